This is an optimization exercise on Yosys and OpenROAD, whose aim is small area, not a production implementation.
Only simulation tests tie the RTL to the original design; equivalence was not proved.
The runs stand in the order in which they began. Some may have run side by side, so a run need not build on the results above it, and the first need not be the original design.
Not every run is shown, and edits may drop behaviour that the tests do not exercise.

File: design/flow/config.mk
export PLATFORM = sky130hd
export DESIGN_NAME = oc8051_top
export DESIGN_NICKNAME = oc8051_top
export VERILOG_FILES = /design/flow/design.v
export SDC_FILE = /design/flow/constraint.sdc
export NUM_CORES = 4
export LEC_CHECK = 0
export CAP_MARGIN = 20
export CORE_MARGIN = 2
export CORE_UTILIZATION = 40
export SLEW_MARGIN = 20
File: design/flow/constraint.sdc
create_clock -name core_clock -period 16.0 [get_ports {wb_clk_i}]
set_input_delay 3.2000 -clock core_clock [delete_from_list [all_inputs] [get_ports {wb_clk_i}]]
set_output_delay 3.2000 -clock core_clock [all_outputs]
set_load 0.01 [all_outputs]
File: design/flow/design.v
module generic_dpram_8_8(
	input           rclk,   
	input           rrst,   
	input           rce,    
	input           oe,	    
	input  [aw-1:0] raddr,  
	output reg [dw-1:0] dout,     
	input          wclk,   
	input          wrst,   
	input          wce,    
	input          we,     
	input [aw-1:0] waddr,  
	input [dw-1:0] di     
);
localparam aw = 8;   
localparam dw = 8;  
reg [dw-1 :0] mem [(1<<aw) -1:0];  
always @(posedge rclk)
begin
    dout <= mem[raddr];
end
always @(posedge wclk)
begin
    if (we && wce)
    begin
        mem[waddr] <= di;
    end
end
endmodule
module oc8051_ram_256x8_two_bist (
input         clk, 
input         wr, 
input         rst,
input         rd_en,
input         wr_en,
input  [7:0]  wr_data,
input  [7:0]  rd_addr,
input  [7:0]  wr_addr,
output [7:0]  rd_data
);
generic_dpram_8_8 oc8051_ram1(
    .rclk  ( clk            ),
    .rrst  ( rst            ),
    .rce   ( rd_en          ),
    .oe    ( 1'b1           ),
    .raddr ( rd_addr        ),
    .dout    ( rd_data        ),
    .wclk  ( clk            ),
    .wrst  ( rst            ),
    .wce   ( wr_en          ),
    .we    ( wr             ),
    .waddr ( wr_addr        ),
    .di    ( wr_data        )
);
endmodule
module oc8051_ram_top (
  input clk, input wr, input bit_addr, input bit_data_in, input rst,
  input [7:0] wr_data,
  input [7:0] rd_addr, input [7:0] wr_addr,
  output bit_data_out,
  output [7:0] rd_data
);
localparam ram_aw = 8;  
reg [7:0] wr_data_m;
reg [7:0] rd_addr_m, wr_addr_m;
wire       rd_en;
reg        bit_addr_r;
reg        rd_en_r;
reg  [7:0] wr_data_r;
wire [7:0] rd_data_m;
reg  [2:0] bit_select;
assign bit_data_out = rd_data[bit_select];
assign rd_data = rd_en_r ? wr_data_r: rd_data_m;
assign rd_en   = (rd_addr_m == wr_addr_m) & wr;
oc8051_ram_256x8_two_bist oc8051_idata(
                           .clk     ( clk        ),
                           .rst     ( rst        ),
                           .rd_addr ( rd_addr_m  ),
                           .rd_data ( rd_data_m  ),
                           .rd_en   ( !rd_en     ),
                           .wr_addr ( wr_addr_m  ),
                           .wr_data ( wr_data_m  ),
                           .wr_en   ( 1'b1       ),
                           .wr      ( wr         )
                           );
always @(posedge clk or posedge rst)
begin
  if (rst) begin
    bit_addr_r <= 1'b0;
    bit_select <= 3'b0;
  end else begin
    bit_addr_r <= bit_addr;
    bit_select <= rd_addr[2:0];
  end
end
always @(posedge clk or posedge rst)
begin
  if (rst) begin
    rd_en_r    <= 1'b0;
    wr_data_r  <= 8'h0;
  end else begin
    rd_en_r    <= rd_en;
    wr_data_r  <= wr_data_m;
  end
end
always @*
begin
  casex ( {bit_addr, rd_addr[7]} )  
      2'b0?: begin rd_addr_m = rd_addr; end
      2'b10: begin rd_addr_m = {4'b0010, rd_addr[6:3]}; end
      2'b11: begin rd_addr_m = {1'b1, rd_addr[6:3], 3'b000}; end
  endcase
end
always @*
begin
  casex ( {bit_addr_r, wr_addr[7]} )  
      2'b0?: begin wr_addr_m = wr_addr; end
      2'b10: begin wr_addr_m = {8'h00, 4'b0010, wr_addr[6:3]}; end
      2'b11: begin wr_addr_m = {8'h00, 1'b1, wr_addr[6:3], 3'b000}; end
  endcase
end
always @*
begin
  casex ( {bit_addr_r, bit_select} )  
      4'b0_???: begin wr_data_m = wr_data; end
      4'b1_000: begin wr_data_m = {rd_data[7:1], bit_data_in}; end
      4'b1_001: begin wr_data_m = {rd_data[7:2], bit_data_in, rd_data[0]}; end
      4'b1_010: begin wr_data_m = {rd_data[7:3], bit_data_in, rd_data[1:0]}; end
      4'b1_011: begin wr_data_m = {rd_data[7:4], bit_data_in, rd_data[2:0]}; end
      4'b1_100: begin wr_data_m = {rd_data[7:5], bit_data_in, rd_data[3:0]}; end
      4'b1_101: begin wr_data_m = {rd_data[7:6], bit_data_in, rd_data[4:0]}; end
      4'b1_110: begin wr_data_m = {rd_data[7], bit_data_in, rd_data[5:0]}; end
      4'b1_111: begin wr_data_m = {bit_data_in, rd_data[6:0]}; end
  endcase
end
endmodule
module oc8051_multiply (
  input clk, input rst, input enable,
  input [7:0] src1, input [7:0] src2,
  output desOv,
  output [7:0] des1, output [7:0] des2
);
wire [15:0] mul_result1, mul_result, shifted;
reg [1:0] cycle;
reg [15:0] tmp_mul;
assign mul_result1 = src1 * (cycle == 2'h0 ? src2[7:6] 
                           : cycle == 2'h1 ? src2[5:4]
                           : cycle == 2'h2 ? src2[3:2]
                           : src2[1:0]);
assign shifted = (cycle == 2'h0 ? 16'h0 : {tmp_mul[13:0], 2'b00});
assign mul_result = mul_result1 + shifted;
assign des1 = mul_result[15:8];
assign des2 = mul_result[7:0];
assign desOv = | des1;
always @(posedge clk or posedge rst)
begin
  if (rst) begin
    cycle <= 2'b0;
    tmp_mul <= 16'b0;
  end else begin
    if (enable) begin cycle <= cycle + 2'b1; end
    tmp_mul <= mul_result;
  end
end
endmodule
module oc8051_divide (
  input clk, input rst, input enable,
  input [7:0] src1, input [7:0] src2,
  output wire desOv,
  output wire [7:0] des1, output wire [7:0] des2);
wire div0, div1;
wire [7:0] rem0, rem1, rem2;
wire [8:0] sub0, sub1;
wire [15:0] cmp0, cmp1;
wire [7:0] div_out, rem_out;
reg [1:0] cycle;
reg [5:0] tmp_div;
reg [7:0] tmp_rem;
assign cmp1 = src2 << ({2'h3 - cycle, 1'b0} + 3'h1);
assign cmp0 = src2 << ({2'h3 - cycle, 1'b0} + 3'h0);
assign rem2 = cycle != 0 ? tmp_rem : src1;
assign sub1 = {1'b0, rem2} - {1'b0, cmp1[7:0]};
assign div1 = |cmp1[15:8] ? 1'b0 : !sub1[8];
assign rem1 = div1 ? sub1[7:0] : rem2[7:0];
assign sub0 = {1'b0, rem1} - {1'b0, cmp0[7:0]};
assign div0 = |cmp0[15:8] ? 1'b0 : !sub0[8];
assign rem0 = div0 ? sub0[7:0] : rem1[7:0];
assign div_out = {tmp_div, div1, div0};
assign rem_out = rem0;
assign desOv = src2 == 8'h0;
always @(posedge clk or posedge rst)
begin
  if (rst) begin
    cycle <= 2'b0;
    tmp_div <= 6'h0;
    tmp_rem <= 8'h0;
  end else begin
    if (enable) begin cycle <= cycle + 2'b1; end
    tmp_div <= div_out[5:0];
    tmp_rem <= rem_out;
  end
end
assign des1 = rem_out;
assign des2 = div_out;
endmodule
module oc8051_alu (
input        clk, input rst, input srcCy, input srcAc, input bit_in,
input  [3:0] op_code,
input [7:0] src1, input [7:0] src2, input [7:0] src3,
output reg       desCy, output reg desAc, output reg desOv,
output reg [7:0] des1, output reg [7:0] des2, output reg [7:0] des_acc,
output wire [7:0] sub_result);
wire [4:0] add1, add2, add3, add4;
wire [3:0] add5, add6, add7, add8;
wire [1:0] add9, adda, addb, addc;
wire [4:0] sub1, sub2, sub3, sub4;
wire [3:0] sub5, sub6, sub7, sub8;
wire [1:0] sub9, suba, subb, subc;
  wire [7:0] mulsrc1, mulsrc2;
  wire mulOv;
  reg enable_mul;
wire [7:0] divsrc1,divsrc2;
wire divOv;
reg enable_div;
reg da_tmp, da_tmp1;
wire [15:0] inc, dec;
oc8051_multiply oc8051_mul1(.clk(clk), .rst(rst), .enable(enable_mul), .src1(src1), .src2(src2), .des1(mulsrc1), .des2(mulsrc2), .desOv(mulOv));
oc8051_divide oc8051_div1(.clk(clk), .rst(rst), .enable(enable_div), .src1(src1), .src2(src2), .des1(divsrc1), .des2(divsrc2), .desOv(divOv));
assign add1 = {1'b0,src1[3:0]};
assign add2 = {1'b0,src2[3:0]};
assign add3 = {3'b000,srcCy};
assign add4 = add1+add2+add3;
assign add5 = {1'b0,src1[6:4]};
assign add6 = {1'b0,src2[6:4]};
assign add7 = {1'b0,1'b0,1'b0,add4[4]};
assign add8 = add5+add6+add7;
assign add9 = {1'b0,src1[7]};
assign adda = {1'b0,src2[7]};
assign addb = {1'b0,add8[3]};
assign addc = add9+adda+addb;
assign sub1 = {1'b1,src1[3:0]};
assign sub2 = {1'b0,src2[3:0]};
assign sub3 = {1'b0,1'b0,1'b0,srcCy};
assign sub4 = sub1-sub2-sub3;
assign sub5 = {1'b1,src1[6:4]};
assign sub6 = {1'b0,src2[6:4]};
assign sub7 = {1'b0,1'b0,1'b0, !sub4[4]};
assign sub8 = sub5-sub6-sub7;
assign sub9 = {1'b1,src1[7]};
assign suba = {1'b0,src2[7]};
assign subb = {1'b0,!sub8[3]};
assign subc = sub9-suba-subb;
assign sub_result = {subc[0],sub8[2:0],sub4[3:0]};
assign inc = {src2, src1} + {15'h0, 1'b1};
assign dec = {src2, src1} - {15'h0, 1'b1};
always @*
begin
  da_tmp = 1'b0;
  da_tmp1 = 1'b0;
  case (op_code)  
    4'b0001: begin
      des_acc = {addc[0],add8[2:0],add4[3:0]};
      des1 = src1;
      des2 = src3+ {7'b0, addc[1]};
      desCy = addc[1];
      desAc = add4[4];
      desOv = addc[1] ^ add8[3];
      enable_mul = 1'b0;
      enable_div = 1'b0;
    end
    4'b0010: begin
      des_acc = sub_result;
      des1 = 8'h00;
      des2 = 8'h00;
      desCy = !subc[1];
      desAc = !sub4[4];
      desOv = !subc[1] ^ !sub8[3];
      enable_mul = 1'b0;
      enable_div = 1'b0;
    end
    4'b0011: begin
      des_acc = mulsrc1;
      des1 = src1;
      des2 = mulsrc2;
      desOv = mulOv;
      desCy = 1'b0;
      desAc = 1'b0;
      enable_mul = 1'b1;
      enable_div = 1'b0;
    end
    4'b0100: begin
      des_acc = divsrc1;
      des1 = src1;
      des2 = divsrc2;
      desOv = divOv;
      desAc = 1'b0;
      desCy = 1'b0;
      enable_mul = 1'b0;
      enable_div = 1'b1;
    end
    4'b0101: begin
      if (srcAc==1'b1 | src1[3:0]>4'b1001) begin {da_tmp, des_acc[3:0]} = {1'b0, src1[3:0]}+ 5'b00110; end
      else begin {da_tmp, des_acc[3:0]} = {1'b0, src1[3:0]}; end
      if (srcCy | da_tmp | src1[7:4]>4'b1001) begin
        {da_tmp1, des_acc[7:4]} = {srcCy, src1[7:4]}+ 5'b00110 + {4'b0, da_tmp}; end
      else begin {da_tmp1, des_acc[7:4]} = {srcCy, src1[7:4]} + {4'b0, da_tmp}; end
      desCy = da_tmp | da_tmp1;
      des1 = src1;
      des2 = 8'h00;
      desAc = 1'b0;
      desOv = 1'b0;
      enable_mul = 1'b0;
      enable_div = 1'b0;
    end
    4'b0110: begin
      des_acc = ~src1;
      des1 = ~src1;
      des2 = 8'h00;
      desCy = !srcCy;
      desAc = 1'b0;
      desOv = 1'b0;
      enable_mul = 1'b0;
      enable_div = 1'b0;
    end
    4'b0111: begin
      des_acc = src1 & src2;
      des1 = src1 & src2;
      des2 = 8'h00;
      desCy = srcCy & bit_in;
      desAc = 1'b0;
      desOv = 1'b0;
      enable_mul = 1'b0;
      enable_div = 1'b0;
    end
    4'b1000: begin
      des_acc = src1 ^ src2;
      des1 = src1 ^ src2;
      des2 = 8'h00;
      desCy = srcCy ^ bit_in;
      desAc = 1'b0;
      desOv = 1'b0;
      enable_mul = 1'b0;
      enable_div = 1'b0;
    end
    4'b1001: begin
      des_acc = src1 | src2;
      des1 = src1 | src2;
      des2 = 8'h00;
      desCy = srcCy | bit_in;
      desAc = 1'b0;
      desOv = 1'b0;
      enable_mul = 1'b0;
      enable_div = 1'b0;
    end
    4'b1010: begin
      des_acc = {src1[6:0], src1[7]};
      des1 = src1 ;
      des2 = 8'h00;
      desCy = srcCy | !bit_in;
      desAc = 1'b0;
      desOv = 1'b0;
      enable_mul = 1'b0;
      enable_div = 1'b0;
    end
    4'b1011: begin
      des_acc = {src1[6:0], srcCy};
      des1 = src1 ;
      des2 = {src1[3:0], src1[7:4]};
      desCy = src1[7];
      desAc = 1'b0;
      desOv = 1'b0;
      enable_mul = 1'b0;
      enable_div = 1'b0;
    end
    4'b1100: begin
      des_acc = {src1[0], src1[7:1]};
      des1 = src1 ;
      des2 = 8'h00;
      desCy = srcCy & !bit_in;
      desAc = 1'b0;
      desOv = 1'b0;
      enable_mul = 1'b0;
      enable_div = 1'b0;
    end
    4'b1101: begin
      des_acc = {srcCy, src1[7:1]};
      des1 = src1 ;
      des2 = 8'h00;
      desCy = src1[0];
      desAc = 1'b0;
      desOv = 1'b0;
      enable_mul = 1'b0;
      enable_div = 1'b0;
    end
    4'b1110: begin
      if (srcCy) begin
        des_acc = dec[7:0];
        des1 = dec[7:0];
        des2 = dec[15:8];
      end else begin
        des_acc = inc[7:0];
        des1 = inc[7:0];
        des2 = inc[15:8];
      end
      desCy = 1'b0;
      desAc = 1'b0;
      desOv = 1'b0;
      enable_mul = 1'b0;
      enable_div = 1'b0;
    end
    4'b1111: begin
      if (srcCy)
      begin
        des_acc = src2;
        des1 = src2;
        des2 = src1;
      end else begin
        des_acc = {src1[7:4],src2[3:0]};
        des1 = {src1[7:4],src2[3:0]};
        des2 = {src2[7:4],src1[3:0]};
      end
      desCy = 1'b0;
      desAc = 1'b0;
      desOv = 1'b0;
      enable_mul = 1'b0;
      enable_div = 1'b0;
    end
    4'b0000: begin
      des_acc = src1;
      des1 = src1;
      des2 = src2;
      desCy = srcCy;
      desAc = srcAc;
      desOv = 1'b0;
      enable_mul = 1'b0;
      enable_div = 1'b0;
    end
  endcase
end
endmodule
module oc8051_alu_src_sel (input clk, input rst, input rd, input [2:0] sel1, input [1:0] sel2, input sel3,
                     input [7:0] acc, input [7:0] ram, input [15:0] pc, input [15:0] dptr,
                     input [7:0] op1, input [7:0] op2, input [7:0] op3,
                     output reg [7:0] src1, output reg [7:0] src2, output reg [7:0] src3);
reg [7:0] op1_r;
reg [7:0] op2_r;
reg [7:0] op3_r;
always @*
begin
  case (sel1)  
    3'b000: src1 = ram;
    3'b011: src1 = acc;
    3'b111: src1 = op1_r;
    3'b001: src1 = op2_r;
    3'b010: src1 = op3_r;
    3'b100: src1 = pc[15:8];
    3'b101: src1 = pc[7:0];
    default: src1 = 8'h00;
  endcase
end
always @*
begin
  case (sel2)  
    2'b01: src2= acc;
    2'b10: src2= 8'h00;
    2'b00: src2= ram;
    2'b11: src2= op2_r;
  endcase
end
always @*
begin
  case (sel3)  
    1'b0:   src3= dptr[15:8];
    1'b1:   src3= pc[15:8];
  endcase
end
always @(posedge clk or posedge rst)
begin
  if (rst)
  begin
    op1_r <= 8'h00;
    op2_r <= 8'h00;
    op3_r <= 8'h00;
  end else begin
    op1_r <= op1;
    op2_r <= op2;
    op3_r <= op3;
  end
end
endmodule
module oc8051_comp (
input [1:0] sel,
input b_in, input cy,
input [7:0] acc, input [7:0] des,
output eq
);
reg eq_r;
assign eq = eq_r; 
always @*
begin
  case (sel)  
    2'b00  : eq_r = (acc == 8'h00);
    2'b01 : eq_r = (des == 8'h00);
    2'b10  : eq_r = cy;
    2'b11 : eq_r = b_in;
  endcase
end
endmodule
module oc8051_cy_select (
input [1:0] cy_sel,
input cy_in, input data_in,
output reg data_out
);
always @*
begin
  case (cy_sel)  
    2'b00: data_out = 1'b0;
    2'b01: data_out = cy_in;
    2'b10: data_out = data_in;
    2'b11: data_out = 1'b1;
  endcase
end
endmodule
module oc8051_indi_addr (
input        clk,         
input          rst,         
input   wr,         
input       sel,         
input  wr_bit,         
input  [1:0] bank,         
input  [7:0] data_in,         
input  [7:0] wr_addr,         
output reg [7:0] ri_out);
reg wr_bit_r;
reg [7:0] buff [0:7];
always @(posedge clk or posedge rst)
begin
  if (rst) begin
    buff[3'b000] <= 8'h00;
    buff[3'b001] <= 8'h00;
    buff[3'b010] <= 8'h00;
    buff[3'b011] <= 8'h00;
    buff[3'b100] <= 8'h00;
    buff[3'b101] <= 8'h00;
    buff[3'b110] <= 8'h00;
    buff[3'b111] <= 8'h00;
  end else begin
    if ((wr) & !(wr_bit_r)) begin
      case (wr_addr)  
        8'h00: begin buff[3'b000] <= data_in; end
        8'h01: begin buff[3'b001] <= data_in; end
        8'h08: begin buff[3'b010] <= data_in; end
        8'h09: begin buff[3'b011] <= data_in; end
        8'h10: begin buff[3'b100] <= data_in; end
        8'h11: begin buff[3'b101] <= data_in; end
        8'h18: begin buff[3'b110] <= data_in; end
        8'h19: begin buff[3'b111] <= data_in; end
      endcase
    end
  end
end
always @*
begin
  ri_out = (({3'b000, bank, 2'b00, sel}==wr_addr) & (wr) & !wr_bit_r) ?
                 data_in : buff[{bank, sel}];
end
always @(posedge clk or posedge rst)
begin
  if (rst) begin
    wr_bit_r <= 1'b0;
  end else begin
    wr_bit_r <= wr_bit;
  end
end
endmodule
module oc8051_decoder (
  input clk, input rst, input eq, input mem_wait, input wait_data,
input [7:0] op_in,
output wr_o, output reg bit_addr, output reg pc_wr, output reg rmw, output istb, output reg src_sel3,
output reg [1:0] psw_set, output reg [1:0] cy_sel, output [1:0] wr_sfr_o,
output reg [1:0] src_sel2, output reg [1:0] comp_sel,
output reg [2:0] mem_act, output reg [2:0] src_sel1, output [2:0] ram_rd_sel_o,
output [2:0] ram_wr_sel_o, output reg [2:0] pc_sel, output [2:0] op1_c,
output [3:0] alu_op_o,
output rd);
reg wr;
reg [3:0] alu_op;
reg [1:0] wr_sfr;
reg [2:0] ram_wr_sel, ram_rd_sel;
reg  [1:0] state;
wire [1:0] state_dec;
reg  [7:0] op;
wire [7:0] op_cur;
reg  [2:0] ram_rd_sel_r;
reg stb_i;
assign rd = !state[0] && !state[1] && !wait_data; 
assign istb = (!state[1]) && stb_i;
assign state_dec = wait_data ? 2'b00 : state;
assign op_cur = mem_wait ? 8'h00
                : (state[0] || state[1] || mem_wait || wait_data) ? op : op_in;
assign op1_c = op_cur[2:0];
assign alu_op_o     = wait_data ? 4'b0000 : alu_op;
assign wr_sfr_o     = wait_data ? 2'b00   : wr_sfr;
assign ram_rd_sel_o = wait_data ? ram_rd_sel_r    : ram_rd_sel;
assign ram_wr_sel_o = wait_data ? 3'b000  : ram_wr_sel;
assign wr_o         = wait_data ? 1'b0            : wr;
always @*
begin
    case (state_dec)  
      2'b01: begin
        casex (op_cur)  
          8'b1000_0100 : begin
              ram_rd_sel = 3'b100;
            end
          8'b1010_0100 : begin
              ram_rd_sel = 3'b100;
            end
          default begin
              ram_rd_sel = 3'b000;
          end
        endcase
        stb_i = 1'b1;
        bit_addr = 1'b0;
        pc_wr = 1'b0;
        pc_sel = 3'b000;
        comp_sel =  2'b01;
        rmw = 1'b0;
      end
      2'b10: begin
        casex (op_cur)  
          8'b1000_0000 : begin
              ram_rd_sel = 3'b000;
              pc_wr = 1'b1;
              pc_sel = 3'b010;
              comp_sel =  2'b01;
              bit_addr = 1'b0;
            end
          8'b0100_0000 : begin
              ram_rd_sel = 3'b110;
              pc_wr = eq;
              pc_sel = 3'b010;
              comp_sel =  2'b10;
              bit_addr = 1'b0;
            end
          8'b0101_0000 : begin
              ram_rd_sel = 3'b110;
              pc_wr = !eq;
              pc_sel = 3'b010;
              comp_sel =  2'b10;
              bit_addr = 1'b0;
            end
          8'b0111_0000 : begin
              ram_rd_sel = 3'b111;
              pc_wr = !eq;
              pc_sel = 3'b010;
              comp_sel =  2'b00;
              bit_addr = 1'b0;
            end
          8'b0110_0000 : begin
              ram_rd_sel = 3'b111;
              pc_wr = eq;
              pc_sel = 3'b010;
              comp_sel =  2'b00;
              bit_addr = 1'b0;
            end
          8'b0010_0010 : begin
              ram_rd_sel = 3'b000;
              pc_wr = 1'b1;
              pc_sel = 3'b000;
              comp_sel =  2'b01;
              bit_addr = 1'b0;
            end
          8'b0011_0010 : begin
              ram_rd_sel = 3'b000;
              pc_wr = 1'b1;
              pc_sel = 3'b000;
              comp_sel =  2'b01;
              bit_addr = 1'b0;
            end
          8'b1011_1xxx : begin
              ram_rd_sel = 3'b000;
              pc_wr = !eq;
              pc_sel = 3'b011;
              comp_sel =  2'b01;
              bit_addr = 1'b0;
            end
          8'b1011_011x : begin
              ram_rd_sel = 3'b000;
              pc_wr = !eq;
              pc_sel = 3'b011;
              comp_sel =  2'b01;
              bit_addr = 1'b0;
            end
          8'b1011_0101 : begin
              ram_rd_sel = 3'b000;
              pc_wr = !eq;
              pc_sel = 3'b011;
              comp_sel =  2'b01;
              bit_addr = 1'b0;
            end
          8'b1011_0100 : begin
              ram_rd_sel = 3'b000;
              pc_wr = !eq;
              pc_sel = 3'b011;
              comp_sel =  2'b01;
              bit_addr = 1'b0;
            end
          8'b1101_1xxx : begin
              ram_rd_sel = 3'b000;
              pc_wr = !eq;
              pc_sel = 3'b010;
              comp_sel =  2'b01;
              bit_addr = 1'b0;
            end
          8'b1101_0101 : begin
              ram_rd_sel = 3'b000;
              pc_wr = !eq;
              pc_sel = 3'b011;
              comp_sel =  2'b01;
              bit_addr = 1'b0;
            end
          8'b0010_0000 : begin
              ram_rd_sel = 3'b000;
              pc_wr = eq;
              pc_sel = 3'b011;
              comp_sel =  2'b11;
              bit_addr = 1'b0;
            end
          8'b0001_0000 : begin
              ram_rd_sel = 3'b000;
              pc_wr = eq;
              pc_sel = 3'b011;
              comp_sel =  2'b11;
              bit_addr = 1'b1;
            end
          8'b0111_0011 : begin
              ram_rd_sel = 3'b000;
              pc_wr = 1'b1;
              pc_sel = 3'b110;
              comp_sel =  2'b01;
              bit_addr = 1'b0;
            end
          8'b0011_0000 : begin
              ram_rd_sel = 3'b000;
              pc_wr = !eq;
              pc_sel = 3'b011;
              comp_sel =  2'b11;
              bit_addr = 1'b1;
            end
          8'b1000_0100 : begin
              ram_rd_sel = 3'b100;
              pc_wr = 1'b0;
              pc_sel = 3'b000;
              comp_sel =  2'b01;
              bit_addr = 1'b0;
            end
          8'b1010_0100 : begin
              ram_rd_sel = 3'b100;
              pc_wr = 1'b0;
              pc_sel = 3'b000;
              comp_sel =  2'b01;
              bit_addr = 1'b0;
            end
          default begin
              ram_rd_sel = 3'b000;
              pc_wr = 1'b0;
              pc_sel = 3'b000;
              comp_sel =  2'b01;
              bit_addr = 1'b0;
          end
        endcase
        rmw = 1'b0;
        stb_i = 1'b1;
      end
      2'b11: begin
        casex (op_cur)  
          8'b1011_1xxx : begin
              ram_rd_sel = 3'b000;
              pc_wr = 1'b0;
              pc_sel = 3'b000;
            end
          8'b1011_011x : begin
              ram_rd_sel = 3'b000;
              pc_wr = 1'b0;
              pc_sel = 3'b000;
            end
          8'b1011_0101 : begin
              ram_rd_sel = 3'b000;
              pc_wr = 1'b0;
              pc_sel = 3'b000;
            end
          8'b1011_0100 : begin
              ram_rd_sel = 3'b000;
              pc_wr = 1'b0;
              pc_sel = 3'b000;
            end
          8'b1101_1xxx : begin
              ram_rd_sel = 3'b000;
              pc_wr = 1'b0;
              pc_sel = 3'b000;
            end
          8'b1101_0101 : begin
              ram_rd_sel = 3'b000;
              pc_wr = 1'b0;
              pc_sel = 3'b000;
            end
          8'b0010_0010 : begin
              ram_rd_sel = 3'b011;
              pc_wr = 1'b1;
              pc_sel = 3'b001;
            end
          8'b0011_0010 : begin
              ram_rd_sel = 3'b011;
              pc_wr = 1'b1;
              pc_sel = 3'b001;
            end
          8'b1000_0100 : begin
              ram_rd_sel = 3'b100;
              pc_wr = 1'b0;
              pc_sel = 3'b000;
            end
          8'b1010_0100 : begin
              ram_rd_sel = 3'b100;
              pc_wr = 1'b0;
              pc_sel = 3'b000;
            end
         default begin
              ram_rd_sel = 3'b000;
              pc_wr = 1'b0;
              pc_sel = 3'b000;
          end
        endcase
        comp_sel =  2'b01;
        rmw = 1'b0;
        stb_i = 1'b1;
        bit_addr = 1'b0;
      end
      2'b00: begin
        casex (op_cur)  
          8'bxxx1_0001 :begin
              ram_rd_sel = 3'b000;
              pc_wr = 1'b1;
              pc_sel = 3'b100;
              comp_sel =  2'b01;
              rmw = 1'b0;
              stb_i = 1'b0;
              bit_addr = 1'b0;
            end
          8'bxxx0_0001 : begin
              ram_rd_sel = 3'b000;
              pc_wr = 1'b1;
              pc_sel = 3'b100;
              comp_sel =  2'b01;
              rmw = 1'b0;
              stb_i = 1'b0;
              bit_addr = 1'b0;
            end
          8'b0010_1xxx : begin
              ram_rd_sel = 3'b000;
              pc_wr = 1'b0;
              pc_sel = 3'b000;
              comp_sel =  2'b01;
              rmw = 1'b0;
              stb_i = 1'b1;
              bit_addr = 1'b0;
            end
          8'b0011_1xxx : begin
             ram_rd_sel = 3'b000;
              pc_wr = 1'b0;
              pc_sel = 3'b000;
              comp_sel =  2'b01;
              rmw = 1'b0;
              stb_i = 1'b1;
              bit_addr = 1'b0;
            end
          8'b0101_1xxx : begin
              ram_rd_sel = 3'b000;
              pc_wr = 1'b0;
              pc_sel = 3'b000;
              comp_sel =  2'b01;
              rmw = 1'b1;
              stb_i = 1'b1;
              bit_addr = 1'b0;
            end
          8'b1011_1xxx : begin
              ram_rd_sel = 3'b000;
              pc_wr = 1'b0;
              pc_sel = 3'b000;
              comp_sel =  2'b01;
              rmw = 1'b0;
              stb_i = 1'b0;
              bit_addr = 1'b0;
            end
          8'b0001_1xxx : begin
              ram_rd_sel = 3'b000;
              pc_wr = 1'b0;
              pc_sel = 3'b000;
              comp_sel =  2'b01;
              rmw = 1'b1;
              stb_i = 1'b1;
              bit_addr = 1'b0;
            end
          8'b1101_1xxx : begin
              ram_rd_sel = 3'b000;
              pc_wr = 1'b0;
              pc_sel = 3'b000;
              comp_sel =  2'b01;
              rmw = 1'b1;
              stb_i = 1'b0;
              bit_addr = 1'b0;
            end
          8'b0000_1xxx : begin
              ram_rd_sel = 3'b000;
              pc_wr = 1'b0;
              pc_sel = 3'b000;
              comp_sel =  2'b01;
              rmw = 1'b1;
              stb_i = 1'b1;
              bit_addr = 1'b0;
            end
          8'b1110_1xxx : begin
              ram_rd_sel = 3'b000;
              pc_wr = 1'b0;
              pc_sel = 3'b000;
              comp_sel =  2'b01;
              rmw = 1'b0;
              stb_i = 1'b1;
              bit_addr = 1'b0;
            end
          8'b1010_1xxx : begin
              ram_rd_sel = 3'b010;
              pc_wr = 1'b0;
              pc_sel = 3'b000;
              comp_sel =  2'b01;
              rmw = 1'b0;
              stb_i = 1'b1;
              bit_addr = 1'b0;
            end
          8'b1000_1xxx : begin
              ram_rd_sel = 3'b000;
              pc_wr = 1'b0;
              pc_sel = 3'b000;
              comp_sel =  2'b01;
              rmw = 1'b0;
              stb_i = 1'b1;
              bit_addr = 1'b0;
            end
          8'b0100_1xxx : begin
              ram_rd_sel = 3'b000;
              pc_wr = 1'b0;
              pc_sel = 3'b000;
              comp_sel =  2'b01;
              rmw = 1'b1;
              stb_i = 1'b1;
              bit_addr = 1'b0;
            end
          8'b1001_1xxx : begin
              ram_rd_sel = 3'b000;
              pc_wr = 1'b0;
              pc_sel = 3'b000;
              comp_sel =  2'b01;
              rmw = 1'b0;
              stb_i = 1'b1;
              bit_addr = 1'b0;
            end
          8'b1100_1xxx : begin
              ram_rd_sel = 3'b000;
              pc_wr = 1'b0;
              pc_sel = 3'b000;
              comp_sel =  2'b01;
              rmw = 1'b0;
              stb_i = 1'b1;
              bit_addr = 1'b0;
            end
          8'b0110_1xxx : begin
              ram_rd_sel = 3'b000;
              pc_wr = 1'b0;
              pc_sel = 3'b000;
              comp_sel =  2'b01;
              rmw = 1'b1;
              stb_i = 1'b1;
              bit_addr = 1'b0;
            end
          8'b0010_011x : begin
              ram_rd_sel = 3'b001;
              pc_wr = 1'b0;
              pc_sel = 3'b000;
              comp_sel =  2'b01;
              rmw = 1'b0;
              stb_i = 1'b1;
              bit_addr = 1'b0;
            end
          8'b0011_011x : begin
              ram_rd_sel = 3'b001;
              pc_wr = 1'b0;
              pc_sel = 3'b000;
              comp_sel =  2'b01;
              rmw = 1'b0;
              stb_i = 1'b1;
              bit_addr = 1'b0;
            end
          8'b0101_011x : begin
              ram_rd_sel = 3'b001;
              pc_wr = 1'b0;
              pc_sel = 3'b000;
              comp_sel =  2'b01;
              rmw = 1'b1;
              stb_i = 1'b1;
              bit_addr = 1'b0;
            end
          8'b1011_011x : begin
              ram_rd_sel = 3'b001;
              pc_wr = 1'b0;
              pc_sel = 3'b000;
              comp_sel =  2'b01;
              rmw = 1'b0;
              stb_i = 1'b0;
              bit_addr = 1'b0;
            end
          8'b0001_011x : begin
              ram_rd_sel = 3'b001;
              pc_wr = 1'b0;
              pc_sel = 3'b000;
              comp_sel =  2'b01;
              rmw = 1'b1;
              stb_i = 1'b1;
              bit_addr = 1'b0;
            end
          8'b0000_011x : begin
              ram_rd_sel = 3'b001;
              pc_wr = 1'b0;
              pc_sel = 3'b000;
              comp_sel =  2'b01;
              rmw = 1'b1;
              stb_i = 1'b1;
              bit_addr = 1'b0;
            end
          8'b1110_011x : begin
              ram_rd_sel = 3'b001;
              pc_wr = 1'b0;
              pc_sel = 3'b000;
              comp_sel =  2'b01;
              rmw = 1'b0;
              stb_i = 1'b1;
              bit_addr = 1'b0;
            end
          8'b1000_011x : begin
              ram_rd_sel = 3'b001;
              pc_wr = 1'b0;
              pc_sel = 3'b000;
              comp_sel =  2'b01;
              rmw = 1'b0;
              stb_i = 1'b1;
              bit_addr = 1'b0;
            end
          8'b1010_011x : begin
              ram_rd_sel = 3'b010;
              pc_wr = 1'b0;
              pc_sel = 3'b000;
              comp_sel =  2'b01;
              rmw = 1'b0;
              stb_i = 1'b1;
              bit_addr = 1'b0;
            end
          8'b1110_001x : begin
              ram_rd_sel = 3'b000;
              pc_wr = 1'b0;
              pc_sel = 3'b000;
              comp_sel =  2'b01;
              rmw = 1'b0;
              stb_i = 1'b0;
              bit_addr = 1'b0;
            end
          8'b1111_001x :begin
              ram_rd_sel = 3'b000;
              pc_wr = 1'b0;
              pc_sel = 3'b000;
              comp_sel =  2'b01;
              rmw = 1'b0;
              stb_i = 1'b0;
              bit_addr = 1'b0;
            end
          8'b0100_011x : begin
              ram_rd_sel = 3'b001;
              pc_wr = 1'b0;
              pc_sel = 3'b000;
              comp_sel =  2'b01;
              rmw = 1'b1;
              stb_i = 1'b1;
              bit_addr = 1'b0;
            end
          8'b1001_011x : begin
              ram_rd_sel = 3'b001;
              pc_wr = 1'b0;
              pc_sel = 3'b000;
              comp_sel =  2'b01;
              rmw = 1'b0;
              stb_i = 1'b1;
              bit_addr = 1'b0;
            end
          8'b1100_011x : begin
              ram_rd_sel = 3'b001;
              pc_wr = 1'b0;
              pc_sel = 3'b000;
              comp_sel =  2'b01;
              rmw = 1'b0;
              stb_i = 1'b1;
              bit_addr = 1'b0;
            end
          8'b1101_011x :begin
              ram_rd_sel = 3'b001;
              pc_wr = 1'b0;
              pc_sel = 3'b000;
              comp_sel =  2'b01;
              rmw = 1'b0;
              stb_i = 1'b1;
              bit_addr = 1'b0;
            end
          8'b0110_011x : begin
              ram_rd_sel = 3'b001;
              pc_wr = 1'b0;
              pc_sel = 3'b000;
              comp_sel =  2'b01;
              rmw = 1'b1;
              stb_i = 1'b1;
              bit_addr = 1'b0;
            end
          8'b0010_0101 : begin
              ram_rd_sel = 3'b010;
              pc_wr = 1'b0;
              pc_sel = 3'b000;
              comp_sel =  2'b01;
              rmw = 1'b0;
              stb_i = 1'b1;
              bit_addr = 1'b0;
            end
          8'b0011_0101 : begin
              ram_rd_sel = 3'b010;
              pc_wr = 1'b0;
              pc_sel = 3'b000;
              comp_sel =  2'b01;
              rmw = 1'b0;
              stb_i = 1'b1;
              bit_addr = 1'b0;
            end
          8'b0101_0101 : begin
              ram_rd_sel = 3'b010;
              pc_wr = 1'b0;
              pc_sel = 3'b000;
              comp_sel =  2'b01;
              rmw = 1'b1;
              stb_i = 1'b1;
              bit_addr = 1'b0;
            end
          8'b0101_0100 : begin
              ram_rd_sel = 3'b000;
              pc_wr = 1'b0;
              pc_sel = 3'b000;
              comp_sel =  2'b01;
              rmw = 1'b1;
              stb_i = 1'b1;
              bit_addr = 1'b0;
            end
          8'b0101_0010 : begin
              ram_rd_sel = 3'b010;
              pc_wr = 1'b0;
              pc_sel = 3'b000;
              comp_sel =  2'b01;
              rmw = 1'b1;
              stb_i = 1'b1;
              bit_addr = 1'b0;
            end
          8'b0101_0011 : begin
              ram_rd_sel = 3'b010;
              pc_wr = 1'b0;
              pc_sel = 3'b000;
              comp_sel =  2'b01;
              rmw = 1'b1;
              stb_i = 1'b1;
              bit_addr = 1'b0;
            end
          8'b1000_0010 : begin
              ram_rd_sel = 3'b010;
              pc_wr = 1'b0;
              pc_sel = 3'b000;
              comp_sel =  2'b01;
              rmw = 1'b1;
              stb_i = 1'b1;
              bit_addr = 1'b1;
            end
          8'b1011_0000 : begin
              ram_rd_sel = 3'b010;
              pc_wr = 1'b0;
              pc_sel = 3'b000;
              comp_sel =  2'b01;
              rmw = 1'b1;
              stb_i = 1'b1;
              bit_addr = 1'b1;
            end
          8'b1011_0101 : begin
              ram_rd_sel = 3'b010;
              pc_wr = 1'b0;
              pc_sel = 3'b000;
              comp_sel =  2'b01;
              rmw = 1'b0;
              stb_i = 1'b0;
              bit_addr = 1'b0;
            end
          8'b1011_0100 : begin
              ram_rd_sel = 3'b000;
              pc_wr = 1'b0;
              pc_sel = 3'b000;
              comp_sel =  2'b01;
              rmw = 1'b0;
              stb_i = 1'b0;
              bit_addr = 1'b0;
            end
          8'b1100_0010 : begin
              ram_rd_sel = 3'b010;
              pc_wr = 1'b0;
              pc_sel = 3'b000;
              comp_sel =  2'b01;
              rmw = 1'b1;
              stb_i = 1'b1;
              bit_addr = 1'b1;
            end
          8'b1011_0010 : begin
              ram_rd_sel = 3'b010;
              pc_wr = 1'b0;
              pc_sel = 3'b000;
              comp_sel =  2'b01;
              rmw = 1'b1;
              stb_i = 1'b1;
              bit_addr = 1'b1;
            end
          8'b0001_0101 : begin
              ram_rd_sel = 3'b010;
              pc_wr = 1'b0;
              pc_sel = 3'b000;
              comp_sel =  2'b01;
              rmw = 1'b1;
              stb_i = 1'b1;
              bit_addr = 1'b0;
            end
          8'b1000_0100 : begin
              ram_rd_sel = 3'b100;
              pc_wr = 1'b0;
              pc_sel = 3'b000;
              comp_sel =  2'b01;
              rmw = 1'b0;
              stb_i = 1'b0;
              bit_addr = 1'b0;
            end
          8'b1101_0101 : begin
              ram_rd_sel = 3'b010;
              pc_wr = 1'b0;
              pc_sel = 3'b000;
              comp_sel =  2'b01;
              rmw = 1'b1;
              stb_i = 1'b0;
              bit_addr = 1'b0;
            end
          8'b0000_0101 : begin
              ram_rd_sel = 3'b010;
              pc_wr = 1'b0;
              pc_sel = 3'b000;
              comp_sel =  2'b01;
              rmw = 1'b1;
              stb_i = 1'b1;
              bit_addr = 1'b0;
            end
          8'b1010_0011 : begin
              ram_rd_sel = 3'b101;
              pc_wr = 1'b0;
              pc_sel = 3'b000;
              comp_sel =  2'b01;
              rmw = 1'b0;
              stb_i = 1'b1;
              bit_addr = 1'b0;
            end
          8'b0010_0000 : begin
              ram_rd_sel = 3'b010;
              pc_wr = 1'b0;
              pc_sel = 3'b011;
              comp_sel =  2'b11;
              rmw = 1'b0;
              stb_i = 1'b0;
              bit_addr = 1'b1;
            end
          8'b0001_0000 : begin
              ram_rd_sel = 3'b010;
              pc_wr = 1'b0;
              pc_sel = 3'b000;
              comp_sel =  2'b11;
              rmw = 1'b0;
              stb_i = 1'b0;
              bit_addr = 1'b1;
            end
          8'b0111_0011 : begin
              ram_rd_sel = 3'b101;
              pc_wr = 1'b0;
              pc_sel = 3'b000;
              comp_sel =  2'b01;
              rmw = 1'b0;
              stb_i = 1'b0;
              bit_addr = 1'b0;
            end
          8'b0011_0000 : begin
              ram_rd_sel = 3'b010;
              pc_wr = 1'b0;
              pc_sel = 3'b011;
              comp_sel =  2'b11;
              rmw = 1'b0;
              stb_i = 1'b0;
              bit_addr = 1'b1;
            end
          8'b0001_0010 :begin
              ram_rd_sel = 3'b000;
              pc_wr = 1'b1;
              pc_sel = 3'b101;
              comp_sel =  2'b01;
              rmw = 1'b0;
              stb_i = 1'b0;
              bit_addr = 1'b0;
            end
          8'b0000_0010 : begin
              ram_rd_sel = 3'b000;
              pc_wr = 1'b1;
              pc_sel = 3'b101;
              comp_sel =  2'b01;
              rmw = 1'b0;
              stb_i = 1'b0;
              bit_addr = 1'b0;
            end
          8'b1110_0101 : begin
              ram_rd_sel = 3'b010;
              pc_wr = 1'b0;
              pc_sel = 3'b000;
              comp_sel =  2'b01;
              rmw = 1'b0;
              stb_i = 1'b1;
              bit_addr = 1'b0;
            end
          8'b1000_0101 : begin
              ram_rd_sel = 3'b010;
              pc_wr = 1'b0;
              pc_sel = 3'b000;
              comp_sel =  2'b01;
              rmw = 1'b0;
              stb_i = 1'b1;
              bit_addr = 1'b0;
            end
          8'b1010_0010 : begin
              ram_rd_sel = 3'b010;
              pc_wr = 1'b0;
              pc_sel = 3'b000;
              comp_sel =  2'b01;
              rmw = 1'b0;
              stb_i = 1'b1;
              bit_addr = 1'b1;
            end
          8'b1001_0010 : begin
              ram_rd_sel = 3'b010;
              pc_wr = 1'b0;
              pc_sel = 3'b000;
              comp_sel =  2'b01;
              rmw = 1'b0;
              stb_i = 1'b1;
              bit_addr = 1'b1;
            end
          8'b1001_0011 :begin
              ram_rd_sel = 3'b101;
              pc_wr = 1'b0;
              pc_sel = 3'b000;
              comp_sel =  2'b01;
              rmw = 1'b0;
              stb_i = 1'b0;
              bit_addr = 1'b0;
            end
          8'b1000_0011 : begin
              ram_rd_sel = 3'b000;
              pc_wr = 1'b0;
              pc_sel = 3'b000;
              comp_sel =  2'b01;
              rmw = 1'b0;
              stb_i = 1'b0;
              bit_addr = 1'b0;
            end
          8'b1110_0000 : begin
              ram_rd_sel = 3'b000;
              pc_wr = 1'b0;
              pc_sel = 3'b000;
              comp_sel =  2'b01;
              rmw = 1'b0;
              stb_i = 1'b0;
              bit_addr = 1'b0;
            end
          8'b1111_0000 : begin
              ram_rd_sel = 3'b000;
              pc_wr = 1'b0;
              pc_sel = 3'b000;
              comp_sel =  2'b01;
              rmw = 1'b0;
              stb_i = 1'b0;
              bit_addr = 1'b0;
            end
          8'b1010_0100 : begin
              ram_rd_sel = 3'b100;
              pc_wr = 1'b0;
              pc_sel = 3'b000;
              comp_sel =  2'b01;
              rmw = 1'b0;
              stb_i = 1'b0;
              bit_addr = 1'b0;
            end
          8'b0100_0101 : begin
              ram_rd_sel = 3'b010;
              pc_wr = 1'b0;
              pc_sel = 3'b000;
              comp_sel =  2'b01;
              rmw = 1'b1;
              stb_i = 1'b1;
              bit_addr = 1'b0;
            end
          8'b0100_0010 : begin
              ram_rd_sel = 3'b010;
              pc_wr = 1'b0;
              pc_sel = 3'b000;
              comp_sel =  2'b01;
              rmw = 1'b1;
              stb_i = 1'b1;
              bit_addr = 1'b0;
            end
          8'b0100_0011 : begin
              ram_rd_sel = 3'b010;
              pc_wr = 1'b0;
              pc_sel = 3'b000;
              comp_sel =  2'b01;
              rmw = 1'b1;
              stb_i = 1'b1;
              bit_addr = 1'b0;
            end
          8'b0111_0010 : begin
              ram_rd_sel = 3'b010;
              pc_wr = 1'b0;
              pc_sel = 3'b000;
              comp_sel =  2'b01;
              rmw = 1'b1;
              stb_i = 1'b1;
              bit_addr = 1'b1;
            end
          8'b1010_0000 : begin
              ram_rd_sel = 3'b010;
              pc_wr = 1'b0;
              pc_sel = 3'b000;
              comp_sel =  2'b01;
              rmw = 1'b1;
              stb_i = 1'b1;
              bit_addr = 1'b1;
            end
          8'b1101_0000 : begin
              ram_rd_sel = 3'b011;
              pc_wr = 1'b0;
              pc_sel = 3'b000;
              comp_sel =  2'b01;
              rmw = 1'b0;
              stb_i = 1'b1;
              bit_addr = 1'b0;
            end
          8'b1100_0000 : begin
              ram_rd_sel = 3'b010;
              pc_wr = 1'b0;
              pc_sel = 3'b000;
              comp_sel =  2'b01;
              rmw = 1'b0;
              stb_i = 1'b1;
              bit_addr = 1'b0;
            end
          8'b0010_0010 : begin
              ram_rd_sel = 3'b011;
              pc_wr = 1'b0;
              pc_sel = 3'b000;
              comp_sel =  2'b01;
              rmw = 1'b0;
              stb_i = 1'b0;
              bit_addr = 1'b0;
            end
          8'b0011_0010 : begin
              ram_rd_sel = 3'b011;
              pc_wr = 1'b0;
              pc_sel = 3'b000;
              comp_sel =  2'b01;
              rmw = 1'b0;
              stb_i = 1'b0;
              bit_addr = 1'b0;
            end
          8'b1101_0010 : begin
              ram_rd_sel = 3'b010;
              pc_wr = 1'b0;
              pc_sel = 3'b000;
              comp_sel =  2'b01;
              rmw = 1'b1;
              stb_i = 1'b1;
              bit_addr = 1'b1;
            end
          8'b1001_0101 : begin
              ram_rd_sel = 3'b010;
              pc_wr = 1'b0;
              pc_sel = 3'b000;
              comp_sel =  2'b01;
              rmw = 1'b0;
              stb_i = 1'b1;
              bit_addr = 1'b0;
            end
          8'b1100_0101 : begin
              ram_rd_sel = 3'b010;
              pc_wr = 1'b0;
              pc_sel = 3'b000;
              comp_sel =  2'b01;
              rmw = 1'b0;
              stb_i = 1'b1;
              bit_addr = 1'b0;
            end
          8'b0110_0101 : begin
              ram_rd_sel = 3'b010;
              pc_wr = 1'b0;
              pc_sel = 3'b000;
              comp_sel =  2'b01;
              rmw = 1'b1;
              stb_i = 1'b1;
              bit_addr = 1'b0;
            end
          8'b0110_0010 : begin
              ram_rd_sel = 3'b010;
              pc_wr = 1'b0;
              pc_sel = 3'b000;
              comp_sel =  2'b01;
              rmw = 1'b1;
              stb_i = 1'b1;
              bit_addr = 1'b0;
            end
          8'b0110_0011 : begin
              ram_rd_sel = 3'b010;
              pc_wr = 1'b0;
              pc_sel = 3'b000;
              comp_sel =  2'b01;
              rmw = 1'b1;
              stb_i = 1'b1;
              bit_addr = 1'b0;
            end
          default: begin
              ram_rd_sel = 3'b000;
              pc_wr = 1'b0;
              pc_sel = 3'b000;
              comp_sel =  2'b01;
              rmw = 1'b0;
              stb_i = 1'b1;
              bit_addr = 1'b0;
           end
        endcase
      end
    endcase
end
always @(posedge clk or posedge rst)
begin
  if (rst) begin
    ram_wr_sel <= 3'b000;
    src_sel1 <= 3'b000;
    src_sel2 <= 2'b00;
    alu_op <= 4'b0000;
    wr <= 1'b0;
    psw_set <= 2'b00;
    cy_sel <= 2'b00;
    src_sel3 <= 1'b0;
    wr_sfr <= 2'b00;
  end else if (!wait_data) begin
    case (state_dec)  
      2'b01: begin
        casex (op_cur)  
          8'b1001_0011 :begin
              ram_wr_sel <= 3'b000;
              src_sel1 <= 3'b111;
              src_sel2 <= 2'b00;
              alu_op <= 4'b0000;
              wr <= 1'b0;
              psw_set <= 2'b00;
              wr_sfr <= 2'b01;
            end
          8'b1000_0011 :begin
              ram_wr_sel <= 3'b000;
              src_sel1 <= 3'b111;
              src_sel2 <= 2'b00;
              alu_op <= 4'b0000;
              wr <= 1'b0;
              psw_set <= 2'b00;
              wr_sfr <= 2'b01;
            end
          8'b1110_0000 : begin
              ram_wr_sel <= 3'b000;
              src_sel1 <= 3'b111;
              src_sel2 <= 2'b00;
              alu_op <= 4'b0000;
              wr <= 1'b0;
              psw_set <= 2'b00;
              wr_sfr <= 2'b01;
            end
          8'b1110_001x : begin
              ram_wr_sel <= 3'b000;
              src_sel1 <= 3'b111;
              src_sel2 <= 2'b00;
              alu_op <= 4'b0000;
              wr <= 1'b0;
              psw_set <= 2'b00;
              wr_sfr <= 2'b01;
            end
          8'b1000_0100 : begin
              ram_wr_sel <= 3'b111;
              src_sel1 <= 3'b011;
              src_sel2 <= 2'b00;
              alu_op <= 4'b0100;
              wr <= 1'b1;
              psw_set <= 2'b10;
              wr_sfr <= 2'b10;
            end
          8'b1010_0100 : begin
              ram_wr_sel <= 3'b111;
              src_sel1 <= 3'b011;
              src_sel2 <= 2'b00;
              alu_op <= 4'b0011;
              wr <= 1'b1;
              psw_set <= 2'b10;
              wr_sfr <= 2'b10;
            end
          default begin
              ram_wr_sel <= 3'b000;
              src_sel1 <= 3'b000;
              src_sel2 <= 2'b00;
              alu_op <= 4'b0000;
              wr <= 1'b0;
              psw_set <= 2'b00;
              wr_sfr <= 2'b00;
          end
        endcase
        cy_sel <= 2'b00;
        src_sel3 <= 1'b0;
      end
      2'b10: begin
        casex (op_cur)  
          8'bxxx1_0001 :begin
              ram_wr_sel <= 3'b011;
              src_sel1 <= 3'b100;
              src_sel2 <= 2'b00;
              alu_op <= 4'b0000;
              wr <= 1'b1;
              psw_set <= 2'b00;
            end
          8'b0001_0010 :begin
              ram_wr_sel <= 3'b011;
              src_sel1 <= 3'b100;
              src_sel2 <= 2'b00;
              alu_op <= 4'b0000;
              wr <= 1'b1;
              psw_set <= 2'b00;
            end
          8'b0001_0000 : begin
              ram_wr_sel <= 3'b001;
              src_sel1 <= 3'b000;
              src_sel2 <= 2'b00;
              alu_op <= 4'b0000;
              wr <= 1'b1;
              psw_set <= 2'b00;
            end
          8'b1000_0100 : begin
              ram_wr_sel <= 3'b000;
              src_sel1 <= 3'b011;
              src_sel2 <= 2'b00;
              alu_op <= 4'b0100;
              wr <= 1'b0;
              psw_set <= 2'b10;
            end
          8'b1010_0100 : begin
              ram_wr_sel <= 3'b000;
              src_sel1 <= 3'b011;
              src_sel2 <= 2'b00;
              alu_op <= 4'b0011;
              wr <= 1'b0;
              psw_set <= 2'b10;
            end
          default begin
              ram_wr_sel <= 3'b000;
              src_sel1 <= 3'b000;
              src_sel2 <= 2'b00;
              alu_op <= 4'b0000;
              wr <= 1'b0;
              psw_set <= 2'b00;
          end
        endcase
        cy_sel <= 2'b00;
        src_sel3 <= 1'b0;
        wr_sfr <= 2'b00;
      end
      2'b11: begin
        casex (op_cur)  
          8'b0010_0010 : begin
              src_sel1 <= 3'b000;
              src_sel2 <= 2'b00;
              alu_op <= 4'b0000;
              psw_set <= 2'b00;
            end
          8'b0011_0010 : begin
              src_sel1 <= 3'b000;
              src_sel2 <= 2'b00;
              alu_op <= 4'b0000;
              psw_set <= 2'b00;
            end
          8'b1000_0100 : begin
              src_sel1 <= 3'b011;
              src_sel2 <= 2'b00;
              alu_op <= 4'b0100;
              psw_set <= 2'b10;
            end
          8'b1010_0100 : begin
              src_sel1 <= 3'b011;
              src_sel2 <= 2'b00;
              alu_op <= 4'b0011;
              psw_set <= 2'b10;
            end
         default begin
              src_sel1 <= 3'b000;
              src_sel2 <= 2'b00;
              alu_op <= 4'b0000;
              psw_set <= 2'b00;
          end
        endcase
        ram_wr_sel <= 3'b000;
        wr <= 1'b0;
        cy_sel <= 2'b00;
        src_sel3 <= 1'b0;
        wr_sfr <= 2'b00;
      end
      default: begin
        casex (op_cur)  
          8'bxxx1_0001 :begin
              ram_wr_sel <= 3'b011;
              src_sel1 <= 3'b101;
              src_sel2 <= 2'b00;
              alu_op <= 4'b0000;
              wr <= 1'b1;
              psw_set <= 2'b00;
              cy_sel <= 2'b00;
              src_sel3 <= 1'b0;
              wr_sfr <= 2'b00;
            end
          8'bxxx0_0001 : begin
              ram_wr_sel <= 3'b000;
              src_sel1 <= 3'b000;
              src_sel2 <= 2'b00;
              alu_op <= 4'b0000;
              wr <= 1'b0;
              psw_set <= 2'b00;
              cy_sel <= 2'b00;
              src_sel3 <= 1'b0;
              wr_sfr <= 2'b00;
            end
          8'b0010_1xxx : begin
              ram_wr_sel <= 3'b000;
              src_sel1 <= 3'b011;
              src_sel2 <= 2'b00;
              alu_op <= 4'b0001;
              wr <= 1'b0;
              psw_set <= 2'b11;
              cy_sel <= 2'b00;
              src_sel3 <= 1'b0;
              wr_sfr <= 2'b01;
            end
          8'b0011_1xxx : begin
              ram_wr_sel <= 3'b000;
              src_sel1 <= 3'b011;
              src_sel2 <= 2'b00;
              alu_op <= 4'b0001;
              wr <= 1'b0;
              psw_set <= 2'b11;
              cy_sel <= 2'b01;
              src_sel3 <= 1'b0;
              wr_sfr <= 2'b01;
            end
          8'b0101_1xxx : begin
              ram_wr_sel <= 3'b000;
              src_sel1 <= 3'b011;
              src_sel2 <= 2'b00;
              alu_op <= 4'b0111;
              wr <= 1'b0;
              psw_set <= 2'b00;
              cy_sel <= 2'b00;
              src_sel3 <= 1'b0;
              wr_sfr <= 2'b01;
            end
          8'b1011_1xxx : begin
              ram_wr_sel <= 3'b000;
              src_sel1 <= 3'b000;
              src_sel2 <= 2'b11;
              alu_op <= 4'b0010;
              wr <= 1'b0;
              psw_set <= 2'b01;
              cy_sel <= 2'b00;
              src_sel3 <= 1'b0;
              wr_sfr <= 2'b00;
            end
          8'b0001_1xxx : begin
              ram_wr_sel <= 3'b000;
              src_sel1 <= 3'b000;
              src_sel2 <= 2'b10;
              alu_op <= 4'b1110;
              wr <= 1'b1;
              psw_set <= 2'b00;
              cy_sel <= 2'b11;
              src_sel3 <= 1'b0;
              wr_sfr <= 2'b00;
            end
          8'b1101_1xxx : begin
              ram_wr_sel <= 3'b000;
              src_sel1 <= 3'b000;
              src_sel2 <= 2'b10;
              alu_op <= 4'b1110;
              wr <= 1'b1;
              psw_set <= 2'b00;
              cy_sel <= 2'b11;
              src_sel3 <= 1'b0;
              wr_sfr <= 2'b00;
            end
          8'b0000_1xxx : begin
              ram_wr_sel <= 3'b000;
              src_sel1 <= 3'b000;
              src_sel2 <= 2'b10;
              alu_op <= 4'b1110;
              wr <= 1'b1;
              psw_set <= 2'b00;
              cy_sel <= 2'b00;
              src_sel3 <= 1'b0;
              wr_sfr <= 2'b00;
            end
          8'b1110_1xxx : begin
              ram_wr_sel <= 3'b000;
              src_sel1 <= 3'b000;
              src_sel2 <= 2'b00;
              alu_op <= 4'b0000;
              wr <= 1'b0;
              psw_set <= 2'b00;
              cy_sel <= 2'b00;
              src_sel3 <= 1'b0;
              wr_sfr <= 2'b01;
            end
          8'b1111_1xxx : begin
              ram_wr_sel <= 3'b000;
              src_sel1 <= 3'b011;
              src_sel2 <= 2'b00;
              alu_op <= 4'b0000;
              wr <= 1'b1;
              psw_set <= 2'b00;
              cy_sel <= 2'b00;
              src_sel3 <= 1'b0;
              wr_sfr <= 2'b00;
            end
          8'b1010_1xxx : begin
              ram_wr_sel <= 3'b000;
              src_sel1 <= 3'b000;
              src_sel2 <= 2'b00;
              alu_op <= 4'b0000;
              wr <= 1'b1;
              psw_set <= 2'b00;
              cy_sel <= 2'b00;
              src_sel3 <= 1'b0;
              wr_sfr <= 2'b00;
            end
          8'b0111_1xxx : begin
              ram_wr_sel <= 3'b000;
              src_sel1 <= 3'b001;
              src_sel2 <= 2'b00;
              alu_op <= 4'b0000;
              wr <= 1'b1;
              psw_set <= 2'b00;
              cy_sel <= 2'b00;
              src_sel3 <= 1'b0;
              wr_sfr <= 2'b00;
            end
          8'b1000_1xxx : begin
              ram_wr_sel <= 3'b001;
              src_sel1 <= 3'b000;
              src_sel2 <= 2'b00;
              alu_op <= 4'b0000;
              wr <= 1'b1;
              psw_set <= 2'b00;
              cy_sel <= 2'b00;
              src_sel3 <= 1'b0;
              wr_sfr <= 2'b00;
            end
          8'b0100_1xxx : begin
              ram_wr_sel <= 3'b000;
              src_sel1 <= 3'b000;
              src_sel2 <= 2'b01;
              alu_op <= 4'b1001;
              wr <= 1'b0;
              psw_set <= 2'b00;
              cy_sel <= 2'b00;
              src_sel3 <= 1'b0;
              wr_sfr <= 2'b01;
            end
          8'b1001_1xxx : begin
              ram_wr_sel <= 3'b000;
              src_sel1 <= 3'b011;
              src_sel2 <= 2'b00;
              alu_op <= 4'b0010;
              wr <= 1'b0;
              psw_set <= 2'b11;
              cy_sel <= 2'b01;
              src_sel3 <= 1'b0;
              wr_sfr <= 2'b01;
            end
          8'b1100_1xxx : begin
              ram_wr_sel <= 3'b000;
              src_sel1 <= 3'b000;
              src_sel2 <= 2'b01;
              alu_op <= 4'b1111;
              wr <= 1'b1;
              psw_set <= 2'b00;
              cy_sel <= 2'b11;
              src_sel3 <= 1'b0;
              wr_sfr <= 2'b10;
            end
          8'b0110_1xxx : begin
              ram_wr_sel <= 3'b000;
              src_sel1 <= 3'b000;
              src_sel2 <= 2'b01;
              alu_op <= 4'b1000;
              wr <= 1'b0;
              psw_set <= 2'b00;
              cy_sel <= 2'b00;
              src_sel3 <= 1'b0;
              wr_sfr <= 2'b01;
            end
          8'b0010_011x : begin
              ram_wr_sel <= 3'b000;
              src_sel1 <= 3'b011;
              src_sel2 <= 2'b00;
              alu_op <= 4'b0001;
              wr <= 1'b0;
              psw_set <= 2'b11;
              cy_sel <= 2'b00;
              src_sel3 <= 1'b0;
              wr_sfr <= 2'b01;
            end
          8'b0011_011x : begin
              ram_wr_sel <= 3'b000;
              src_sel1 <= 3'b011;
              src_sel2 <= 2'b00;
              alu_op <= 4'b0001;
              wr <= 1'b0;
              psw_set <= 2'b11;
              cy_sel <= 2'b01;
              src_sel3 <= 1'b0;
              wr_sfr <= 2'b01;
            end
          8'b0101_011x : begin
              ram_wr_sel <= 3'b000;
              src_sel1 <= 3'b011;
              src_sel2 <= 2'b00;
              alu_op <= 4'b0111;
              wr <= 1'b0;
              psw_set <= 2'b00;
              cy_sel <= 2'b00;
              src_sel3 <= 1'b0;
              wr_sfr <= 2'b01;
            end
          8'b1011_011x : begin
              ram_wr_sel <= 3'b000;
              src_sel1 <= 3'b000;
              src_sel2 <= 2'b11;
              alu_op <= 4'b0010;
              wr <= 1'b0;
              psw_set <= 2'b01;
              cy_sel <= 2'b00;
              src_sel3 <= 1'b0;
              wr_sfr <= 2'b00;
            end
          8'b0001_011x : begin
              ram_wr_sel <= 3'b010;
              src_sel1 <= 3'b000;
              src_sel2 <= 2'b10;
              alu_op <= 4'b1110;
              wr <= 1'b1;
              psw_set <= 2'b00;
              cy_sel <= 2'b11;
              src_sel3 <= 1'b0;
              wr_sfr <= 2'b00;
            end
          8'b0000_011x : begin
              ram_wr_sel <= 3'b010;
              src_sel1 <= 3'b000;
              src_sel2 <= 2'b10;
              alu_op <= 4'b1110;
              wr <= 1'b1;
              psw_set <= 2'b00;
              cy_sel <= 2'b00;
              src_sel3 <= 1'b0;
              wr_sfr <= 2'b00;
            end
          8'b1110_011x : begin
              ram_wr_sel <= 3'b000;
              src_sel1 <= 3'b000;
              src_sel2 <= 2'b00;
              alu_op <= 4'b0000;
              wr <= 1'b0;
              psw_set <= 2'b00;
              cy_sel <= 2'b00;
              src_sel3 <= 1'b0;
              wr_sfr <= 2'b01;
            end
          8'b1000_011x : begin
              ram_wr_sel <= 3'b001;
              src_sel1 <= 3'b000;
              src_sel2 <= 2'b00;
              alu_op <= 4'b0000;
              wr <= 1'b1;
              psw_set <= 2'b00;
              cy_sel <= 2'b00;
              src_sel3 <= 1'b0;
              wr_sfr <= 2'b00;
            end
          8'b1111_011x : begin
              ram_wr_sel <= 3'b010;
              src_sel1 <= 3'b011;
              src_sel2 <= 2'b00;
              alu_op <= 4'b0000;
              wr <= 1'b1;
              psw_set <= 2'b00;
              cy_sel <= 2'b00;
              src_sel3 <= 1'b0;
              wr_sfr <= 2'b00;
            end
          8'b1010_011x : begin
              ram_wr_sel <= 3'b010;
              src_sel1 <= 3'b000;
              src_sel2 <= 2'b00;
              alu_op <= 4'b0000;
              wr <= 1'b1;
              psw_set <= 2'b00;
              cy_sel <= 2'b00;
              src_sel3 <= 1'b0;
              wr_sfr <= 2'b00;
            end
          8'b0111_011x : begin
              ram_wr_sel <= 3'b010;
              src_sel1 <= 3'b001;
              src_sel2 <= 2'b00;
              alu_op <= 4'b0000;
              wr <= 1'b1;
              psw_set <= 2'b00;
              cy_sel <= 2'b00;
              src_sel3 <= 1'b0;
              wr_sfr <= 2'b00;
            end
          8'b1110_001x : begin
              ram_wr_sel <= 3'b000;
              src_sel1 <= 3'b000;
              src_sel2 <= 2'b00;
              alu_op <= 4'b0000;
              wr <= 1'b0;
              psw_set <= 2'b00;
              cy_sel <= 2'b00;
              src_sel3 <= 1'b0;
              wr_sfr <= 2'b00;
            end
          8'b1111_001x :begin
              ram_wr_sel <= 3'b000;
              src_sel1 <= 3'b000;
              src_sel2 <= 2'b00;
              alu_op <= 4'b0000;
              wr <= 1'b0;
              psw_set <= 2'b00;
              cy_sel <= 2'b00;
              src_sel3 <= 1'b0;
              wr_sfr <= 2'b00;
            end
          8'b0100_011x : begin
              ram_wr_sel <= 3'b000;
              src_sel1 <= 3'b000;
              src_sel2 <= 2'b01;
              alu_op <= 4'b1001;
              wr <= 1'b0;
              psw_set <= 2'b00;
              cy_sel <= 2'b00;
              src_sel3 <= 1'b0;
              wr_sfr <= 2'b01;
            end
          8'b1001_011x : begin
              ram_wr_sel <= 3'b000;
              src_sel1 <= 3'b011;
              src_sel2 <= 2'b00;
              alu_op <= 4'b0010;
              wr <= 1'b0;
              psw_set <= 2'b11;
              cy_sel <= 2'b01;
              src_sel3 <= 1'b0;
              wr_sfr <= 2'b01;
            end
          8'b1100_011x : begin
              ram_wr_sel <= 3'b010;
              src_sel1 <= 3'b000;
              src_sel2 <= 2'b01;
              alu_op <= 4'b1111;
              wr <= 1'b1;
              psw_set <= 2'b00;
              cy_sel <= 2'b11;
              src_sel3 <= 1'b0;
              wr_sfr <= 2'b10;
            end
          8'b1101_011x :begin
              ram_wr_sel <= 3'b010;
              src_sel1 <= 3'b000;
              src_sel2 <= 2'b01;
              alu_op <= 4'b1111;
              wr <= 1'b1;
              psw_set <= 2'b00;
              cy_sel <= 2'b00;
              src_sel3 <= 1'b0;
              wr_sfr <= 2'b10;
            end
          8'b0110_011x : begin
              ram_wr_sel <= 3'b000;
              src_sel1 <= 3'b000;
              src_sel2 <= 2'b01;
              alu_op <= 4'b1000;
              wr <= 1'b0;
              psw_set <= 2'b00;
              cy_sel <= 2'b00;
              src_sel3 <= 1'b0;
              wr_sfr <= 2'b01;
            end
          8'b0010_0101 : begin
              ram_wr_sel <= 3'b000;
              src_sel1 <= 3'b011;
              src_sel2 <= 2'b00;
              alu_op <= 4'b0001;
              wr <= 1'b0;
              psw_set <= 2'b11;
              cy_sel <= 2'b00;
              src_sel3 <= 1'b0;
              wr_sfr <= 2'b01;
            end
          8'b0010_0100 : begin
              ram_wr_sel <= 3'b000;
              src_sel1 <= 3'b001;
              src_sel2 <= 2'b01;
              alu_op <= 4'b0001;
              wr <= 1'b0;
              psw_set <= 2'b11;
              cy_sel <= 2'b00;
              src_sel3 <= 1'b0;
              wr_sfr <= 2'b01;
            end
          8'b0011_0101 : begin
              ram_wr_sel <= 3'b000;
              src_sel1 <= 3'b011;
              src_sel2 <= 2'b00;
              alu_op <= 4'b0001;
              wr <= 1'b0;
              psw_set <= 2'b11;
              cy_sel <= 2'b01;
              src_sel3 <= 1'b0;
              wr_sfr <= 2'b01;
            end
          8'b0011_0100 : begin
              ram_wr_sel <= 3'b000;
              src_sel1 <= 3'b001;
              src_sel2 <= 2'b01;
              alu_op <= 4'b0001;
              wr <= 1'b0;
              psw_set <= 2'b11;
              cy_sel <= 2'b01;
              src_sel3 <= 1'b0;
              wr_sfr <= 2'b01;
            end
          8'b0101_0101 : begin
              ram_wr_sel <= 3'b000;
              src_sel1 <= 3'b011;
              src_sel2 <= 2'b00;
              alu_op <= 4'b0111;
              wr <= 1'b0;
              psw_set <= 2'b00;
              cy_sel <= 2'b00;
              src_sel3 <= 1'b0;
              wr_sfr <= 2'b01;
            end
          8'b0101_0100 : begin
              ram_wr_sel <= 3'b000;
              src_sel1 <= 3'b001;
              src_sel2 <= 2'b01;
              alu_op <= 4'b0111;
              wr <= 1'b0;
              psw_set <= 2'b00;
              cy_sel <= 2'b00;
              src_sel3 <= 1'b0;
              wr_sfr <= 2'b01;
            end
          8'b0101_0010 : begin
              ram_wr_sel <= 3'b001;
              src_sel1 <= 3'b011;
              src_sel2 <= 2'b00;
              alu_op <= 4'b0111;
              wr <= 1'b1;
              psw_set <= 2'b00;
              cy_sel <= 2'b00;
              src_sel3 <= 1'b0;
              wr_sfr <= 2'b00;
            end
          8'b0101_0011 : begin
              ram_wr_sel <= 3'b001;
              src_sel1 <= 3'b010;
              src_sel2 <= 2'b00;
              alu_op <= 4'b0111;
              wr <= 1'b1;
              psw_set <= 2'b00;
              cy_sel <= 2'b00;
              src_sel3 <= 1'b0;
              wr_sfr <= 2'b00;
            end
          8'b1000_0010 : begin
              ram_wr_sel <= 3'b000;
              src_sel1 <= 3'b000;
              src_sel2 <= 2'b00;
              alu_op <= 4'b0111;
              wr <= 1'b0;
              psw_set <= 2'b01;
              cy_sel <= 2'b01;
              src_sel3 <= 1'b0;
              wr_sfr <= 2'b00;
            end
          8'b1011_0000 : begin
              ram_wr_sel <= 3'b000;
              src_sel1 <= 3'b000;
              src_sel2 <= 2'b00;
              alu_op <= 4'b1100;
              wr <= 1'b0;
              psw_set <= 2'b01;
              cy_sel <= 2'b01;
              src_sel3 <= 1'b0;
              wr_sfr <= 2'b00;
            end
          8'b1011_0101 : begin
              ram_wr_sel <= 3'b000;
              src_sel1 <= 3'b011;
              src_sel2 <= 2'b00;
              alu_op <= 4'b0010;
              wr <= 1'b0;
              psw_set <= 2'b01;
              cy_sel <= 2'b00;
              src_sel3 <= 1'b0;
              wr_sfr <= 2'b00;
            end
          8'b1011_0100 : begin
              ram_wr_sel <= 3'b000;
              src_sel1 <= 3'b011;
              src_sel2 <= 2'b11;
              alu_op <= 4'b0010;
              wr <= 1'b0;
              psw_set <= 2'b01;
              cy_sel <= 2'b00;
              src_sel3 <= 1'b0;
              wr_sfr <= 2'b00;
            end
          8'b1110_0100 : begin
              ram_wr_sel <= 3'b000;
              src_sel1 <= 3'b011;
              src_sel2 <= 2'b01;
              alu_op <= 4'b0010;
              wr <= 1'b0;
              psw_set <= 2'b00;
              cy_sel <= 2'b00;
              src_sel3 <= 1'b1;
              wr_sfr <= 2'b01;
            end
          8'b1100_0011 : begin
              ram_wr_sel <= 3'b000;
              src_sel1 <= 3'b000;
              src_sel2 <= 2'b00;
              alu_op <= 4'b0000;
              wr <= 1'b0;
              psw_set <= 2'b01;
              cy_sel <= 2'b00;
              src_sel3 <= 1'b1;
              wr_sfr <= 2'b00;
            end
          8'b1100_0010 : begin
              ram_wr_sel <= 3'b001;
              src_sel1 <= 3'b000;
              src_sel2 <= 2'b00;
              alu_op <= 4'b0000;
              wr <= 1'b1;
              psw_set <= 2'b00;
              cy_sel <= 2'b00;
              src_sel3 <= 1'b1;
              wr_sfr <= 2'b00;
            end
          8'b1111_0100 : begin
              ram_wr_sel <= 3'b000;
              src_sel1 <= 3'b011;
              src_sel2 <= 2'b00;
              alu_op <= 4'b0110;
              wr <= 1'b0;
              psw_set <= 2'b00;
              cy_sel <= 2'b00;
              src_sel3 <= 1'b0;
              wr_sfr <= 2'b01;
            end
          8'b1011_0011 : begin
              ram_wr_sel <= 3'b000;
              src_sel1 <= 3'b000;
              src_sel2 <= 2'b00;
              alu_op <= 4'b0110;
              wr <= 1'b0;
              psw_set <= 2'b01;
              cy_sel <= 2'b01;
              src_sel3 <= 1'b0;
              wr_sfr <= 2'b00;
            end
          8'b1011_0010 : begin
              ram_wr_sel <= 3'b001;
              src_sel1 <= 3'b000;
              src_sel2 <= 2'b00;
              alu_op <= 4'b0110;
              wr <= 1'b1;
              psw_set <= 2'b00;
              cy_sel <= 2'b10;
              src_sel3 <= 1'b0;
              wr_sfr <= 2'b00;
            end
          8'b1101_0100 : begin
              ram_wr_sel <= 3'b000;
              src_sel1 <= 3'b011;
              src_sel2 <= 2'b00;
              alu_op <= 4'b0101;
              wr <= 1'b0;
              psw_set <= 2'b01;
              cy_sel <= 2'b01;
              src_sel3 <= 1'b0;
              wr_sfr <= 2'b01;
            end
          8'b0001_0100 : begin
              ram_wr_sel <= 3'b000;
              src_sel1 <= 3'b011;
              src_sel2 <= 2'b10;
              alu_op <= 4'b1110;
              wr <= 1'b0;
              psw_set <= 2'b00;
              cy_sel <= 2'b11;
              src_sel3 <= 1'b0;
              wr_sfr <= 2'b01;
            end
          8'b0001_0101 : begin
              ram_wr_sel <= 3'b001;
              src_sel1 <= 3'b000;
              src_sel2 <= 2'b10;
              alu_op <= 4'b1110;
              wr <= 1'b1;
              psw_set <= 2'b00;
              cy_sel <= 2'b11;
              src_sel3 <= 1'b0;
              wr_sfr <= 2'b00;
            end
          8'b1000_0100 : begin
              ram_wr_sel <= 3'b000;
              src_sel1 <= 3'b011;
              src_sel2 <= 2'b00;
              alu_op <= 4'b0100;
              wr <= 1'b0;
              psw_set <= 2'b10;
              cy_sel <= 2'b00;
              src_sel3 <= 1'b0;
              wr_sfr <= 2'b00;
            end
          8'b1101_0101 : begin
              ram_wr_sel <= 3'b001;
              src_sel1 <= 3'b000;
              src_sel2 <= 2'b10;
              alu_op <= 4'b1110;
              wr <= 1'b1;
              psw_set <= 2'b00;
              cy_sel <= 2'b11;
              src_sel3 <= 1'b0;
              wr_sfr <= 2'b00;
            end
          8'b0000_0100 : begin
              ram_wr_sel <= 3'b000;
              src_sel1 <= 3'b011;
              src_sel2 <= 2'b10;
              alu_op <= 4'b1110;
              wr <= 1'b0;
              psw_set <= 2'b00;
              cy_sel <= 2'b00;
              src_sel3 <= 1'b0;
              wr_sfr <= 2'b01;
            end
          8'b0000_0101 : begin
              ram_wr_sel <= 3'b001;
              src_sel1 <= 3'b000;
              src_sel2 <= 2'b10;
              alu_op <= 4'b1110;
              wr <= 1'b1;
              psw_set <= 2'b00;
              cy_sel <= 2'b00;
              src_sel3 <= 1'b0;
              wr_sfr <= 2'b00;
            end
          8'b1010_0011 : begin
              ram_wr_sel <= 3'b000;
              src_sel1 <= 3'b000;
              src_sel2 <= 2'b10;
              alu_op <= 4'b0001;
              wr <= 1'b0;
              psw_set <= 2'b00;
              cy_sel <= 2'b11;
              src_sel3 <= 1'b0;
              wr_sfr <= 2'b11;
            end
          8'b0010_0000 : begin
              ram_wr_sel <= 3'b000;
              src_sel1 <= 3'b000;
              src_sel2 <= 2'b00;
              alu_op <= 4'b0000;
              wr <= 1'b0;
              psw_set <= 2'b00;
              cy_sel <= 2'b00;
              src_sel3 <= 1'b1;
              wr_sfr <= 2'b00;
            end
          8'b0001_0000 :begin
              ram_wr_sel <= 3'b000;
              src_sel1 <= 3'b000;
              src_sel2 <= 2'b00;
              alu_op <= 4'b0000;
              wr <= 1'b0;
              psw_set <= 2'b00;
              cy_sel <= 2'b00;
              src_sel3 <= 1'b1;
              wr_sfr <= 2'b00;
            end
          8'b0100_0000 : begin
              ram_wr_sel <= 3'b000;
              src_sel1 <= 3'b000;
              src_sel2 <= 2'b00;
              alu_op <= 4'b0000;
              wr <= 1'b0;
              psw_set <= 2'b00;
              cy_sel <= 2'b00;
              src_sel3 <= 1'b1;
              wr_sfr <= 2'b00;
            end
          8'b0111_0011 : begin
              ram_wr_sel <= 3'b000;
              src_sel1 <= 3'b011;
              src_sel2 <= 2'b00;
              alu_op <= 4'b0001;
              wr <= 1'b0;
              psw_set <= 2'b00;
              cy_sel <= 2'b00;
              src_sel3 <= 1'b0;
              wr_sfr <= 2'b00;
            end
          8'b0011_0000 : begin
              ram_wr_sel <= 3'b000;
              src_sel1 <= 3'b000;
              src_sel2 <= 2'b00;
              alu_op <= 4'b0000;
              wr <= 1'b0;
              psw_set <= 2'b00;
              cy_sel <= 2'b00;
              src_sel3 <= 1'b1;
              wr_sfr <= 2'b00;
            end
          8'b0101_0000 : begin
              ram_wr_sel <= 3'b000;
              src_sel1 <= 3'b000;
              src_sel2 <= 2'b00;
              alu_op <= 4'b0000;
              wr <= 1'b0;
              psw_set <= 2'b00;
              cy_sel <= 2'b00;
              src_sel3 <= 1'b1;
              wr_sfr <= 2'b00;
            end
          8'b0111_0000 :begin
              ram_wr_sel <= 3'b000;
              src_sel1 <= 3'b000;
              src_sel2 <= 2'b00;
              alu_op <= 4'b0000;
              wr <= 1'b0;
              psw_set <= 2'b00;
              cy_sel <= 2'b00;
              src_sel3 <= 1'b1;
              wr_sfr <= 2'b00;
            end
          8'b0110_0000 : begin
              ram_wr_sel <= 3'b000;
              src_sel1 <= 3'b000;
              src_sel2 <= 2'b00;
              alu_op <= 4'b0000;
              wr <= 1'b0;
              psw_set <= 2'b00;
              cy_sel <= 2'b00;
              src_sel3 <= 1'b1;
              wr_sfr <= 2'b00;
            end
          8'b0001_0010 :begin
              ram_wr_sel <= 3'b011;
              src_sel1 <= 3'b101;
              src_sel2 <= 2'b00;
              alu_op <= 4'b0000;
              wr <= 1'b1;
              psw_set <= 2'b00;
              cy_sel <= 2'b00;
              src_sel3 <= 1'b0;
              wr_sfr <= 2'b00;
            end
          8'b0000_0010 : begin
              ram_wr_sel <= 3'b000;
              src_sel1 <= 3'b000;
              src_sel2 <= 2'b00;
              alu_op <= 4'b0000;
              wr <= 1'b0;
              psw_set <= 2'b00;
              cy_sel <= 2'b00;
              src_sel3 <= 1'b0;
              wr_sfr <= 2'b00;
            end
          8'b1110_0101 : begin
              ram_wr_sel <= 3'b000;
              src_sel1 <= 3'b000;
              src_sel2 <= 2'b00;
              alu_op <= 4'b0000;
              wr <= 1'b0;
              psw_set <= 2'b00;
              cy_sel <= 2'b00;
              src_sel3 <= 1'b0;
              wr_sfr <= 2'b01;
            end
          8'b0111_0100 : begin
              ram_wr_sel <= 3'b000;
              src_sel1 <= 3'b001;
              src_sel2 <= 2'b00;
              alu_op <= 4'b0000;
              wr <= 1'b0;
              psw_set <= 2'b00;
              cy_sel <= 2'b00;
              src_sel3 <= 1'b0;
              wr_sfr <= 2'b01;
            end
          8'b1111_0101 : begin
              ram_wr_sel <= 3'b001;
              src_sel1 <= 3'b011;
              src_sel2 <= 2'b00;
              alu_op <= 4'b0000;
              wr <= 1'b1;
              psw_set <= 2'b00;
              cy_sel <= 2'b00;
              src_sel3 <= 1'b0;
              wr_sfr <= 2'b00;
            end
          8'b1000_0101 : begin
              ram_wr_sel <= 3'b101;
              src_sel1 <= 3'b000;
              src_sel2 <= 2'b00;
              alu_op <= 4'b0000;
              wr <= 1'b1;
              psw_set <= 2'b00;
              cy_sel <= 2'b00;
              src_sel3 <= 1'b0;
              wr_sfr <= 2'b00;
            end
          8'b0111_0101 : begin
              ram_wr_sel <= 3'b001;
              src_sel1 <= 3'b010;
              src_sel2 <= 2'b00;
              alu_op <= 4'b0000;
              wr <= 1'b1;
              psw_set <= 2'b00;
              cy_sel <= 2'b00;
              src_sel3 <= 1'b0;
              wr_sfr <= 2'b00;
            end
          8'b1010_0010 : begin
              ram_wr_sel <= 3'b000;
              src_sel1 <= 3'b000;
              src_sel2 <= 2'b00;
              alu_op <= 4'b0000;
              wr <= 1'b0;
              psw_set <= 2'b01;
              cy_sel <= 2'b10;
              src_sel3 <= 1'b0;
              wr_sfr <= 2'b00;
            end
          8'b1001_0010 : begin
              ram_wr_sel <= 3'b001;
              src_sel1 <= 3'b000;
              src_sel2 <= 2'b00;
              alu_op <= 4'b0000;
              wr <= 1'b1;
              psw_set <= 2'b00;
              cy_sel <= 2'b01;
              src_sel3 <= 1'b0;
              wr_sfr <= 2'b00;
            end
          8'b1001_0000 : begin
              ram_wr_sel <= 3'b000;
              src_sel1 <= 3'b010;
              src_sel2 <= 2'b11;
              alu_op <= 4'b0000;
              wr <= 1'b0;
              psw_set <= 2'b00;
              cy_sel <= 2'b00;
              src_sel3 <= 1'b0;
              wr_sfr <= 2'b11;
            end
          8'b1001_0011 :begin
              ram_wr_sel <= 3'b000;
              src_sel1 <= 3'b011;
              src_sel2 <= 2'b00;
              alu_op <= 4'b0001;
              wr <= 1'b0;
              psw_set <= 2'b00;
              cy_sel <= 2'b00;
              src_sel3 <= 1'b0;
              wr_sfr <= 2'b00;
            end
          8'b1000_0011 : begin
              ram_wr_sel <= 3'b000;
              src_sel1 <= 3'b101;
              src_sel2 <= 2'b01;
              alu_op <= 4'b0001;
              wr <= 1'b0;
              psw_set <= 2'b00;
              cy_sel <= 2'b00;
              src_sel3 <= 1'b1;
              wr_sfr <= 2'b00;
            end
          8'b1110_0000 : begin
              ram_wr_sel <= 3'b000;
              src_sel1 <= 3'b000;
              src_sel2 <= 2'b00;
              alu_op <= 4'b0000;
              wr <= 1'b0;
              psw_set <= 2'b00;
              cy_sel <= 2'b00;
              src_sel3 <= 1'b0;
              wr_sfr <= 2'b00;
            end
          8'b1111_0000 : begin
              ram_wr_sel <= 3'b000;
              src_sel1 <= 3'b000;
              src_sel2 <= 2'b00;
              alu_op <= 4'b0000;
              wr <= 1'b0;
              psw_set <= 2'b00;
              cy_sel <= 2'b00;
              src_sel3 <= 1'b0;
              wr_sfr <= 2'b00;
            end
          8'b1010_0100 : begin
              ram_wr_sel <= 3'b000;
              src_sel1 <= 3'b011;
              src_sel2 <= 2'b00;
              alu_op <= 4'b0011;
              wr <= 1'b0;
              psw_set <= 2'b10;
              cy_sel <= 2'b00;
              src_sel3 <= 1'b0;
              wr_sfr <= 2'b00;
            end
          8'b0100_0101 : begin
              ram_wr_sel <= 3'b000;
              src_sel1 <= 3'b000;
              src_sel2 <= 2'b01;
              alu_op <= 4'b1001;
              wr <= 1'b0;
              psw_set <= 2'b00;
              cy_sel <= 2'b00;
              src_sel3 <= 1'b0;
              wr_sfr <= 2'b01;
            end
          8'b0100_0100 : begin
              ram_wr_sel <= 3'b000;
              src_sel1 <= 3'b001;
              src_sel2 <= 2'b01;
              alu_op <= 4'b1001;
              wr <= 1'b0;
              psw_set <= 2'b00;
              cy_sel <= 2'b00;
              src_sel3 <= 1'b0;
              wr_sfr <= 2'b01;
            end
          8'b0100_0010 : begin
              ram_wr_sel <= 3'b001;
              src_sel1 <= 3'b000;
              src_sel2 <= 2'b01;
              alu_op <= 4'b1001;
              wr <= 1'b1;
              psw_set <= 2'b00;
              cy_sel <= 2'b00;
              src_sel3 <= 1'b0;
              wr_sfr <= 2'b00;
            end
          8'b0100_0011 : begin
              ram_wr_sel <= 3'b001;
              src_sel1 <= 3'b010;
              src_sel2 <= 2'b00;
              alu_op <= 4'b1001;
              wr <= 1'b1;
              psw_set <= 2'b00;
              cy_sel <= 2'b00;
              src_sel3 <= 1'b0;
              wr_sfr <= 2'b00;
            end
          8'b0111_0010 : begin
              ram_wr_sel <= 3'b000;
              src_sel1 <= 3'b000;
              src_sel2 <= 2'b00;
              alu_op <= 4'b1001;
              wr <= 1'b0;
              psw_set <= 2'b01;
              cy_sel <= 2'b01;
              src_sel3 <= 1'b0;
              wr_sfr <= 2'b00;
            end
          8'b1010_0000 : begin
              ram_wr_sel <= 3'b000;
              src_sel1 <= 3'b000;
              src_sel2 <= 2'b00;
              alu_op <= 4'b1010;
              wr <= 1'b0;
              psw_set <= 2'b01;
              cy_sel <= 2'b01;
              src_sel3 <= 1'b0;
              wr_sfr <= 2'b00;
            end
          8'b1101_0000 : begin
              ram_wr_sel <= 3'b001;
              src_sel1 <= 3'b000;
              src_sel2 <= 2'b00;
              alu_op <= 4'b0000;
              wr <= 1'b1;
              psw_set <= 2'b00;
              cy_sel <= 2'b00;
              src_sel3 <= 1'b0;
              wr_sfr <= 2'b00;
            end
          8'b1100_0000 : begin
              ram_wr_sel <= 3'b011;
              src_sel1 <= 3'b000;
              src_sel2 <= 2'b00;
              alu_op <= 4'b0000;
              wr <= 1'b1;
              psw_set <= 2'b00;
              cy_sel <= 2'b00;
              src_sel3 <= 1'b0;
              wr_sfr <= 2'b00;
            end
          8'b0010_0010 : begin
              ram_wr_sel <= 3'b000;
              src_sel1 <= 3'b000;
              src_sel2 <= 2'b00;
              alu_op <= 4'b0000;
              wr <= 1'b0;
              psw_set <= 2'b00;
              cy_sel <= 2'b00;
              src_sel3 <= 1'b0;
              wr_sfr <= 2'b00;
            end
          8'b0011_0010 : begin
              ram_wr_sel <= 3'b000;
              src_sel1 <= 3'b000;
              src_sel2 <= 2'b00;
              alu_op <= 4'b0000;
              wr <= 1'b0;
              psw_set <= 2'b00;
              cy_sel <= 2'b00;
              src_sel3 <= 1'b0;
              wr_sfr <= 2'b00;
            end
          8'b0010_0011 : begin
              ram_wr_sel <= 3'b000;
              src_sel1 <= 3'b011;
              src_sel2 <= 2'b00;
              alu_op <= 4'b1010;
              wr <= 1'b0;
              psw_set <= 2'b00;
              cy_sel <= 2'b00;
              src_sel3 <= 1'b0;
              wr_sfr <= 2'b01;
            end
          8'b0011_0011 : begin
              ram_wr_sel <= 3'b000;
              src_sel1 <= 3'b011;
              src_sel2 <= 2'b00;
              alu_op <= 4'b1011;
              wr <= 1'b0;
              psw_set <= 2'b01;
              cy_sel <= 2'b01;
              src_sel3 <= 1'b0;
              wr_sfr <= 2'b01;
            end
          8'b0000_0011 : begin
              ram_wr_sel <= 3'b000;
              src_sel1 <= 3'b011;
              src_sel2 <= 2'b00;
              alu_op <= 4'b1100;
              wr <= 1'b0;
              psw_set <= 2'b00;
              cy_sel <= 2'b00;
              src_sel3 <= 1'b0;
              wr_sfr <= 2'b01;
            end
          8'b0001_0011 : begin
              ram_wr_sel <= 3'b000;
              src_sel1 <= 3'b011;
              src_sel2 <= 2'b00;
              alu_op <= 4'b1101;
              wr <= 1'b0;
              psw_set <= 2'b01;
              cy_sel <= 2'b01;
              src_sel3 <= 1'b0;
              wr_sfr <= 2'b01;
            end
          8'b1101_0011 : begin
              ram_wr_sel <= 3'b000;
              src_sel1 <= 3'b000;
              src_sel2 <= 2'b00;
              alu_op <= 4'b0000;
              wr <= 1'b0;
              psw_set <= 2'b01;
              cy_sel <= 2'b11;
              src_sel3 <= 1'b1;
              wr_sfr <= 2'b00;
            end
          8'b1101_0010 : begin
              ram_wr_sel <= 3'b001;
              src_sel1 <= 3'b000;
              src_sel2 <= 2'b00;
              alu_op <= 4'b0000;
              wr <= 1'b1;
              psw_set <= 2'b00;
              cy_sel <= 2'b11;
              src_sel3 <= 1'b1;
              wr_sfr <= 2'b00;
            end
          8'b1000_0000 : begin
              ram_wr_sel <= 3'b000;
              src_sel1 <= 3'b000;
              src_sel2 <= 2'b00;
              alu_op <= 4'b0000;
              wr <= 1'b0;
              psw_set <= 2'b00;
              cy_sel <= 2'b00;
              src_sel3 <= 1'b1;
              wr_sfr <= 2'b00;
            end
          8'b1001_0101 : begin
              ram_wr_sel <= 3'b000;
              src_sel1 <= 3'b011;
              src_sel2 <= 2'b00;
              alu_op <= 4'b0010;
              wr <= 1'b0;
              psw_set <= 2'b11;
              cy_sel <= 2'b01;
              src_sel3 <= 1'b0;
              wr_sfr <= 2'b01;
            end
          8'b1001_0100 : begin
              ram_wr_sel <= 3'b000;
              src_sel1 <= 3'b011;
              src_sel2 <= 2'b11;
              alu_op <= 4'b0010;
              wr <= 1'b0;
              psw_set <= 2'b11;
              cy_sel <= 2'b01;
              src_sel3 <= 1'b0;
              wr_sfr <= 2'b01;
            end
          8'b1100_0100 : begin
              ram_wr_sel <= 3'b000;
              src_sel1 <= 3'b011;
              src_sel2 <= 2'b00;
              alu_op <= 4'b1011;
              wr <= 1'b0;
              psw_set <= 2'b00;
              cy_sel <= 2'b00;
              src_sel3 <= 1'b0;
              wr_sfr <= 2'b10;
            end
          8'b1100_0101 : begin
              ram_wr_sel <= 3'b001;
              src_sel1 <= 3'b000;
              src_sel2 <= 2'b01;
              alu_op <= 4'b1111;
              wr <= 1'b1;
              psw_set <= 2'b00;
              cy_sel <= 2'b11;
              src_sel3 <= 1'b0;
              wr_sfr <= 2'b10;
            end
          8'b0110_0101 : begin
              ram_wr_sel <= 3'b000;
              src_sel1 <= 3'b000;
              src_sel2 <= 2'b01;
              alu_op <= 4'b1000;
              wr <= 1'b0;
              psw_set <= 2'b00;
              cy_sel <= 2'b00;
              src_sel3 <= 1'b0;
              wr_sfr <= 2'b01;
            end
          8'b0110_0100 : begin
              ram_wr_sel <= 3'b000;
              src_sel1 <= 3'b001;
              src_sel2 <= 2'b01;
              alu_op <= 4'b1000;
              wr <= 1'b0;
              psw_set <= 2'b00;
              cy_sel <= 2'b00;
              src_sel3 <= 1'b0;
              wr_sfr <= 2'b01;
            end
          8'b0110_0010 : begin
              ram_wr_sel <= 3'b001;
              src_sel1 <= 3'b000;
              src_sel2 <= 2'b01;
              alu_op <= 4'b1000;
              wr <= 1'b1;
              psw_set <= 2'b00;
              cy_sel <= 2'b00;
              src_sel3 <= 1'b0;
              wr_sfr <= 2'b00;
            end
          8'b0110_0011 : begin
              ram_wr_sel <= 3'b001;
              src_sel1 <= 3'b010;
              src_sel2 <= 2'b00;
              alu_op <= 4'b1000;
              wr <= 1'b1;
              psw_set <= 2'b00;
              cy_sel <= 2'b00;
              src_sel3 <= 1'b0;
              wr_sfr <= 2'b00;
            end
          default: begin
              ram_wr_sel <= 3'b000;
              src_sel1 <= 3'b000;
              src_sel2 <= 2'b00;
              alu_op <= 4'b0000;
              wr <= 1'b0;
              psw_set <= 2'b00;
              cy_sel <= 2'b00;
              src_sel3 <= 1'b0;
              wr_sfr <= 2'b00;
           end
        endcase
      end
      endcase
  end
end
always @(posedge clk or posedge rst)
begin
  if (rst) begin op <= 8'b00; end
  else if (state==2'b00) begin op <= op_in; end
end
always @(posedge clk or posedge rst)
begin
  if (rst) begin
    state <= 2'b11; end
  else if  (!mem_wait & !wait_data) begin
    case (state)  
      2'b10: begin  state <= 2'b01; end
      2'b11: begin  state <= 2'b10; end
      2'b00:
          casex (op_in)  
            8'bxxx1_0001   : begin  state <= 2'b10; end
            8'bxxx0_0001    : begin  state <= 2'b10; end
            8'b1011_1xxx  : begin  state <= 2'b10; end
            8'b1011_011x  : begin  state <= 2'b10; end
            8'b1011_0101  : begin  state <= 2'b10; end
            8'b1011_0100  : begin  state <= 2'b10; end
            8'b0000_0010    : begin  state <= 2'b10; end
            8'b1101_1xxx  : begin  state <= 2'b10; end
            8'b1101_0101  : begin  state <= 2'b10; end
            8'b0001_0010   : begin  state <= 2'b10; end
            8'b1001_0011 : begin  state <= 2'b11; end
            8'b1000_0011 : begin  state <= 2'b11; end
            8'b1110_001x : begin  state <= 2'b10; end
            8'b1111_001x : begin  state <= 2'b10; end
            8'b1110_0000 : begin  state <= 2'b10; end
            8'b1111_0000 : begin  state <= 2'b10; end
            8'b0010_0010     : begin  state <= 2'b11; end
            8'b0011_0010    : begin  state <= 2'b11; end
            8'b1000_0000    : begin  state <= 2'b10; end
            8'b0010_0000      : begin  state <= 2'b10; end
            8'b0001_0000     : begin  state <= 2'b10; end
            8'b0100_0000      : begin  state <= 2'b10; end
            8'b0111_0011   : begin  state <= 2'b10; end
            8'b0101_0000     : begin  state <= 2'b10; end
            8'b0011_0000     : begin  state <= 2'b10; end
            8'b0111_0000     : begin  state <= 2'b10; end
            8'b0110_0000      : begin  state <= 2'b10; end
            8'b1000_0100     : begin  state <= 2'b11; end
            8'b1010_0100     : begin  state <= 2'b11; end
          endcase
      default: begin  state <= 2'b00; end
    endcase
  end
end
always @(posedge clk or posedge rst)
begin
  if (rst) begin
    mem_act <= 3'b111;
  end else if (!rd) begin
    mem_act <= 3'b111;
  end else begin
    casex (op_cur)  
      8'b1111_001x : begin mem_act <= 3'b011; end
      8'b1111_0000 : begin mem_act <= 3'b001; end
      8'b1110_001x : begin mem_act <= 3'b010; end
      8'b1110_0000 : begin mem_act <= 3'b000; end
      8'b1001_0011 : begin mem_act <= 3'b100; end
      8'b1000_0011 : begin mem_act <= 3'b100; end
      default : begin mem_act <= 3'b111; end
    endcase
  end
end
always @(posedge clk or posedge rst)
begin
  if (rst) begin
    ram_rd_sel_r <= 3'h0;
  end else begin
    ram_rd_sel_r <= ram_rd_sel;
  end
end
endmodule
module oc8051_memory_interface (
input         clk,
input         rst,
input         wr_i,
input         wr_bit_i,
input         bit_in,
input         sfr_bit,
input         dack_i,
input [2:0]   mem_act,
input [7:0]   in_ram,
input [7:0]   sfr,
input [7:0]   acc,
input [7:0]   sp_w,
input [31:0]  idat_i,
output reg    bit_out,
output        mem_wait,
output reg    reti,
output reg [7:0]  iram_out,
output [7:0]  wr_dat,
output        wr_o,
output        wr_bit_o,
input         iack_i,
input [7:0]   des_acc,
input [7:0]   des1,
input [7:0]   des2,
output [15:0] iadr_o,
input [7:0]   ri,
input [7:0]   ddat_i,
input [15:0]  dptr,
output reg    dstb_o,
output reg    dwe_o,
output reg [7:0]  ddat_o,
output [15:0] dadr_o,
input [2:0]   rd_sel,
input [2:0]   wr_sel,
input [4:0]   rn,
input [7:0]   sp,
output reg    rd_ind,
output reg    wr_ind,
output reg [7:0]  wr_addr,
output reg [7:0]  rd_addr,
input         intr,
input         rd,
input         ea, 
input         ea_int, 
input         istb,
input  [7:0]  int_v,
input  [31:0] idat_onchip,
output reg    int_ack,
output        istb_o,
output reg [7:0] op1_out,
output [7:0] op3_out,
output [7:0] op2_out,
input [2:0]   pc_wr_sel,
input         pc_wr,
output reg [15:0] pc
);
reg [7:0]        sp_r;
reg           rd_addr_r;
reg           dack_ir;
reg [7:0]     ddat_ir;
reg [23:0]    idat_ir;
wire          ea_rom_sel;
reg [4:0]     rn_r;
reg [7:0]     ri_r;
reg [7:0]     imm_r;
reg [7:0]     imm2_r;
reg [7:0]     op1_r;
wire [7:0]    imm;
wire [7:0]    imm2;
reg           int_ack_t;
reg           int_ack_buff;
reg [7:0]     int_vec_buff;
reg [7:0]     op2_buff;
reg [7:0]     op3_buff;
reg [7:0]     op1_o;
reg [7:0]     op2_o;
reg [7:0]     op3_o;
reg [7:0]     op1_xt;
reg [7:0]     op2_xt;
reg [7:0]     op3_xt;
reg [7:0]     op1;
reg [7:0]     op2;
reg [7:0]     op3;
wire [7:0]    op2_direct;
reg [15:0]    pc_buf;
wire [15:0]   alu;
reg           int_buff;
reg           int_buff1;  
reg           istb_t;
reg           imem_wait;
reg [15:0]    iadr_t;
reg [15:0]    dadr_ot;
reg           dmem_wait;
wire          pc_wait;
wire [1:0]    bank;
wire [7:0]    isr_call;
reg [1:0]     op_length;
reg [2:0]     op_pos;
wire          inc_pc;
reg           pc_wr_r;
wire [15:0]   pc_out;
reg [31:0]    idat_cur;
reg [31:0]    idat_old;
reg           inc_pc_r;
reg           pc_wr_r2;
reg [7:0]     cdata;
reg           cdone;
assign bank       = rn[4:3];
assign imm        = op2_out;
assign imm2       = op3_out;
assign alu        = {des2, des_acc};
assign ea_rom_sel = ea && ea_int;
assign wr_o       = wr_i;
assign wr_bit_o   = wr_bit_i;
assign mem_wait   = dmem_wait || imem_wait || pc_wr_r2;
assign istb_o     = (istb || (istb_t & !iack_i)) && !dstb_o && !ea_rom_sel;
assign pc_wait    = rd && (ea_rom_sel || (!istb_t && iack_i));
assign wr_dat     = des1;
always @*
begin
  if (rd_addr_r && !rd_ind) begin
    iram_out = sfr;
    bit_out = sfr_bit;
  end else begin
    iram_out = in_ram;
    bit_out = bit_in;
  end
end
always @*
begin
  case (rd_sel)  
    3'b000   : begin rd_addr = {3'h0, rn}; end
    3'b001    : begin rd_addr = ri; end
    3'b010    : begin rd_addr = imm; end
    3'b011   : begin rd_addr = sp; end
    3'b100    : begin rd_addr = 8'hf0; end
    3'b101 : begin rd_addr = 8'h82; end
    3'b110  : begin rd_addr = 8'hd0; end
    3'b111  : begin rd_addr = 8'he0; end
  endcase
end
always @*
begin
  case (wr_sel)  
    3'b000 : begin wr_addr = {3'h0, rn_r}; end
    3'b010  : begin wr_addr = ri_r; end
    3'b001  : begin wr_addr = imm_r; end
    3'b011 : begin wr_addr = sp_w; end
    3'b101 : begin wr_addr = imm2_r; end
    3'b111  : begin wr_addr = 8'hf0; end
    default : begin wr_addr = 8'h00; end
  endcase
end
always @(posedge clk or posedge rst)
begin
  if (rst) begin
    rd_ind <= 1'b0; end
  else if ((rd_sel==3'b001) || (rd_sel==3'b011)) begin
    rd_ind <= 1'b1;
  end else begin
    rd_ind <= 1'b0;
  end
end
always @*
begin
  if ((wr_sel==3'b010) || (wr_sel==3'b011)) begin
    wr_ind = 1'b1;
  end else begin
    wr_ind = 1'b0;
  end
end
assign iadr_o = (istb_t) ? iadr_t : pc_out;
always @(posedge clk or posedge rst)
begin
  if (rst) begin
    iadr_t <= 23'h0;
    istb_t <= 1'b0;
    imem_wait <= 1'b0;
    idat_ir <= 24'h0;
  end else if (mem_act==3'b100) begin
    iadr_t <= alu;
    istb_t <= 1'b1;
    imem_wait <= 1'b1;
  end else if (ea_rom_sel && imem_wait) begin
    imem_wait <= 1'b0;
  end else if (!imem_wait && istb_t) begin
    istb_t <= 1'b0;
  end else if (iack_i) begin
    imem_wait <= 1'b0;
    idat_ir <= idat_i [23:0];
  end
end
assign dadr_o = dadr_ot;
always @(posedge clk or posedge rst)
begin
  if (rst) begin
    dwe_o <= 1'b0;
    dmem_wait <= 1'b0;
    dstb_o <= 1'b0;
    ddat_o <= 8'h00;
    dadr_ot <= 23'h0;
  end else if (dack_i) begin
    dwe_o <= 1'b0;
    dstb_o <= 1'b0;
    dmem_wait <= 1'b0;
  end else begin
    case (mem_act)  
      3'b000: begin   
        dwe_o <= 1'b0;
        dstb_o <= 1'b1;
        ddat_o <= 8'h00;
        dadr_ot <= {7'h0, dptr};
        dmem_wait <= 1'b1;
      end
      3'b001: begin   
        dwe_o <= 1'b1;
        dstb_o <= 1'b1;
        ddat_o <= acc;
        dadr_ot <= {7'h0, dptr};
        dmem_wait <= 1'b1;
      end
      3'b010:   begin   
        dwe_o <= 1'b0;
        dstb_o <= 1'b1;
        ddat_o <= 8'h00;
        dadr_ot <= {15'h0, ri};
        dmem_wait <= 1'b1;
      end
      3'b011: begin     
        dwe_o <= 1'b1;
        dstb_o <= 1'b1;
        ddat_o <= acc;
        dadr_ot <= {15'h0, ri};
        dmem_wait <= 1'b1;
      end
    endcase
  end
end
always @(posedge clk or posedge rst)
begin
  if (rst) begin
    idat_cur <= 32'h0;
    idat_old <= 32'h0;
  end else if ((iack_i | ea_rom_sel) & (inc_pc | pc_wr_r2)) begin
    idat_cur <= ea_rom_sel ? idat_onchip : idat_i;
    idat_old <= idat_cur;
  end
end
always @(posedge clk or posedge rst)
begin
  if (rst) begin
    cdata <= 8'h00;
    cdone <= 1'b0;
  end else if (istb_t) begin
    cdata <= ea_rom_sel ? idat_onchip[7:0] : idat_i[7:0];
    cdone <= 1'b1;
  end else begin
    cdone <= 1'b0;
  end
end
always @*
begin
  case (op_pos)   
    3'b000: begin
       op1 = idat_old[7:0]  ;
       op2 = idat_old[15:8] ;
       op3 = idat_old[23:16];
      end
    3'b001: begin
       op1 = idat_old[15:8] ;
       op2 = idat_old[23:16];
       op3 = idat_old[31:24];
      end
    3'b010: begin
       op1 = idat_old[23:16];
       op2 = idat_old[31:24];
       op3 = idat_cur[7:0]  ;
      end
    3'b011: begin
       op1 = idat_old[31:24];
       op2 = idat_cur[7:0]  ;
       op3 = idat_cur[15:8] ;
      end
    3'b100: begin
       op1 = idat_cur[7:0]  ;
       op2 = idat_cur[15:8] ;
       op3 = idat_cur[23:16];
      end
    default: begin
       op1 = idat_cur[15:8] ;
       op2 = idat_cur[23:16];
       op3 = idat_cur[31:24];
      end
  endcase
end
always @*
begin
  if (dack_ir) begin
    op1_out = ddat_ir;
  end else if (cdone) begin
    op1_out = cdata;
  end else begin
    op1_out = op1_o;
  end
end
assign op3_out = (rd) ? op3_o : op3_buff;
assign op2_out = (rd) ? op2_o : op2_buff;
always @*
begin
  if (iack_i) begin
    op1_xt = idat_i[7:0];
    op2_xt = idat_i[15:8];
    op3_xt = idat_i[23:16];
  end else if (!rd) begin
    op1_xt = idat_ir[7:0];
    op2_xt = idat_ir[15:8];
    op3_xt = idat_ir[23:16];
  end else begin
    op1_xt = 8'h00;
    op2_xt = 8'h00;
    op3_xt = 8'h00;
  end
end
always @*
begin
  if (int_ack_t && (iack_i || ea_rom_sel)) begin
    op1_o = 8'b0001_0010;
    op2_o = 8'h00;
    op3_o = int_vec_buff;
  end else begin
    op1_o = op1;
    op2_o = op2;
    op3_o = op3;
  end
end
always @(posedge clk or posedge rst)
begin
  if (rst) begin reti <= 1'b0; end
  else if ((op1_o==8'b0011_0010) & rd & !mem_wait) begin reti <= 1'b1; end
  else begin reti <= 1'b0; end
end
always @(posedge clk or posedge rst)
begin
  if (rst) begin
    op2_buff <= 8'h0;
    op3_buff <= 8'h0;
  end else if (rd) begin
    op2_buff <= op2_o;
    op3_buff <= op3_o;
  end
end
always @*
begin
  casex (op1_out)  
    8'bxxx1_0001 : begin  op_length = 2'h2; end
    8'bxxx0_0001 : begin   op_length = 2'h2; end
    8'b1011_1xxx : begin op_length = 2'h3; end
    8'b1101_1xxx : begin op_length = 2'h2; end
    8'b1010_1xxx : begin op_length = 2'h2; end
    8'b0111_1xxx : begin op_length = 2'h2; end
    8'b1000_1xxx : begin op_length = 2'h2; end
    8'b1011_011x : begin op_length = 2'h3; end
    8'b1000_011x : begin op_length = 2'h2; end
    8'b1010_011x : begin op_length = 2'h2; end
    8'b0111_011x : begin op_length = 2'h2; end
    8'b0010_0101 : begin  op_length = 2'h2; end
    8'b0010_0100 : begin  op_length = 2'h2; end
    8'b0011_0101 : begin op_length = 2'h2; end
    8'b0011_0100 : begin op_length = 2'h2; end
    8'b0101_0101 : begin  op_length = 2'h2; end
    8'b0101_0100 : begin  op_length = 2'h2; end
    8'b0101_0010 : begin op_length = 2'h2; end
    8'b0101_0011 : begin op_length = 2'h3; end
    8'b1000_0010 : begin  op_length = 2'h2; end
    8'b1011_0000 : begin op_length = 2'h2; end
    8'b1011_0101 : begin op_length = 2'h3; end
    8'b1011_0100 : begin op_length = 2'h3; end
    8'b1100_0010 : begin  op_length = 2'h2; end
    8'b1011_0010 : begin  op_length = 2'h2; end
    8'b0001_0101 : begin  op_length = 2'h2; end
    8'b1101_0101 : begin op_length = 2'h3; end
    8'b0000_0101 : begin  op_length = 2'h2; end
    8'b0010_0000 : begin     op_length = 2'h3; end
    8'b0001_0000 : begin    op_length = 2'h3; end
    8'b0100_0000 : begin     op_length = 2'h2; end
    8'b0011_0000 : begin    op_length = 2'h3; end
    8'b0101_0000 : begin    op_length = 2'h2; end
    8'b0111_0000 : begin    op_length = 2'h2; end
    8'b0110_0000 : begin     op_length = 2'h2; end
    8'b0001_0010 : begin  op_length = 2'h3; end
    8'b0000_0010 : begin   op_length = 2'h3; end
    8'b1110_0101 : begin  op_length = 2'h2; end
    8'b0111_0100 : begin  op_length = 2'h2; end
    8'b1111_0101 : begin op_length = 2'h2; end
    8'b1000_0101 : begin op_length = 2'h3; end
    8'b0111_0101 : begin op_length = 2'h3; end
    8'b1010_0010 : begin op_length = 2'h2; end
    8'b1001_0010 : begin op_length = 2'h2; end
    8'b1001_0000 : begin op_length = 2'h3; end
    8'b0100_0101 : begin  op_length = 2'h2; end
    8'b0100_0100 : begin  op_length = 2'h2; end
    8'b0100_0010 : begin op_length = 2'h2; end
    8'b0100_0011 : begin op_length = 2'h3; end
    8'b0111_0010 : begin  op_length = 2'h2; end
    8'b1010_0000 : begin op_length = 2'h2; end
    8'b1101_0000 : begin    op_length = 2'h2; end
    8'b1100_0000 : begin   op_length = 2'h2; end
    8'b1101_0010 : begin op_length = 2'h2; end
    8'b1000_0000 : begin   op_length = 2'h2; end
    8'b1001_0101 : begin op_length = 2'h2; end
    8'b1001_0100 : begin op_length = 2'h2; end
    8'b1100_0101 : begin  op_length = 2'h2; end
    8'b0110_0101 : begin  op_length = 2'h2; end
    8'b0110_0100 : begin  op_length = 2'h2; end
    8'b0110_0010 : begin op_length = 2'h2; end
    8'b0110_0011 : begin op_length = 2'h3; end
    default:       begin  op_length = 2'h1; end
  endcase
end
assign inc_pc = ((op_pos[2] | (&op_pos[1:0])) & rd) | pc_wr_r2;
always @(posedge rst or posedge clk)
begin
  if (rst) begin
    op_pos <= 3'h0;
  end else if (pc_wr_r2) begin
    op_pos <= 3'h4; 
  end else if (inc_pc & rd) begin
    op_pos[2]   <= op_pos[2] & !op_pos[1] & op_pos[0] & (&op_length);
    op_pos[1:0] <= op_pos[1:0] + op_length;
  end else if (rd) begin
    op_pos <= op_pos + {1'b0, op_length};
  end
end
always @(posedge clk or posedge rst)
begin
 if (rst) begin
   int_ack_t <= 1'b0;
   int_vec_buff <= 8'h00;
 end else if (intr) begin
   int_ack_t <= 1'b1;
   int_vec_buff <= int_v;
 end else if (rd && (ea_rom_sel || iack_i) && !pc_wr_r2) begin int_ack_t <= 1'b0; end
end
always @(posedge clk or posedge rst)
begin
  if (rst) begin int_ack_buff <= 1'b0; end
  else begin int_ack_buff <= int_ack_t; end
end
always @(posedge clk or posedge rst)
begin
  if (rst) int_ack <= 1'b0;
  else begin
    if ((int_ack_buff) & !(int_ack_t))
    begin
      int_ack <= 1'b1;
    end else begin int_ack <= 1'b0; end
  end
end
always @(posedge clk or posedge rst)
begin
  if (rst) begin
    int_buff1 <= 1'b0;
  end else begin
    int_buff1 <= int_buff;
  end
end
always @(posedge clk or posedge rst)
begin
  if (rst) begin
    int_buff <= 1'b0;
  end else if (intr) begin
    int_buff <= 1'b1;
  end else if (pc_wait) begin
    int_buff <= 1'b0;
  end
end
wire [7:0]  pcs_source;
reg  [15:0] pcs_result;
reg         pcs_cy;
assign pcs_source = pc_wr_sel[0] ? op3_out : op2_out;
always @*
begin
  pcs_cy = 1'b0;
  if (pcs_source[7]) begin
    {pcs_cy, pcs_result[7:0]} = {1'b0, pc[7:0]} + {1'b0, pcs_source};
    pcs_result[15:8] = pc[15:8] - {7'h0, !pcs_cy};
  end else begin
    pcs_result = pc + {8'h00, pcs_source};
  end
end
always @(posedge clk or posedge rst)
begin
  if (rst) begin
    pc <= 16'h0;
  end else if (pc_wr_r2) begin
    pc <= pc_buf;
  end else if (rd & !int_ack_t) begin
    pc <= pc_buf - 16'h8 + {13'h0, op_pos} + {14'h0, op_length};
  end
end
always @(posedge clk or posedge rst)
begin
  if (rst) begin
    pc_buf <= 23'h0;
  end else if (pc_wr) begin
      case (pc_wr_sel)  
        3'b110: begin pc_buf        <= alu; end
        3'b000: begin  pc_buf[7:0]   <= alu[7:0]; end
        3'b001: begin  pc_buf[15:8]  <= alu[7:0]; end
        3'b100: begin pc_buf[10:0]  <= {op1_out[7:5], op2_out}; end
        3'b101: begin pc_buf        <= {op2_out, op3_out}; end
        3'b010: begin pc_buf        <= pcs_result; end
        3'b011: begin pc_buf        <= pcs_result; end
      endcase
  end else begin
      pc_buf <= pc_out;
  end
end
assign pc_out = inc_pc ? pc_buf + 16'h4
                       : pc_buf ;
always @(posedge clk or posedge rst)
begin
  if (rst) begin
    ddat_ir <= 8'h00;
  end else if (dack_i) begin
    ddat_ir <= ddat_i;
  end
end
always @(posedge clk or posedge rst)
begin
  if (rst) begin
    rn_r      <= 5'd0;
    ri_r      <= 8'h00;
    imm_r     <= 8'h00;
    imm2_r    <= 8'h00;
    rd_addr_r <= 1'b0;
    op1_r     <= 8'h0;
    dack_ir   <= 1'b0;
    sp_r      <= 1'b0;
    pc_wr_r   <= 1'b0;
    pc_wr_r2  <= 1'b0;
  end else begin
    rn_r      <= rn;
    ri_r      <= ri;
    imm_r     <= imm;
    imm2_r    <= imm2;
    rd_addr_r <= rd_addr[7];
    op1_r     <= op1_out;
    dack_ir   <= dack_i;
    sp_r      <= sp;
    pc_wr_r   <= pc_wr && (pc_wr_sel != 3'b001);
    pc_wr_r2  <= pc_wr_r;
  end
end
always @(posedge clk or posedge rst)
begin
  if (rst) begin
    inc_pc_r  <= 1'b1;
  end else if (istb) begin
    inc_pc_r  <= inc_pc;
  end
end
endmodule
module oc8051_acc (input clk, input rst, 
                 input bit_in, input [7:0] data_in, input [7:0] data2_in, 
                 output reg [7:0] data_out,
                 input wr, input wr_bit, input [7:0] wr_addr,
                 output wire p, input [1:0] wr_sfr);
reg [7:0] acc;
wire wr_acc, wr2_acc, wr_bit_acc;
assign p = ^acc;
assign wr_acc     = (wr_sfr==2'b01) | (wr & !wr_bit & (wr_addr==8'he0));
assign wr2_acc    = (wr_sfr==2'b10);
assign wr_bit_acc = (wr & wr_bit & (wr_addr[7:3]==5'b11100));
always @*
begin
  if (wr2_acc) begin
    acc = data2_in;
  end else if (wr_acc) begin
    acc = data_in;
  end else if (wr_bit_acc) begin
    case (wr_addr[2:0])  
      3'b000: acc = {data_out[7:1], bit_in};
      3'b001: acc = {data_out[7:2], bit_in, data_out[0]};
      3'b010: acc = {data_out[7:3], bit_in, data_out[1:0]};
      3'b011: acc = {data_out[7:4], bit_in, data_out[2:0]};
      3'b100: acc = {data_out[7:5], bit_in, data_out[3:0]};
      3'b101: acc = {data_out[7:6], bit_in, data_out[4:0]};
      3'b110: acc = {data_out[7],   bit_in, data_out[5:0]};
      3'b111: acc = {bit_in, data_out[6:0]};
    endcase
  end else begin
    acc = data_out;
  end
end
always @(posedge clk or posedge rst)
begin
  if (rst)
  begin
    data_out <= 8'h00;
  end else begin
    data_out <= acc;
  end
end
endmodule
module oc8051_b_register ( 
input clk, input rst, input bit_in,
input [7:0] data_in, input wr, input wr_bit,
input [7:0] wr_addr, output reg [7:0] data_out);
always @(posedge clk or posedge rst)
begin
  if (rst) begin
    data_out <= 8'h00;
  end else if (wr) begin
    if (!wr_bit) begin
      if (wr_addr==8'hf0) begin
        data_out <= data_in; end
    end else begin
      if (wr_addr[7:3]==5'b11110) begin
        data_out[wr_addr[2:0]] <= bit_in; end
    end
  end
end
endmodule
module oc8051_sp (
  input clk, input rst, input wr, input wr_bit,
  input [2:0] ram_rd_sel, input [2:0] ram_wr_sel,
  input [7:0] data_in, input [7:0] wr_addr,
  output reg [7:0] sp_out, output reg [7:0] sp_w
);
reg pop;
wire write;
wire [7:0] sp_t;
reg [7:0] sp;
assign write = ((wr_addr==8'h81) & (wr) & !(wr_bit));
assign sp_t= write ? data_in : sp;
always @(posedge clk or posedge rst)
begin
  if (rst) begin
    sp <= 8'b0000_0111;
  end else if (write) begin
    sp <= data_in;
  end else begin
    sp <= sp_out;
  end
end
always @*
begin
  if (ram_wr_sel==3'b011) begin sp_w = sp + 8'h01; end
  else begin sp_w = sp; end
end
always @*
begin
  if (write) begin sp_out = sp_t; end
  else if (ram_wr_sel==3'b011) begin sp_out = sp_t + 8'h01; end
  else begin sp_out = sp_t - {7'b0, pop}; end
end
always @(posedge clk or posedge rst)
begin
  if (rst) begin
    pop <= 1'b0;
  end else if (ram_rd_sel==3'b011) begin
    pop <= 1'b1;
  end else begin
    pop <= 1'b0;
  end
end
endmodule
module oc8051_dptr(
input clk, input rst, input wr, input wr_bit,
input [1:0] wr_sfr,
input [7:0] addr, input [7:0] data_in, input [7:0] data2_in,
output reg [7:0] data_hi, output reg [7:0] data_lo
);
always @(posedge clk or posedge rst)
begin
  if (rst) begin
    data_hi <= 8'h00;
    data_lo <= 8'h00;
  end else if (wr_sfr==2'b11) begin
    data_hi <= data2_in;
    data_lo <= data_in;
  end else if ((addr==8'h83) & (wr) & !(wr_bit)) begin
    data_hi <= data_in;
  end else if ((addr==8'h82) & (wr) & !(wr_bit)) begin
    data_lo <= data_in;
  end
end
endmodule
module oc8051_psw (
input clk, 
input rst, 
input wr, 
input p, 
input cy_in, 
input ac_in, 
input ov_in, 
input wr_bit,
input [1:0] set,
input [7:0] wr_addr, input [7:0] data_in,
output [1:0] bank_sel,
output [7:0] data_out
);
reg [7:1] data;
wire wr_psw;
assign wr_psw = (wr & (wr_addr==8'hd0) && !wr_bit);
assign bank_sel = wr_psw ? data_in[4:3]:data[4:3];
assign data_out = {data[7:1], p};
always @(posedge clk or posedge rst)
begin
  if (rst)
  begin
    data <= 8'h00;
  end else begin
    if (wr & (wr_bit==1'b0) & (wr_addr==8'hd0)) begin
      data[7:1] <= data_in[7:1];
    end else if (wr & wr_bit & (wr_addr[7:3]==5'b11010)) begin
      data[wr_addr[2:0]] <= cy_in;
    end else begin
      case (set)  
        2'b01: begin
          data[7] <= cy_in;
        end
        2'b10: begin
          data[7] <= cy_in;
          data[2] <= ov_in;
        end
        2'b11:begin
          data[7] <= cy_in;
          data[6] <= ac_in;
          data[2] <= ov_in;
        end
      endcase
    end
  end
end
endmodule
module oc8051_ports (
  input        clk,         
  input        rst,         
  input        wr,         
  input        wr_bit,         
  input        bit_in,         
  input        rmw,         
  input [7:0]  wr_addr,         
  input [7:0]  data_in,          
  output reg [7:0]    p0_out,
  input  [7:0]        p0_in,
  output [7:0]        p0_data,
  output reg [7:0]    p1_out,
  input  [7:0]        p1_in,
  output [7:0]        p1_data,
  output reg [7:0]    p2_out,
  input  [7:0]        p2_in,
  output [7:0]        p2_data,
  output reg [7:0]    p3_out,
  input  [7:0]        p3_in,
  output [7:0]        p3_data
);
assign p0_data = rmw ? p0_out : p0_in;
assign p1_data = rmw ? p1_out : p1_in;
assign p2_data = rmw ? p2_out : p2_in;
assign p3_data = rmw ? p3_out : p3_in;
always @(posedge clk or posedge rst)
begin
  if (rst) begin
    p0_out <= 8'b1111_1111;
    p1_out <= 8'b1111_1111;
    p2_out <= 8'b1111_1111;
    p3_out <= 8'b1111_1111;
  end else if (wr) begin
    if (!wr_bit) begin
      case (wr_addr)  
        8'h80: begin p0_out <= data_in; end
        8'h90: begin p1_out <= data_in; end
        8'ha0: begin p2_out <= data_in; end
        8'hb0: begin p3_out <= data_in; end
      endcase
    end else begin
      case (wr_addr[7:3])  
        5'b10000: begin p0_out[wr_addr[2:0]] <= bit_in; end
        5'b10010: begin p1_out[wr_addr[2:0]] <= bit_in; end
        5'b10100: begin p2_out[wr_addr[2:0]] <= bit_in; end
        5'b10110: begin p3_out[wr_addr[2:0]] <= bit_in; end
      endcase
    end
  end
end
endmodule
module oc8051_uart (
input clk,
input rst,
input bit_in,
input wr,
input rxd,
input wr_bit,
input t1_ow,
input brate2,
input pres_ow,
input rclk,
input tclk,
input [7:0] data_in,
input [7:0] wr_addr,
output reg txd,
output intr,
output reg [7:0] scon,
output reg [7:0] pcon,
output [7:0] sbuf
);
reg t1_ow_buf;
reg trans;
reg receive;
reg tx_done;
reg rx_done;
reg rxd_r;
reg shift_tr;
reg shift_re;
reg [1:0]  rx_sam;
reg [3:0]  tr_count;
reg [3:0]  re_count;
reg [7:0]  sbuf_rxd;
reg [11:0] sbuf_rxd_tmp;
reg [10:0] sbuf_txd;
assign sbuf = sbuf_rxd;
assign intr = scon[1] | scon [0];
wire ren;
wire tb8;
wire rb8;
wire ri;
assign ren = scon[4];
assign tb8 = scon[3];
assign rb8 = scon[2];
assign ri  = scon[0];
always @(posedge clk or posedge rst)
begin
  if (rst) begin
    scon <= 8'b0000_0000;
  end else if ((wr) & !(wr_bit) & (wr_addr==8'h98)) begin
    scon <= data_in;
  end else if ((wr) & (wr_bit) & (wr_addr[7:3]==5'b10011)) begin
    scon[wr_addr[2:0]] <= bit_in;
  end else if (tx_done) begin
    scon[1] <= 1'b1;
  end else if (!rx_done) begin
    if (scon[7:6]==2'b00) begin
      scon[0] <= 1'b1;
    end else if ((sbuf_rxd_tmp[11]) | !(scon[5])) begin
      scon[0] <= 1'b1;
      scon[2] <= sbuf_rxd_tmp[11];
    end else begin
      scon[2] <= sbuf_rxd_tmp[11];
    end
  end
end
wire smod;
assign smod = pcon[7];
always @(posedge clk or posedge rst)
begin
  if (rst)
  begin
    pcon <= 8'b0000_0000;
  end else if ((wr_addr==8'h87) & (wr) & !(wr_bit)) begin
    pcon <= data_in;
  end
end
wire wr_sbuf;
assign wr_sbuf = (wr_addr==8'h99) & (wr) & !(wr_bit);
always @(posedge clk or posedge rst)
begin
  if (rst) begin
    txd      <= 1'b1;
    tr_count <= 4'd0;
    trans    <= 1'b0;
    sbuf_txd <= 11'h00;
    tx_done  <= 1'b0;
  end else if (wr_sbuf) begin
    case (scon[7:6])  
      2'b00: begin   
        sbuf_txd <= {3'b001, data_in};
      end
      2'b01: begin  
        sbuf_txd <= {2'b01, data_in, 1'b0};
      end
      default: begin   
        sbuf_txd <= {1'b1, tb8, data_in, 1'b0};
      end
    endcase
    trans    <= 1'b1;
    tr_count <= 4'd0;
    tx_done  <= 1'b0;
  end else if (trans & (scon[7:6] == 2'b00) & pres_ow)  
  begin
    if (~|sbuf_txd[10:1]) begin
      trans   <= 1'b0;
      tx_done <= 1'b1;
    end else begin
      {sbuf_txd, txd} <= {1'b0, sbuf_txd};
      tx_done         <= 1'b0;
    end
  end else if (trans & (scon[7:6] != 2'b00) & shift_tr) begin  
    tr_count <= tr_count + 4'd1;
    if (~|tr_count) begin
      if (~|sbuf_txd[10:0]) begin
        trans   <= 1'b0;
        tx_done <= 1'b1;
        txd <= 1'b1;
      end else begin
        {sbuf_txd, txd} <= {1'b0, sbuf_txd};
        tx_done         <= 1'b0;
      end
    end
  end else if (!trans) begin
    txd     <= 1'b1;
    tx_done <= 1'b0;
  end
end
reg sc_clk_tr;
reg smod_clk_tr;
always @*
begin
  if (scon[7:6]==8'b10) begin  
    sc_clk_tr = 1'b1;
  end else if (tclk) begin 
    sc_clk_tr = brate2;
  end else begin 
    sc_clk_tr = !t1_ow_buf & t1_ow;
  end
end
always @(posedge clk or posedge rst)
begin
  if (rst) begin
    smod_clk_tr <= 1'b0;
    shift_tr    <= 1'b0;
  end else if (sc_clk_tr) begin
    if (smod) begin
      shift_tr <= 1'b1;
    end else begin
      shift_tr    <=  smod_clk_tr;
      smod_clk_tr <= !smod_clk_tr;
    end
  end else begin
    shift_tr <= 1'b0;
  end
end
always @(posedge clk or posedge rst)
begin
  if (rst) begin
    re_count     <= 4'd0;
    receive      <= 1'b0;
    sbuf_rxd     <= 8'h00;
    sbuf_rxd_tmp <= 12'd0;
    rx_done      <= 1'b1;
    rxd_r        <= 1'b1;
    rx_sam       <= 2'b00;
  end else if (!rx_done) begin
    receive <= 1'b0;
    rx_done <= 1'b1;
    sbuf_rxd <= sbuf_rxd_tmp[10:3];
  end else if (receive & (scon[7:6]==2'b00) & pres_ow) begin  
    {sbuf_rxd_tmp, rx_done} <= {rxd, sbuf_rxd_tmp};
  end else if (receive & (scon[7:6]!=2'b00) & shift_re) begin  
    re_count <= re_count + 4'd1;
    case (re_count)  
      4'h7: begin rx_sam[0] <= rxd; end
      4'h8: begin rx_sam[1] <= rxd; end
      4'h9: begin
        {sbuf_rxd_tmp, rx_done} <= {(rxd==rx_sam[0] ? rxd : rx_sam[1]), sbuf_rxd_tmp};
      end
    endcase
  end else if (scon[7:6]==2'b00) begin  
    rx_done <= 1'b1;
    if (ren && !ri && !receive) begin
      receive      <= 1'b1;
      sbuf_rxd_tmp <= 10'h0ff;
    end
  end else if (ren & shift_re) begin
    rxd_r <= rxd;
    rx_done <= 1'b1;
    re_count <= 4'h0;
    receive <= (rxd_r & !rxd);
    sbuf_rxd_tmp <= 10'h1ff;
  end else if (!ren) begin
    rxd_r <= rxd;
  end else begin
    rx_done <= 1'b1;
  end
end
reg sc_clk_re, smod_clk_re;
always @*
begin
  if (scon[7:6]==8'b10) begin  
    sc_clk_re = 1'b1;
  end else if (rclk) begin 
    sc_clk_re = brate2;
  end else begin 
    sc_clk_re = !t1_ow_buf & t1_ow;
  end
end
always @(posedge clk or posedge rst)
begin
  if (rst) begin
    smod_clk_re <= 1'b0;
    shift_re    <= 1'b0;
  end else if (sc_clk_re) begin
    if (smod) begin
      shift_re <= 1'b1;
    end else begin
      shift_re    <=  smod_clk_re;
      smod_clk_re <= !smod_clk_re;
    end
  end else begin
    shift_re <= 1'b0;
  end
end
always @(posedge clk or posedge rst)
begin
  if (rst) begin
    t1_ow_buf <= 1'b0;
  end else begin
    t1_ow_buf <= t1_ow;
  end
end
endmodule
module oc8051_int (
  input clk, input rst,
  input [7:0] wr_addr, input [7:0] data_in,
  input wr, input tf0, input tf1, input t2_int, input ie0, input ie1,
  input reti, input wr_bit, input bit_in, input ack, input uart_int,
  output tr0, output tr1, output intr,
  output reg [7:0] int_vec,
  output reg [7:0] ie,
  output wire [7:0] tcon,
  output reg [7:0] ip
);
reg [3:0] tcon_s;
reg tcon_tf1, tcon_tf0, tcon_ie1, tcon_ie0;
reg [2:0] isrc_cur;
reg [2:0] isrc [1:0];
reg [1:0] int_dept;
reg [1:0] int_dept_1;
reg int_proc;
reg [1:0] int_lev [1:0];
reg cur_lev;
always @*
begin
  isrc_cur = int_proc ? isrc[int_dept_1] : 2'h0;
  int_dept_1 = int_dept - 2'b01;
  cur_lev = int_lev[int_dept_1];
end
wire [5:0] int_l0, int_l1;
wire [5:0] ip_l0, ip_l1;
wire [5:0] int_src;
wire il0, il1;
reg tf0_buff, tf1_buff, ie0_buff, ie1_buff;
assign ip_l0 = ~ip[5:0];
assign ip_l1 = ip[5:0];
assign int_src = {t2_int, uart_int, tcon_tf1, tcon_ie1, tcon_tf0, tcon_ie0};
assign int_l0 = ip_l0 & {ie[5:0]} & int_src;
assign int_l1 = ip_l1 & {ie[5:0]} & int_src;
assign il0 = |int_l0;
assign il1 = |int_l1;
assign tcon = {tcon_tf1, tcon_s[3], tcon_tf0, tcon_s[2], tcon_ie1, tcon_s[1], tcon_ie0, tcon_s[0]};
assign tr0 = tcon_s[2];
assign tr1 = tcon_s[3];
assign intr = |int_vec;
always @(posedge clk or posedge rst)
begin
 if (rst) begin
   ip <=8'b0000_0000;
 end else if ((wr) & !(wr_bit) & (wr_addr==8'hb7)) begin
   ip <= data_in;
 end else if ((wr) & (wr_bit) & (wr_addr[7:3]==5'b10111)) begin
   ip[wr_addr[2:0]] <= bit_in;
  end
end
always @(posedge clk or posedge rst)
begin
 if (rst) begin
   ie <=8'b0000_0000;
 end else if ((wr) & !(wr_bit) & (wr_addr==8'ha8)) begin
   ie <= data_in;
 end else if ((wr) & (wr_bit) & (wr_addr[7:3]==5'b10101)) begin
   ie[wr_addr[2:0]] <= bit_in;
 end
end
always @(posedge clk or posedge rst)
begin
 if (rst) begin
   tcon_s <=4'b0000;
 end else if ((wr) & !(wr_bit) & (wr_addr==8'h88)) begin
   tcon_s <= {data_in[6], data_in[4], data_in[2], data_in[0]};
 end else if ((wr) & (wr_bit) & (wr_addr[7:3]==5'b10001)) begin
   case (wr_addr[2:0])  
     3'b000: begin tcon_s[0] <= bit_in; end
     3'b010: begin tcon_s[1] <= bit_in; end
     3'b100: begin tcon_s[2] <= bit_in; end
     3'b110: begin tcon_s[3] <= bit_in; end
   endcase
 end
end
always @(posedge clk or posedge rst)
begin
 if (rst) begin
   tcon_tf1 <=1'b0;
 end else if ((wr) & !(wr_bit) & (wr_addr==8'h88)) begin
   tcon_tf1 <= data_in[7];
 end else if ((wr) & (wr_bit) & (wr_addr=={5'b10001, 3'b111})) begin
   tcon_tf1 <= bit_in;
 end else if (!(tf1_buff) & (tf1)) begin
   tcon_tf1 <= 1'b1;
 end else if (ack & (isrc_cur==3'b100)) begin
   tcon_tf1 <= 1'b0;
 end
end
always @(posedge clk or posedge rst)
begin
 if (rst) begin
   tcon_tf0 <=1'b0;
 end else if ((wr) & !(wr_bit) & (wr_addr==8'h88)) begin
   tcon_tf0 <= data_in[5];
 end else if ((wr) & (wr_bit) & (wr_addr=={5'b10001, 3'b101})) begin
   tcon_tf0 <= bit_in;
 end else if (!(tf0_buff) & (tf0)) begin
   tcon_tf0 <= 1'b1;
 end else if (ack & (isrc_cur==3'b010)) begin
   tcon_tf0 <= 1'b0;
 end
end
always @(posedge clk or posedge rst)
begin
 if (rst) begin
   tcon_ie0 <=1'b0;
 end else if ((wr) & !(wr_bit) & (wr_addr==8'h88)) begin
   tcon_ie0 <= data_in[1];
 end else if ((wr) & (wr_bit) & (wr_addr=={5'b10001, 3'b001})) begin
   tcon_ie0 <= bit_in;
 end else if (((tcon_s[0]) & (ie0_buff) & !(ie0)) | (!(tcon_s[0]) & !(ie0))) begin
   tcon_ie0 <= 1'b1;
 end else if (ack & (isrc_cur==3'b001) & (tcon_s[0])) begin
   tcon_ie0 <= 1'b0;
 end else if (!(tcon_s[0]) & (ie0)) begin
   tcon_ie0 <= 1'b0;
 end
end
always @(posedge clk or posedge rst)
begin
 if (rst) begin
   tcon_ie1 <=1'b0;
 end else if ((wr) & !(wr_bit) & (wr_addr==8'h88)) begin
   tcon_ie1 <= data_in[3];
 end else if ((wr) & (wr_bit) & (wr_addr=={5'b10001, 3'b011})) begin
   tcon_ie1 <= bit_in;
 end else if (((tcon_s[1]) & (ie1_buff) & !(ie1)) | (!(tcon_s[1]) & !(ie1))) begin
   tcon_ie1 <= 1'b1;
 end else if (ack & (isrc_cur==3'b011) & (tcon_s[1])) begin
   tcon_ie1 <= 1'b0;
 end else if (!(tcon_s[1]) & (ie1)) begin
   tcon_ie1 <= 1'b0;
 end
end
always @(posedge clk or posedge rst)
begin
  if (rst) begin
    int_vec <= 8'h00;
    int_dept <= 2'b0;
    isrc[0] <= 3'h0;
    isrc[1] <= 3'h0;
    int_proc <= 1'b0;
    int_lev[0] <= 1'b0;
    int_lev[1] <= 1'b0;
  end else if (reti & int_proc) begin   
   if (int_dept==2'b01)
     int_proc <= 1'b0;
   int_dept <= int_dept - 2'b01;
  end else if (((ie[7]) & (!cur_lev) || !int_proc) & il1) begin   
   int_proc <= 1'b1;
   int_lev[int_dept] <= 1'b1;
   int_dept <= int_dept + 2'b01;
   if (int_l1[0]) begin
     int_vec <= 8'h03;
     isrc[int_dept] <= 3'b001;
   end else if (int_l1[1]) begin
     int_vec <= 8'h0b;
     isrc[int_dept] <= 3'b010;
   end else if (int_l1[2]) begin
     int_vec <= 8'h13;
     isrc[int_dept] <= 3'b011;
   end else if (int_l1[3]) begin
     int_vec <= 8'h1b;
     isrc[int_dept] <= 3'b100;
   end else if (int_l1[4]) begin
     int_vec <= 8'h23;
     isrc[int_dept] <= 3'b101;
   end else if (int_l1[5]) begin
     int_vec <= 8'h2b;
     isrc[int_dept] <= 3'b110;
   end
 end else if ((ie[7]) & !int_proc & il0) begin   
   int_proc <= 1'b1;
   int_lev[int_dept] <= 1'b0;
   int_dept <= 2'b01;
   if (int_l0[0]) begin
     int_vec <= 8'h03;
     isrc[int_dept] <= 3'b001;
   end else if (int_l0[1]) begin
     int_vec <= 8'h0b;
     isrc[int_dept] <= 3'b010;
   end else if (int_l0[2]) begin
     int_vec <= 8'h13;
     isrc[int_dept] <= 3'b011;
   end else if (int_l0[3]) begin
     int_vec <= 8'h1b;
     isrc[int_dept] <= 3'b100;
   end else if (int_l0[4]) begin
     int_vec <= 8'h23;
     isrc[int_dept] <= 3'b101;
   end else if (int_l0[5]) begin
     int_vec <= 8'h2b;
     isrc[int_dept] <= 3'b110;
   end
 end else begin
   int_vec <= 8'h00;
 end
end
always @(posedge clk or posedge rst)
begin
  if (rst) begin
    tf0_buff <= 1'b0;
    tf1_buff <= 1'b0;
    ie0_buff <= 1'b0;
    ie1_buff <= 1'b0;
  end else begin
    tf0_buff <= tf0;
    tf1_buff <= tf1;
    ie0_buff <= ie0;
    ie1_buff <= ie1;
  end
end
endmodule
module oc8051_tc (
input clk,
input rst,
input [7:0]  wr_addr,
input [7:0]  data_in,
input wr,
input wr_bit,
input ie0,
input ie1,
input tr0,
input tr1,
input t0,
input t1,
input pres_ow,
output reg [7:0] tmod,
output reg [7:0] tl0,
output reg [7:0] th0,
output reg [7:0] tl1,
output reg [7:0] th1,
output reg tf0,
output tf1
);
reg tf1_0, tf1_1, t0_buff, t1_buff;
wire tc0_add, tc1_add;
assign tc0_add = (tr0 & (!tmod[3] | !ie0) & ((!tmod[2] & pres_ow) | (tmod[2] & !t0 & t0_buff)));
assign tc1_add = (tr1 & (!tmod[7] | !ie1) & ((!tmod[6] & pres_ow) | (tmod[6] & !t1 & t1_buff)));
assign tf1= tf1_0 | tf1_1;
always @(posedge clk or posedge rst)
begin
 if (rst) begin
   tmod <=8'b0000_0000;
 end else if ((wr) & !(wr_bit) & (wr_addr==8'h89)) begin
    tmod <= data_in;
  end
end
always @(posedge clk or posedge rst)
begin
 if (rst) begin
   tl0 <=8'b0000_0000;
   th0 <=8'b0000_0000;
   tf0 <= 1'b0;
   tf1_0 <= 1'b0;
 end else if ((wr) & !(wr_bit) & (wr_addr==8'h8a)) begin
   tl0 <= data_in;
   tf0 <= 1'b0;
   tf1_0 <= 1'b0;
 end else if ((wr) & !(wr_bit) & (wr_addr==8'h8c)) begin
   th0 <= data_in;
   tf0 <= 1'b0;
   tf1_0 <= 1'b0;
 end else begin
     case (tmod[1:0])  
      2'b00: begin                        
        tf1_0 <= 1'b0;
        if (tc0_add)
          {tf0, th0,tl0[4:0]} <= {1'b0, th0, tl0[4:0]}+ 1'b1;
      end
      2'b01: begin                        
        tf1_0 <= 1'b0;
        if (tc0_add)
          {tf0, th0,tl0} <= {1'b0, th0, tl0}+ 1'b1;
      end
      2'b10: begin                        
        tf1_0 <= 1'b0;
        if (tc0_add) begin
          if (tl0 == 8'b1111_1111) begin
            tf0 <=1'b1;
            tl0 <=th0;
           end
          else begin
            tl0 <=tl0 + 8'h1;
            tf0 <= 1'b0;
          end
        end
      end
      2'b11: begin                        
         if (tc0_add)
           {tf0, tl0} <= {1'b0, tl0} +1'b1;
         if (tr1 & pres_ow)
           {tf1_0, th0} <= {1'b0, th0} +1'b1;
      end
    endcase
 end
end
always @(posedge clk or posedge rst)
begin
 if (rst) begin
   tl1 <=8'b0000_0000;
   th1 <=8'b0000_0000;
   tf1_1 <= 1'b0;
 end else if ((wr) & !(wr_bit) & (wr_addr==8'h8b)) begin
   tl1 <= data_in;
   tf1_1 <= 1'b0;
 end else if ((wr) & !(wr_bit) & (wr_addr==8'h8d)) begin
   th1 <= data_in;
   tf1_1 <= 1'b0;
 end else begin
     case (tmod[5:4])  
      2'b00: begin                        
        if (tc1_add)
          {tf1_1, th1,tl1[4:0]} <= {1'b0, th1, tl1[4:0]}+ 1'b1;
      end
      2'b01: begin                        
        if (tc1_add)
          {tf1_1, th1,tl1} <= {1'b0, th1, tl1}+ 1'b1;
      end
      2'b10: begin                        
        if (tc1_add) begin
          if (tl1 == 8'b1111_1111) begin
            tf1_1 <=1'b1;
            tl1 <=th1;
           end
          else begin
            tl1 <=tl1 + 8'h1;
            tf1_1 <= 1'b0;
          end
        end
      end
    endcase
 end
end
always @(posedge clk or posedge rst)
begin
  if (rst) begin
    t0_buff <= 1'b0;
    t1_buff <= 1'b0;
  end else begin
    t0_buff <= t0;
    t1_buff <= t1;
  end
end
endmodule
module oc8051_tc2 (
input clk,
input rst,
input [7:0] wr_addr,
input [7:0] data_in,
input wr,
input wr_bit,
input t2,
input t2ex,
input bit_in,
input pres_ow,         
output reg [7:0] t2con,
output reg [7:0] tl2,
output reg [7:0] th2,
output reg [7:0] rcap2l,
output reg [7:0] rcap2h,
output tc2_int,
output rclk,
output tclk,
output reg brate2
);
reg neg_trans, t2ex_r, t2_r, tc2_event, tf2_set;
wire run;
wire tf2, exf2, exen2, tr2, ct2, cprl2;
assign tc2_int = tf2 | exf2;
assign tf2   = t2con[7];
assign exf2  = t2con[6];
assign rclk  = t2con[5];
assign tclk  = t2con[4];
assign exen2 = t2con[3];
assign tr2   = t2con[2];
assign ct2   = t2con[1];
assign cprl2 = t2con[0];
always @(posedge clk or posedge rst)
begin
  if (rst) begin
    t2con <= 8'h00;
  end else if ((wr) & !(wr_bit) & (wr_addr==8'hc8)) begin
    t2con <= data_in;
  end else if ((wr) & (wr_bit) & (wr_addr[7:3]==5'b11001)) begin
    t2con[wr_addr[2:0]] <= bit_in;
  end else if (tf2_set) begin
    t2con[7] <= 1'b1;
  end else if (exen2 & neg_trans) begin
    t2con[6] <= 1'b1;
  end
end
assign run = tr2 & ((!ct2 & pres_ow) | (ct2 & tc2_event));
always @(posedge clk or posedge rst)
begin
  if (rst) begin
    tl2 <= 8'h00;
    th2 <= 8'h00;
    brate2 <= 1'b0;
    tf2_set <= 1'b0;
  end else if ((wr) & !(wr_bit) & (wr_addr==8'hcd)) begin
    th2 <= data_in;
  end else if ((wr) & !(wr_bit) & (wr_addr==8'hcc)) begin
    tl2 <= data_in;
  end else if (!(rclk | tclk) & !cprl2 & exen2 & neg_trans) begin
    th2 <= rcap2h;
    tl2 <= rcap2l;
    tf2_set <= 1'b0;
  end else if (run) begin
    if (rclk | tclk) begin
      if (&{th2, tl2}) begin
        th2 <= rcap2h;
        tl2 <= rcap2l;
        brate2 <= 1'b1;
      end else begin
        {brate2, th2, tl2}  <= {1'b0, th2, tl2} + 17'h1;
      end
      tf2_set <= 1'b0;
    end else if (cprl2) begin
      {tf2_set, th2, tl2}  <= {1'b0, th2, tl2} + 17'h1;
    end else begin
      if (&{th2, tl2}) begin
        th2 <= rcap2h;
        tl2 <= rcap2l;
        tf2_set <= 1'b1;
      end else begin
        {tf2_set, th2, tl2} <= {1'b0, th2, tl2} + 17'h1;
      end
    end
  end else begin tf2_set <= 1'b0; end
end
always @(posedge clk or posedge rst)
begin
  if (rst) begin
    rcap2l <= 8'h00;
    rcap2h <= 8'h00;
  end else if ((wr) & !(wr_bit) & (wr_addr==8'hcb)) begin
    rcap2h <= data_in;
  end else if ((wr) & !(wr_bit) & (wr_addr==8'hca)) begin
    rcap2l <= data_in;
  end else if (!(rclk | tclk) & exen2 & cprl2 & neg_trans) begin
    rcap2l <= tl2;
    rcap2h <= th2;
  end
end
always @(posedge clk or posedge rst)
begin
  if (rst) begin
    neg_trans <= 1'b0;
    t2ex_r <= 1'b0;
  end else if (t2ex) begin
    neg_trans <= 1'b0;
    t2ex_r <= 1'b1;
  end else if (t2ex_r) begin
    neg_trans <= 1'b1;
    t2ex_r <= 1'b0;
  end else begin
    neg_trans <= 1'b0;
    t2ex_r <= t2ex_r;
  end
end
always @(posedge clk or posedge rst)
begin
  if (rst) begin
    tc2_event <= 1'b0;
    t2_r <= 1'b0;
  end else if (t2) begin
    tc2_event <= 1'b0;
    t2_r <= 1'b1;
  end else if (!t2 & t2_r) begin
    tc2_event <= 1'b1;
    t2_r <= 1'b0;
  end else begin
    tc2_event <= 1'b0;
  end
end
endmodule
module oc8051_sfr (
input  clk,         
input  rst,         
input  we,      
input  bit_in,
input  desAc,
input  desOv,
input  rmw,
input  int_ack,
input  int0,
input  int1,
input  reti,
input  wr_bit,
input [1:0] psw_set,
input [1:0] wr_sfr,
input [1:0] comp_sel,
input [2:0] ram_rd_sel,
input [2:0] ram_wr_sel,
input [7:0] adr0,          
input [7:0] adr1,          
input [7:0] des_acc,
input [7:0] dat1,         
input [7:0] dat2,         
output reg bit_out,
output intr,
output srcAc,
output cy,
output reg wait_data,
output comp_wait,
output [1:0] bank_sel,
output reg [7:0] dat0,         
output [7:0] int_src,
output [7:0] dptr_hi,
output [7:0] dptr_lo,
output [7:0] acc,
output [7:0] sp,
output [7:0] sp_w,
input  [7:0] p0_in,
output [7:0] p0_out,
input  [7:0] p1_in,
output [7:0] p1_out,
input  [7:0] p2_in,
output [7:0] p2_out,
input  [7:0] p3_in,
output [7:0] p3_out,
input        rxd,
output       txd,
input             t0, input t1,
input             t2, input t2ex
);
reg [7:0]  adr0_r;
reg        wr_bit_r;
reg [2:0]  ram_wr_sel_r;
wire   [7:0] p0_data;
wire   [7:0] p1_data;
wire   [7:0] p2_data;
wire   [7:0] p3_data;
wire       p;
wire uart_int;
wire tf0;
wire tf1;
wire tr0;
wire tr1;
wire rclk;
wire tclk;
wire brate2;
wire tc2_int;
wire [7:0] b_reg;
wire [7:0] psw;
wire [7:0] t2con;
wire [7:0] tl2;
wire [7:0] th2;
wire [7:0] rcap2l;
wire [7:0] rcap2h;
wire [7:0] tmod;
wire [7:0] tl0;
wire [7:0] th0;
wire [7:0] tl1;
wire [7:0] th1;
wire [7:0] scon;
wire [7:0] pcon;
wire [7:0] sbuf;
wire [7:0] ie;
wire [7:0] tcon;
wire [7:0] ip;
reg        pres_ow;
reg [3:0]  prescaler;
assign cy = psw[7];
assign srcAc = psw [6];
oc8051_acc oc8051_acc1(.clk(clk), 
                       .rst(rst), 
                       .bit_in(bit_in), 
                       .data_in(des_acc),
                       .data2_in(dat2),
                       .wr(we),
                       .wr_bit(wr_bit_r),
                       .wr_sfr(wr_sfr),
                       .wr_addr(adr1),
                       .data_out(acc),
                       .p(p));
oc8051_b_register oc8051_b_register (.clk(clk),
                                     .rst(rst),
                                     .bit_in(bit_in),
                                     .data_in(des_acc),
                                     .wr(we), 
                                     .wr_bit(wr_bit_r), 
                                     .wr_addr(adr1),
                                     .data_out(b_reg));
oc8051_sp oc8051_sp1(.clk(clk), 
                     .rst(rst), 
                     .ram_rd_sel(ram_rd_sel), 
                     .ram_wr_sel(ram_wr_sel), 
                     .wr_addr(adr1), 
                     .wr(we), 
                     .wr_bit(wr_bit_r), 
                     .data_in(dat1), 
                     .sp_out(sp), 
                     .sp_w(sp_w));
oc8051_dptr oc8051_dptr1(.clk(clk), 
                         .rst(rst), 
                         .addr(adr1), 
                         .data_in(des_acc),
                         .data2_in(dat2), 
                         .wr(we), 
                         .wr_bit(wr_bit_r),
                         .data_hi(dptr_hi),
                         .data_lo(dptr_lo), 
                         .wr_sfr(wr_sfr));
oc8051_psw oc8051_psw1 (.clk(clk), 
                        .rst(rst), 
                        .wr_addr(adr1), 
                        .data_in(dat1),
                        .wr(we), 
                        .wr_bit(wr_bit_r), 
                        .data_out(psw), 
                        .p(p), 
                        .cy_in(bit_in),
                        .ac_in(desAc), 
                        .ov_in(desOv), 
                        .set(psw_set), 
                        .bank_sel(bank_sel));
  oc8051_ports oc8051_ports1(.clk(clk),
                           .rst(rst),
                           .bit_in(bit_in),
                           .data_in(dat1),
                           .wr(we),
                           .wr_bit(wr_bit_r),
                           .wr_addr(adr1),
                           .p0_out(p0_out),
                           .p0_in(p0_in),
                           .p0_data(p0_data),
                           .p1_out(p1_out),
                           .p1_in(p1_in),
                           .p1_data(p1_data),
                           .p2_out(p2_out),
                           .p2_in(p2_in),
                           .p2_data(p2_data),
                           .p3_out(p3_out),
                           .p3_in(p3_in),
                           .p3_data(p3_data),
                           .rmw(rmw));
  oc8051_uart oc8051_uatr1 (.clk(clk), 
                            .rst(rst), 
                            .bit_in(bit_in),
                            .data_in(dat1), 
                            .wr(we), 
                            .wr_bit(wr_bit_r), 
                            .wr_addr(adr1),
                            .rxd(rxd), 
                            .txd(txd), 
                            .intr(uart_int),
                            .brate2(brate2),
                            .t1_ow(tf1),
                            .pres_ow(pres_ow),
                            .rclk(rclk),
                            .tclk(tclk),
                            .scon(scon),
                            .pcon(pcon),
                            .sbuf(sbuf));
oc8051_int oc8051_int1 (.clk(clk), 
                        .rst(rst), 
                        .wr_addr(adr1), 
                        .bit_in(bit_in),
                        .ack(int_ack), 
                        .data_in(dat1),
                        .wr(we), 
                        .wr_bit(wr_bit_r),
                        .tf0(tf0), 
                        .tf1(tf1), 
                        .t2_int(tc2_int), 
                        .tr0(tr0), 
                        .tr1(tr1),
                        .ie0(int0), 
                        .ie1(int1),
                        .uart_int(uart_int),
                        .reti(reti),
                        .intr(intr),
                        .int_vec(int_src),
                        .ie(ie),
                        .tcon(tcon), 
                        .ip(ip));
  oc8051_tc oc8051_tc1(.clk(clk), 
                       .rst(rst), 
                       .wr_addr(adr1),
                       .data_in(dat1), 
                       .wr(we), 
                       .wr_bit(wr_bit_r), 
                       .ie0(int0), 
                       .ie1(int1), 
                       .tr0(tr0),
                       .tr1(tr1), 
                       .t0(t0), 
                       .t1(t1), 
                       .tf0(tf0), 
                       .tf1(tf1), 
                       .pres_ow(pres_ow),
                       .tmod(tmod), 
                       .tl0(tl0), 
                       .th0(th0), 
                       .tl1(tl1), 
                       .th1(th1));
  oc8051_tc2 oc8051_tc21(.clk(clk), 
                         .rst(rst), 
                         .wr_addr(adr1),
                         .data_in(dat1), 
                         .wr(we),
                         .wr_bit(wr_bit_r), 
                         .bit_in(bit_in), 
                         .t2(t2), 
                         .t2ex(t2ex),
                         .rclk(rclk), 
                         .tclk(tclk), 
                         .brate2(brate2), 
                         .tc2_int(tc2_int), 
                         .pres_ow(pres_ow),
                         .t2con(t2con), 
                         .tl2(tl2), 
                         .th2(th2), 
                         .rcap2l(rcap2l), 
                         .rcap2h(rcap2h));
always @(posedge clk or posedge rst)
begin
  if (rst) begin
    adr0_r <= 8'h00;
    ram_wr_sel_r <= 3'b000;
    wr_bit_r <= 1'b0;
  end else begin
    adr0_r <= adr0;
    ram_wr_sel_r <= ram_wr_sel;
    wr_bit_r <= wr_bit;
  end
end
assign comp_wait = !(
                    ((comp_sel==2'b00) &
                       ((wr_sfr==2'b01) |
                        (wr_sfr==2'b10) |
                        ((adr1==8'he0) & we & !wr_bit_r) |
                        ((adr1[7:3]==5'b11100) & we & wr_bit_r))) |
                    ((comp_sel==2'b10) &
                       ((|psw_set) |
                        ((adr1==8'hd0) & we & !wr_bit_r) |
                        ((adr1[7:3]==5'b11010) & we & wr_bit_r))) |
                    ((comp_sel==2'b11) &
                       ((adr1[7:3]==adr0[7:3]) & (~&adr1[2:0]) &  we & !wr_bit_r) |
                       ((adr1==adr0) & adr1[7] & we & !wr_bit_r)));
always @(posedge clk or posedge rst)
begin
  if (rst) begin
    dat0 <= 8'h00;
    wait_data <= 1'b0;
  end else if ((wr_sfr==2'b11) & (adr0==8'h82)) begin                                 
    dat0 <= des_acc;
    wait_data <= 1'b0;
  end else if (
      (
        ((wr_sfr==2'b01) & (adr0==8'he0)) |          
        (adr1[7] & (adr1==adr0) & we & !wr_bit_r) |                         
        (adr1[7] & (adr1[7:3]==adr0[7:3]) & (~&adr0[2:0]) &  we & wr_bit_r)  
      ) & !wait_data) begin
    wait_data <= 1'b1;
  end else if ((
      ((|psw_set) & (adr0==8'hd0)) |
      ((wr_sfr==2'b10) & (adr0==8'he0)) |          
      ((wr_sfr==2'b11) & (adr0==8'h83))         
      ) & !wait_data) begin
    wait_data <= 1'b1;
  end else begin
    case (adr0)  
      8'he0:   begin      dat0 <= acc; end
      8'hd0:   begin      dat0 <= psw; end
      8'h80:   begin      dat0 <= p0_data; end
      8'h90:   begin      dat0 <= p1_data; end
      8'ha0:   begin      dat0 <= p2_data; end
      8'hb0:   begin      dat0 <= p3_data; end
      8'h81:   begin      dat0 <= sp; end
      8'hf0:   begin      dat0 <= b_reg; end
      8'h83:   begin      dat0 <= dptr_hi; end
      8'h82:   begin      dat0 <= dptr_lo; end
      8'h98:   begin      dat0 <= scon; end
      8'h99:   begin      dat0 <= sbuf; end
      8'h87:   begin      dat0 <= pcon; end
      8'h8c:   begin      dat0 <= th0; end
      8'h8d:   begin      dat0 <= th1; end
      8'h8a:   begin      dat0 <= tl0; end
      8'h8b:   begin      dat0 <= tl1; end
      8'h89:   begin      dat0 <= tmod; end
      8'hb7:   begin      dat0 <= ip; end
      8'ha8:   begin      dat0 <= ie; end
      8'h88:   begin      dat0 <= tcon; end
      8'hcb:   begin      dat0 <= rcap2h; end
      8'hca:   begin      dat0 <= rcap2l; end
      8'hcd:   begin      dat0 <= th2; end
      8'hcc:   begin      dat0 <= tl2; end
      8'hc8:   begin      dat0 <= t2con; end
    endcase
    wait_data <= 1'b0;
  end
end
always @(posedge clk or posedge rst)
begin
  if (rst) begin
    bit_out <= 1'h0;
  end else if (
          ((adr1[7:3]==adr0[7:3]) & (~&adr1[2:0]) &  we & !wr_bit_r) |
          ((wr_sfr==2'b01) & (adr0[7:3]==5'b11100))          
  ) begin
    bit_out <= dat1[adr0[2:0]];
  end else if ((adr1==adr0) & we & wr_bit_r) begin
    bit_out <= bit_in;
  end else begin
    case (adr0[7:3])  
      5'b11100: begin bit_out <= acc[adr0[2:0]]; end
      5'b11010: begin bit_out <= psw[adr0[2:0]]; end
      5'b10000: begin bit_out <= p0_data[adr0[2:0]]; end
      5'b10010: begin bit_out <= p1_data[adr0[2:0]]; end
      5'b10100: begin bit_out <= p2_data[adr0[2:0]]; end
      5'b10110: begin bit_out <= p3_data[adr0[2:0]]; end
      5'b11110: begin  bit_out <= b_reg[adr0[2:0]]; end
      5'b10111: begin bit_out <= ip[adr0[2:0]]; end
      5'b10101: begin bit_out <= ie[adr0[2:0]]; end
      5'b10001: begin bit_out <= tcon[adr0[2:0]]; end
      5'b10011: begin bit_out <= scon[adr0[2:0]]; end
      5'b11001: begin bit_out <= t2con[adr0[2:0]]; end
    endcase
  end
end
always @(posedge clk or posedge rst)
begin
  if (rst) begin
    prescaler <= 4'h0;
    pres_ow <= 1'b0;
  end else if (prescaler==4'b1011) begin
    prescaler <= 4'h0;
    pres_ow <= 1'b1;
  end else begin
    prescaler <= prescaler + 4'h1;
    pres_ow <= 1'b0;
  end
end
endmodule
module oc8051_top (
input wb_clk_i,   
input wb_rst_i,   
input int0_i,   
input int1_i,   
input ea_in,    
input wbd_ack_i,    
input wbi_ack_i,    
input wbd_err_i,    
input wbi_err_i,    
input [7:0]   wbd_dat_i,    
input [31:0]  wbi_dat_i,    
output wbd_we_o,   
output wbd_stb_o,    
output wbd_cyc_o,    
output wbi_stb_o,    
output wbi_cyc_o,    
output [7:0]  wbd_dat_o,    
output [15:0] wbd_adr_o,    
output [15:0] wbi_adr_o,    
input  [7:0]  p0_i,   
output [7:0]  p0_o,   
input  [7:0]  p1_i,   
output [7:0]  p1_o,   
input  [7:0]  p2_i,   
output [7:0]  p2_o,   
input  [7:0]  p3_i,   
output [7:0]  p3_o,   
input rxd_i,    
output txd_o,    
input t0_i,   
input t1_i,   
input t2_i,   
input t2ex_i  
);
wire [7:0] dptr_hi;
wire [7:0] dptr_lo; 
wire [7:0] ri; 
wire [7:0] data_out;
wire [7:0] op1;
wire [7:0] op2;
wire [7:0] op3;
wire [7:0] acc;
wire [7:0] p0_out;
wire [7:0] p1_out;
wire [7:0] p2_out;
wire [7:0] p3_out;
wire [7:0] sp;
wire [7:0] sp_w;
wire [31:0] idat_onchip;
wire [15:0] pc;
assign wbd_cyc_o = wbd_stb_o;
wire        src_sel3;
wire [1:0]  wr_sfr;
wire [1:0] src_sel2;
wire [2:0]  ram_rd_sel;         
wire [2:0] ram_wr_sel;         
wire [2:0] src_sel1;
wire [7:0]  ram_data;
wire [7:0] ram_out;         
wire [7:0] sfr_out;
wire [7:0] wr_dat;
wire [7:0] wr_addr;         
wire [7:0] rd_addr;         
wire sfr_bit;
wire [1:0]  cy_sel;         
wire [1:0] bank_sel;
wire rom_addr_sel;         
wire rmw;
wire ea_int;
wire reti;
wire intr;
wire int_ack;
wire istb;
wire [7:0]  int_src;
wire        mem_wait;
wire [2:0]  mem_act;
wire [3:0]  alu_op;         
wire [1:0]  psw_set;     
wire [7:0]  src1;         
wire [7:0] src2;         
wire [7:0] src3;         
wire [7:0] des_acc;
wire [7:0] des1;         
wire [7:0] des2;         
wire        desCy;         
wire desAc;
wire desOv;         
wire alu_cy;
wire wr;  
wire wr_o;
wire        rd;                 
wire pc_wr;
wire [2:0]  pc_wr_sel;         
wire [7:0]  op1_n;  
wire [7:0] op2_n;
wire [7:0] op3_n;
wire [1:0]  comp_sel;         
wire        eq;                 
wire srcAc;
wire cy;
wire rd_ind;
wire wr_ind;
wire comp_wait;
wire [2:0]  op1_cur;
wire        bit_addr;         
wire bit_data;         
wire bit_out;         
wire bit_addr_o;
wire wait_data;
wire iack_i;
wire istb_o;
wire icyc_o;
wire [31:0] idat_i;
wire [15:0] iadr_o;
oc8051_decoder oc8051_decoder1(.clk(wb_clk_i), 
                               .rst(wb_rst_i), 
                               .op_in(op1_n), 
                               .op1_c(op1_cur),
                               .ram_rd_sel_o(ram_rd_sel), 
                               .ram_wr_sel_o(ram_wr_sel), 
                               .bit_addr(bit_addr),
                               .src_sel1(src_sel1),
                               .src_sel2(src_sel2),
                               .src_sel3(src_sel3),
                               .alu_op_o(alu_op),
                               .psw_set(psw_set),
                               .cy_sel(cy_sel),
                               .wr_o(wr),
                               .pc_wr(pc_wr),
                               .pc_sel(pc_wr_sel),
                               .comp_sel(comp_sel),
                               .eq(eq),
                               .wr_sfr_o(wr_sfr),
                               .rd(rd),
                               .rmw(rmw),
                               .istb(istb),
                               .mem_act(mem_act),
                               .mem_wait(mem_wait),
                               .wait_data(wait_data));
wire [7:0] sub_result;
oc8051_alu oc8051_alu1(.rst(wb_rst_i),
                       .clk(wb_clk_i),
                       .op_code(alu_op),
                       .src1(src1),
                       .src2(src2),
                       .src3(src3),
                       .srcCy(alu_cy),
                       .srcAc(srcAc),
                       .des_acc(des_acc),
                       .sub_result(sub_result),
                       .des1(des1),
                       .des2(des2),
                       .desCy(desCy),
                       .desAc(desAc),
                       .desOv(desOv),
                       .bit_in(bit_out));
oc8051_ram_top oc8051_ram_top1(.clk(wb_clk_i),
                               .rst(wb_rst_i),
                               .rd_addr(rd_addr),
                               .rd_data(ram_data),
                               .wr_addr(wr_addr),
                               .bit_addr(bit_addr_o),
                               .wr_data(wr_dat),
                               .wr(wr_o && (!wr_addr[7] || wr_ind)),
                               .bit_data_in(desCy),
                               .bit_data_out(bit_data)
                               );
oc8051_alu_src_sel oc8051_alu_src_sel1(.clk(wb_clk_i),
                                       .rst(wb_rst_i),
                                       .rd(rd),
                                       .sel1(src_sel1),
                                       .sel2(src_sel2),
                                       .sel3(src_sel3),
                                       .acc(acc),
                                       .ram(ram_out),
                                       .pc(pc),
                                       .dptr({dptr_hi, dptr_lo}),
                                       .op1(op1_n),
                                       .op2(op2_n),
                                       .op3(op3_n),
                                       .src1(src1),
                                       .src2(src2),
                                       .src3(src3));
oc8051_comp oc8051_comp1(.sel(comp_sel),
                         .eq(eq),
                         .b_in(bit_out),
                         .cy(cy),
                         .acc(acc),
                         .des(sub_result)
                         );
  assign ea_int = 1'b0;
  assign idat_onchip = 32'h0;
oc8051_cy_select oc8051_cy_select1(.cy_sel(cy_sel), 
                                   .cy_in(cy), 
                                   .data_in(bit_out),
                                   .data_out(alu_cy));
oc8051_indi_addr oc8051_indi_addr1 (.clk(wb_clk_i), 
                                    .rst(wb_rst_i), 
                                    .wr_addr(wr_addr),
                                    .data_in(wr_dat),
                                    .wr(wr_o),
                                    .wr_bit(bit_addr_o), 
                                    .ri_out(ri),
                                    .sel(op1_cur[0]),
                                    .bank(bank_sel));
assign icyc_o = istb_o;
oc8051_memory_interface oc8051_memory_interface1(.clk(wb_clk_i), 
                       .rst(wb_rst_i),
                       .wr_i(wr), 
                       .wr_o(wr_o), 
                       .wr_bit_i(bit_addr), 
                       .wr_bit_o(bit_addr_o), 
                       .wr_dat(wr_dat),
                       .des_acc(des_acc),
                       .des1(des1),
                       .des2(des2),
                       .rd_addr(rd_addr),
                       .wr_addr(wr_addr),
                       .wr_ind(wr_ind),
                       .bit_in(bit_data),
                       .in_ram(ram_data),
                       .sfr(sfr_out),
                       .sfr_bit(sfr_bit),
                       .bit_out(bit_out),
                       .iram_out(ram_out),
                       .iack_i(iack_i),
                       .iadr_o(iadr_o),
                       .idat_i(idat_i),
                       .istb_o(istb_o),
                       .idat_onchip(idat_onchip),
                       .dadr_o(wbd_adr_o),
                       .ddat_o(wbd_dat_o),
                       .dwe_o(wbd_we_o),
                       .dstb_o(wbd_stb_o),
                       .ddat_i(wbd_dat_i),
                       .dack_i(wbd_ack_i),
                       .rd_sel(ram_rd_sel),
                       .wr_sel(ram_wr_sel),
                       .rn({bank_sel, op1_cur}),
                       .rd_ind(rd_ind),
                       .rd(rd),
                       .mem_act(mem_act),
                       .mem_wait(mem_wait),
                       .ea(ea_in),
                       .ea_int(ea_int),
                       .op1_out(op1_n),
                       .op2_out(op2_n),
                       .op3_out(op3_n),
                       .intr(intr), 
                       .int_v(int_src), 
                       .int_ack(int_ack), 
                       .istb(istb),
                       .reti(reti),
                       .pc_wr_sel(pc_wr_sel), 
                       .pc_wr(pc_wr & comp_wait),
                       .pc(pc),
                       .sp_w(sp_w), 
                       .dptr({dptr_hi, dptr_lo}),
                       .ri(ri), 
                       .acc(acc),
                       .sp(sp)
                       );
oc8051_sfr oc8051_sfr1(.rst(wb_rst_i), 
                       .clk(wb_clk_i), 
                       .adr0(rd_addr[7:0]), 
                       .adr1(wr_addr[7:0]),
                       .dat0(sfr_out),
                       .dat1(wr_dat),
                       .dat2(des2),
                       .des_acc(des_acc),
                       .we(wr_o && !wr_ind),
                       .bit_in(desCy),
                       .bit_out(sfr_bit), 
                       .wr_bit(bit_addr_o),
                       .ram_rd_sel(ram_rd_sel),
                       .ram_wr_sel(ram_wr_sel),
                       .wr_sfr(wr_sfr),
                       .comp_sel(comp_sel),
                       .comp_wait(comp_wait),
                       .acc(acc),
                       .sp(sp), 
                       .sp_w(sp_w),
                       .bank_sel(bank_sel), 
                       .desAc(desAc), 
                       .desOv(desOv), 
                       .psw_set(psw_set),
                       .srcAc(srcAc), 
                       .cy(cy),
                       .rmw(rmw),
                       .p0_out(p0_o),
                       .p0_in(p0_i),
                       .p1_out(p1_o),
                       .p1_in(p1_i),
                       .p2_out(p2_o),
                       .p2_in(p2_i),
                       .p3_out(p3_o),
                       .p3_in(p3_i),
                       .rxd(rxd_i), .txd(txd_o),
                       .int_ack(int_ack),
                       .intr(intr),
                       .int0(int0_i),
                       .int1(int1_i),
                       .reti(reti),
                       .int_src(int_src),
                       .t0(t0_i),
                       .t1(t1_i),
                       .t2(t2_i),
                       .t2ex(t2ex_i),
                       .dptr_hi(dptr_hi),
                       .dptr_lo(dptr_lo),
                       .wait_data(wait_data)
);
assign wbi_adr_o = iadr_o    ;
assign idat_i    = wbi_dat_i ;
assign wbi_stb_o = 1'b1      ;
assign iack_i    = wbi_ack_i ;
assign wbi_cyc_o = 1'b1      ;
endmodule
File: design/flow/run.sh
#!/bin/bash
# synth_recipe.tcl (not shown) runs the flow's synth.tcl, then flattens the netlist and writes it again
# the make line also repeats each setting of config.mk as NAME=value (left out here)
make -C /OpenROAD-flow-scripts/flow DESIGN_CONFIG=/design/flow/config.mk WORK_HOME=/design/flow/orfs CLKGATE_MAP_FILE= SYNTH_SCRIPT=/design/flow/synth_recipe.tcl finish
==> results.py, run 1 <==
metrics = {
    "timing": {
        "slew_viol_final": 0,
        "slew_headroom_pct": 11.6,
        "fin_crit_ns": 12.51,
        "period_share_pct": 78.2,
        "setup_tns_ns": 0,
        "finalSetupViolations": 0,
        "skew_ns": 0.0862,
        "tightest_slew_ns": 1.32,
        "fmax_mhz": 80.0,
        "rsz0062_at_grt": "no",
        "hold_viol_final": 0,
    },
    "floorplan": {
        "dieArea_um2": 330000,
        "row_count": 209,
        "num_io_pins": 164,
        "start_util_pct": 40.1,
        "die-width_um": 574,
        "die_y_um": 574,
        "coreArea_um2": 324000,
    },
    "global_route": {
        "antenna_found_initial": 27,
        "grt_max_degree": 197,
        "grt_pass1_vias": 97200,
        "grtUsageTotal_pct": 29.0,
        "grt_overflow": 0,
        "grt_pass1_wl_um": 704000,
    },
    "route": {
        "drtIter0Drc": 13200,
        "vias_per_cell": 6.25,
        "wl_per_cell_um": 30.3,
        "drt-total-wl_um": 494000,
        "drc": 0,
        "num_vias": 102000,
        "firstDrtPassIters": 8,
        "ant_nets": 0,
    },
    "critical_path": {
        "cp_max_fo": 111,
        "worstPathRequired_ns": 16.82,
        "slowest_delay_ns": 0.88,
        "crit_buf_inv": 5,
        "r2r_cells": 37,
        "critPathTopFamily": "compound AO/OA/AOI/OAI gates",
        "cp.arrival_ns": 13.32,
        "start_kind": "input pin",
        "regToRegEndpoint": "oc8051_ram_top1.oc8051_idata.oc8051_ram1.dout[7]",
        "crit_type": "in -> reg",
        "worstSetupEndpointType": "flip-flop",
        "path_cells": "clkdlybuf4s50_1 -> nand2_1 -> nand2b_1 -> a2bb2oi_1 -> nand3b_1 -> inv_2 -> o311a_1 -> nand2_1 -> a2111oi_2 -> o21ai_1 -> o211ai_2 -> nor2_2 -> a2111oi_4 -> o21ai_4 -> nand2_4 -> buf_12 -> buf_12 -> mux2_2 -> o2bb2ai_1 -> nor4_1 -> a31oi_1 -> nor4_1 -> buf_4 -> nand4_1",
        "rrSetupSlack_ns": 3.56,
        "timing.rr.start": "oc8051_memory_interface1.rd_ind",
        "cp_slowest_cell": "a2111oi_4",
    },
    "min_path": {
        "whs_path_depth": 0,
        "hold_end": "oc8051_memory_interface1.pc_wr_r2",
        "hold_class": "reg -> reg",
        "min_from": "oc8051_memory_interface1.pc_wr_r",
    },
    "synth": {
        "syn_avg_cell_area_um2": 11.1,
        "synth_area_um2": 130000,
        "synth-main-ff-cell": "edfxtp_1",
        "synth_edf_count": 2048,
        "ys_ff_latch": 2707,
        "yosysSeqAreaShare_pct": 60.0,
        "ys_warn_count": 25,
        "synth_top_area_share_pct": 47.3,
        "synthTopCellsByArea": "edfxtp_1, dfrtp_1, nand2_1, a21oi_1, mux2i_1",
        "synth_cells": 11700,
        "yosysUniqueCellTypes": 138,
        "yosys.area.top_type": "edfxtp_1",
        "synth-async-reset-ratio_pct": 24.0,
    },
    "final_layout": {
        "mostFrequentLayoutCell": "edfxtp_1",
        "drive_above_1_share_pct": 9.88,
        "area_delta_synth_final_pct": 12.9,
        "layout.nets": 12000,
        "fin_cells": 16300,
        "fin_util_pct": 45.3,
        "final_cell_mix": "edfxtp_1, nand2_1, nor2_1, a21oi_1, o21ai_0",
    },
    "placed_design": {
        "dpl.hpwl_um": 331000,
        "gp_congestion": 1.05,
        "numPortBuffers": 158,
        "dp.cells": 15700,
    },
    "clock_tree": {
        "clock-root-buffer": "clkbuf_16",
        "cts_buffers": 303,
        "cts_num_sinks": 2707,
        "post_cts_resized": 0,
        "cts_tree": "built",
        "path_clk_slew_ns": 0.06,
        "clk_latency_ns": 0.96,
        "post_cts_buffers": 0,
        "cts.path.max_buffers": 4,
        "cts_hold_repair.buffers": 0,
        "htree_levels": 5,
    },
    "run": {
        "maxCapViolCount": 0,
    },
    "run_status": {
        "outcome": "no timing/DRC/antenna violations",
    },
}
## per-layer routing
metal  GRT usage [%]  up-vias  part of all wire [%]
li1                -    43900                     -
met1            38.3    51100                    40
met2            44.9     5581                    45
met3            5.52     1220                   9.0
met4            16.3        6                   6.2
met5               0        -                0.0077
## logic make-up (layout without fill, tap and decap cells)
| group | Yosys count | after routing | share of synthesized area (%) |
|---|---|---|---|
| buffers and inverters | 998 | 1251 | 3.21 |
| other | 1 | 25 | 0.00289 |
| AO/OA/AOI/OAI | 3027 | 3027 | 15.3 |
| XOR/XNOR | 142 | 142 | 0.978 |
| adder cells (fa/ha/maj) | 173 | 173 | 1.80 |
| AND/OR/NAND/NOR | 4143 | 4143 | 14.6 |
| multiplexers | 505 | 505 | 4.10 |
| flip-flops | 2707 | 2707 | 60.0 |
## Yosys cell counts (all sizes together), types with 43 or more instances
library cell and n:
nand2b 79, o22ai 104, nor2 770, mux2 166, mux2i 334, a21oi 674, a2111oi 45, o31ai 47
clkbuf 485, dfstp 43, xnor2 99, nand2 1942, inv 200, a211oi 413, o21ai 690, nand3 336
and3 336, a31oi 280, nor4 117, and2 52, a221oi 64, a32oi 49, buf 301, dfrtp 608
nor3 152, o211ai 67, edfxtp 2048, a21o 48, a22oi 119, nor2b 54, a311oi 66, ha 148
nand4 129
## cell type report
class / count / area (um2)
clock inverters: 140 / 1360
fillers: 29800 / 177000
clock buffers: 407 / 8370
inverters: 212 / 803
repair buffers: 492 / 4430
well taps: 4325 / 5410
multi-input cells: 7992 / 48300
flip-flops and latches: 2707 / 78000
diodes: 23 / 57.6
## state kept, by name, indices dropped and copies added (netlist names), 11 cells and up, named ones only
signal and flops:
oc8051_memory_interface1.pc 16, oc8051_memory_interface1.pc_buf 16, oc8051_alu1.oc8051_mul1.tmp_mul 14, oc8051_ram_top1.oc8051_idata.oc8051_ram1.mem 2048, oc8051_memory_interface1.idat_cur 32, oc8051_sfr1.oc8051_uatr1.sbuf_txd 11, oc8051_memory_interface1.idat_old 32, oc8051_memory_interface1.iadr_t 16
oc8051_indi_addr1.buff 64, oc8051_memory_interface1.dadr_ot 16, oc8051_sfr1.oc8051_uatr1.sbuf_rxd_tmp 12
## per-stage QoR
stage,setup WS [ns],area [um2],hold WS [ns]
floorplan,1.27,130000,0.331
detailed placement,2.85,137000,0.336
global route,3.15,147000,0.361
finish,3.49,147000,0.351
CTS,3.79,147000,0.350
global placement,2.83,137000,0.334
## worst max-delay path by stage
| stage | slack [ns] | depth (start not counted) | startpoint | to |
|---|---|---|---|---|
| after detailed placement | 2.85 | 24 | wbi_ack_i | oc8051_ram_top1.oc8051_idata.oc8051_ram1.dout[6] |
| final | 3.49 | 24 | wbi_ack_i | oc8051_ram_top1.oc8051_idata.oc8051_ram1.dout[7] |
| after global placement | 2.83 | 24 | wbi_ack_i | oc8051_ram_top1.oc8051_idata.oc8051_ram1.dout[7] |
| after floorplan | 1.27 | 28 | oc8051_ram_top1.bit_select[1] | oc8051_ram_top1.oc8051_idata.oc8051_ram1.mem[0][7] |
| after global routing | 3.15 | 24 | wbi_ack_i | oc8051_ram_top1.oc8051_idata.oc8051_ram1.dout[7] |
| after CTS | 3.79 | 23 | wbi_ack_i | oc8051_ram_top1.oc8051_idata.oc8051_ram1.dout[4] |
Power of run 1 is not shown: default switching activity piles up to over one toggle a cycle in this logic, so the estimate is an artifact.
==> run 2: changes to the inputs <==
--- a/design/flow/design.v
+++ b/design/flow/design.v
@@ -1,88 +1,20 @@
-module generic_dpram_8_8(
-	input           rclk,   
-	input           rrst,   
-	input           rce,    
-	input           oe,	    
-	input  [aw-1:0] raddr,  
-	output reg [dw-1:0] dout,     
-	input          wclk,   
-	input          wrst,   
-	input          wce,    
-	input          we,     
-	input [aw-1:0] waddr,  
-	input [dw-1:0] di     
-);
-localparam aw = 8;   
-localparam dw = 8;  
-reg [dw-1 :0] mem [(1<<aw) -1:0];  
-always @(posedge rclk)
-begin
-    dout <= mem[raddr];
-end
-always @(posedge wclk)
-begin
-    if (we && wce)
-    begin
-        mem[waddr] <= di;
-    end
-end
-endmodule
-module oc8051_ram_256x8_two_bist (
-input         clk, 
-input         wr, 
-input         rst,
-input         rd_en,
-input         wr_en,
-input  [7:0]  wr_data,
-input  [7:0]  rd_addr,
-input  [7:0]  wr_addr,
-output [7:0]  rd_data
-);
-generic_dpram_8_8 oc8051_ram1(
-    .rclk  ( clk            ),
-    .rrst  ( rst            ),
-    .rce   ( rd_en          ),
-    .oe    ( 1'b1           ),
-    .raddr ( rd_addr        ),
-    .dout    ( rd_data        ),
-    .wclk  ( clk            ),
-    .wrst  ( rst            ),
-    .wce   ( wr_en          ),
-    .we    ( wr             ),
-    .waddr ( wr_addr        ),
-    .di    ( wr_data        )
-);
-endmodule
 module oc8051_ram_top (
   input clk, input wr, input bit_addr, input bit_data_in, input rst,
   input [7:0] wr_data,
   input [7:0] rd_addr, input [7:0] wr_addr,
   output bit_data_out,
-  output [7:0] rd_data
+  output [7:0] rd_data,
+  input        ri_wr,      
+  input        ri_sel,     
+  input  [1:0] ri_bank,    
+  output [7:0] ri_out
 );
-localparam ram_aw = 8;  
-reg [7:0] wr_data_m;
-reg [7:0] rd_addr_m, wr_addr_m;
-wire       rd_en;
+wire [7:0] mem [0:255];
+reg  [7:0] raddr_r;
 reg        bit_addr_r;
-reg        rd_en_r;
-reg  [7:0] wr_data_r;
-wire [7:0] rd_data_m;
 reg  [2:0] bit_select;
-assign bit_data_out = rd_data[bit_select];
-assign rd_data = rd_en_r ? wr_data_r: rd_data_m;
-assign rd_en   = (rd_addr_m == wr_addr_m) & wr;
-oc8051_ram_256x8_two_bist oc8051_idata(
-                           .clk     ( clk        ),
-                           .rst     ( rst        ),
-                           .rd_addr ( rd_addr_m  ),
-                           .rd_data ( rd_data_m  ),
-                           .rd_en   ( !rd_en     ),
-                           .wr_addr ( wr_addr_m  ),
-                           .wr_data ( wr_data_m  ),
-                           .wr_en   ( 1'b1       ),
-                           .wr      ( wr         )
-                           );
+reg  [7:0] ri_valid;
+reg  [7:0] rd_addr_m, wr_addr_m, wr_data_m;
 always @(posedge clk or posedge rst)
 begin
   if (rst) begin
@@ -93,46 +25,81 @@
     bit_select <= rd_addr[2:0];
   end
 end
-always @(posedge clk or posedge rst)
-begin
-  if (rst) begin
-    rd_en_r    <= 1'b0;
-    wr_data_r  <= 8'h0;
-  end else begin
-    rd_en_r    <= rd_en;
-    wr_data_r  <= wr_data_m;
-  end
-end
 always @*
 begin
-  casex ( {bit_addr, rd_addr[7]} )  
-      2'b0?: begin rd_addr_m = rd_addr; end
-      2'b10: begin rd_addr_m = {4'b0010, rd_addr[6:3]}; end
-      2'b11: begin rd_addr_m = {1'b1, rd_addr[6:3], 3'b000}; end
+  casex ( {bit_addr, rd_addr[7]} )
+      2'b0?: rd_addr_m = rd_addr;
+      2'b10: rd_addr_m = {4'b0010, rd_addr[6:3]};
+      default: rd_addr_m = {1'b1, rd_addr[6:3], 3'b000};
   endcase
 end
 always @*
 begin
-  casex ( {bit_addr_r, wr_addr[7]} )  
-      2'b0?: begin wr_addr_m = wr_addr; end
-      2'b10: begin wr_addr_m = {8'h00, 4'b0010, wr_addr[6:3]}; end
-      2'b11: begin wr_addr_m = {8'h00, 1'b1, wr_addr[6:3], 3'b000}; end
+  casex ( {bit_addr_r, wr_addr[7]} )
+      2'b0?: wr_addr_m = wr_addr;
+      2'b10: wr_addr_m = {4'b0010, wr_addr[6:3]};
+      default: wr_addr_m = {1'b1, wr_addr[6:3], 3'b000};
   endcase
 end
 always @*
 begin
-  casex ( {bit_addr_r, bit_select} )  
-      4'b0_???: begin wr_data_m = wr_data; end
-      4'b1_000: begin wr_data_m = {rd_data[7:1], bit_data_in}; end
-      4'b1_001: begin wr_data_m = {rd_data[7:2], bit_data_in, rd_data[0]}; end
-      4'b1_010: begin wr_data_m = {rd_data[7:3], bit_data_in, rd_data[1:0]}; end
-      4'b1_011: begin wr_data_m = {rd_data[7:4], bit_data_in, rd_data[2:0]}; end
-      4'b1_100: begin wr_data_m = {rd_data[7:5], bit_data_in, rd_data[3:0]}; end
-      4'b1_101: begin wr_data_m = {rd_data[7:6], bit_data_in, rd_data[4:0]}; end
-      4'b1_110: begin wr_data_m = {rd_data[7], bit_data_in, rd_data[5:0]}; end
-      4'b1_111: begin wr_data_m = {bit_data_in, rd_data[6:0]}; end
-  endcase
+  wr_data_m = wr_data;
+  if (bit_addr_r) begin
+    wr_data_m = rd_data;
+    wr_data_m[bit_select] = bit_data_in;
+  end
+end
+always @(posedge clk)
+  raddr_r <= rd_addr_m;
+genvar w;
+generate
+  for (w = 0; w < 256; w = w + 1) begin : word
+    reg [7:0] q;
+    always @(posedge clk)
+      if (wr && (wr_addr_m == w))
+        q <= wr_data_m;
+    assign mem[w] = q;
+  end
+endgenerate
+wire [31:0] rlo;
+wire [7:0] rhi;
+genvar g;
+generate
+  for (g = 0; g < 32; g = g + 1) begin : declo
+    assign rlo[g] = (raddr_r[4:0] == g);
+  end
+  for (g = 0; g < 8; g = g + 1) begin : dechi
+    assign rhi[g] = (raddr_r[7:5] == g);
+  end
+endgenerate
+reg [7:0] grp [0:7];
+reg [7:0] rd_or;
+integer j, h;
+always @*
+begin
+  for (h = 0; h < 8; h = h + 1) begin
+    grp[h] = 8'h00;
+    for (j = 0; j < 32; j = j + 1)
+      grp[h] = grp[h] | ({8{rlo[j]}} & mem[h*32+j]);
+  end
+  rd_or = 8'h00;
+  for (h = 0; h < 8; h = h + 1)
+    rd_or = rd_or | ({8{rhi[h]}} & grp[h]);
+end
+assign rd_data = rd_or;
+assign bit_data_out = rd_data[bit_select];
+wire [2:0] ri_idx = {ri_bank, ri_sel};
+wire [7:0] ri_addr = {3'b000, ri_bank, 2'b00, ri_sel};
+wire       ri_we = ri_wr & !bit_addr_r;
+always @(posedge clk or posedge rst)
+begin
+  if (rst)
+    ri_valid <= 8'h00;
+  else if (ri_we && (wr_addr[7:5] == 3'b000) && (wr_addr[2:1] == 2'b00))
+    ri_valid[{wr_addr[4:3], wr_addr[0]}] <= 1'b1;
 end
+assign ri_out = (ri_we && (wr_addr == ri_addr)) ? wr_data :
+                ri_valid[ri_idx] ? mem[ri_addr] : 8'h00;
 endmodule
 module oc8051_multiply (
   input clk, input rst, input enable,
@@ -441,10 +408,9 @@
 module oc8051_alu_src_sel (input clk, input rst, input rd, input [2:0] sel1, input [1:0] sel2, input sel3,
                      input [7:0] acc, input [7:0] ram, input [15:0] pc, input [15:0] dptr,
                      input [7:0] op1, input [7:0] op2, input [7:0] op3,
+                     input [7:0] op2_r, input [7:0] op3_r,  
                      output reg [7:0] src1, output reg [7:0] src2, output reg [7:0] src3);
 reg [7:0] op1_r;
-reg [7:0] op2_r;
-reg [7:0] op3_r;
 always @*
 begin
   case (sel1)  
@@ -479,12 +445,8 @@
   if (rst)
   begin
     op1_r <= 8'h00;
-    op2_r <= 8'h00;
-    op3_r <= 8'h00;
   end else begin
     op1_r <= op1;
-    op2_r <= op2;
-    op3_r <= op3;
   end
 end
 endmodule
@@ -521,58 +483,6 @@
   endcase
 end
 endmodule
-module oc8051_indi_addr (
-input        clk,         
-input          rst,         
-input   wr,         
-input       sel,         
-input  wr_bit,         
-input  [1:0] bank,         
-input  [7:0] data_in,         
-input  [7:0] wr_addr,         
-output reg [7:0] ri_out);
-reg wr_bit_r;
-reg [7:0] buff [0:7];
-always @(posedge clk or posedge rst)
-begin
-  if (rst) begin
-    buff[3'b000] <= 8'h00;
-    buff[3'b001] <= 8'h00;
-    buff[3'b010] <= 8'h00;
-    buff[3'b011] <= 8'h00;
-    buff[3'b100] <= 8'h00;
-    buff[3'b101] <= 8'h00;
-    buff[3'b110] <= 8'h00;
-    buff[3'b111] <= 8'h00;
-  end else begin
-    if ((wr) & !(wr_bit_r)) begin
-      case (wr_addr)  
-        8'h00: begin buff[3'b000] <= data_in; end
-        8'h01: begin buff[3'b001] <= data_in; end
-        8'h08: begin buff[3'b010] <= data_in; end
-        8'h09: begin buff[3'b011] <= data_in; end
-        8'h10: begin buff[3'b100] <= data_in; end
-        8'h11: begin buff[3'b101] <= data_in; end
-        8'h18: begin buff[3'b110] <= data_in; end
-        8'h19: begin buff[3'b111] <= data_in; end
-      endcase
-    end
-  end
-end
-always @*
-begin
-  ri_out = (({3'b000, bank, 2'b00, sel}==wr_addr) & (wr) & !wr_bit_r) ?
-                 data_in : buff[{bank, sel}];
-end
-always @(posedge clk or posedge rst)
-begin
-  if (rst) begin
-    wr_bit_r <= 1'b0;
-  end else begin
-    wr_bit_r <= wr_bit;
-  end
-end
-endmodule
 module oc8051_decoder (
   input clk, input rst, input eq, input mem_wait, input wait_data,
 input [7:0] op_in,
@@ -3095,6 +3005,8 @@
 output reg [7:0] op1_out,
 output [7:0] op3_out,
 output [7:0] op2_out,
+  output [7:0] op2_reg,    
+  output [7:0] op3_reg,    
 input [2:0]   pc_wr_sel,
 input         pc_wr,
 output reg [15:0] pc
@@ -3107,8 +3019,6 @@
 wire          ea_rom_sel;
 reg [4:0]     rn_r;
 reg [7:0]     ri_r;
-reg [7:0]     imm_r;
-reg [7:0]     imm2_r;
 reg [7:0]     op1_r;
 wire [7:0]    imm;
 wire [7:0]    imm2;
@@ -3189,9 +3099,9 @@
   case (wr_sel)  
     3'b000 : begin wr_addr = {3'h0, rn_r}; end
     3'b010  : begin wr_addr = ri_r; end
-    3'b001  : begin wr_addr = imm_r; end
+    3'b001  : begin wr_addr = op2_buff; end
     3'b011 : begin wr_addr = sp_w; end
-    3'b101 : begin wr_addr = imm2_r; end
+    3'b101 : begin wr_addr = op3_buff; end
     3'b111  : begin wr_addr = 8'hf0; end
     default : begin wr_addr = 8'h00; end
   endcase
@@ -3350,6 +3260,8 @@
 end
 assign op3_out = (rd) ? op3_o : op3_buff;
 assign op2_out = (rd) ? op2_o : op2_buff;
+assign op2_reg = op2_buff;
+assign op3_reg = op3_buff;
 always @*
 begin
   if (iack_i) begin
@@ -3526,13 +3438,9 @@
 always @*
 begin
   pcs_cy = 1'b0;
-  if (pcs_source[7]) begin
-    {pcs_cy, pcs_result[7:0]} = {1'b0, pc[7:0]} + {1'b0, pcs_source};
-    pcs_result[15:8] = pc[15:8] - {7'h0, !pcs_cy};
-  end else begin
-    pcs_result = pc + {8'h00, pcs_source};
-  end
+  pcs_result = pc + {{8{pcs_source[7]}}, pcs_source};
 end
+wire [4:0] pc_delta = {2'b00, op_pos} + {3'b000, op_length} - 5'd8;
 always @(posedge clk or posedge rst)
 begin
   if (rst) begin
@@ -3540,7 +3448,7 @@
   end else if (pc_wr_r2) begin
     pc <= pc_buf;
   end else if (rd & !int_ack_t) begin
-    pc <= pc_buf - 16'h8 + {13'h0, op_pos} + {14'h0, op_length};
+    pc <= pc_buf + {{11{pc_delta[4]}}, pc_delta};
   end
 end
 always @(posedge clk or posedge rst)
@@ -3576,8 +3484,6 @@
   if (rst) begin
     rn_r      <= 5'd0;
     ri_r      <= 8'h00;
-    imm_r     <= 8'h00;
-    imm2_r    <= 8'h00;
     rd_addr_r <= 1'b0;
     op1_r     <= 8'h0;
     dack_ir   <= 1'b0;
@@ -3587,8 +3493,6 @@
   end else begin
     rn_r      <= rn;
     ri_r      <= ri;
-    imm_r     <= imm;
-    imm2_r    <= imm2;
     rd_addr_r <= rd_addr[7];
     op1_r     <= op1_out;
     dack_ir   <= dack_i;
@@ -5003,6 +4907,7 @@
 wire [7:0]  op1_n;  
 wire [7:0] op2_n;
 wire [7:0] op3_n;
+wire [7:0] op2_reg, op3_reg;
 wire [1:0]  comp_sel;         
 wire        eq;                 
 wire srcAc;
@@ -5072,7 +4977,11 @@
                                .wr_data(wr_dat),
                                .wr(wr_o && (!wr_addr[7] || wr_ind)),
                                .bit_data_in(desCy),
-                               .bit_data_out(bit_data)
+                               .bit_data_out(bit_data),
+                               .ri_wr(wr_o),
+                               .ri_sel(op1_cur[0]),
+                               .ri_bank(bank_sel),
+                               .ri_out(ri)
                                );
 oc8051_alu_src_sel oc8051_alu_src_sel1(.clk(wb_clk_i),
                                        .rst(wb_rst_i),
@@ -5087,6 +4996,8 @@
                                        .op1(op1_n),
                                        .op2(op2_n),
                                        .op3(op3_n),
+                                       .op2_r(op2_reg),
+                                       .op3_r(op3_reg),
                                        .src1(src1),
                                        .src2(src2),
                                        .src3(src3));
@@ -5103,15 +5014,6 @@
                                    .cy_in(cy), 
                                    .data_in(bit_out),
                                    .data_out(alu_cy));
-oc8051_indi_addr oc8051_indi_addr1 (.clk(wb_clk_i), 
-                                    .rst(wb_rst_i), 
-                                    .wr_addr(wr_addr),
-                                    .data_in(wr_dat),
-                                    .wr(wr_o),
-                                    .wr_bit(bit_addr_o), 
-                                    .ri_out(ri),
-                                    .sel(op1_cur[0]),
-                                    .bank(bank_sel));
 assign icyc_o = istb_o;
 oc8051_memory_interface oc8051_memory_interface1(.clk(wb_clk_i), 
                        .rst(wb_rst_i),
@@ -5155,6 +5057,8 @@
                        .op1_out(op1_n),
                        .op2_out(op2_n),
                        .op3_out(op3_n),
+                       .op2_reg(op2_reg),
+                       .op3_reg(op3_reg),
                        .intr(intr), 
                        .int_v(int_src), 
                        .int_ack(int_ack), 
--- a/design/flow/config.mk
+++ b/design/flow/config.mk
@@ -8,4 +8,5 @@
 export CAP_MARGIN = 20
 export CORE_MARGIN = 2
 export CORE_UTILIZATION = 40
+export CTS_BUF_LIST = sky130_fd_sc_hd__clkbuf_8
 export SLEW_MARGIN = 20
==> run 2 against run 1 <==
Effect of this change:
- area after synthesis down 4.5%
- synthesized cell count down 10%
- clock-buffer cell count up 46
- still clean
- worst setup slack worse by 1.8 ns
- register-to-register slack worse by 1.9 ns
- flip-flop and latch count down 65
- global-route usage up 5.1 points
- core utilization up 0.35 points
==> results.py, run 2 <==
metrics = {
    "run_status": {
        "outcome": "no timing/DRC/antenna violations",
    },
    "floorplan": {
        "die-width_um": 561,
        "num_io_pins": 164,
        "coreArea_um2": 309000,
        "row_count": 204,
        "start_util_pct": 40.2,
        "dieArea_um2": 315000,
        "die_y_um": 561,
    },
    "clock_tree": {
        "cts_tree": "built",
        "clock-root-buffer": "clkbuf_8",
        "clk_latency_ns": 1.19,
        "path_clk_slew_ns": 0.06,
        "post_cts_buffers": 0,
        "cts_hold_repair.buffers": 0,
        "htree_levels": 5,
        "post_cts_resized": 0,
        "cts.path.max_buffers": 4,
        "cts_num_sinks": 2642,
        "cts_buffers": 431,
    },
    "synth": {
        "netlist_top_cells_count": "edfxtp_1, nor2_1, nand2_1",
        "synth-main-ff-cell": "edfxtp_1",
        "syn_avg_cell_area_um2": 11.9,
        "synth_top_area_share_pct": 49.5,
        "synth_cells": 10500,
        "ys_ff_latch": 2642,
        "yosysSeqAreaShare_pct": 61.5,
        "yosys.area.top_type": "edfxtp_1",
        "synthTopCellsByArea": "edfxtp_1, dfrtp_1, a22oi_1, nor2_1, nand2_1",
        "synth_edf_count": 2048,
        "synth-async-reset-ratio_pct": 22.2,
        "synth_area_um2": 124000,
        "yosysUniqueCellTypes": 112,
        "ys_warn_count": 23,
        "synth.most_common_cell": "edfxtp_1",
    },
    "global_route": {
        "grt_overflow": 0,
        "antenna_found_initial": 33,
        "grt_pass1_vias": 95200,
        "grt_max_degree": 225,
        "grt_pass1_wl_um": 763000,
        "grtUsageTotal_pct": 34.1,
    },
    "critical_path": {
        "worstSetupEndpointType": "flip-flop",
        "start_kind": "flip-flop",
        "slowest_delay_ns": 1.15,
        "worstPathRequired_ns": 16.91,
        "cp_slowest_cell": "a2111oi_2",
        "cpMostUsedCell": "buf_4",
        "cp.arrival_ns": 15.21,
        "cp_max_fo": 101,
        "crit_type": "reg -> reg",
    },
    "route": {
        "firstDrtPassIters": 8,
        "drc": 0,
        "wl_per_cell_um": 36.3,
        "drt-total-wl_um": 555000,
        "vias_per_cell": 6.65,
        "ant_nets": 0,
        "num_vias": 101000,
        "drtIter0Drc": 16900,
    },
    "timing": {
        "skew_ns": 0.144,
        "period_share_pct": 89.4,
        "setup_tns_ns": 0,
        "fin_crit_ns": 14.30,
        "tightest_slew_ns": 1.31,
        "hold_viol_final": 0,
        "finalSetupViolations": 0,
        "fmax_mhz": 69.9,
        "slew_viol_final": 0,
        "slew_headroom_pct": 10.3,
        "rsz0062_at_grt": "no",
    },
    "final_layout": {
        "largest-register": "oc8051_ram_top1.word.q",
        "drive_above_1_share_pct": 13.6,
        "area_delta_synth_final_pct": 13.6,
        "largestRegisters": "oc8051_ram_top1.word.q (2048), oc8051_memory_interface1.idat_cur (32), oc8051_memory_interface1.idat_old (32)",
        "layout.nets": 11100,
        "final_cell_mix": "edfxtp_1, nand2_1, nor2_1, o21ai_0, dfrtp_1",
        "largest_register_ffs": 2048,
        "mostFrequentLayoutCell": "edfxtp_1",
    },
    "placed_design": {
        "gp_congestion": 1.03,
        "numPortBuffers": 158,
        "dpl.hpwl_um": 368000,
    },
    "min_path": {
        "hold_class": "reg -> reg",
    },
    "run": {
        "maxCapViolCount": 0,
    },
}
==> run 2: changes by cell type after synthesis, sizes merged, moves of 74 or more <==
| cell | change |
|---|---|
| a2111oi | +91 |
| a211oi | -335 |
| a21oi | -275 |
| a22oi | +382 |
| a31oi | -200 |
| buf | -115 |
| mux2i | -89 |
| nand2 | -1144 |
| nand3 | +137 |
| nand4 | +74 |
| nor2 | +110 |
| o21ai | -104 |
==> run 2: metrics by stage <==
step	std cells	hold WS (ns)	util (%)	setup WS, ns	area [um2]
floorplan	10500	0.331	-	0.358	124000
global route	15300	0.382	45.7	1.48	141000
global placement	14500	0.335	42.9	2.11	132000
finish	15300	0.350	45.7	1.70	141000
CTS	15300	0.350	45.6	2.08	141000
detailed placement	14500	0.336	42.9	2.13	133000
==> run 2: cell families after synthesis <==
logic type | after synthesis | share of synthesized area, %
DFF | 2642 | 61.5
xor gates and xnor gates | 156 | 1.12
other | 1 | 0.00302
muxes | 436 | 3.77
AOI/OAI and AO/OA | 2726 | 15.3
adders and majority gates | 169 | 1.84
and+or+nand+nor | 3394 | 13.4
buffers and inverters | 946 | 3.04
==> run 2: worst paths after layout <==
path | start | end | slack (ns) | depth (start not counted)
min in group asynchronous | wb_rst_i | oc8051_sfr1.oc8051_tc21.tc2_event | 2.60 | 3
max | oc8051_ram_top1.raddr_r[0] | oc8051_sfr1.dat0[0] | 1.70 | 47
max reg2reg | oc8051_ram_top1.raddr_r[0] | oc8051_sfr1.dat0[0] | 1.70 | 47
min | oc8051_memory_interface1.pc_wr_r | oc8051_memory_interface1.pc_wr_r2 | 0.35 | 0
max in group asynchronous | wb_rst_i | oc8051_sfr1.wr_bit_r | 10.47 | 6
min reg2reg | oc8051_memory_interface1.pc_wr_r | oc8051_memory_interface1.pc_wr_r2 | 0.35 | 0
==> run 2: final cells by class <==
type                       count  area (um2)
antenna                       11        27.5
sequential                  2642       76400
multi-input combinational   6883       44900
tap                         4120        5150
timing repair buffer         607        5320
clock buffer                 453        6230
fill                       28000      168000
clock inverter               311        2060
inverter                     243         916
==> run 2: per-layer routing <==
metal | GRT usage (%) | wire (um) | vias to the layer above
li1 | - | - | 41200
met1 | 44.3 | 205000 | 50600
met2 | 52.2 | 244000 | 7901
met3 | 8.26 | 67300 | 1781
met4 | 19.7 | 38100 | 20
met5 | 0 | 111 | -
==> run 2: worst max-delay path: cells and delay by family (launching register included) <==
| kind | cells | cell delay, ns |
|---|---|---|
| xor gates and xnor gates | 3 | 0.79 |
| adders and majority gates | 2 | 0.46 |
| and+or+nand+nor | 12 | 2.51 |
| AOI/OAI and AO/OA | 21 | 6.62 |
| buffers and inverters | 8 | 1.99 |
| muxes | 1 | 0.36 |
| DFF | 1 | 0.84 |
Power of run 2 is not shown: the default activity estimate is doubtful for this run.
==> run 3: changes to the inputs <==
--- a/design/flow/design.v
+++ b/design/flow/design.v
@@ -123,12 +123,12 @@
 begin
   if (rst) begin
     cycle <= 2'b0;
-    tmp_mul <= 16'b0;
   end else begin
     if (enable) begin cycle <= cycle + 2'b1; end
-    tmp_mul <= mul_result;
   end
 end
+always @(posedge clk)
+  tmp_mul <= mul_result;
 endmodule
 module oc8051_divide (
   input clk, input rst, input enable,
@@ -160,13 +160,13 @@
   if (rst) begin
     cycle <= 2'b0;
     tmp_div <= 6'h0;
-    tmp_rem <= 8'h0;
   end else begin
     if (enable) begin cycle <= cycle + 2'b1; end
     tmp_div <= div_out[5:0];
-    tmp_rem <= rem_out;
   end
 end
+always @(posedge clk)
+  tmp_rem <= rem_out;
 assign des1 = rem_out;
 assign des2 = div_out;
 endmodule
@@ -3024,7 +3024,8 @@
 wire [7:0]    imm2;
 reg           int_ack_t;
 reg           int_ack_buff;
-reg [7:0]     int_vec_buff;
+reg [3:0]     int_vec_r;      
+wire [7:0]    int_vec_buff = {2'b00, int_vec_r[2:0], 1'b0, {2{int_vec_r[3]}}};
 reg [7:0]     op2_buff;
 reg [7:0]     op3_buff;
 reg [7:0]     op1_o;
@@ -3392,10 +3393,10 @@
 begin
  if (rst) begin
    int_ack_t <= 1'b0;
-   int_vec_buff <= 8'h00;
+   int_vec_r <= 4'h0;
  end else if (intr) begin
    int_ack_t <= 1'b1;
-   int_vec_buff <= int_v;
+   int_vec_r <= {int_v[0], int_v[5:3]};
  end else if (rd && (ea_rom_sel || iack_i) && !pc_wr_r2) begin int_ack_t <= 1'b0; end
 end
 always @(posedge clk or posedge rst)
@@ -3976,7 +3977,7 @@
   input wr, input tf0, input tf1, input t2_int, input ie0, input ie1,
   input reti, input wr_bit, input bit_in, input ack, input uart_int,
   output tr0, output tr1, output intr,
-  output reg [7:0] int_vec,
+  output [7:0] int_vec,
   output reg [7:0] ie,
   output wire [7:0] tcon,
   output reg [7:0] ip
@@ -3984,17 +3985,21 @@
 reg [3:0] tcon_s;
 reg tcon_tf1, tcon_tf0, tcon_ie1, tcon_ie0;
 reg [2:0] isrc_cur;
-reg [2:0] isrc [1:0];
+reg [3:0] int_vec_r;
+assign int_vec = {2'b00, int_vec_r[2:0], 1'b0, {2{int_vec_r[3]}}};
+reg [2:0] isrc0_c, isrc1_c;  
+wire [2:0] isrc0 = isrc0_c + 3'd1;
+wire [2:0] isrc1 = isrc1_c + 3'd1;
 reg [1:0] int_dept;
 reg [1:0] int_dept_1;
 reg int_proc;
-reg [1:0] int_lev [1:0];
+reg int_lev0, int_lev1;    
 reg cur_lev;
 always @*
 begin
-  isrc_cur = int_proc ? isrc[int_dept_1] : 2'h0;
+  isrc_cur = int_proc ? (int_dept_1[0] ? isrc1 : isrc0) : 2'h0;
   int_dept_1 = int_dept - 2'b01;
-  cur_lev = int_lev[int_dept_1];
+  cur_lev = int_dept_1[0] ? int_lev1 : int_lev0;
 end
 wire [5:0] int_l0, int_l1;
 wire [5:0] ip_l0, ip_l1;
@@ -4110,65 +4115,65 @@
 always @(posedge clk or posedge rst)
 begin
   if (rst) begin
-    int_vec <= 8'h00;
+    int_vec_r <= 4'b0000;
     int_dept <= 2'b0;
-    isrc[0] <= 3'h0;
-    isrc[1] <= 3'h0;
+    isrc0_c <= 3'h7;
+    isrc1_c <= 3'h7;
     int_proc <= 1'b0;
-    int_lev[0] <= 1'b0;
-    int_lev[1] <= 1'b0;
+    int_lev0 <= 1'b0;
+    int_lev1 <= 1'b0;
   end else if (reti & int_proc) begin   
    if (int_dept==2'b01)
      int_proc <= 1'b0;
    int_dept <= int_dept - 2'b01;
   end else if (((ie[7]) & (!cur_lev) || !int_proc) & il1) begin   
    int_proc <= 1'b1;
-   int_lev[int_dept] <= 1'b1;
+   if (int_dept == 2'd0) int_lev0 <= 1'b1; else if (int_dept == 2'd1) int_lev1 <= 1'b1;
    int_dept <= int_dept + 2'b01;
    if (int_l1[0]) begin
-     int_vec <= 8'h03;
-     isrc[int_dept] <= 3'b001;
+     int_vec_r <= {1'b1, 3'd0};
+     if (int_dept == 2'd0) isrc0_c <= 3'd0; else if (int_dept == 2'd1) isrc1_c <= 3'd0;
    end else if (int_l1[1]) begin
-     int_vec <= 8'h0b;
-     isrc[int_dept] <= 3'b010;
+     int_vec_r <= {1'b1, 3'd1};
+     if (int_dept == 2'd0) isrc0_c <= 3'd1; else if (int_dept == 2'd1) isrc1_c <= 3'd1;
    end else if (int_l1[2]) begin
-     int_vec <= 8'h13;
-     isrc[int_dept] <= 3'b011;
+     int_vec_r <= {1'b1, 3'd2};
+     if (int_dept == 2'd0) isrc0_c <= 3'd2; else if (int_dept == 2'd1) isrc1_c <= 3'd2;
    end else if (int_l1[3]) begin
-     int_vec <= 8'h1b;
-     isrc[int_dept] <= 3'b100;
+     int_vec_r <= {1'b1, 3'd3};
+     if (int_dept == 2'd0) isrc0_c <= 3'd3; else if (int_dept == 2'd1) isrc1_c <= 3'd3;
    end else if (int_l1[4]) begin
-     int_vec <= 8'h23;
-     isrc[int_dept] <= 3'b101;
+     int_vec_r <= {1'b1, 3'd4};
+     if (int_dept == 2'd0) isrc0_c <= 3'd4; else if (int_dept == 2'd1) isrc1_c <= 3'd4;
    end else if (int_l1[5]) begin
-     int_vec <= 8'h2b;
-     isrc[int_dept] <= 3'b110;
+     int_vec_r <= {1'b1, 3'd5};
+     if (int_dept == 2'd0) isrc0_c <= 3'd5; else if (int_dept == 2'd1) isrc1_c <= 3'd5;
    end
  end else if ((ie[7]) & !int_proc & il0) begin   
    int_proc <= 1'b1;
-   int_lev[int_dept] <= 1'b0;
+   if (int_dept == 2'd0) int_lev0 <= 1'b0; else if (int_dept == 2'd1) int_lev1 <= 1'b0;
    int_dept <= 2'b01;
    if (int_l0[0]) begin
-     int_vec <= 8'h03;
-     isrc[int_dept] <= 3'b001;
+     int_vec_r <= {1'b1, 3'd0};
+     if (int_dept == 2'd0) isrc0_c <= 3'd0; else if (int_dept == 2'd1) isrc1_c <= 3'd0;
    end else if (int_l0[1]) begin
-     int_vec <= 8'h0b;
-     isrc[int_dept] <= 3'b010;
+     int_vec_r <= {1'b1, 3'd1};
+     if (int_dept == 2'd0) isrc0_c <= 3'd1; else if (int_dept == 2'd1) isrc1_c <= 3'd1;
    end else if (int_l0[2]) begin
-     int_vec <= 8'h13;
-     isrc[int_dept] <= 3'b011;
+     int_vec_r <= {1'b1, 3'd2};
+     if (int_dept == 2'd0) isrc0_c <= 3'd2; else if (int_dept == 2'd1) isrc1_c <= 3'd2;
    end else if (int_l0[3]) begin
-     int_vec <= 8'h1b;
-     isrc[int_dept] <= 3'b100;
+     int_vec_r <= {1'b1, 3'd3};
+     if (int_dept == 2'd0) isrc0_c <= 3'd3; else if (int_dept == 2'd1) isrc1_c <= 3'd3;
    end else if (int_l0[4]) begin
-     int_vec <= 8'h23;
-     isrc[int_dept] <= 3'b101;
+     int_vec_r <= {1'b1, 3'd4};
+     if (int_dept == 2'd0) isrc0_c <= 3'd4; else if (int_dept == 2'd1) isrc1_c <= 3'd4;
    end else if (int_l0[5]) begin
-     int_vec <= 8'h2b;
-     isrc[int_dept] <= 3'b110;
+     int_vec_r <= {1'b1, 3'd5};
+     if (int_dept == 2'd0) isrc0_c <= 3'd5; else if (int_dept == 2'd1) isrc1_c <= 3'd5;
    end
  end else begin
-   int_vec <= 8'h00;
+   int_vec_r <= 4'b0000;
  end
 end
 always @(posedge clk or posedge rst)
==> design/flow/flow/run.sh (new file) <==
#!/bin/bash
# Own layout flow: the standard ORFS flow, with these changes
#  - synthesis: the standard synthesis script, but ABC maps with an area-oriented
#    script (flow/area.abc) instead of ORFS's delay-oriented one; registers are untouched
#  - port buffers: every input and output still gets a buffer, of the smallest buffer cell
#  - clock tree: small clock buffers in small clusters and no dummy loads
# Each tool's output goes to a log file in this folder (make_synth.log, make_finish.log),
# and ORFS's own per-step logs are under orfs/logs/.
set -euo pipefail
W=$PWD
sed -e "s|log_cmd abc {\*}\$abc_args|set abc_args [lreplace \$abc_args 0 1 -script $W/flow/area.abc]\n  log_cmd abc {*}\$abc_args|" \
  "$FLOW_HOME/scripts/synth.tcl" > "$W/flow_synth.tcl"
grep -q "$W/flow/area.abc" "$W/flow_synth.tcl"
sed -e "s|\$::env(SCRIPTS_DIR)/synth.tcl|$W/flow_synth.tcl|" synth_recipe.tcl > "$W/flow_synth_recipe.tcl"
grep -q "$W/flow_synth.tcl" "$W/flow_synth_recipe.tcl"
bash standard.sh synth SYNTH_SCRIPT="$W/flow_synth_recipe.tcl" > "$W/make_synth.log" 2>&1
bash standard.sh finish \
  BUFFER_PORTS_ARGS="-buffer_cell sky130_fd_sc_hd__buf_1" \
  CTS_ARGS="-sink_clustering_enable -repair_clock_nets -dont_use_dummy_load -buf_list sky130_fd_sc_hd__clkbuf_4 -root_buf sky130_fd_sc_hd__clkbuf_16 -sink_clustering_size 10 -sink_clustering_max_diameter 40" \
  > "$W/make_finish.log" 2>&1
==> design/flow/flow/area.abc (new file) <==
strash
&get -n
&fraig -x
&put
scorr
dc2
strash
&get -n
&dch -f
&nf -R 1000 -p -C 32 -F 8
&put
strash
&get -n
&dch -f
&nf -R 1000 -p -C 32 -F 8
&put
strash
&get -n
&dch -f
&nf -R 1000 -p -C 32 -F 8
&put
==> design/flow/standard.sh (new file) <==
#!/bin/bash
# synth_recipe.tcl (not shown) runs the flow's synth.tcl, then flattens the netlist and writes it again
# the make line also repeats each setting of config.mk as NAME=value (left out here)
make -C /OpenROAD-flow-scripts/flow DESIGN_CONFIG=/design/flow/config.mk WORK_HOME=/design/flow/orfs CLKGATE_MAP_FILE= SYNTH_SCRIPT=/design/flow/synth_recipe.tcl "${@:-finish}"
--- a/design/flow/config.mk
+++ b/design/flow/config.mk
@@ -7,6 +7,5 @@
 export LEC_CHECK = 0
 export CAP_MARGIN = 20
 export CORE_MARGIN = 2
-export CORE_UTILIZATION = 40
-export CTS_BUF_LIST = sky130_fd_sc_hd__clkbuf_8
+export CORE_UTILIZATION = 45
 export SLEW_MARGIN = 20
removed: design/flow/run.sh
==> run 3 against run 2 <==
Effect of this change:
- still clean
- clock-buffer cell count is 47 lower
- non-clock buffer count is 140 lower
- cell area is 13% lower
- global-route usage is 0.72 points lower
- worst setup slack worse by 0.55 ns
- wire length is 22% lower
- synthesized cell count is 23% lower
- flip-flop and latch count stayed put
- clock skew is 0.0078 ns lower
- critical path type unchanged
- critical endpoint is now oc8051_sfr1.dat0[2]
==> results.py, run 3 <==
metrics = {
    "placed_design": {
        "gp_congestion": 1.03,
        "dp.cells": 11900,
        "placed_area_um2": 119000,
        "dpl.hpwl_um": 288000,
        "numPortBuffers": 158,
    },
    "route": {
        "num_vias": 84800,
        "drtIter0Drc": 15300,
        "drt-total-wl_um": 431000,
        "wl_per_cell_um": 35.0,
        "ant_nets": 0,
        "firstDrtPassIters": 11,
        "drc": 0,
        "vias_per_cell": 6.90,
    },
    "floorplan": {
        "dieArea_um2": 252000,
        "die_y_um": 502,
        "row_count": 182,
        "coreArea_um2": 246000,
        "num_io_pins": 164,
        "start_util_pct": 45.3,
        "die-width_um": 502,
    },
    "timing": {
        "fin_crit_ns": 14.85,
        "tightest_slew_ns": 1.30,
        "setup_tns_ns": 0,
        "period_share_pct": 92.8,
        "fmax_mhz": 67.3,
        "slew_viol_final": 0,
        "slew_headroom_pct": 13.2,
        "rsz0062_at_grt": "no",
        "finalSetupViolations": 0,
        "hold_viol_final": 0,
        "skew_ns": 0.136,
    },
    "critical_path": {
        "cp_slowest_cell": "nor4_1",
        "cp.arrival_ns": 15.63,
        "start_kind": "flip-flop",
        "worstPathRequired_ns": 16.77,
        "crit_type": "reg -> reg",
        "cpMostUsedCell": "buf_4",
        "cp_max_fo": 21,
        "slowest_delay_ns": 0.93,
        "worstSetupEndpointType": "flip-flop",
    },
    "global_route": {
        "grt_pass1_vias": 80900,
        "antenna_found_initial": 17,
        "grtUsageTotal_pct": 33.4,
        "grt_max_degree": 224,
        "grt_overflow": 0,
        "grt_pass1_wl_um": 605000,
    },
    "clock_tree": {
        "cts_num_sinks": 2642,
        "post_cts_buffers": 0,
        "clock-root-buffer": "clkbuf_16",
        "post_cts_resized": 0,
        "htree_levels": 5,
        "cts_hold_repair.buffers": 0,
        "cts_tree": "built",
        "cts.path.max_buffers": 4,
        "clk_latency_ns": 0.95,
        "path_clk_slew_ns": 0.10,
        "cts_buffers": 406,
    },
    "synth": {
        "synth-main-ff-cell": "edfxtp_1",
        "synthTopCellsByArea": "edfxtp_1, dfrtp_1, a222oi_1, nor2_1, nand2_1",
        "syn_avg_cell_area_um2": 13.8,
        "synth_cells": 8102,
        "ys_warn_count": 21,
        "synth.most_common_cell": "edfxtp_1",
        "synth-async-reset-ratio_pct": 21.3,
        "yosysSeqAreaShare_pct": 68.3,
        "ys_ff_latch": 2642,
        "yosys.area.top_type": "edfxtp_1",
        "synth_top_area_share_pct": 55.1,
        "synth_edf_count": 2048,
        "yosysUniqueCellTypes": 79,
        "synth_area_um2": 112000,
        "netlist_top_cells_count": "edfxtp_1, nor2_1, a222oi_1",
    },
    "final_layout": {
        "drive_above_1_share_pct": 9.54,
        "postLayoutCellArea_um2": 123000,
        "area_delta_synth_final_pct": 10.3,
        "fillCellCount": 21400,
        "mostFrequentLayoutCell": "edfxtp_1",
        "final_cell_mix": "edfxtp_1, nor2_1, a222oi_1, nand2_1, dfrtp_1",
        "layout.nets": 9232,
        "fin_util_pct": 50.0,
        "largest_register_ffs": 2048,
        "largest-register": "oc8051_ram_top1.word.q",
        "largestRegisters": "oc8051_ram_top1.word.q (2048), oc8051_memory_interface1.idat_cur (32), oc8051_memory_interface1.idat_old (32)",
        "fin_cells": 12300,
    },
    "run_status": {
        "outcome": "no timing/DRC/antenna violations",
    },
    "run": {
        "maxCapViolCount": 0,
    },
    "min_path": {
        "hold_class": "reg -> reg",
    },
}
==> run 3: changes by cell type after synthesis, moves of 121 or more <==
cell and change:
clkbuf_1 -517, mux2i_1 -169, and3_1 -357, mux2_1 +140
nand2_1 -167, a222oi_1 +613, inv_1 -227, mux2_2 -185
buf_2 -121, a22oi_1 -256, nor2_1 -140, clkinv_1 +152
o21ai_0 -131, nand3_1 -250
==> run 3: path summary, 6_finish.rpt <==
path | end | from | depth (start not counted) | slack (ns)
worst min register to register | oc8051_memory_interface1.pc_wr_r2 | oc8051_memory_interface1.pc_wr_r | 0 | 0.36
max in group asynchronous | oc8051_sfr1.oc8051_int1.int_vec_r[1] | wb_rst_i | 4 | 11.29
worst min-delay path | oc8051_memory_interface1.pc_wr_r2 | oc8051_memory_interface1.pc_wr_r | 0 | 0.36
worst max register to register | oc8051_sfr1.dat0[2] | oc8051_ram_top1.raddr_r[2] | 43 | 1.15
min in group asynchronous | oc8051_memory_interface1.dstb_o | wb_rst_i | 2 | 2.40
worst max-delay path | oc8051_sfr1.dat0[2] | oc8051_ram_top1.raddr_r[2] | 43 | 1.15
==> run 3: through the flow <==
stage	hold slack [ns]	worst slack, ns
after detailed placement	0.339	1.72
final	0.360	1.15
after CTS	0.363	1.64
after global routing	0.379	0.868
after global placement	0.337	1.79
after floorplan	0.331	0.737
==> run 3: area by class of cell <==
cell class / instances / area (um2) / share of cell area (%)
sequential: 2642 / 76300 / 62.0
multi-input combinational: 5295 / 35300 / 28.6
tap: 3312 / 4140 / 3.37
clock buffer: 406 / 3630 / 2.95
timing repair buffer: 467 / 3150 / 2.56
inverter: 162 / 616 / 0.500
antenna: 9 / 22.5 / 0.0183
==> run 3: kinds of logic (layout without fill, tap and decap cells) <==
group	count (synthesis)	count (layout)	share of synthesized area (%)
AO/OA/AOI/OAI	2454	2454	16.3
XOR/XNOR	131	131	1.03
adder cells (fa/ha/maj)	173	173	2.08
buffers and inverters	166	1035	0.568
flip-flops	2642	2642	68.3
multiplexers	217	217	2.13
other	1	11	0.00336
AND/OR/NAND/NOR	2318	2318	9.60
==> run 3: metal layers <==
layer	part of all wire, %	global-route usage (%)
met5	0.027	0
met4	6.1	17.7
met3	11	7.17
met2	45	51.8
met1	37	44.2
==> run 3: worst max-delay path, delay by kind of cell, from the launching register on <==
| kind | cells | cell delay (ns) |
|---|---|---|
| simple gates | 19 | 7.19 |
| compound gates | 16 | 4.43 |
| buf+inv | 6 | 1.90 |
| mux | 1 | 0.60 |
| flops | 1 | 0.37 |
| xor+xnor | 1 | 0.15 |
Power of run 3 is not shown: the default activity estimate is doubtful for this run.
==> run 4: changes to the inputs <==
--- a/design/flow/design.v
+++ b/design/flow/design.v
@@ -3987,9 +3987,7 @@
 reg [2:0] isrc_cur;
 reg [3:0] int_vec_r;
 assign int_vec = {2'b00, int_vec_r[2:0], 1'b0, {2{int_vec_r[3]}}};
-reg [2:0] isrc0_c, isrc1_c;  
-wire [2:0] isrc0 = isrc0_c + 3'd1;
-wire [2:0] isrc1 = isrc1_c + 3'd1;
+reg [2:0] isrc0, isrc1;    
 reg [1:0] int_dept;
 reg [1:0] int_dept_1;
 reg int_proc;
@@ -4117,8 +4115,6 @@
   if (rst) begin
     int_vec_r <= 4'b0000;
     int_dept <= 2'b0;
-    isrc0_c <= 3'h7;
-    isrc1_c <= 3'h7;
     int_proc <= 1'b0;
     int_lev0 <= 1'b0;
     int_lev1 <= 1'b0;
@@ -4132,22 +4128,16 @@
    int_dept <= int_dept + 2'b01;
    if (int_l1[0]) begin
      int_vec_r <= {1'b1, 3'd0};
-     if (int_dept == 2'd0) isrc0_c <= 3'd0; else if (int_dept == 2'd1) isrc1_c <= 3'd0;
    end else if (int_l1[1]) begin
      int_vec_r <= {1'b1, 3'd1};
-     if (int_dept == 2'd0) isrc0_c <= 3'd1; else if (int_dept == 2'd1) isrc1_c <= 3'd1;
    end else if (int_l1[2]) begin
      int_vec_r <= {1'b1, 3'd2};
-     if (int_dept == 2'd0) isrc0_c <= 3'd2; else if (int_dept == 2'd1) isrc1_c <= 3'd2;
    end else if (int_l1[3]) begin
      int_vec_r <= {1'b1, 3'd3};
-     if (int_dept == 2'd0) isrc0_c <= 3'd3; else if (int_dept == 2'd1) isrc1_c <= 3'd3;
    end else if (int_l1[4]) begin
      int_vec_r <= {1'b1, 3'd4};
-     if (int_dept == 2'd0) isrc0_c <= 3'd4; else if (int_dept == 2'd1) isrc1_c <= 3'd4;
    end else if (int_l1[5]) begin
      int_vec_r <= {1'b1, 3'd5};
-     if (int_dept == 2'd0) isrc0_c <= 3'd5; else if (int_dept == 2'd1) isrc1_c <= 3'd5;
    end
  end else if ((ie[7]) & !int_proc & il0) begin   
    int_proc <= 1'b1;
@@ -4155,27 +4145,36 @@
    int_dept <= 2'b01;
    if (int_l0[0]) begin
      int_vec_r <= {1'b1, 3'd0};
-     if (int_dept == 2'd0) isrc0_c <= 3'd0; else if (int_dept == 2'd1) isrc1_c <= 3'd0;
    end else if (int_l0[1]) begin
      int_vec_r <= {1'b1, 3'd1};
-     if (int_dept == 2'd0) isrc0_c <= 3'd1; else if (int_dept == 2'd1) isrc1_c <= 3'd1;
    end else if (int_l0[2]) begin
      int_vec_r <= {1'b1, 3'd2};
-     if (int_dept == 2'd0) isrc0_c <= 3'd2; else if (int_dept == 2'd1) isrc1_c <= 3'd2;
    end else if (int_l0[3]) begin
      int_vec_r <= {1'b1, 3'd3};
-     if (int_dept == 2'd0) isrc0_c <= 3'd3; else if (int_dept == 2'd1) isrc1_c <= 3'd3;
    end else if (int_l0[4]) begin
      int_vec_r <= {1'b1, 3'd4};
-     if (int_dept == 2'd0) isrc0_c <= 3'd4; else if (int_dept == 2'd1) isrc1_c <= 3'd4;
    end else if (int_l0[5]) begin
      int_vec_r <= {1'b1, 3'd5};
-     if (int_dept == 2'd0) isrc0_c <= 3'd5; else if (int_dept == 2'd1) isrc1_c <= 3'd5;
    end
  end else begin
    int_vec_r <= 4'b0000;
  end
 end
+wire       isrc_l1 = ((ie[7]) & (!cur_lev) || !int_proc) & il1;
+wire [5:0] int_lx = isrc_l1 ? int_l1 : int_l0;
+wire       isrc_we = !(reti & int_proc) & (isrc_l1 | ((ie[7]) & !int_proc & il0));
+wire [2:0] isrc_new = int_lx[0] ? 3'b001 : int_lx[1] ? 3'b010 : int_lx[2] ? 3'b011 :
+                      int_lx[3] ? 3'b100 : int_lx[4] ? 3'b101 : 3'b110;
+always @(posedge clk or posedge rst)
+begin
+  if (rst) begin
+    isrc0 <= 3'h0;
+    isrc1 <= 3'h0;
+  end else if (isrc_we) begin
+    if (int_dept == 2'd0) isrc0 <= isrc_new;
+    if (int_dept == 2'd1) isrc1 <= isrc_new;
+  end
+end
 always @(posedge clk or posedge rst)
 begin
   if (rst) begin
==> run 4 against run 3 <==
Effect of this change:
- final cell count about the same
- worst setup slack got worse by 0.22 ns
- via count decreased by 0.67%
- cell area decreased by 0.11%
- area after synthesis about the same
- first-iteration DRC count decreased by 1.7%
- largest cell class unchanged
- clock-buffer cell count decreased by 4
- maximum frequency decreased by 1.5%
- flip-flop and latch count unchanged
- synthesized cell count about the same
- worst hold slack got worse by 0.0070 ns
- critical path depth increased by 4
==> results.py, run 4 <==
metrics = {
    "run_status": {
        "outcome": "no timing/DRC/antenna violations",
    },
    "floorplan": {
        "start_util_pct": 45.3,
        "die-width_um": 502,
        "dieArea_um2": 252000,
        "die_y_um": 502,
        "row_count": 182,
        "coreArea_um2": 246000,
        "num_io_pins": 164,
    },
    "final_layout": {
        "fin_cells": 12300,
        "final_cell_mix": "edfxtp_1, nor2_1, a222oi_1, nand2_1, dfrtp_1",
        "largest-register": "oc8051_ram_top1.word.q",
        "fin_util_pct": 50.0,
        "area_delta_synth_final_pct": 10.2,
        "fillCellCount": 21400,
        "largest_register_ffs": 2048,
        "largestRegisters": "oc8051_ram_top1.word.q (2048), oc8051_memory_interface1.idat_cur (32), oc8051_memory_interface1.idat_old (32)",
        "mostFrequentLayoutCell": "edfxtp_1",
        "layout.nets": 9209,
        "drive_above_1_share_pct": 9.34,
    },
    "synth": {
        "synth_top_area_share_pct": 55.1,
        "synth_cells": 8107,
        "ys_warn_count": 21,
        "ys_ff_latch": 2642,
        "synth.most_common_cell": "edfxtp_1",
        "yosys.area.top_type": "edfxtp_1",
        "syn_avg_cell_area_um2": 13.8,
        "yosysSeqAreaShare_pct": 68.3,
        "synthTopCellsByArea": "edfxtp_1, dfrtp_1, a222oi_1, nor2_1, nand2_1",
        "yosysUniqueCellTypes": 76,
        "synth-main-ff-cell": "edfxtp_1",
        "synth-async-reset-ratio_pct": 21.3,
        "synth_area_um2": 112000,
        "synth_edf_count": 2048,
        "netlist_top_cells_count": "edfxtp_1, nor2_1, a222oi_1",
    },
    "critical_path": {
        "cp.arrival_ns": 15.76,
        "cp_max_fo": 25,
        "crit_type": "reg -> reg",
        "cp_slowest_cell": "a2111oi_0",
        "start_kind": "flip-flop",
        "slowest_delay_ns": 0.87,
        "worstPathRequired_ns": 16.69,
        "worstSetupEndpointType": "flip-flop",
    },
    "route": {
        "firstDrtPassIters": 15,
        "ant_nets": 0,
        "vias_per_cell": 6.86,
        "drc": 0,
        "wl_per_cell_um": 35.1,
        "drt-total-wl_um": 431000,
        "num_vias": 84200,
        "drtIter0Drc": 15000,
    },
    "clock_tree": {
        "post_cts_resized": 0,
        "cts_hold_repair.buffers": 0,
        "cts_tree": "built",
        "cts_buffers": 402,
        "htree_levels": 5,
        "clk_latency_ns": 0.94,
        "clock-root-buffer": "clkbuf_16",
        "cts_num_sinks": 2642,
        "path_clk_slew_ns": 0.06,
        "post_cts_buffers": 0,
        "cts.path.max_buffers": 4,
    },
    "placed_design": {
        "dp.cells": 11900,
        "dpl.hpwl_um": 287000,
        "gp_congestion": 1.03,
        "numPortBuffers": 158,
    },
    "timing": {
        "fmax_mhz": 66.3,
        "period_share_pct": 94.2,
        "tightest_slew_ns": 1.29,
        "finalSetupViolations": 0,
        "slew_headroom_pct": 13.8,
        "holdWs_ns": 0.353,
        "rsz0062_at_grt": "no",
        "fin_crit_ns": 15.07,
        "hold_viol_final": 0,
        "setup_tns_ns": 0,
        "skew_ns": 0.138,
        "slew_viol_final": 0,
    },
    "global_route": {
        "grt_max_degree": 257,
        "antenna_found_initial": 14,
        "grt_overflow": 0,
        "grtUsageTotal_pct": 33.5,
        "grt_pass1_wl_um": 605000,
        "grt_pass1_vias": 80700,
    },
    "min_path": {
        "hold_class": "reg -> reg",
    },
    "run": {
        "maxCapViolCount": 0,
    },
}
==> run 4: cell types whose count changed in the layout (fill, tap and decap cells not counted), sizes merged, moves of 15 or more <==
cell | before | now
mux2i | 75 | 59
buf | 467 | 444
clkinv | 161 | 176
o21a | 24 | 43
==> run 4: cell type report <==
type,instances,area [um2],area share [%]
sequential,2642,76300,62.0
tap,3312,4140,3.37
multi-input combinational,5285,35300,28.7
inverter,177,672,0.546
antenna,18,45.0,0.0366
timing repair buffer,445,2950,2.40
clock buffer,402,3600,2.92
==> run 4: per-stage QoR <==
stage                     instance area (um2)  worst slack [ns]
after detailed placement               119000              1.78
after CTS                              123000              1.66
after global placement                 119000              1.90
after floorplan                        112000              2.24
final                                  123000             0.927
after global routing                   123000             0.617
==> run 4: cell families after synthesis <==
kind of cell | Yosys count | synth area share [%]
AOI/OAI and AO/OA | 2471 | 16.4
xor gates and xnor gates | 140 | 1.10
adders and majority gates | 170 | 2.05
buffers and inverters | 181 | 0.619
DFF | 2642 | 68.3
muxes | 199 | 1.96
other | 1 | 0.00336
and+or+nand+nor | 2303 | 9.54
==> run 4: path summary, 6_finish.rpt <==
check	from	endpoint	slack, ns	cells after the start
min	oc8051_memory_interface1.pc_wr_r	oc8051_memory_interface1.pc_wr_r2	0.35	0
max in group asynchronous	wb_rst_i	oc8051_sfr1.oc8051_uatr1.sbuf_txd[7]	11.15	4
min reg2reg	oc8051_memory_interface1.pc_wr_r	oc8051_memory_interface1.pc_wr_r2	0.35	0
max reg2reg	oc8051_ram_top1.raddr_r[3]	oc8051_sfr1.bit_out	0.93	47
min in group asynchronous	wb_rst_i	oc8051_memory_interface1.idat_cur[11]	2.45	2
max	oc8051_ram_top1.raddr_r[3]	oc8051_sfr1.bit_out	0.93	47
==> run 4: worst max-delay path, delay by kind of cell (launching register included) <==
kind | cells | cell delay, ns
flip-flops | 1 | 0.38
buffers and inverters | 5 | 1.13
adder cells (fa/ha/maj) | 4 | 1.69
AND/OR/NAND/NOR | 15 | 4.45
multiplexers | 1 | 0.61
AO/OA/AOI/OAI | 19 | 5.85
XOR/XNOR | 3 | 0.71
==> run 4: layer usage <==
layer  track usage, %  part of all wire, %  vias up
li1                 -                    -    35200
met2             52.9                   46     5635
met1             43.9                   38    42200
met4             17.9                  6.4        4
met5                0               0.0074        -
met3             6.48                   10     1217
Power of run 4 is not shown: the default activity estimate is doubtful for this run.
==> run 5: changes to the inputs <==
--- a/design/flow/config.mk
+++ b/design/flow/config.mk
@@ -7,5 +7,5 @@
 export LEC_CHECK = 0
 export CAP_MARGIN = 20
 export CORE_MARGIN = 2
-export CORE_UTILIZATION = 45
+export CORE_UTILIZATION = 50
 export SLEW_MARGIN = 20
==> run 5 against run 4 <==
Effect of this change:
- still clean on timing, DRC and antenna
- flip-flop and latch count unchanged
- die area down 9.9%
- wire length up 0.41%
- non-clock buffer count up 32
- core utilization up 5.3 points
- highest routed layer unchanged
==> results.py, run 5 <==
metrics = {
    "run_status": {
        "outcome": "no timing/DRC/antenna violations",
    },
    "floorplan": {
        "coreArea_um2": 222000,
        "num_io_pins": 164,
        "die_y_um": 476,
        "start_util_pct": 50.3,
        "die-width_um": 476,
        "dieArea_um2": 227000,
        "row_count": 173,
    },
    "final_layout": {
        "area_delta_synth_final_pct": 10.0,
        "layout.nets": 9250,
        "largestRegisters": "oc8051_ram_top1.word.q (2048), oc8051_memory_interface1.idat_cur (32), oc8051_memory_interface1.idat_old (32)",
        "final_cell_mix": "edfxtp_1, nor2_1, a222oi_1, nand2_1, dfrtp_1",
        "largest_register_ffs": 2048,
        "mostFrequentLayoutCell": "edfxtp_1",
        "fillCellCount": 18600,
        "largest-register": "oc8051_ram_top1.word.q",
        "drive_above_1_share_pct": 9.64,
    },
    "min_path": {
        "whs_path_depth": 0,
        "min_from": "oc8051_memory_interface1.pc_wr_r",
        "hold_end": "oc8051_memory_interface1.pc_wr_r2",
        "hold_class": "reg -> reg",
    },
    "synth": {
        "yosysUniqueCellTypes": 76,
        "ys_warn_count": 21,
        "synth_top_area_share_pct": 55.1,
        "synth-main-ff-cell": "edfxtp_1",
        "synth_cells": 8107,
        "ys_ff_latch": 2642,
        "synth_area_um2": 112000,
        "yosysSeqAreaShare_pct": 68.3,
        "netlist_top_cells_count": "edfxtp_1, nor2_1, a222oi_1",
        "synthTopCellsByArea": "edfxtp_1, dfrtp_1, a222oi_1, nor2_1, nand2_1",
        "syn_avg_cell_area_um2": 13.8,
        "synth_edf_count": 2048,
        "yosys.area.top_type": "edfxtp_1",
        "synth.most_common_cell": "edfxtp_1",
        "synth-async-reset-ratio_pct": 21.3,
    },
    "critical_path": {
        "timing.rr.start": "oc8051_ram_top1.raddr_r[2]",
        "crit_type": "reg -> reg",
        "worstPathRequired_ns": 16.67,
        "cp_slowest_cell": "nor4_1",
        "r2r_cells": 38,
        "rrSetupSlack_ns": 1.47,
        "slowest_delay_ns": 0.93,
        "cpMostUsedCell": "a21oi_1",
        "cp.arrival_ns": 15.21,
        "crit_buf_inv": 4,
        "worstSetupEndpointType": "flip-flop",
        "critPathTopFamily": "compound AO/OA/AOI/OAI gates",
        "cp_max_fo": 20,
        "regToRegEndpoint": "oc8051_sfr1.dat0[0]",
        "start_kind": "flip-flop",
        "critical_path_depth": 38,
    },
    "timing": {
        "skew_ns": 0.139,
        "fmax_mhz": 68.8,
        "fin_crit_ns": 14.53,
        "hold_viol_final": 0,
        "slew_headroom_pct": 16.3,
        "period_share_pct": 90.8,
        "setup_tns_ns": 0,
        "rsz0062_at_grt": "no",
        "finalSetupViolations": 0,
        "holdWs_ns": 0.336,
        "slew_viol_final": 0,
        "tightest_slew_ns": 1.24,
    },
    "placed_design": {
        "dpl.hpwl_um": 287000,
        "numPortBuffers": 158,
        "gp_congestion": 1.04,
    },
    "clock_tree": {
        "clk_latency_ns": 0.94,
        "cts_tree": "built",
        "clock-root-buffer": "clkbuf_16",
        "cts_buffers": 411,
        "htree_levels": 5,
        "path_clk_slew_ns": 0.09,
        "post_cts_resized": 0,
        "post_cts_buffers": 0,
        "cts.path.max_buffers": 4,
        "cts_hold_repair.buffers": 0,
        "cts_num_sinks": 2642,
    },
    "route": {
        "num_vias": 84900,
        "vias_per_cell": 7.09,
        "firstDrtPassIters": 10,
        "ant_nets": 0,
        "drt-total-wl_um": 432000,
        "wl_per_cell_um": 36.1,
        "drtIter0Drc": 15900,
        "drc": 0,
    },
    "global_route": {
        "grt_pass1_wl_um": 608000,
        "antenna_found_initial": 15,
        "grtUsageTotal_pct": 37.2,
        "grt_pass1_vias": 80200,
        "grt_overflow": 0,
        "grt_max_degree": 221,
    },
    "run": {
        "maxCapViolCount": 0,
    },
}
==> run 5: metrics by stage <==
step,instance area [um2],util [%],setup WS [ns],std cells
finish,123000,55.3,1.47,12000
detailed placement,119000,53.6,2.09,11600
global placement,119000,53.6,2.03,11600
global route,123000,55.3,1.31,12000
floorplan,112000,-,2.24,8108
CTS,123000,55.2,1.98,12000
==> run 5: worst max path at each step <==
stage / end / startpoint
after floorplan: oc8051_alu1.oc8051_div1.cycle[0] / wb_rst_i
after global placement: oc8051_sfr1.bit_out / oc8051_ram_top1.raddr_r[3]
after detailed placement: oc8051_sfr1.bit_out / oc8051_ram_top1.raddr_r[2]
after CTS: oc8051_sfr1.bit_out / oc8051_ram_top1.raddr_r[3]
after global routing: oc8051_sfr1.bit_out / oc8051_ram_top1.raddr_r[3]
final: oc8051_sfr1.dat0[0] / oc8051_ram_top1.raddr_r[2]
==> run 5: metal layers <==
| metal | vias to the layer above | GRT usage [%] | part of all wire (%) | routed length [um] |
|---|---|---|---|---|
| met2 | 5890 | 56.2 | 44 | 192000 |
| met1 | 42700 | 52.1 | 39 | 168000 |
| met5 | - | 0 | 0.043 | 188 |
| met4 | 16 | 17.5 | 5.6 | 24100 |
| met3 | 1098 | 7.19 | 11 | 47400 |
| li1 | 35300 | - | - | - |
==> run 5: logic make-up (layout without fill, tap and decap cells) <==
family,Yosys count,count (layout),synth area share [%]
buffers and inverters,181,1065,0.619
flip-flops,2642,2642,68.3
adder cells (fa/ha/maj),170,170,2.05
AND/OR/NAND/NOR,2303,2303,9.54
multiplexers,199,199,1.96
XOR/XNOR,140,140,1.10
AO/OA/AOI/OAI,2471,2471,16.4
other,1,13,0.00336
==> run 5: layout make-up <==
| class | count | area [um2] | area share (%) |
|---|---|---|---|
| sequential | 2642 | 76300 | 62.1 |
| inverter | 177 | 672 | 0.547 |
| tap | 2975 | 3720 | 3.03 |
| clock buffer | 411 | 3660 | 2.98 |
| antenna | 11 | 27.5 | 0.0224 |
| multi-input combinational | 5285 | 35200 | 28.7 |
| timing repair buffer | 477 | 3190 | 2.60 |
==> run 5: worst register-to-register path: cells and delay by family (launching register included) <==
kind / cells / cell delay (ns)
AND/OR/NAND/NOR: 10 / 4.34
adder cells (fa/ha/maj): 2 / 0.66
buffers and inverters: 4 / 1.53
AO/OA/AOI/OAI: 20 / 6.61
flip-flops: 1 / 0.33
XOR/XNOR: 1 / 0.14
multiplexers: 1 / 0.73
Power of run 5 is not shown: the default activity estimate is doubtful for this run.

-- port drivers added, routing unchanged --
The flow's constraints put no driver on any port. The routed layouts listed below were extracted and timed again, unchanged, in two steps.
Step 1 sets driving cells, clkbuf_16 on the clock port and buf_2 on the other inputs (assumed; they add their load-dependent delay and slew).
Step 2 moves the port delays by t, midway between the first and last clock arrival at a register: inputs arrive t later, outputs are due t later. That takes back most of the time a late clock gives input paths.
a / b / c = ideal / step 1 / step 2; a / b = the first two.
| run | t, ns | setup WS [ns] | pins driven straight from the clock port |
|---|---|---|---|
| run 1 | 1.016 | 3.494 / 3.560 / 2.547 | 1 |
| run 2 | 1.228 | 1.698 / 1.698 / 1.698 | 1 |
| run 3 | 0.983 | 1.148 / 1.148 / 1.148 | 1 |
| run 4 | 0.963 | 0.927 / 0.927 / 0.927 | 1 |
| run 5 | 0.974 | 1.467 / 1.467 / 1.467 | 1 |
After both steps setup and hold are still met in every run listed. The setup slack of run 1, which loses most, moves by +0.066 ns with the drivers and by -0.947 ns with both steps.
